What follows belongs to an exercise in optimizing a design on an open flow for small area, a short achievable clock period and few clock cycles per item; a production flow would make more cautious choices.
At most, simulation tests tie the RTL to the original design; equivalence was not proved.
The runs stand in the order in which they began. Some may have run side by side, so a run need not build on the results above it, and the first need not be the original design.
Not every run is shown, and edits may drop behaviour that the tests do not exercise.
The RTL of runs 2 to 13, 15 and 17 was laid out without a check of its function.
Power is estimated from default activity; no workload was simulated.

File: design/flow/design.v
`timescale 1ns / 1ps
module s_axi_lite #(
    parameter S_AXI_DATA_WIDTH  = 32,
    parameter S_AXI_ADDR_WIDTH  = 32,
    parameter S_AXI_MEM_DEPTH   = 8 
)
(
    input                               s_axi_clk,
    input                               s_axi_resetn,
    input                               s_axi_awvalid,
    input      [S_AXI_ADDR_WIDTH-1:0]   s_axi_awaddr,
    output                              s_axi_awready,
    input                               s_axi_wvalid,
    input      [S_AXI_DATA_WIDTH-1:0]   s_axi_wdata,
    input      [S_AXI_DATA_WIDTH/8-1:0] s_axi_wstrb,
    output                              s_axi_wready,
    input                               s_axi_bready,
    output      [1:0]                   s_axi_bresp,
    output                              s_axi_bvalid,
    input                               s_axi_arvalid,
    input      [S_AXI_ADDR_WIDTH-1:0]   s_axi_araddr,
    output                              s_axi_arready,
    input                               s_axi_rready,
    output     [S_AXI_DATA_WIDTH-1:0]   s_axi_rdata,
    output      [1:0]                   s_axi_rresp,
    output                              s_axi_rvalid
);
localparam AW_HS = 0, AW_WT = 1;  
localparam W_WT  = 0, W_HS  = 1;  
localparam B_WT  = 0, B_HS  = 1;  
localparam AR_HS = 0, AR_WT = 1;  
localparam R_WT  = 0, R_HS  = 1;  
reg [S_AXI_ADDR_WIDTH-1:0] awaddr;  
reg                        awready;  
reg                        awstate;  
reg                        wready;  
reg                        wstate;  
reg      [1:0]             bresp;  
reg                        bvalid;  
reg                        bstate;  
reg [S_AXI_ADDR_WIDTH-1:0] araddr;  
reg                        arready;  
reg                        arstate;  
reg [S_AXI_DATA_WIDTH-1:0] rdata;  
reg      [1:0]             rresp;  
reg                        rvalid;  
reg                        rstate;  
reg [S_AXI_DATA_WIDTH-1:0] slv_mem [0:S_AXI_MEM_DEPTH-1];  
integer i;
wire    aw_handshake = s_axi_awvalid & s_axi_awready;  
wire    w_handshake  = s_axi_wvalid  & s_axi_wready;   
wire    b_handshake  = s_axi_bready  & s_axi_bvalid;   
wire    ar_handshake = s_axi_arvalid & s_axi_arready;  
wire    r_handshake  = s_axi_rready  & s_axi_rvalid;   
wire    addr_err     = (awaddr >= S_AXI_MEM_DEPTH);  
wire    slv_err      = addr_err; 
wire    invalid_read = (s_axi_araddr>>2)>=S_AXI_MEM_DEPTH;
assign  s_axi_awready = awready;
assign  s_axi_wready  = wready;
assign  s_axi_bvalid  = bvalid;
assign  s_axi_bresp   = bresp;
assign  s_axi_arready = arready;
assign  s_axi_rdata   = rdata;
assign  s_axi_rresp   = rresp;
assign  s_axi_rvalid  = rvalid;
always @(posedge s_axi_clk) begin  
    if(!s_axi_resetn) begin
        awready <= 0; awstate <= AW_HS;
    end 
    else begin
        case(awstate) 
            AW_HS: begin
                if(aw_handshake) begin
                    awready <= 0;
                    awaddr  <= s_axi_awaddr >> 2;  
                    awstate <= AW_WT;
                end
                else awready <= 1;
            end
            AW_WT: begin
                if(b_handshake) begin
                    awready <= 1;
                    awstate <= AW_HS;
                end
                else awready <= 0;
            end
            default: awstate <= AW_HS;
        endcase 
    end
end
always @(posedge s_axi_clk) begin    
    if(!s_axi_resetn) begin
        wstate <= W_WT; wready <= 0;
        for(i = 0; i<S_AXI_MEM_DEPTH; i = i + 1) begin
            slv_mem[i] <= 0;
        end
    end
    else begin
        case(wstate)
            W_WT: begin
                if(aw_handshake) begin
                    wready <= 1;
                    wstate <= W_HS;
                end
                else wready <= 0;
            end
            W_HS: begin
                if(w_handshake) begin
                    wready <= 0;
                    wstate <= W_WT;
                    if(!addr_err) begin  
                        for(i = 0; i <S_AXI_DATA_WIDTH/8; i = i + 1) begin
                            if(s_axi_wstrb[i]) slv_mem[awaddr][8*i+:8] <= s_axi_wdata[8*i+:8];
                        end
                    end
                end
            end
            default: wstate <=W_WT;
        endcase
    end
end
always @(posedge s_axi_clk) begin    
    if(!s_axi_resetn) begin
        bstate <= B_WT; bvalid <= 0;
    end
    else begin
        case(bstate)
            B_WT: begin
                if(w_handshake) begin
                    bresp  <= slv_err ? 2'b10:2'b00;
                    bvalid <= 1;
                    bstate <= B_HS; 
                end
                else bvalid <= 0;
            end
            B_HS: begin
                if(b_handshake) begin
                    bstate <= B_WT;
                    bvalid <= 0;
                end
                else bvalid <= 1;
            end
            default : bstate <= B_WT;
        endcase
    end
end
always @(posedge s_axi_clk) begin           
    if(!s_axi_resetn) begin
        arstate <= AR_HS; arready <= 0;
    end
    else begin
        case (arstate)
            AR_HS: begin
                if(ar_handshake) begin
                    arready <= 0;
                    arstate <= AR_WT;
                    araddr  <= s_axi_araddr >> 2;
                end
                else arready <= 1;
            end 
            AR_WT: begin
                if(r_handshake) begin
                    arready <= 1;
                    arstate <= AR_HS;
                end
                else arready <= 0;
            end
            default: arstate <= AR_HS;
        endcase
    end
end
always @(posedge s_axi_clk) begin
    if(!s_axi_resetn) begin
        rstate <= R_WT; rvalid <= 0;
    end
    else begin
        case (rstate)
            R_WT: begin
                if(ar_handshake) begin
                    rvalid <= 1;
                    if(invalid_read) begin 
                        rresp <= 2'b10;
                        rdata <= 0;
                    end
                    else begin
                        rresp <= 2'b00;
                        rdata <= slv_mem[s_axi_araddr>>2];
                    end                                  
                    rstate <= R_HS;
                end
                else rvalid <= 0;
            end
            R_HS: begin
                if(r_handshake) begin
                    rvalid <= 0;
                    rstate <= R_WT;
                end
                else rvalid <= 1;
            end
            default: rstate <= R_WT; 
        endcase
    end
end
endmodule
`timescale 1ns / 1ps
module top_module#(
    parameter S_AXI_DATA_WIDTH  = 32,
    parameter S_AXI_ADDR_WIDTH  = 32,
    parameter S_AXI_MEM_DEPTH   = 8  
)(
    input                               s_axi_clk,
    input                               s_axi_resetn,
    input                               s_axi_awvalid,
    input      [S_AXI_ADDR_WIDTH-1:0]   s_axi_awaddr,
    output                              s_axi_awready,
    input                               s_axi_wvalid,
    input      [S_AXI_DATA_WIDTH-1:0]   s_axi_wdata,
    input      [S_AXI_DATA_WIDTH/8-1:0] s_axi_wstrb,
    output                              s_axi_wready,
    input                               s_axi_bready,
    output      [1:0]                   s_axi_bresp,
    output                              s_axi_bvalid,
    input                               s_axi_arvalid,
    input      [S_AXI_ADDR_WIDTH-1:0]   s_axi_araddr,
    output                              s_axi_arready,
    input                               s_axi_rready,
    output     [S_AXI_DATA_WIDTH-1:0]   s_axi_rdata,
    output      [1:0]                   s_axi_rresp,
    output                              s_axi_rvalid
    );
    s_axi_lite #(
    .S_AXI_ADDR_WIDTH(S_AXI_ADDR_WIDTH),
    .S_AXI_DATA_WIDTH(S_AXI_DATA_WIDTH),
    .S_AXI_MEM_DEPTH(S_AXI_MEM_DEPTH)
     )Slave(
    .s_axi_clk(s_axi_clk),
    .s_axi_resetn(s_axi_resetn),
    .s_axi_awvalid(s_axi_awvalid),
    .s_axi_awaddr(s_axi_awaddr),
    .s_axi_awready(s_axi_awready),
    .s_axi_wvalid(s_axi_wvalid),
    .s_axi_wdata(s_axi_wdata),
    .s_axi_wstrb(s_axi_wstrb),
    .s_axi_wready(s_axi_wready),
    .s_axi_bready(s_axi_bready),
    .s_axi_bvalid(s_axi_bvalid),
    .s_axi_bresp(s_axi_bresp),
    .s_axi_arvalid(s_axi_arvalid),
    .s_axi_arready(s_axi_arready),
    .s_axi_araddr(s_axi_araddr),
    .s_axi_rready(s_axi_rready),
    .s_axi_rvalid(s_axi_rvalid),
    .s_axi_rdata(s_axi_rdata),
    .s_axi_rresp(s_axi_rresp)
    );
endmodule
File: design/flow/config.mk
export PLATFORM = sky130hd
export DESIGN_NAME = top_module
export DESIGN_NICKNAME = top_module
export VERILOG_FILES = /design/flow/design.v
export SDC_FILE = /design/flow/constraint.sdc
export NUM_CORES = 4
export LEC_CHECK = 0
export CAP_MARGIN = 20
export CORE_MARGIN = 2
export CORE_UTILIZATION = 40
export SLEW_MARGIN = 20
File: design/flow/run.sh
#!/bin/bash
# synth_recipe.tcl (not shown) runs the flow's synth.tcl, then flattens the netlist and writes it again
# the make line also repeats each setting of config.mk as NAME=value (left out here)
make -C /OpenROAD-flow-scripts/flow DESIGN_CONFIG=/design/flow/config.mk WORK_HOME=/design/flow/orfs CLKGATE_MAP_FILE= SYNTH_SCRIPT=/design/flow/synth_recipe.tcl finish
File: design/flow/constraint.sdc
create_clock -name core_clock -period 4.0 [get_ports {s_axi_clk}]
set_input_delay 0.8000 -clock core_clock [delete_from_list [all_inputs] [get_ports {s_axi_clk}]]
set_output_delay 0.8000 -clock core_clock [all_outputs]
set_load 0.01 [all_outputs]
==> impl_results.md, run 1 <==
- Number of clock sinks: 328
- WL/cell: 22.1 um
- Top post-synthesis cells by count: 320 x edfxtp_1, 245 x nor3_1, 64 x mux4_2, 59 x clkbuf_1, 38 x nand2_1
- Top FF cell, synth: edfxtp_1
- Share of cells above drive strength 1: 0.220
- Largest net degree at the start of global routing: 89
- Clock Path Buffers: 3
- Final Wtd Congestion: 0.771
- DIE AREA: 0.0390 mm2
- FF+latch area: 0.00977 mm2
- Sum of negative setup slack: 0 ns
- Post-Synth XOR/XNOR Area: 0
- RR Startpoint: Slave.awaddr[21]
- Critical path capture point: Slave.slv_mem[3][9]
- First-pass GRT wire length: 55700 um
- Synth top area cells: edfxtp_1 64%, mux4_2 9.6%, nor3_1 8.2%
- Max FO, Critical Path: 17
- FF-to-FF path depth: 5
- Final Cycle Share: 0.714
- Worst IR drop on VDD: 0.000366 V
- Mapped Area: 0.0150 mm2
- RSZ-0062 raised after global routing: no
- Final instance area: approximately 0.018 mm2
- Clk latency of the worst-skew pair: 0.52 ns
- Layout area overhead: 21.6%
- FFs w/ async S/R, synth: 0
- Pre-CTS worst setup slack: 0.857 ns
- H-tree depth: 2
- Initial antenna violation count: 0
- I/O pin count: around 150
- Post-DR vias/cell: 5.63
- Detailed Routing Iterations Pass 1: 8
- Placed inst area: 0.0170 mm2
- Most numerous cell in the Yosys netlist: edfxtp_1
- Final WL: 36100 um
- Min-delay worst type: reg2reg
- Top-area cell type share of the netlist area: 0.642
- Detail Placement HPWL: ~23000 um
- Dpl cells: about 1600
- Vias in the first global route: 9717
- Starting Density: 0.408
- CTS tree: yes
- Synth Register Bits: ~330
- Final hold vios: 0
- Via Count: 9175
- Final Skew: 0.00927 ns
- Syn Inst Count: 977
- Max cap viols: 0
- Period minus WS final: around 2.9 ns
- Status: complete, no violations
- Arrival time worst endpoint: between 3 and 4 ns
- Core area: 0.0367 mm2
- Cell taking the most area after synthesis: edfxtp_1
- Worst R2R End: Slave.slv_mem[3][9]
- Setup violations, final: 0
- Setup Buffers After CTS: 0
- Root buf cell: clkbuf_16
- Slew HR: 0.430
- Pins Over Slew Limit: 0
- Post-synthesis compound-gate area fraction: 0.0197
- Avg Inst Size Synth: around 15 um2
- Synth unique cells: 37
- Layout net count: approximately 1200
- WHS: 0.542 ns
- R2r setup slk: 1.14 ns
- Setup slack after layout: ~1.1 ns
- DIE HEIGHT: 197 um
- Mux contribution to synthesized area: 0.119
- Grt ovf: 0
- Post-synthesis adder-cell area fraction: 0
- CP Capture Type: flop
- FP Rows: 70
- Startpoint Class: flop
- PD cells: between 400 and 500 mW/mm2
- Slew @ Worst Pin: 0.849 ns
- Critical path origin: Slave.awaddr[21]
- N_diodes: 0
- Simple-Gate Fraction of Synth Area: 0.169
- Post-synth EDFFs: 320
- Clk pin slew, worst setup/hold paths: 0.05 ns
- Tot GR Track Use: 0.188
- Fill cells: just over 3000
- CTS buffer count: 38
- Setup Crit Path Kind: reg2reg
- Seq/Total Area, Yosys: 0.652
- Largest family of logic cells by synthesized area: simple AND/OR/NAND/NOR gates
- Critical Path RT: 4.23 ns
- Post-DRT Antenna Nets: 0
- Post-CTS Resized: 0
- Leak Pwr: 5.61 nW
- Die X: 197 um
- DR DRC count: 0
- CTS Hold Bufs: 0
- Max Fclk: 0.350 GHz
- Drt initial violations: 722
- Layout Cells excl Fill: 1630
- Synth warn: 1
- Port bufs: 141
- Area of the multi-input gates: between 0.004 and 0.005 mm2
## layout by cell type, fill, tap and decap left out, types with 12 or more instances in the layout
master	synthesis	final
o31ai_1	28	28
mux4_2	64	64
nor3_2	13	13
mux2i_1	34	34
buf_4	2	75
nor4_2	27	27
nand2_1	38	38
nor4_1	12	12
edfxtp_1	320	320
clkbuf_16	0	41
clkdlybuf4s50_1	0	138
clkbuf_1	59	12
nor3_1	245	245
nand3_1	33	33
## power breakdown
| group | total [mW] | internal, mW | switching [mW] |
|---|---|---|---|
| logic | 0.507 | 0.272 | 0.235 |
| registers | 3.95 | 3.91 | 0.0437 |
| clock network | 3.26 | 1.93 | 1.33 |
## sequential cells by signal (all words and copies together) (netlist names)
signal,count
Slave.rdata,32
Slave.wstate,1
Slave.rvalid,1
Slave.slv_mem,256
Slave.arstate,1
Slave.awaddr,30
Slave.arready,1
Slave.bstate,1
Slave.awstate,1
Slave.awready,1
Slave.rresp,1
Slave.wready,1
Slave.bresp,1
## metal layers
| metal | routed length, um | GRT usage | vias up |
|---|---|---|---|
| li1 | - | - | 4244 |
| met3 | 1700 | 0.0304 | 54 |
| met5 | 0 | 0 | - |
| met2 | 18800 | 0.336 | 251 |
| met4 | 723 | 0.0524 | 0 |
| met1 | 14900 | 0.237 | 4626 |
## how the worst min path moves through the flow
stage / start / endpoint / slack [ns] / cells past startpoint
final: Slave.wready / Slave.wready / 0.54 / 1
after global placement: Slave.wready / Slave.wready / 0.54 / 1
after global routing: Slave.arstate / Slave.arstate / 0.58 / 2
after floorplan: Slave.arstate / Slave.arstate / 0.53 / 2
after CTS: Slave.wready / Slave.wready / 0.55 / 1
after detailed placement: Slave.wready / Slave.wready / 0.53 / 1
## worst max-delay path, stage by stage (launching register included)
cell,delay [ns]
edfxtp_1,0.40
nor4_4,0.69
buf_4,0.29
nand3_4,0.32
o41ai_1,0.60
buf_4,0.25
## layout make-up
cell class                      count  share of cell area
Clock buffer                       53              0.0588
Clock inverter                     14             0.00522
Inverter                            4            0.000824
Multi-Input combinational cell    543               0.254
Sequential cell                   328               0.536
Tap cell                          468              0.0322
Timing Repair Buffer              220               0.113
## stage by stage
stage / power (mW) / utilization
3_5_place_dp: 4.54 / 0.465
6_report: 7.72 / 0.496
5_1_grt: 7.97 / 0.496
2_1_floorplan: 4.28 / -
3_3_place_gp: 4.53 / 0.465
4_1_cts: 7.80 / 0.496
## cell families after synthesis
family | Yosys count
AND/OR/NAND/NOR | 404
flip-flops | 328
buffers and inverters | 107
multiplexers | 98
AO/OA/AOI/OAI | 39
other | 1
Testbench counts, summed over its fixed seeds: cycles 39,304, ops 24,000.
==> run 2: changes to the inputs <==
==> design/flow/design.v (replaced) <==
`timescale 1ns / 1ps
module s_axi_lite #(
    parameter S_AXI_DATA_WIDTH  = 32,
    parameter S_AXI_ADDR_WIDTH  = 32,
    parameter S_AXI_MEM_DEPTH   = 8
)
(
    input                               s_axi_clk,
    input                               s_axi_resetn,
    input                               s_axi_awvalid,
    input      [S_AXI_ADDR_WIDTH-1:0]   s_axi_awaddr,
    output                              s_axi_awready,
    input                               s_axi_wvalid,
    input      [S_AXI_DATA_WIDTH-1:0]   s_axi_wdata,
    input      [S_AXI_DATA_WIDTH/8-1:0] s_axi_wstrb,
    output                              s_axi_wready,
    input                               s_axi_bready,
    output      [1:0]                   s_axi_bresp,
    output                              s_axi_bvalid,
    input                               s_axi_arvalid,
    input      [S_AXI_ADDR_WIDTH-1:0]   s_axi_araddr,
    output                              s_axi_arready,
    input                               s_axi_rready,
    output     [S_AXI_DATA_WIDTH-1:0]   s_axi_rdata,
    output      [1:0]                   s_axi_rresp,
    output                              s_axi_rvalid
);
reg                        bvalid;
reg                        berr;
reg                        rvalid;
reg                        rerr;
reg [S_AXI_DATA_WIDTH-1:0] rdata;
reg [S_AXI_DATA_WIDTH-1:0] slv_mem [0:S_AXI_MEM_DEPTH-1];
integer i, j;
wire b_free  = ~bvalid | s_axi_bready;
wire r_free  = ~rvalid | s_axi_rready;
wire wr      = s_axi_awvalid & s_axi_wvalid & b_free;
wire rd      = s_axi_arvalid & r_free;
wire aw_err  = (s_axi_awaddr >> 2) >= S_AXI_MEM_DEPTH;
wire ar_err  = (s_axi_araddr >> 2) >= S_AXI_MEM_DEPTH;
wire [$clog2(S_AXI_MEM_DEPTH)-1:0] aw_idx = s_axi_awaddr[2 +: $clog2(S_AXI_MEM_DEPTH)];
wire [$clog2(S_AXI_MEM_DEPTH)-1:0] ar_idx = s_axi_araddr[2 +: $clog2(S_AXI_MEM_DEPTH)];
assign s_axi_awready = s_axi_wvalid  & b_free;
assign s_axi_wready  = s_axi_awvalid & b_free;
assign s_axi_bvalid  = bvalid;
assign s_axi_bresp   = {berr, 1'b0};
assign s_axi_arready = r_free;
assign s_axi_rvalid  = rvalid;
assign s_axi_rdata   = rdata;
assign s_axi_rresp   = {rerr, 1'b0};
always @(posedge s_axi_clk) begin
    if (!s_axi_resetn) begin
        bvalid <= 1'b0;
    end else if (wr) begin
        bvalid <= 1'b1;
        berr   <= aw_err;
    end else if (s_axi_bready) begin
        bvalid <= 1'b0;
    end
end
always @(posedge s_axi_clk) begin
    if (!s_axi_resetn) begin
        rvalid <= 1'b0;
    end else if (rd) begin
        rvalid <= 1'b1;
        rerr   <= ar_err;
        rdata  <= ar_err ? {S_AXI_DATA_WIDTH{1'b0}} : slv_mem[ar_idx];
    end else if (s_axi_rready) begin
        rvalid <= 1'b0;
    end
end
always @(posedge s_axi_clk) begin
    for (i = 0; i < S_AXI_MEM_DEPTH; i = i + 1)
        for (j = 0; j < S_AXI_DATA_WIDTH/8; j = j + 1)
            if (!s_axi_resetn)
                slv_mem[i][8*j +: 8] <= 8'd0;
            else if (wr && !aw_err && aw_idx == i && s_axi_wstrb[j])
                slv_mem[i][8*j +: 8] <= s_axi_wdata[8*j +: 8];
end
endmodule
`timescale 1ns / 1ps
module top_module#(
    parameter S_AXI_DATA_WIDTH  = 32,
    parameter S_AXI_ADDR_WIDTH  = 32,
    parameter S_AXI_MEM_DEPTH   = 8  
)(
    input                               s_axi_clk,
    input                               s_axi_resetn,
    input                               s_axi_awvalid,
    input      [S_AXI_ADDR_WIDTH-1:0]   s_axi_awaddr,
    output                              s_axi_awready,
    input                               s_axi_wvalid,
    input      [S_AXI_DATA_WIDTH-1:0]   s_axi_wdata,
    input      [S_AXI_DATA_WIDTH/8-1:0] s_axi_wstrb,
    output                              s_axi_wready,
    input                               s_axi_bready,
    output      [1:0]                   s_axi_bresp,
    output                              s_axi_bvalid,
    input                               s_axi_arvalid,
    input      [S_AXI_ADDR_WIDTH-1:0]   s_axi_araddr,
    output                              s_axi_arready,
    input                               s_axi_rready,
    output     [S_AXI_DATA_WIDTH-1:0]   s_axi_rdata,
    output      [1:0]                   s_axi_rresp,
    output                              s_axi_rvalid
    );
    s_axi_lite #(
    .S_AXI_ADDR_WIDTH(S_AXI_ADDR_WIDTH),
    .S_AXI_DATA_WIDTH(S_AXI_DATA_WIDTH),
    .S_AXI_MEM_DEPTH(S_AXI_MEM_DEPTH)
     )Slave(
    .s_axi_clk(s_axi_clk),
    .s_axi_resetn(s_axi_resetn),
    .s_axi_awvalid(s_axi_awvalid),
    .s_axi_awaddr(s_axi_awaddr),
    .s_axi_awready(s_axi_awready),
    .s_axi_wvalid(s_axi_wvalid),
    .s_axi_wdata(s_axi_wdata),
    .s_axi_wstrb(s_axi_wstrb),
    .s_axi_wready(s_axi_wready),
    .s_axi_bready(s_axi_bready),
    .s_axi_bvalid(s_axi_bvalid),
    .s_axi_bresp(s_axi_bresp),
    .s_axi_arvalid(s_axi_arvalid),
    .s_axi_arready(s_axi_arready),
    .s_axi_araddr(s_axi_araddr),
    .s_axi_rready(s_axi_rready),
    .s_axi_rvalid(s_axi_rvalid),
    .s_axi_rdata(s_axi_rdata),
    .s_axi_rresp(s_axi_rresp)
    );
endmodule
==> run 2 against run 1 <==
Compared with the run above:
- non-clock buffer count decreased by 23
- first-iteration DRC count increased by 1.2%
- highest routed layer unchanged
- total power is 16% lower
- critical path type is now in2out
==> impl_results.md, run 2 <==
- Status: complete, no violations (unchanged)
- CTS Hold Bufs: 0 (unchanged)
- WL/cell: 18.3 um (was 22.1 um)
- Pins Over Slew Limit: 0 (unchanged)
- Largest register FFs: 256 (unchanged)
- Number of clock sinks: 292 (was 328)
- Met3 WL post-DR: 1350 um (was 1700 um)
- Synth Register Bits: 292 (was 328)
- WL met1: 16400 um (was 14900 um)
- FP Rows: 66 (was 70)
- CP Capture Type: output pin (was flop)
- Final hold vios: 0 (unchanged)
- Post-DR vias/cell: 5.16 (was 5.63)
- Post-CTS Resized: 0 (unchanged)
- Slew @ Worst Pin: 1.04 ns (was 0.849 ns)
- Initial antenna violation count: 0 (unchanged)
- CP peak stage delay: 0.55 ns (was 0.69 ns)
- Detailed Routing Iterations Pass 1: 5 (was 8)
- Post-layout util: 0.505 (was 0.496)
- DR WL met2: 17000 um (was 18800 um)
- RSZ-0062 raised after global routing: no (unchanged)
- Share of cells above drive strength 1: 0.109 (was 0.220)
- Commonest non-fill, non-tap cell in the layout: nand2_1 (was edfxtp_1)
- Top-area cell type share of the netlist area: 0.386 (was 0.642)
- Hold endpoint: Slave.slv_mem[5][4] (was Slave.wready)
- Max cap viols: 0 (unchanged)
- Clk latency of the worst-skew pair: 0.56 ns (was 0.52 ns)
- Most frequent cells in the layout: 306 x nand2_1, 303 x mux2i_1, 258 x dfxtp_1 (was 320 x edfxtp_1, 245 x nor3_1, 138 x clkdlybuf4s50_1)
- Crit-path cells: clkdlybuf4s50_1, nand2b_1, and2_1, clkdlybuf4s50_1 (was nor4_4, buf_4, nand3_4, o41ai_1, buf_4)
- WHS Path Cells: 2 (was 1)
- Max Fclk: 0.349 GHz (was 0.350 GHz)
- Port bufs: 141 (unchanged)
- Starting Density: 0.409 (was 0.408)
- Top Family by Delay on Critical Path: buffers and inverters (was simple AND/OR/NAND/NOR gates)
- Avg Inst Size Synth: 10.2 um2 (was 15.3 um2)
- H-tree depth: 1 (was 2)
- Dpl cells: 1870 (was 1563)
- Sum of negative setup slack: 0 ns (unchanged)
- Vias in the first global route: 9894 (was 9717)
- Hold_sp: Slave.slv_mem[5][4] (was Slave.wready)
- Core area: 0.0327 mm2 (was 0.0367 mm2)
- Min-delay worst type: reg2reg (unchanged)
- FFs w/ async S/R, synth: 0 (unchanged)
- Final instance area: 0.0165 mm2 (was 0.0182 mm2)
- Worst Path Buf+Inv: 2 (unchanged)
- Seq/Total Area, Yosys: 0.462 (was 0.652)
- Synth unique cells: 38 (was 37)
- Synth top area cells: dfxtp_1 39%, mux2i_1 23%, nand2_1 8.6% (was edfxtp_1 64%, mux4_2 9.6%, nor3_1 8.2%)
- CP max-delay cell: clkdlybuf4s50_1 (was nor4_4)
- Grt ovf: 0 (unchanged)
- CP dominant cell by count: clkdlybuf4s50_1 (was buf_4)
- Setup Buffers After CTS: 0 (unchanged)
- Synth warn: 2 (was 1)
- Clk pin slew, worst setup/hold paths: 0.06 ns (was 0.05 ns)
- Placed inst area: 0.0154 mm2 (was 0.0170 mm2)
- Layout net count: 1568 (was 1242)
- Startpoint Class: input pin (was flop)
- FF-to-FF path depth: 6 (was 5)
- Mapped Area: 0.0134 mm2 (was 0.0150 mm2)
- I/O pin count: 148 (unchanged)
- Tot GR Track Use: 0.199 (was 0.188)
- Period minus WS final: 2.87 ns (was 2.86 ns)
- RR Startpoint: Slave.bvalid (was Slave.awaddr[21])
- DR top layer: met4 (unchanged)
- Die X: 187 um (was 197 um)
- Regs by FF count: Slave.slv_mem (256), Slave.rdata (32) (was Slave.slv_mem (256), Slave.rdata (32), Slave.awaddr (30))
- Post-DRT Antenna Nets: 0 (unchanged)
- DIE HEIGHT: 187 um (was 197 um)
- Arrival time worst endpoint: 2.07 ns (was 3.08 ns)
- DIE AREA: 0.0349 mm2 (was 0.0390 mm2)
- N_diodes: 0 (unchanged)
- Drt initial violations: 731 (was 722)
- Detail Placement HPWL: 21900 um (was 23100 um)
- Via Count: 9955 (was 9175)
- Final Wtd Congestion: 0.761 (was 0.771)
- Post-synth EDFFs: 34 (was 320)
- Top post-synthesis cells by count: 307 x nand2_1, 303 x mux2i_1, 258 x dfxtp_1, 63 x clkbuf_1, 48 x nor2_1 (was 320 x edfxtp_1, 245 x nor3_1, 64 x mux4_2, 59 x clkbuf_1, 38 x nand2_1)
- Final WL: 35300 um (was 36100 um)
- Register with the most flip-flops: Slave.slv_mem (unchanged)
- Clock Path Buffers: 3 (unchanged)
- Top FF cell, synth: dfxtp_1 (was edfxtp_1)
- Max FO, Critical Path: 4 (was 17)
- Worst IR drop on VDD: 0.000338 V (was 0.000366 V)
- Layout area overhead: 23.3% (was 21.6%)
- Layout Cells excl Fill: 1928 (was 1630)
- Final Cycle Share: 0.717 (was 0.714)
- DR DRC count: 0 (unchanged)
- Setup Crit Path Kind: in2out (was reg2reg)
- Most numerous cell in the Yosys netlist: nand2_1 (was edfxtp_1)
- Worst R2R End: Slave.slv_mem[0][21] (was Slave.slv_mem[3][9])
- Leak Pwr: 5.82 nW (was 5.61 nW)
- PD cells: 392 mW/mm2 (was 424 mW/mm2)
- Slew HR: 0.305 (was 0.430)
- CTS tree: yes (unchanged)
- Fill cells: 3021 (was 3089)
- Largest net degree at the start of global routing: 132 (was 89)
- CTS buffer count: 31 (was 38)
- Cell taking the most area after synthesis: dfxtp_1 (was edfxtp_1)
- R2r setup slk: 1.83 ns (was 1.14 ns)
- Critical Path RT: 3.20 ns (was 4.23 ns)
- Setup violations, final: 0 (unchanged)
- First-pass GRT wire length: 56000 um (was 55700 um)
- Final Skew: 0.0154 ns (was 0.00927 ns)
- Root buf cell: clkbuf_16 (unchanged)
- Syn Inst Count: 1318 (was 977)
==> run 2: stage by stage <==
step / power, mW / hold slack, ns / setup slack (ns)
floorplan: 3.26 / 0.432 / 1.34
global route: 6.68 / 0.469 / 1.05
finish: 6.47 / 0.452 / 1.13
CTS: 6.52 / 0.457 / 1.12
detailed placement: 3.49 / 0.443 / 0.597
global placement: 3.49 / 0.440 / 0.639
==> run 2: logic make-up after synthesis <==
kind of cell | Yosys count | share of synthesized area
simple gates | 481 | 0.191
compound gates | 109 | 0.0616
buf+inv | 122 | 0.0408
mux | 313 | 0.244
flops | 292 | 0.462
other cells | 1 | 0.000280
==> run 2: worst max path at each step <==
stage	from	endpoint	slack, ns	cells after the start
2_1_floorplan	s_axi_awaddr[30]	Slave.slv_mem[1][16]	1.34	6
5_1_grt	s_axi_awaddr[7]	Slave.slv_mem[2][21]	1.05	7
3_5_place_dp	s_axi_awaddr[30]	Slave.slv_mem[0][21]	0.60	7
3_3_place_gp	s_axi_awaddr[30]	Slave.slv_mem[0][21]	0.64	7
4_1_cts	s_axi_bready	s_axi_wready	1.12	4
6_report	s_axi_bready	s_axi_wready	1.13	4
==> run 2: metal layers <==
| layer | GRT usage | vias to the layer above |
|---|---|---|
| met5 | 0 | - |
| met4 | 0.0360 | 0 |
| met3 | 0.0281 | 40 |
| met2 | 0.345 | 192 |
| met1 | 0.267 | 4806 |
| li1 | - | 4917 |
==> run 2: cell type report <==
| class | instances | area [um2] | share of cell area |
|---|---|---|---|
| Clock buffer | 39 | 866 | 0.0525 |
| Timing Repair Buffer | 197 | 1870 | 0.114 |
| Tap cell | 442 | 553 | 0.0335 |
| Sequential cell | 292 | 6190 | 0.375 |
| Multi-Input combinational cell | 905 | 6670 | 0.404 |
| Clock inverter | 19 | 221 | 0.0134 |
| Inverter | 34 | 128 | 0.00773 |
==> run 2: worst reg2reg max path: cells and delay by family, from the launching register on <==
family        cells  cell delay, ns
simple gates      3            0.99
flops             1            0.31
mux               1            0.21
buf+inv           2            0.60
==> run 2: where the power goes <==
part           internal [mW]  leakage [nW]  total, mW  switching [mW]
logic                  0.183          2.89      0.440           0.257
registers               2.98          2.38       2.98         0.00504
clock network           1.85         0.547       3.04            1.20
==> run 3: changes to the inputs <==
--- a/design/flow/design.v
+++ b/design/flow/design.v
@@ -70,11 +70,16 @@
     end
 end
+wire [S_AXI_DATA_WIDTH-1:0] wd = s_axi_wdata & {S_AXI_DATA_WIDTH{s_axi_resetn}};
+reg  [S_AXI_DATA_WIDTH/8-1:0] ben [0:S_AXI_MEM_DEPTH-1];
+always @(*) begin
+    for (i = 0; i < S_AXI_MEM_DEPTH; i = i + 1)
+        for (j = 0; j < S_AXI_DATA_WIDTH/8; j = j + 1)
+            ben[i][j] = ~s_axi_resetn | (wr & ~aw_err & (aw_idx == i) & s_axi_wstrb[j]);
+end
 always @(posedge s_axi_clk) begin
     for (i = 0; i < S_AXI_MEM_DEPTH; i = i + 1)
         for (j = 0; j < S_AXI_DATA_WIDTH/8; j = j + 1)
-            if (!s_axi_resetn)
-                slv_mem[i][8*j +: 8] <= 8'd0;
-            else if (wr && !aw_err && aw_idx == i && s_axi_wstrb[j])
-                slv_mem[i][8*j +: 8] <= s_axi_wdata[8*j +: 8];
+            if (ben[i][j])
+                slv_mem[i][8*j +: 8] <= wd[8*j +: 8];
 end
 endmodule
==> run 3 against run 2 <==
Compared with the run above:
- still clean on timing, DRC and antenna
- routed wire length shrank 27%
- critical path depth unchanged
- sequential power rose by 23%
==> impl_results.md, run 3 <==
- Status: complete, no violations (unchanged)
- Clock Path Buffers: 3 (unchanged)
- Vias in the first global route: 7226 (was 9894)
- WHS: 0.541 ns (was 0.452 ns)
- Top FF cell, synth: edfxtp_1 (was dfxtp_1)
- Clk pin slew, worst setup/hold paths: 0.06 ns (about the same)
- H-tree depth: 1 (unchanged)
- Worst IR drop on VDD: 0.000248 V (was 0.000338 V)
- Layout area overhead: 24.9% (was 23.3%)
- Slew HR: 0.427 (was 0.305)
- Mux contribution to synthesized area: 0.0270 (was 0.244)
- Post-DR vias/cell: 5.25 (was 5.16)
- Post-layout util: 0.504 (was 0.505)
- Seq/Total Area, Yosys: 0.737 (was 0.462)
- Area of the multi-input gates: 0.00270 mm2 (was 0.00667 mm2)
- Grt ovf: 0 (unchanged)
- Critical Path RT: 3.20 ns (about the same)
- Core area: 0.0294 mm2 (was 0.0327 mm2)
- Initial antenna violation count: 1 (was 0)
- Tot GR Track Use: 0.167 (was 0.199)
- Pins Over Slew Limit: 0 (unchanged)
- Mapped Area: 0.0119 mm2 (was 0.0134 mm2)
- Post-CTS Resized: 0 (unchanged)
- Detail Placement HPWL: 15900 um (was 21900 um)
- N_diodes: 0 (unchanged)
- Dpl cells: 1309 (was 1870)
- Setup Buffers After CTS: 0 (unchanged)
- Min-delay worst type: reg2reg (unchanged)
- Most frequent cells in the layout: 290 x edfxtp_1, 137 x clkdlybuf4s50_1, 64 x a221oi_1 (was 306 x nand2_1, 303 x mux2i_1, 258 x dfxtp_1)
- Largest family of logic cells by synthesized area: simple AND/OR/NAND/NOR gates (was multiplexers)
- Number of clock sinks: 292 (unchanged)
- Largest net degree at the start of global routing: 69 (was 132)
- Arrival time worst endpoint: 2.08 ns (was 2.07 ns)
- I/O pin count: 148 (unchanged)
- Largest register FFs: 256 (unchanged)
- Final Skew: 0.0162 ns (was 0.0154 ns)
- Post-DRT Antenna Nets: 0 (unchanged)
- Final Cycle Share: 0.720 (was 0.717)
- Layout Cells excl Fill: 1362 (was 1928)
- Drt initial violations: 494 (was 731)
- Leak Pwr: 5.14 nW (was 5.82 nW)
- Syn Inst Count: 796 (was 1318)
- CTS buffer count: 30 (was 31)
- Fill cells: 2496 (was 3021)
- Final WL: 25900 um (was 35300 um)
- Post-synth EDFFs: 290 (was 34)
- Final Wtd Congestion: 0.717 (was 0.761)
- DIE AREA: 0.0311 mm2 (was 0.0349 mm2)
- Synth Register Bits: 292 (unchanged)
- Avg Inst Size Synth: 14.9 um2 (was 10.2 um2)
- Setup Crit Path Kind: in2out (unchanged)
- Post-synthesis adder-cell area fraction: 0 (unchanged)
- RSZ-0062 raised after global routing: no (unchanged)
- Die X: 176 um (was 187 um)
- Via Count: 7156 (was 9955)
- Detailed Routing Iterations Pass 1: 5 (unchanged)
- Register with the most flip-flops: Slave.slv_mem (unchanged)
- Commonest non-fill, non-tap cell in the layout: edfxtp_1 (was nand2_1)
- FF+latch area: 0.00875 mm2 (was 0.00619 mm2)
- Startpoint Class: input pin (unchanged)
- DIE HEIGHT: 176 um (was 187 um)
- FFs w/ async S/R, synth: 0 (unchanged)
- Max Fclk: 0.347 GHz (was 0.349 GHz)
- Sum of negative setup slack: 0 ns (unchanged)
- Max FO, Critical Path: 4 (unchanged)
- Post-Synth XOR/XNOR Area: 0 (unchanged)
- CTS Hold Bufs: 0 (unchanged)
- Starting Density: 0.404 (was 0.409)
- Synth unique cells: 32 (was 38)
- CP Capture Type: output pin (unchanged)
- Pre-CTS worst setup slack: 0.695 ns (was 0.597 ns)
- Top post-synthesis cells by count: 290 x edfxtp_1, 64 x a221oi_1, 44 x o21ai_0, 37 x nand3_1, 36 x clkbuf_1 (was 307 x nand2_1, 303 x mux2i_1, 258 x dfxtp_1, 63 x clkbuf_1, 48 x nor2_1)
- Most numerous cell in the Yosys netlist: edfxtp_1 (was nand2_1)
- DR DRC count: 0 (unchanged)
- Setup violations, final: 0 (unchanged)
- Post-synthesis compound-gate area fraction: 0.0991 (was 0.0616)
- Placed inst area: 0.0138 mm2 (was 0.0154 mm2)
- Final Power: 7.10 mW (was 6.47 mW)
- Root buf cell: clkbuf_16 (unchanged)
- Final instance area: 0.0148 mm2 (was 0.0165 mm2)
- CTS tree: yes (unchanged)
- Port bufs: 141 (unchanged)
- R2r setup slk: 2.01 ns (was 1.83 ns)
- Final hold vios: 0 (unchanged)
- Slew @ Worst Pin: 0.856 ns (was 1.04 ns)
- Period minus WS final: 2.88 ns (was 2.87 ns)
- Regs by FF count: Slave.slv_mem (256), Slave.rdata (32) (unchanged)
- First-pass GRT wire length: 39900 um (was 56000 um)
- FP Rows: 63 (was 66)
- Max cap viols: 0 (unchanged)
- Layout net count: 1058 (was 1568)
- PD cells: 479 mW/mm2 (was 392 mW/mm2)
- Synth top area cells: edfxtp_1 73%, a221oi_1 4.7%, mux2i_1 2.7% (was dfxtp_1 39%, mux2i_1 23%, nand2_1 8.6%)
- Clk latency of the worst-skew pair: 0.55 ns (was 0.56 ns)
- Synth warn: 3 (was 2)
- Top-area cell type share of the netlist area: 0.734 (was 0.386)
- Cell taking the most area after synthesis: edfxtp_1 (was dfxtp_1)
- Share of cells above drive strength 1: 0.104 (was 0.109)
- Setup slack after layout: 1.12 ns (was 1.13 ns)
- WL/cell: 19.0 um (was 18.3 um)
- Simple-Gate Fraction of Synth Area: 0.100 (was 0.191)
[run 3: cell types whose count changed in the layout (fill, tap and decap cells not counted), sizes merged, moves of 33 or more]
cell | previous run | this run
nor4 | 44 | 11
mux2i | 303 | 32
edfxtp | 34 | 290
nand2 | 307 | 13
dfxtp | 258 | 2
o21ai | 0 | 64
[run 3: worst paths after layout]
check | cells after the start | to | start
max | 4 | s_axi_awready | s_axi_bready
min | 2 | Slave.rvalid | Slave.rvalid
max reg2reg | 5 | Slave.slv_mem[6][14] | Slave.bvalid
min reg2reg | 2 | Slave.rvalid | Slave.rvalid
[run 3: area by class of cell]
type / instances / share of cell area
inverter: 33 / 0.00836
timing repair buffer: 185 / 0.117
clock inverter: 17 / 0.0152
tap: 390 / 0.0329
clock buffer: 36 / 0.0536
multi-input combinational: 409 / 0.182
sequential: 292 / 0.590
[run 3: critical path, cell delays in order]
cell and delay (ns):
clkdlybuf4s50_1 0.45, nand2b_1 0.14, and2_1 0.15, clkdlybuf4s50_1 0.54
[run 3: per-layer routing]
metal  global-route usage  share of wire
met1                0.217           0.42
met2                0.287           0.48
met3               0.0284          0.070
met4               0.0496          0.022
met5                    0        0.00050
[run 3: cells by family (layout without fill, tap and decap cells)]
kind of cell / count (synthesis) / after routing
multiplexers: 32 / 32
AO/OA/AOI/OAI: 162 / 162
other: 1 / 2
flip-flops: 292 / 292
buffers and inverters: 96 / 271
AND/OR/NAND/NOR: 213 / 213
[run 3: where the power goes]
group	switching, mW	leakage (nW)	internal, mW
clock	1.13	0.488	1.73
combinational	0.308	1.87	0.260
sequential	0.0531	2.78	3.61
==> run 4: changes to the inputs <==
--- a/design/flow/config.mk
+++ b/design/flow/config.mk
@@ -9,3 +9,4 @@
 export CORE_MARGIN = 2
 export CORE_UTILIZATION = 40
+export CTS_BUF_LIST = sky130_fd_sc_hd__clkbuf_4
 export SLEW_MARGIN = 20
==> run 4 against run 3 <==
Compared with the run above:
- synthesized cell count unchanged
- count of clock-buffer cells in the layout up 67
- final area down 1.1%
- critical path type unchanged
- critical endpoint unchanged
==> impl_results.md, run 4 <==
- Most numerous cell in the Yosys netlist: edfxtp_1 (unchanged)
- RSZ-0062 raised after global routing: no (unchanged)
- CP Capture Type: output pin (unchanged)
- Mapped Area: 0.0119 mm2 (unchanged)
- WHS Path Cells: 2 (unchanged)
- Vias in the first global route: 7534 (was 7226)
- Cell taking the most area after synthesis: edfxtp_1 (unchanged)
- Critical Path RT: 3.20 ns (about the same)
- Critical path origin: s_axi_bready (unchanged)
- CTS Hold Bufs: 0 (unchanged)
- Largest register FFs: 256 (unchanged)
- Max Fclk: 0.347 GHz (about the same)
- Pins Over Slew Limit: 0 (unchanged)
- Max cap viols: 0 (unchanged)
- DR DRC count: 0 (unchanged)
- FP Rows: 63 (unchanged)
- Max FO, Critical Path: 4 (unchanged)
- Synth warn: 3 (unchanged)
- Top post-synthesis cells by count: 290 x edfxtp_1, 64 x a221oi_1, 44 x o21ai_0, 37 x nand3_1, 36 x clkbuf_1 (unchanged)
- DIE HEIGHT: 176 um (unchanged)
- Most frequent cells in the layout: 290 x edfxtp_1, 137 x clkdlybuf4s50_1, 103 x clkbuf_4 (was 290 x edfxtp_1, 137 x clkdlybuf4s50_1, 64 x a221oi_1)
- Hold_sp: Slave.rvalid (unchanged)
- Detailed Routing Iterations Pass 1: 5 (unchanged)
- Slew @ Worst Pin: 0.836 ns (was 0.856 ns)
- Min-delay worst type: reg2reg (unchanged)
- PD cells: 445 mW/mm2 (was 479 mW/mm2)
- Port bufs: 141 (unchanged)
- FF+latch area: 0.00875 mm2 (unchanged)
- Post-synth EDFFs: 290 (unchanged)
- I/O pin count: 148 (unchanged)
- Setup Crit Path Kind: in2out (unchanged)
- Avg Inst Size Synth: 14.9 um2 (unchanged)
- Die X: 176 um (unchanged)
- Synth unique cells: 32 (unchanged)
- Commonest non-fill, non-tap cell in the layout: edfxtp_1 (unchanged)
- Clk pin slew, worst setup/hold paths: 0.07 ns (was 0.06 ns)
- Layout area overhead: 23.6% (was 24.9%)
- Number of clock sinks: 292 (unchanged)
- Setup Buffers After CTS: 0 (unchanged)
- Leak Pwr: 5.17 nW (was 5.14 nW)
- Clock Path Buffers: 3 (unchanged)
- Post-DRT Antenna Nets: 0 (unchanged)
- Final Skew: 0.0418 ns (was 0.0162 ns)
- Largest net degree at the start of global routing: 69 (unchanged)
- Post-CTS Resized: 0 (unchanged)
- FFs w/ async S/R, synth: 0 (unchanged)
- Via Count: 7419 (was 7156)
- CTS buffer count: 73 (was 30)
- Seq/Total Area, Yosys: 0.737 (unchanged)
- Register with the most flip-flops: Slave.slv_mem (unchanged)
- Layout net count: 1101 (was 1058)
- Post-layout util: 0.499 (was 0.504)
- Grt ovf: 0 (unchanged)
- Period minus WS final: 2.88 ns (about the same)
- DIE AREA: 0.0311 mm2 (unchanged)
- Arrival time worst endpoint: 2.08 ns (about the same)
- Slew HR: 0.440 (was 0.427)
- Clk latency of the worst-skew pair: 0.65 ns (was 0.55 ns)
- Regs by FF count: Slave.slv_mem (256), Slave.rdata (32) (unchanged)
- Setup violations, final: 0 (unchanged)
- Initial antenna violation count: 2 (was 1)
- Share of cells above drive strength 1: 0.157 (was 0.104)
- Status: complete, no violations (unchanged)
- Synth Register Bits: 292 (unchanged)
- Post-DR vias/cell: 5.17 (was 5.25)
- WL/cell: 18.2 um (was 19.0 um)
- FF-to-FF path depth: 5 (unchanged)
- Synth top area cells: edfxtp_1 73%, a221oi_1 4.7%, mux2i_1 2.7% (unchanged)
- Final WL: 26100 um (was 25900 um)
- Final Cycle Share: 0.721 (was 0.720)
- Core area: 0.0294 mm2 (unchanged)
- Worst IR drop on VDD: 0.000154 V (was 0.000248 V)
- Starting Density: 0.404 (unchanged)
- RR Startpoint: Slave.bvalid (unchanged)
- Final Wtd Congestion: 0.717 (unchanged)
- Top FF cell, synth: edfxtp_1 (unchanged)
- CTS tree: yes (unchanged)
- Top-area cell type share of the netlist area: 0.734 (unchanged)
- Root buf cell: clkbuf_4 (was clkbuf_16)
- Drt initial violations: 387 (was 494)
- Detail Placement HPWL: 15900 um (unchanged)
- Startpoint Class: input pin (unchanged)
- First-pass GRT wire length: 40300 um (was 39900 um)
- Sum of negative setup slack: 0 ns (unchanged)
- Syn Inst Count: 796 (unchanged)
- H-tree depth: 3 (was 1)
- Tot GR Track Use: 0.171 (was 0.167)
- Final hold vios: 0 (unchanged)
- Fill cells: 2574 (was 2496)
- Area of the multi-input gates: 0.00270 mm2 (unchanged)
## run 4: critical path: stages
cell and delay, ns:
clkdlybuf4s50_1 0.45, nand2b_1 0.14, and2_1 0.15, clkdlybuf4s50_1 0.54
## run 4: per-layer routing
layer	routed length [um]	up-vias	global-route usage
met4	523	2	0.0682
met5	10	-	0
met2	12800	257	0.289
li1	-	3534	-
met1	11000	3591	0.212
met3	1740	35	0.0420
## run 4: layout make-up
type	instances	area share
diodes	1	0.000171
clock buffers	103	0.0527
clock inverters	22	0.00589
inverters	33	0.00845
multi-input cells	409	0.184
flip-flops and latches	292	0.597
well taps	390	0.0333
repair buffers	185	0.119
## run 4: power breakdown
part | switching (mW) | internal, mW | leakage, nW | total (mW)
clock | 1.11 | 1.19 | 0.521 | 2.29
sequential | 0.0533 | 3.61 | 2.78 | 3.67
combinational | 0.308 | 0.260 | 1.87 | 0.567
total | 1.47 | 5.06 | 5.17 | 6.53
## run 4: per-stage QoR
| step | worst slack [ns] | instance area [um2] | hold WS [ns] | power, mW | cells |
|---|---|---|---|---|---|
| after CTS | 1.11 | 14700 | 0.557 | 6.62 | 1434 |
| after detailed placement | 0.695 | 13800 | 0.536 | 4.31 | 1309 |
| after floorplan | 1.30 | 11900 | 0.546 | 4.02 | 797 |
| final | 1.12 | 14700 | 0.542 | 6.53 | 1435 |
| after global routing | 1.07 | 14700 | 0.594 | 6.84 | 1435 |
| after global placement | 0.727 | 13800 | 0.530 | 4.29 | 1309 |
## run 4: cells by family after synthesis
kind of cell    after synthesis  synth area share
simple gates                213             0.100
compound gates              162            0.0991
flops                       292             0.737
mux                          32            0.0270
buf+inv                      96            0.0359
other cells                   1          0.000316
## run 4: final timing paths
kind	to	slack, ns
max	s_axi_awready	1.12
min reg2reg	Slave.rvalid	0.54
min	Slave.rvalid	0.54
max reg2reg	Slave.slv_mem[6][15]	2.00
==> run 5: changes to the inputs <==
--- a/design/flow/config.mk
+++ b/design/flow/config.mk
@@ -9,4 +9,4 @@
 export CORE_MARGIN = 2
 export CORE_UTILIZATION = 40
-export CTS_BUF_LIST = sky130_fd_sc_hd__clkbuf_4
+export SETUP_SLACK_MARGIN = 1.8
 export SLEW_MARGIN = 20
==> run 5 against run 4 <==
Compared with the run above:
- still clean on timing, DRC and antenna
- die area is the same
- register-to-register slack improved by 0.27 ns
- critical path depth up 1
- total power rose by 12%
- fmax increased by 30%
- sequential cell count unchanged
- combinational power increased by 14%
- area after synthesis did not move
- hold slack worse by 0.016 ns
- critical path type is now in2reg
==> impl_results.md, run 5 <==
- CTS Hold Bufs: 0 (unchanged)
- Leak Pwr: 5.59 nW (was 5.17 nW)
- Comb power frac: 0.088 (was 0.087)
- Detailed Routing Iterations Pass 1: 4 (was 5)
- Slew @ Worst Pin: 0.958 ns (was 0.836 ns)
- DIE AREA: 0.0311 mm2 (unchanged)
- CTS buffer count: 30 (was 73)
- Top-area cell type share of the netlist area: 0.734 (unchanged)
- WHS Path Cells: 2 (unchanged)
- Fill cells: 2356 (was 2574)
- WL/cell: 19.9 um (was 18.2 um)
- NetSw: 1.55 mW (was 1.47 mW)
- Post-synth EDFFs: 290 (unchanged)
- Vias in the first global route: 7275 (was 7534)
- Setup Crit Path Kind: in2reg (was in2out)
- Grt ovf: 0 (unchanged)
- Clock Path Buffers: 3 (unchanged)
- CTS tree: yes (unchanged)
- PD cells: 463 mW/mm2 (was 445 mW/mm2)
- Slew HR: 0.362 (was 0.440)
- Setup violations, final: 0 (unchanged)
- Layout Cells excl Fill: 1376 (was 1435)
- CP max-delay cell: clkdlybuf4s50_1 (unchanged)
- Sw Ratio: 0.212 (was 0.225)
- Layout area overhead: 33.0% (was 23.6%)
- Most numerous cell in the Yosys netlist: edfxtp_1 (unchanged)
- Top FF cell, synth: edfxtp_1 (unchanged)
- Placed inst area: 0.0139 mm2 (was 0.0138 mm2)
- Root buf cell: clkbuf_16 (was clkbuf_4)
- Mapped Area: 0.0119 mm2 (unchanged)
- Avg Inst Size Synth: 14.9 um2 (unchanged)
- CP Capture Type: flop (was output pin)
- Arrival time worst endpoint: 2.48 ns (was 2.08 ns)
- DIE HEIGHT: 176 um (unchanged)
- Max FO, Critical Path: 8 (was 4)
- Cell-internal power: 5.75 mW (was 5.06 mW)
- Min-delay worst type: reg2reg (unchanged)
- Max cap viols: 0 (unchanged)
- Port bufs: 141 (unchanged)
- Synth unique cells: 32 (unchanged)
- Commonest non-fill, non-tap cell in the layout: edfxtp_1 (unchanged)
- DR DRC count: 0 (unchanged)
- Syn Inst Count: 796 (unchanged)
- Clk pin slew, worst setup/hold paths: 0.06 ns (was 0.07 ns)
- Synth warn: 3 (unchanged)
- I/O pin count: 148 (unchanged)
- Initial antenna violation count: 1 (was 2)
- Critical Path RT: 4.26 ns (was 3.20 ns)
- Worst IR drop on VDD: 0.000265 V (was 0.000154 V)
- Top Family by Delay on Critical Path: buffers and inverters (unchanged)
- N_diodes: 0 (was 1)
- Final Cycle Share: 0.555 (was 0.721)
- Regs by FF count: Slave.slv_mem (256), Slave.rdata (32) (unchanged)
- Synth Register Bits: 292 (unchanged)
- Final WL: 27400 um (was 26100 um)
- Post-DR vias/cell: 5.30 (was 5.17)
- Cell taking the most area after synthesis: edfxtp_1 (unchanged)
- FFs w/ async S/R, synth: 0 (unchanged)
- Final Power: 7.30 mW (was 6.53 mW)
- Clk latency of the worst-skew pair: 0.56 ns (was 0.65 ns)
- Number of cells on the critical path: 5 (was 4)
- Die X: 176 um (unchanged)
- Startpoint Class: input pin (unchanged)
- FF-to-FF path depth: 6 (was 5)
- Clock group share of total power: 0.409 (was 0.351)
- Drt initial violations: 488 (was 387)
- Core area: 0.0294 mm2 (unchanged)
- Pins Over Slew Limit: 0 (unchanged)
- Largest register FFs: 256 (unchanged)
- Final instance area: 0.0158 mm2 (was 0.0147 mm2)
- First-pass GRT wire length: 41600 um (was 40300 um)
- Tot GR Track Use: 0.177 (was 0.171)
- Final hold vios: 0 (unchanged)
- Status: complete, no violations (unchanged)
- Final Skew: 0.0178 ns (was 0.0418 ns)
- Register with the most flip-flops: Slave.slv_mem (unchanged)
- Synth top area cells: edfxtp_1 73%, a221oi_1 4.7%, mux2i_1 2.7% (unchanged)
- Crit-path cells: clkdlybuf4s50_1, nor2b_2, nand2_1, o21ai_4, buf_12 (was clkdlybuf4s50_1, nand2b_1, and2_1, clkdlybuf4s50_1)
- Layout net count: 1069 (was 1101)
- CP peak stage delay: 0.73 ns (was 0.54 ns)
- WHS: 0.526 ns (was 0.542 ns)
- Worst Path Buf+Inv: 2 (unchanged)
- Via Count: 7294 (was 7419)
- Final Wtd Congestion: 0.690 (was 0.717)
- Starting Density: 0.404 (unchanged)
- Period minus WS final: 2.22 ns (was 2.88 ns)
- Top post-synthesis cells by count: 290 x edfxtp_1, 64 x a221oi_1, 44 x o21ai_0, 37 x nand3_1, 36 x clkbuf_1 (unchanged)
- Max Fclk: 0.451 GHz (was 0.347 GHz)
- H-tree depth: 1 (was 3)
- Share of cells above drive strength 1: 0.170 (was 0.157)
- Flop pwr share: 0.503 (was 0.562)
- Detail Placement HPWL: 15500 um (was 15900 um)
- FP Rows: 63 (unchanged)
- Sum of negative setup slack: 0 ns (unchanged)
- Most frequent cells in the layout: 290 x edfxtp_1, 74 x clkdlybuf4s50_1, 64 x a221oi_1 (was 290 x edfxtp_1, 137 x clkdlybuf4s50_1, 103 x clkbuf_4)
- RSZ-0062 raised after global routing: yes (was no)
- Largest net degree at the start of global routing: 99 (was 69)
- Number of clock sinks: 292 (unchanged)
- Dpl cells: 1282 (was 1309)
- Seq/Total Area, Yosys: 0.737 (unchanged)
- Post-DRT Antenna Nets: 0 (unchanged)
run 5: cell counts after synthesis:
No cell type changed its count.
run 5: layout make-up:
| type | count | area, um2 | share of cell area |
|---|---|---|---|
| flip-flops and latches | 292 | 8750 | 0.554 |
| multi-input cells | 409 | 3130 | 0.198 |
| repair buffers | 196 | 2210 | 0.140 |
| clock buffers | 38 | 862 | 0.0546 |
| well taps | 390 | 488 | 0.0309 |
| clock inverters | 18 | 218 | 0.0138 |
| inverters | 33 | 124 | 0.00785 |
run 5: metal layers:
metal / vias up / routed length (um) / global-route usage
met1: 3632 / 11900 / 0.233
met3: 38 / 1480 / 0.0317
met2: 187 / 13400 / 0.299
li1: 3435 / - / -
met5: - / 12 / 0
met4: 2 / 540 / 0.0530
run 5: worst min-delay path, stage by stage, from the launching register on:
cell and delay [ns]:
dfxtp_1 0.33, nand2b_4 0.08, a21boi_0 0.07
run 5: worst paths after layout:
check                        from                   to  slack [ns]
hold / removal       Slave.bvalid         Slave.bvalid        0.53
hold reg to reg      Slave.bvalid         Slave.bvalid        0.53
setup reg to reg     Slave.bvalid  Slave.slv_mem[2][8]        2.27
setup / recovery  s_axi_awaddr[4]  Slave.slv_mem[6][8]        1.78
run 5: kinds of logic after synthesis:
group / share of synthesized area
buffers and inverters: 0.0359
other: 0.000316
flip-flops: 0.737
multiplexers: 0.0270
AO/OA/AOI/OAI: 0.0991
AND/OR/NAND/NOR: 0.100
run 5: timing repair:
action,in CTS,in global routing
cloned,1,0
gates resized for setup,102,15
setup endpoints to repair,295,238
hold endpoints to repair,0,0
setup buffers,36,1
pin swaps,43,10
run 5: power by group through the flow:
stage / combinational [mW] / clock [mW] / sequential [mW]
after floorplan: 0.315 / 0 / 3.73
after global placement: 0.571 / 0 / 3.73
after detailed placement: 0.578 / 0 / 3.74
after CTS: 0.646 / 3.03 / 3.67
after global routing: 0.701 / 3.13 / 3.69
final: 0.645 / 2.99 / 3.67
run 5: metrics by stage:
stage,setup WS (ns),utilization
after floorplan,1.53,-
after CTS,1.69,0.535
after global routing,1.78,0.537
after detailed placement,0.800,0.472
after global placement,0.791,0.472
final,1.78,0.537
==> run 6: changes to the inputs <==
==> design/flow/flow/run.sh (new file) <==
#!/bin/bash
set -euo pipefail
export BUFFER_PORTS_ARGS="-buffer_cell sky130_fd_sc_hd__buf_1"
bash standard.sh > standard.log 2>&1
==> design/flow/standard.sh (new file) <==
#!/bin/bash
# synth_recipe.tcl (not shown) runs the flow's synth.tcl, then flattens the netlist and writes it again
# the make line also repeats each setting of config.mk as NAME=value (left out here)
make -C /OpenROAD-flow-scripts/flow DESIGN_CONFIG=/design/flow/config.mk WORK_HOME=/design/flow/orfs CLKGATE_MAP_FILE= SYNTH_SCRIPT=/design/flow/synth_recipe.tcl "${@:-finish}"
--- a/design/flow/config.mk
+++ b/design/flow/config.mk
@@ -9,4 +9,3 @@
 export CORE_MARGIN = 2
 export CORE_UTILIZATION = 40
-export SETUP_SLACK_MARGIN = 1.8
 export SLEW_MARGIN = 20
removed: design/flow/run.sh
==> run 6 against run 5 <==
Compared with the run above:
- sequential share of layout area is 7.8 points higher
- area after synthesis stayed put
- still clean
- hold slack worse by 0.029 ns
- largest cell class unchanged
- highest routed layer unchanged
- sequential cell count stayed put
- die area stayed put
==> impl_results.md, run 6 <==
- CTS Hold Bufs: 0 (unchanged)
- Top post-synthesis cells by count: 290 x edfxtp_1, 64 x a221oi_1, 44 x o21ai_0, 37 x nand3_1, 36 x clkbuf_1 (unchanged)
- DR DRC count: 0 (unchanged)
- Setup violations, final: 0 (unchanged)
- Clock Path Buffers: 3 (unchanged)
- Clk latency of the worst-skew pair: 0.54 ns (was 0.56 ns)
- Seq/Total Area, Yosys: 0.737 (unchanged)
- FFs w/ async S/R, synth: 0 (unchanged)
- Most numerous cell in the Yosys netlist: edfxtp_1 (unchanged)
- Setup Crit Path Kind: in2reg (unchanged)
- Detailed Routing Iterations Pass 1: 4 (unchanged)
- Share of cells above drive strength 1: 0.0969 (was 0.170)
- Max Fclk: 0.408 GHz (was 0.451 GHz)
- Post-CTS Resized: 0 (was 102)
- Synth Register Bits: 292 (unchanged)
- Synth unique cells: 32 (unchanged)
- N_diodes: 0 (unchanged)
- Grt ovf: 0 (unchanged)
- Final Power: 6.72 mW (was 7.30 mW)
- Largest net degree at the start of global routing: 105 (was 99)
- Startpoint Class: input pin (unchanged)
- Clk pin slew, worst setup/hold paths: 0.06 ns (about the same)
- RR Startpoint: Slave.bvalid (unchanged)
- DIE HEIGHT: 176 um (unchanged)
- Syn Inst Count: 796 (unchanged)
- PD cells: 486 mW/mm2 (was 463 mW/mm2)
- Setup slack after layout: 1.55 ns (was 1.78 ns)
- WHS Path Cells: 3 (was 2)
- Avg Inst Size Synth: 14.9 um2 (unchanged)
- Final Cycle Share: 0.613 (was 0.555)
- Starting Density: 0.404 (unchanged)
- Setup Buffers After CTS: 0 (was 36)
- FP Rows: 63 (unchanged)
- WL/cell: 19.0 um (was 19.9 um)
- Worst R2R End: Slave.slv_mem[4][14] (was Slave.slv_mem[2][8])
- Crit-path cells: buf_1, nor4_1, and4_1, nand4_4, o21ai_1, buf_4 (was clkdlybuf4s50_1, nor2b_2, nand2_1, o21ai_4, buf_12)
- Pins Over Slew Limit: 0 (unchanged)
- Number of clock sinks: 292 (unchanged)
- I/O pin count: 148 (unchanged)
- Final instance area: 0.0138 mm2 (was 0.0158 mm2)
- Max FO, Critical Path: 16 (was 8)
- Top-area cell type share of the netlist area: 0.734 (unchanged)
- Via Count: 7035 (was 7294)
- Root buf cell: clkbuf_16 (unchanged)
- CTS buffer count: 30 (unchanged)
- Initial antenna violation count: 3 (was 1)
- Leak Pwr: 4.70 nW (was 5.59 nW)
- Detail Placement HPWL: 15600 um (was 15500 um)
- CP max-delay cell: o21ai_1 (was clkdlybuf4s50_1)
- Final Skew: 0.00535 ns (was 0.0178 ns)
- Drt initial violations: 376 (was 488)
- Fill cells: 2597 (was 2356)
- Port bufs: 141 (unchanged)
- First-pass GRT wire length: 39400 um (was 41600 um)
- Die X: 176 um (unchanged)
- Min-delay worst type: in2reg (was reg2reg)
- Worst IR drop on VDD: 0.000276 V (was 0.000265 V)
- Post-synth EDFFs: 290 (unchanged)
- Synth warn: 3 (unchanged)
- Top FF cell, synth: edfxtp_1 (unchanged)
- Max cap viols: 0 (unchanged)
- Period minus WS final: 2.45 ns (was 2.22 ns)
- Largest register FFs: 256 (unchanged)
- Arrival time worst endpoint: 2.71 ns (was 2.48 ns)
- Critical Path RT: 4.25 ns (was 4.26 ns)
- Tot GR Track Use: 0.166 (was 0.177)
- FF-to-FF path depth: 5 (was 6)
- Cell taking the most area after synthesis: edfxtp_1 (unchanged)
- Final Wtd Congestion: 0.744 (was 0.690)
- Most frequent cells in the layout: 290 x edfxtp_1, 137 x buf_1, 64 x a221oi_1 (was 290 x edfxtp_1, 74 x clkdlybuf4s50_1, 64 x a221oi_1)
- Synth top area cells: edfxtp_1 73%, a221oi_1 4.7%, mux2i_1 2.7% (unchanged)
- DIE AREA: 0.0311 mm2 (unchanged)
- Hold endpoint: Slave.rvalid (was Slave.bvalid)
- FF+latch area: 0.00875 mm2 (unchanged)
- Slew @ Worst Pin: 1.05 ns (was 0.958 ns)
- WHS: 0.497 ns (was 0.526 ns)
- Worst Path Buf+Inv: 2 (unchanged)
- Regs by FF count: Slave.slv_mem (256), Slave.rdata (32) (unchanged)
- CP peak stage delay: 0.55 ns (was 0.73 ns)
- Post-DR vias/cell: 5.17 (was 5.30)
- Sum of negative setup slack: 0 ns (unchanged)
- CP Capture Type: flop (unchanged)
- Final hold vios: 0 (unchanged)
- Post-DRT Antenna Nets: 0 (unchanged)
- Slew HR: 0.303 (was 0.362)
- Placed inst area: 0.0129 mm2 (was 0.0139 mm2)
- Layout net count: 1056 (was 1069)
- Top Family by Delay on Critical Path: simple AND/OR/NAND/NOR gates (was buffers and inverters)
- Register with the most flip-flops: Slave.slv_mem (unchanged)
- Status: complete, no violations (unchanged)
- CTS tree: yes (unchanged)
- R2r setup slk: 1.93 ns (was 2.27 ns)
- Final WL: 25900 um (was 27400 um)
- Commonest non-fill, non-tap cell in the layout: edfxtp_1 (unchanged)
- Hold_sp: s_axi_arvalid (was Slave.bvalid)
- Layout area overhead: 16.6% (was 33.0%)
- Core area: 0.0294 mm2 (unchanged)
- Area of the multi-input gates: 0.00270 mm2 (was 0.00313 mm2)
- Pre-CTS worst setup slack: 0.975 ns (was 0.800 ns)
- Mapped Area: 0.0119 mm2 (unchanged)
- RSZ-0062 raised after global routing: no (was yes)
- Vias in the first global route: 6928 (was 7275)
- H-tree depth: 1 (unchanged)
[run 6: changes by cell type in the layout (fill, tap and decap cells not counted), moves of 20 or more]
cell,change
buf_1,+137
buf_12,-32
buf_4,+21
clkdlybuf4s50_1,-74
dlygate4sd2_1,-52
o21ai_1,+20
o21ai_4,-32
[run 6: logic make-up after synthesis]
family          synth area share
compound gates            0.0991
buf+inv                   0.0359
other cells             0.000316
simple gates               0.100
flops                      0.737
mux                       0.0270
[run 6: through the flow]
stage / cells / util
CTS: 1360 / 0.471
floorplan: 797 / -
detailed placement: 1307 / 0.440
global route: 1360 / 0.471
finish: 1360 / 0.471
global placement: 1307 / 0.440
[run 6: where the power goes]
group / switching (mW) / total (mW) / leakage, nW / internal [mW]
Sequential: 0.0552 / 3.67 / 2.78 / 3.62
Combinational: 0.306 / 0.480 / 1.48 / 0.174
Clock: 1.11 / 2.57 / 0.435 / 1.47
[run 6: how the worst max path moves through the flow]
stage	from	endpoint	slack, ns	cells past startpoint
final	s_axi_awaddr[15]	Slave.slv_mem[4][14]	1.55	6
after global routing	s_axi_awaddr[15]	Slave.slv_mem[3][23]	1.45	5
after CTS	s_axi_awaddr[15]	Slave.slv_mem[4][14]	1.55	6
after detailed placement	s_axi_awaddr[15]	Slave.slv_mem[3][20]	0.97	5
after global placement	s_axi_awaddr[15]	Slave.slv_mem[4][15]	0.98	6
after floorplan	s_axi_awaddr[24]	Slave.slv_mem[6][16]	1.30	4
[run 6: area by class of cell]
type / count / share of cell area
flip-flops and latches: 292 / 0.632
multi-input cells: 409 / 0.195
repair buffers: 183 / 0.0627
clock buffers: 36 / 0.0574
well taps: 390 / 0.0353
inverters: 33 / 0.00895
clock inverters: 17 / 0.00805
[run 6: worst min-delay path, stage by stage]
cell,delay (ns)
buf_1,0.08
inv_1,0.05
a21boi_0,0.06
[run 6: routing by layer]
layer,track usage,up-vias,part of all wire
li1,-,3400,-
met3,0.0299,44,0.055
met2,0.285,210,0.49
met1,0.218,3375,0.43
met4,0.0437,6,0.021
met5,0,-,0.0015
==> run 7: changes to the inputs <==
==> design/flow/flow/run.sh (replaced) <==
#!/bin/bash
set -euo pipefail
export BUFFER_PORTS_ARGS="-buffer_cell sky130_fd_sc_hd__buf_1"
export CTS_ARGS="-sink_clustering_enable -repair_clock_nets -sink_clustering_size 20 -sink_clustering_max_diameter 60 -buf_list sky130_fd_sc_hd__clkbuf_8 -dont_use_dummy_load"
bash standard.sh > standard.log 2>&1
--- a/design/flow/config.mk
+++ b/design/flow/config.mk
@@ -9,3 +9,4 @@
 export CORE_MARGIN = 2
 export CORE_UTILIZATION = 40
+export SETUP_SLACK_MARGIN = 2.2
 export SLEW_MARGIN = 20
==> run 7 against run 6 <==
Compared with the run above:
- critical path depth rose by 1
- combinational power grew 47%
- first-iteration DRC count grew 56%
- utilization increased by 4.7 points
- sequential cell count did not move
- total power decreased by 13%
- critical endpoint is now Slave.slv_mem[5][25]
==> impl_results.md, run 7 <==
- Max Fclk: 0.487 GHz (was 0.408 GHz)
- FP Rows: 63 (unchanged)
- Clk latency of the worst-skew pair: 0.58 ns (was 0.54 ns)
- Max cap viols: 0 (unchanged)
- Detailed Routing Iterations Pass 1: 5 (was 4)
- Core area: 0.0294 mm2 (unchanged)
- Mapped Area: 0.0119 mm2 (unchanged)
- FFs w/ async S/R, synth: 0 (unchanged)
- Via Count: 7537 (was 7035)
- CTS buffer count: 24 (was 30)
- Post-synth EDFFs: 290 (unchanged)
- Root buf cell: clkbuf_8 (was clkbuf_16)
- Synth unique cells: 32 (unchanged)
- Setup Crit Path Kind: in2reg (unchanged)
- Top post-synthesis cells by count: 290 x edfxtp_1, 64 x a221oi_1, 44 x o21ai_0, 37 x nand3_1, 36 x clkbuf_1 (unchanged)
- WHS: 0.461 ns (was 0.497 ns)
- Final Wtd Congestion: 0.697 (was 0.744)
- Setup slack after layout: 1.94 ns (was 1.55 ns)
- Regs by FF count: Slave.slv_mem (256), Slave.rdata (32) (unchanged)
- Detail Placement HPWL: 15300 um (was 15600 um)
- Synth top area cells: edfxtp_1 73%, a221oi_1 4.7%, mux2i_1 2.7% (unchanged)
- PD cells: 383 mW/mm2 (was 486 mW/mm2)
- CTS tree: yes (unchanged)
- H-tree depth: 1 (unchanged)
- WL/cell: 22.7 um (was 19.0 um)
- Setup violations, final: 0 (unchanged)
- CP Capture Type: flop (unchanged)
- Layout net count: 1087 (was 1056)
- Grt ovf: 0 (unchanged)
- Sum of negative setup slack: 0 ns (unchanged)
- Max FO, Critical Path: 8 (was 16)
- Starting Density: 0.404 (unchanged)
- Seq/Total Area, Yosys: 0.737 (unchanged)
- Status: complete, no violations (unchanged)
- Avg Inst Size Synth: 14.9 um2 (unchanged)
- Commonest non-fill, non-tap cell in the layout: edfxtp_1 (unchanged)
- Final Skew: 0.0545 ns (was 0.00535 ns)
- Pins Over Slew Limit: 0 (unchanged)
- Cell taking the most area after synthesis: edfxtp_1 (unchanged)
- Share of cells above drive strength 1: 0.278 (was 0.0969)
- Largest net degree at the start of global routing: 129 (was 105)
- Layout area overhead: 28.3% (was 16.6%)
- Critical Path RT: 4.29 ns (was 4.25 ns)
- Synth Register Bits: 292 (unchanged)
- Tot GR Track Use: 0.185 (was 0.166)
- Post-DRT Antenna Nets: 0 (unchanged)
- Drt initial violations: 586 (was 376)
- Clk pin slew, worst setup/hold paths: 0.10 ns (was 0.06 ns)
- Period minus WS final: 2.06 ns (was 2.45 ns)
- DIE HEIGHT: 176 um (unchanged)
- Final hold vios: 0 (unchanged)
- Clock Path Buffers: 3 (unchanged)
- Slew @ Worst Pin: 0.577 ns (was 1.05 ns)
- Final WL: 31000 um (was 25900 um)
- Register with the most flip-flops: Slave.slv_mem (unchanged)
- Largest register FFs: 256 (unchanged)
- Final Cycle Share: 0.514 (was 0.613)
- Startpoint Class: input pin (unchanged)
- Number of clock sinks: 292 (unchanged)
- Top-area cell type share of the netlist area: 0.734 (unchanged)
- DIE AREA: 0.0311 mm2 (unchanged)
- Pre-CTS worst setup slack: 0.721 ns (was 0.975 ns)
- RSZ-0062 raised after global routing: yes (was no)
- Arrival time worst endpoint: 2.34 ns (was 2.71 ns)
- Min-delay worst type: in2reg (unchanged)
- CTS Hold Bufs: 0 (unchanged)
- Initial antenna violation count: 1 (was 3)
- Top FF cell, synth: edfxtp_1 (unchanged)
- First-pass GRT wire length: 43400 um (was 39400 um)
- Worst IR drop on VDD: 0.000220 V (was 0.000276 V)
- Die X: 176 um (unchanged)
- Vias in the first global route: 7271 (was 6928)
- Most numerous cell in the Yosys netlist: edfxtp_1 (unchanged)
- Final Power: 5.83 mW (was 6.72 mW)
- R2r setup slk: 2.10 ns (was 1.93 ns)
- Post-DR vias/cell: 5.51 (was 5.17)
- Syn Inst Count: 796 (unchanged)
- I/O pin count: 148 (unchanged)
- Slew HR: 0.610 (was 0.303)
- DR DRC count: 0 (unchanged)
- Leak Pwr: 5.21 nW (was 4.70 nW)
- Port bufs: 141 (unchanged)
- Most frequent cells in the layout: 290 x edfxtp_1, 103 x buf_1, 37 x nand3_1 (was 290 x edfxtp_1, 137 x buf_1, 64 x a221oi_1)
- Synth warn: 3 (unchanged)
run 7: cells by family (layout without fill, tap and decap cells):
group	count (synthesis)	count (layout)	share of synthesized area
other	1	3	0.000316
and+or+nand+nor	213	213	0.100
buffers and inverters	96	277	0.0359
AOI/OAI and AO/OA	162	162	0.0991
DFF	292	292	0.737
muxes	32	32	0.0270
run 7: per-stage QoR:
| stage | area [um2] | cells | utilization |
|---|---|---|---|
| final | 15200 | 1369 | 0.518 |
| after global routing | 15200 | 1368 | 0.518 |
| after CTS | 14900 | 1353 | 0.506 |
| after detailed placement | 13400 | 1274 | 0.456 |
| after global placement | 13400 | 1274 | 0.456 |
| after floorplan | 12700 | 797 | - |
run 7: area by class of cell:
cell class	count	area, um2
Fill cell	2384	14200
Inverter	33	124
Multi-Input combinational cell	409	3560
Antenna cell	1	2.50
Tap cell	390	488
Timing Repair Buffer	220	1970
Sequential cell	292	8750
Clock buffer	24	330
run 7: path summary, 6_finish.rpt:
kind	startpoint	to	cells past startpoint
worst min-delay path	s_axi_arvalid	Slave.rvalid	3
worst max-delay path	s_axi_awaddr[24]	Slave.slv_mem[5][25]	7
worst max register to register	Slave.bvalid	Slave.slv_mem[5][25]	8
worst min register to register	Slave.slv_mem[0][30]	Slave.rdata[30]	2
run 7: worst max-delay path, stage by stage:
cell and delay, ns:
buf_1 0.07, or4_4 0.56, nor2_8 0.17, nand4_4 0.16
clkbuf_16 0.24, o21ai_4 0.18, buf_12 0.15
run 7: report_power, final:
part	internal [mW]	switching, mW	total [mW]
clock	0.538	0.924	1.46
sequential	3.61	0.0577	3.67
combinational	0.301	0.404	0.705
run 7: timing repair:
| action | CTS | global route |
|---|---|---|
| setup endpoints to repair | 327 | 306 |
| setup buffers | 49 | 7 |
| gates resized for setup | 45 | 57 |
| gates cloned | 6 | 8 |
| pin swaps | 35 | 20 |
| hold endpoints to repair | 0 | 0 |
run 7: per-layer routing:
metal / part of all wire / GRT usage
met1: 0.43 / 0.253
met2: 0.49 / 0.309
met3: 0.060 / 0.0265
met4: 0.025 / 0.0548
met5: 0 / 0
==> run 8: changes to the inputs <==
--- a/design/flow/config.mk
+++ b/design/flow/config.mk
@@ -9,4 +9,4 @@
 export CORE_MARGIN = 2
 export CORE_UTILIZATION = 40
-export SETUP_SLACK_MARGIN = 2.2
+export SETUP_SLACK_MARGIN = 1.8
 export SLEW_MARGIN = 20
==> run 8 against run 7 <==
Compared with the run above:
- count of clock-buffer cells in the layout fell by 2
- clock skew shrank 0.0070 ns
- sequential cell count stayed put
- first-iteration DRC count shrank 20%
- routed wire length is 16% lower
- area after synthesis unchanged
- register-to-register slack improved by 0.08 ns
- sequential share of layout area is 6.6 points higher
==> impl_results.md, run 8 <==
- Avg Inst Size Synth: 14.9 um2 (unchanged)
- Critical Path RT: 3.20 ns (was 4.29 ns)
- Largest net degree at the start of global routing: 121 (was 129)
- Post-layout util: 0.464 (was 0.518)
- CTS buffer count: 22 (was 24)
- Number of clock sinks: 292 (unchanged)
- Setup slack after layout: 1.86 ns (was 1.94 ns)
- Synth top area cells: edfxtp_1 73%, a221oi_1 4.7%, mux2i_1 2.7% (unchanged)
- Commonest non-fill, non-tap cell in the layout: edfxtp_1 (unchanged)
- Top post-synthesis cells by count: 290 x edfxtp_1, 64 x a221oi_1, 44 x o21ai_0, 37 x nand3_1, 36 x clkbuf_1 (unchanged)
- Sum of negative setup slack: 0 ns (unchanged)
- Leak Pwr: 4.49 nW (was 5.21 nW)
- First-pass GRT wire length: 39500 um (was 43400 um)
- NetSw: 1.28 mW (was 1.39 mW)
- Flop pwr share: 0.658 (was 0.629)
- CTS tree: yes (unchanged)
- Final Power: 5.57 mW (was 5.83 mW)
- Setup violations, final: 0 (unchanged)
- Placed inst area: 0.0130 mm2 (was 0.0134 mm2)
- Min-delay worst type: in2reg (unchanged)
- Regs by FF count: Slave.slv_mem (256), Slave.rdata (32) (unchanged)
- Cell taking the most area after synthesis: edfxtp_1 (unchanged)
- Max FO, Critical Path: 4 (was 8)
- Synth warn: 3 (unchanged)
- Dpl cells: 1279 (was 1274)
- PD cells: 408 mW/mm2 (was 383 mW/mm2)
- Post-DRT Antenna Nets: 0 (unchanged)
- Detail Placement HPWL: 15200 um (was 15300 um)
- Slew HR: 0.403 (was 0.610)
- Port bufs: 141 (unchanged)
- Mapped Area: 0.0119 mm2 (unchanged)
- Pins Over Slew Limit: 0 (unchanged)
- Tot GR Track Use: 0.167 (was 0.185)
- WHS: 0.470 ns (was 0.461 ns)
- Max cap viols: 0 (unchanged)
- Startpoint Class: input pin (unchanged)
- Slew @ Worst Pin: 0.896 ns (was 0.577 ns)
- Top FF cell, synth: edfxtp_1 (unchanged)
- Root buf cell: clkbuf_8 (unchanged)
- Seq/Total Area, Yosys: 0.737 (unchanged)
- Starting Density: 0.404 (unchanged)
- Cell-internal power: 4.29 mW (was 4.45 mW)
- DIE HEIGHT: 176 um (unchanged)
- Drt initial violations: 469 (was 586)
- Top-area cell type share of the netlist area: 0.734 (unchanged)
- Most numerous cell in the Yosys netlist: edfxtp_1 (unchanged)
- Final hold vios: 0 (unchanged)
- Share of cells above drive strength 1: 0.103 (was 0.278)
- Vias in the first global route: 6807 (was 7271)
- I/O pin count: 148 (unchanged)
- Final instance area: 0.0136 mm2 (was 0.0152 mm2)
- Syn Inst Count: 796 (unchanged)
- H-tree depth: 1 (unchanged)
- RSZ-0062 raised after global routing: no (was yes)
- WL/cell: 19.9 um (was 22.7 um)
- Sw Ratio: 0.229 (was 0.238)
- Largest register FFs: 256 (unchanged)
- CP Capture Type: output pin (was flop)
- Die X: 176 um (unchanged)
- Clock Path Buffers: 3 (unchanged)
- Layout Cells excl Fill: 1318 (was 1369)
- Max Fclk: 0.468 GHz (was 0.487 GHz)
- Worst IR drop on VDD: 0.000264 V (was 0.000220 V)
- Final Wtd Congestion: 0.694 (was 0.697)
- FP Rows: 63 (unchanged)
- Detailed Routing Iterations Pass 1: 5 (unchanged)
- Via Count: 7039 (was 7537)
- Layout area overhead: 15.0% (was 28.3%)
- DR DRC count: 0 (unchanged)
- Final WL: 26200 um (was 31000 um)
- Final Cycle Share: 0.534 (was 0.514)
- Initial antenna violation count: 6 (was 1)
- Register with the most flip-flops: Slave.slv_mem (unchanged)
- Clk pin slew, worst setup/hold paths: 0.11 ns (was 0.10 ns)
- Comb power frac: 0.093 (was 0.121)
- Synth unique cells: 32 (unchanged)
- Synth Register Bits: 292 (unchanged)
- Status: complete, no violations (unchanged)
- Final Skew: 0.0476 ns (was 0.0545 ns)
- Core area: 0.0294 mm2 (unchanged)
- DIE AREA: 0.0311 mm2 (unchanged)
- Post-DR vias/cell: 5.34 (was 5.51)
- Pre-CTS worst setup slack: 0.826 ns (was 0.721 ns)
- Grt ovf: 0 (unchanged)
- Most frequent cells in the layout: 290 x edfxtp_1, 137 x buf_1, 64 x a221oi_1 (was 290 x edfxtp_1, 103 x buf_1, 37 x nand3_1)
- Fill cells: 2568 (was 2384)
- FFs w/ async S/R, synth: 0 (unchanged)
- Layout net count: 1035 (was 1087)
- Setup Crit Path Kind: in2out (was in2reg)
- Arrival time worst endpoint: 1.34 ns (was 2.34 ns)
- Clk latency of the worst-skew pair: 0.55 ns (was 0.58 ns)
- Post-synth EDFFs: 290 (unchanged)
- Clock group share of total power: 0.250 (about the same)
- Period minus WS final: 2.14 ns (was 2.06 ns)
==> run 8: cell families (layout without fill, tap and decap cells) <==
| kind of cell | count (synthesis) | count (layout) | synth area share |
|---|---|---|---|
| other | 1 | 4 | 0.000316 |
| multiplexers | 32 | 32 | 0.0270 |
| AO/OA/AOI/OAI | 162 | 162 | 0.0991 |
| buffers and inverters | 96 | 225 | 0.0359 |
| flip-flops | 292 | 292 | 0.737 |
| AND/OR/NAND/NOR | 213 | 213 | 0.100 |
==> run 8: final timing paths <==
| check | start | to | slack, ns | depth (start not counted) |
|---|---|---|---|---|
| worst min-delay path | s_axi_arvalid | Slave.rvalid | 0.47 | 3 |
| worst min register to register | Slave.rvalid | Slave.rvalid | 0.54 | 2 |
| worst max register to register | Slave.bvalid | Slave.slv_mem[0][25] | 2.18 | 5 |
| worst max-delay path | s_axi_bready | s_axi_wready | 1.86 | 4 |
==> run 8: final cells by class <==
type / count / area (um2) / share of cell area
inverter: 33 / 124 / 0.00908
sequential: 292 / 8750 / 0.641
antenna: 2 / 5.00 / 0.000367
timing repair buffer: 170 / 913 / 0.0669
multi-input combinational: 409 / 3070 / 0.225
tap: 390 / 488 / 0.0358
clock buffer: 22 / 303 / 0.0222
==> run 8: what timing repair did <==
item,CTS,global route
pin swaps,14,0
cloned,0,1
setup buffers,14,0
setup endpoints to repair,256,13
resized for setup,12,4
hold buffers,0,0
endpoints found under the hold margin,0,0
==> run 8: layer usage <==
metal	wire, um	up-vias	part of all wire	GRT usage
met5	34	-	0.0013	0
met4	518	6	0.020	0.0410
met3	1750	43	0.067	0.0304
met2	12800	205	0.49	0.275
met1	11200	3463	0.43	0.231
li1	-	3322	-	-
==> run 8: power by group through the flow <==
stage,registers (mW),clock network (mW),logic [mW]
3_3_place_gp,3.73,0,0.482
6_report,3.66,1.39,0.516
2_1_floorplan,3.73,0,0.315
4_1_cts,3.66,1.42,0.517
5_1_grt,3.68,1.53,0.576
3_5_place_dp,3.73,0,0.489
==> run 8: critical path: stages <==
cell	delay (ns)
buf_1	0.07
nand2b_1	0.17
and2_1	0.17
buf_1	0.13
==> run 9: changes to the inputs <==
==> design/flow/flow/run.sh (replaced) <==
#!/bin/bash
set -euo pipefail
export BUFFER_PORTS_ARGS="-buffer_cell sky130_fd_sc_hd__buf_1"

bash standard.sh > standard.log 2>&1
--- a/design/flow/config.mk
+++ b/design/flow/config.mk
@@ -6,7 +6,7 @@
 export NUM_CORES = 4
 export LEC_CHECK = 0
-export CAP_MARGIN = 20
+export CAP_MARGIN = 0
 export CORE_MARGIN = 2
 export CORE_UTILIZATION = 40
 export SETUP_SLACK_MARGIN = 1.8
-export SLEW_MARGIN = 20
+export SLEW_MARGIN = 0
==> run 9 against run 8 <==
Compared with the run above:
- utilization up 2.2 points
- area after synthesis unchanged
- via count up 1.7%
- first-iteration DRC count up 4.9%
- critical path depth unchanged
- count of clock-buffer cells in the layout up 12
- sequential cell count unchanged
- non-clock buffer count up 3
- fmax about the same
==> impl_results.md, run 9 <==
- First-pass GRT wire length: 40300 um (was 39500 um)
- FF+latch area: 0.00875 mm2 (unchanged)
- Clk pin slew, worst setup/hold paths: 0.06 ns (was 0.11 ns)
- RR Startpoint: Slave.bvalid (unchanged)
- Starting Density: 0.404 (unchanged)
- Worst R2R End: Slave.slv_mem[7][18] (was Slave.slv_mem[0][25])
- Period minus WS final: 2.14 ns (about the same)
- Placed inst area: 0.0130 mm2 (unchanged)
- Top FF cell, synth: edfxtp_1 (unchanged)
- WHS Path Cells: 3 (unchanged)
- Mapped Area: 0.0119 mm2 (unchanged)
- Register with the most flip-flops: Slave.slv_mem (unchanged)
- CTS Hold Bufs: 0 (unchanged)
- Setup violations, final: 0 (unchanged)
- Final hold vios: 0 (unchanged)
- WL/cell: 19.6 um (was 19.9 um)
- Tot GR Track Use: 0.170 (was 0.167)
- Port bufs: 141 (unchanged)
- Synth warn: 3 (unchanged)
- Synth unique cells: 32 (unchanged)
- Final Wtd Congestion: 0.694 (unchanged)
- Initial antenna violation count: 6 (unchanged)
- DR DRC count: 0 (unchanged)
- Detailed Routing Iterations Pass 1: 4 (was 5)
- Clk latency of the worst-skew pair: 0.55 ns (about the same)
- Final Cycle Share: 0.534 (about the same)
- Slew @ Worst Pin: 0.893 ns (was 0.896 ns)
- Synth Register Bits: 292 (unchanged)
- WHS: 0.493 ns (was 0.470 ns)
- Hold_sp: s_axi_arvalid (unchanged)
- Most numerous cell in the Yosys netlist: edfxtp_1 (unchanged)
- Slew HR: 0.405 (was 0.403)
- Leak Pwr: 4.80 nW (was 4.49 nW)
- Synth top area cells: edfxtp_1 73%, a221oi_1 4.7%, mux2i_1 2.7% (unchanged)
- Hold endpoint: Slave.rvalid (unchanged)
- Die X: 176 um (unchanged)
- Final Skew: 0.0104 ns (was 0.0476 ns)
- Top-area cell type share of the netlist area: 0.734 (unchanged)
- CTS tree: yes (unchanged)
- RSZ-0062 raised after global routing: no (unchanged)
- Detail Placement HPWL: 15200 um (unchanged)
- Fill cells: 2509 (was 2568)
- Max cap viols: 0 (unchanged)
- Worst IR drop on VDD: 0.000244 V (was 0.000264 V)
- Cell taking the most area after synthesis: edfxtp_1 (unchanged)
- H-tree depth: 1 (unchanged)
- Post-synth EDFFs: 290 (unchanged)
- PD cells: 477 mW/mm2 (was 408 mW/mm2)
- FF-to-FF path depth: 5 (unchanged)
- Commonest non-fill, non-tap cell in the layout: edfxtp_1 (unchanged)
- Final instance area: 0.0143 mm2 (was 0.0136 mm2)
- Area of the multi-input gates: 0.00307 mm2 (unchanged)
- CP Capture Type: output pin (unchanged)
- Sum of negative setup slack: 0 ns (unchanged)
- Setup Crit Path Kind: in2out (unchanged)
- DIE AREA: 0.0311 mm2 (unchanged)
- Vias in the first global route: 6991 (was 6807)
- Largest register FFs: 256 (unchanged)
- DIE HEIGHT: 176 um (unchanged)
- Drt initial violations: 492 (was 469)
- Min-delay worst type: in2reg (unchanged)
- Avg Inst Size Synth: 14.9 um2 (unchanged)
- Pins Over Slew Limit: 0 (unchanged)
- Regs by FF count: Slave.slv_mem (256), Slave.rdata (32) (unchanged)
- Arrival time worst endpoint: 1.34 ns (about the same)
- FP Rows: 63 (unchanged)
- FFs w/ async S/R, synth: 0 (unchanged)
- Final Power: 6.81 mW (was 5.57 mW)
- Share of cells above drive strength 1: 0.121 (was 0.103)
- Grt ovf: 0 (unchanged)
- Max FO, Critical Path: 4 (unchanged)
- Core area: 0.0294 mm2 (unchanged)
- Post-layout util: 0.486 (was 0.464)
- Clock Path Buffers: 3 (unchanged)
- Most frequent cells in the layout: 290 x edfxtp_1, 137 x buf_1, 64 x a221oi_1 (unchanged)
- Syn Inst Count: 796 (unchanged)
- Critical Path RT: 3.20 ns (about the same)
- Top post-synthesis cells by count: 290 x edfxtp_1, 64 x a221oi_1, 44 x o21ai_0, 37 x nand3_1, 36 x clkbuf_1 (unchanged)
- I/O pin count: 148 (unchanged)
- CTS buffer count: 29 (was 22)
- Post-DRT Antenna Nets: 0 (unchanged)
- R2r setup slk: 2.23 ns (was 2.18 ns)
- Number of clock sinks: 292 (unchanged)
- Post-DR vias/cell: 5.29 (was 5.34)
- Startpoint Class: input pin (unchanged)
- Layout net count: 1045 (was 1035)
- Final WL: 26500 um (was 26200 um)
- Layout area overhead: 20.5% (was 15.0%)
- Root buf cell: clkbuf_16 (was clkbuf_8)
- Status: complete, no violations (unchanged)
- Via Count: 7156 (was 7039)
- Max Fclk: 0.468 GHz (about the same)
- Largest net degree at the start of global routing: 121 (unchanged)
- Seq/Total Area, Yosys: 0.737 (unchanged)
==> run 9: changes by cell type in the layout (fill, tap and decap cells not counted), sizes merged <==
cell and change:
clkinvlp +1, buf +2, diode +1, clkbuf +13, clkinv +15, bufinv +3
==> run 9: kinds of logic (layout without fill, tap and decap cells) <==
kind of cell | count (synthesis) | in the layout | synth area share
and+or+nand+nor | 213 | 213 | 0.100
AOI/OAI and AO/OA | 162 | 162 | 0.0991
DFF | 292 | 292 | 0.737
other | 1 | 5 | 0.000316
muxes | 32 | 32 | 0.0270
buffers and inverters | 96 | 259 | 0.0359
==> run 9: report_power, final <==
part | total, mW | internal, mW | switching (mW)
registers | 3.67 | 3.61 | 0.0526
logic | 0.522 | 0.193 | 0.329
clock network | 2.62 | 1.51 | 1.11
==> run 9: per-layer routing <==
layer | global-route usage | up-vias | share of wire
li1 | - | 3380 | -
met2 | 0.283 | 170 | 0.48
met3 | 0.0310 | 40 | 0.052
met4 | 0.0382 | 6 | 0.017
met5 | 0 | - | 0.0015
met1 | 0.232 | 3560 | 0.45
==> run 9: worst max-delay path, cell delays in order <==
cell and delay (ns):
buf_1 0.07, nand2b_1 0.17, and2_1 0.17, buf_1 0.13
==> run 9: final cells by class <==
type                    count  share of cell area
diodes                      3            0.000525
clock buffers              34              0.0521
clock inverters            19              0.0114
inverters                  33             0.00867
multi-input cells         409               0.215
flip-flops and latches    292               0.612
well taps                 390              0.0341
repair buffers            173              0.0665
==> run 9: worst max path at each step <==
| stage | from | to | depth (start not counted) |
|---|---|---|---|
| after floorplan | s_axi_awaddr[24] | Slave.slv_mem[3][0] | 5 |
| after global placement | s_axi_awaddr[24] | Slave.slv_mem[7][28] | 5 |
| after detailed placement | s_axi_awaddr[24] | Slave.slv_mem[7][21] | 5 |
| after CTS | s_axi_araddr[2] | Slave.rdata[2] | 6 |
| after global routing | s_axi_bready | s_axi_wready | 4 |
| final | s_axi_bready | s_axi_wready | 4 |
==> run 9: per-stage QoR <==
stage	instances	setup slack (ns)
3_5_place_dp	1279	0.826
4_1_cts	1349	1.86
2_1_floorplan	797	1.53
6_report	1353	1.86
5_1_grt	1351	1.83
3_3_place_gp	1279	0.846
==> run 9: what timing repair did <==
action | 4_1_cts | 5_1_grt
endpoints found under the setup margin | 257 | 6
pin swaps | 16 | 0
setup buffers | 17 | 0
gates resized for setup | 13 | 2
gates cloned | 0 | 1
==> run 10: changes to the inputs <==
--- a/design/flow/design.v
+++ b/design/flow/design.v
@@ -26,47 +26,44 @@
     output                              s_axi_rvalid
 );
-reg                        bvalid;
-reg                        berr;
-reg                        rvalid;
-reg                        rerr;
-reg [S_AXI_DATA_WIDTH-1:0] rdata;
+localparam IW = $clog2(S_AXI_MEM_DEPTH);
+integer i, j;
 reg [S_AXI_DATA_WIDTH-1:0] slv_mem [0:S_AXI_MEM_DEPTH-1];
-integer i, j;
-wire b_free  = ~bvalid | s_axi_bready;
-wire r_free  = ~rvalid | s_axi_rready;
-wire wr      = s_axi_awvalid & s_axi_wvalid & b_free;
-wire rd      = s_axi_arvalid & r_free;
+reg  [IW:0] aw_e0, aw_e1;       
+reg  [1:0]  aw_cnt;
+reg         awready, wready;
+reg         b_e0, b_e1;         
+reg  [1:0]  b_cnt;
+reg         bvalid;
 wire aw_err  = (s_axi_awaddr >> 2) >= S_AXI_MEM_DEPTH;
-wire ar_err  = (s_axi_araddr >> 2) >= S_AXI_MEM_DEPTH;
-wire [$clog2(S_AXI_MEM_DEPTH)-1:0] aw_idx = s_axi_awaddr[2 +: $clog2(S_AXI_MEM_DEPTH)];
-wire [$clog2(S_AXI_MEM_DEPTH)-1:0] ar_idx = s_axi_araddr[2 +: $clog2(S_AXI_MEM_DEPTH)];
-assign s_axi_awready = s_axi_wvalid  & b_free;
-assign s_axi_wready  = s_axi_awvalid & b_free;
-assign s_axi_bvalid  = bvalid;
-assign s_axi_bresp   = {berr, 1'b0};
-assign s_axi_arready = r_free;
-assign s_axi_rvalid  = rvalid;
-assign s_axi_rdata   = rdata;
-assign s_axi_rresp   = {rerr, 1'b0};
+wire [IW:0] aw_in = {aw_err, s_axi_awaddr[2 +: IW]};
+wire aw_push = s_axi_awvalid & awready;
+wire w_fire  = s_axi_wvalid & wready;
+wire b_pop   = bvalid & s_axi_bready;
+wire [1:0] aw_cnt_n = aw_cnt + aw_push - w_fire;
+wire [1:0] b_cnt_n  = b_cnt + w_fire - b_pop;
 always @(posedge s_axi_clk) begin
     if (!s_axi_resetn) begin
-        bvalid <= 1'b0;
-    end else if (wr) begin
-        bvalid <= 1'b1;
-        berr   <= aw_err;
-    end else if (s_axi_bready) begin
-        bvalid <= 1'b0;
+        aw_cnt  <= 2'd0;
+        awready <= 1'b0;
+        wready  <= 1'b0;
+        b_cnt   <= 2'd0;
+        bvalid  <= 1'b0;
+    end else begin
+        aw_cnt  <= aw_cnt_n;
+        awready <= aw_cnt_n != 2'd2;
+        wready  <= aw_cnt_n != 2'd0 && b_cnt_n != 2'd2;
+        b_cnt   <= b_cnt_n;
+        bvalid  <= b_cnt_n != 2'd0;
     end
 end
 always @(posedge s_axi_clk) begin
-    if (!s_axi_resetn) begin
-        rvalid <= 1'b0;
-    end else if (rd) begin
-        rvalid <= 1'b1;
-        rerr   <= ar_err;
-        rdata  <= ar_err ? {S_AXI_DATA_WIDTH{1'b0}} : slv_mem[ar_idx];
-    end else if (s_axi_rready) begin
-        rvalid <= 1'b0;
-    end
+    if (w_fire) aw_e0 <= (aw_cnt == 2'd2) ? aw_e1 : aw_in;
+    else if (aw_push && aw_cnt == 2'd0) aw_e0 <= aw_in;
+    if (aw_push) aw_e1 <= aw_in;
+end
+always @(posedge s_axi_clk) begin
+    if (b_pop) b_e0 <= (b_cnt == 2'd2) ? b_e1 : aw_e0[IW];
+    else if (w_fire && b_cnt == 2'd0) b_e0 <= aw_e0[IW];
+    if (w_fire) b_e1 <= aw_e0[IW];
 end
 wire [S_AXI_DATA_WIDTH-1:0] wd = s_axi_wdata & {S_AXI_DATA_WIDTH{s_axi_resetn}};
@@ -75,5 +72,5 @@
     for (i = 0; i < S_AXI_MEM_DEPTH; i = i + 1)
         for (j = 0; j < S_AXI_DATA_WIDTH/8; j = j + 1)
-            ben[i][j] = ~s_axi_resetn | (wr & ~aw_err & (aw_idx == i) & s_axi_wstrb[j]);
+            ben[i][j] = ~s_axi_resetn | (w_fire & ~aw_e0[IW] & (aw_e0[IW-1:0] == i) & s_axi_wstrb[j]);
 end
 always @(posedge s_axi_clk) begin
@@ -83,4 +80,42 @@
                 slv_mem[i][8*j +: 8] <= wd[8*j +: 8];
 end
+reg                        rvalid, rfull, arready;
+reg                        rerr;
+reg [S_AXI_DATA_WIDTH-1:0] rdata;
+reg [IW:0]                 ar_q;       
+wire ar_err  = (s_axi_araddr >> 2) >= S_AXI_MEM_DEPTH;
+wire [IW:0] ar_in = {ar_err, s_axi_araddr[2 +: IW]};
+wire ar_push = s_axi_arvalid & arready;
+wire r_pop   = rvalid & s_axi_rready;
+wire r_load  = rfull ? r_pop : (ar_push & (~rvalid | r_pop));
+wire [IW:0] r_src = rfull ? ar_q : ar_in;
+wire r_valid_n = rfull | ar_push | (rvalid & ~r_pop);
+wire r_full_n  = rfull ? ~r_pop : (ar_push & rvalid & ~r_pop);
+always @(posedge s_axi_clk) begin
+    if (!s_axi_resetn) begin
+        rvalid  <= 1'b0;
+        rfull   <= 1'b0;
+        arready <= 1'b0;
+    end else begin
+        rvalid  <= r_valid_n;
+        rfull   <= r_full_n;
+        arready <= ~r_full_n;
+    end
+end
+always @(posedge s_axi_clk) begin
+    if (ar_push) ar_q <= ar_in;
+    if (r_load) begin
+        rerr  <= r_src[IW];
+        rdata <= r_src[IW] ? {S_AXI_DATA_WIDTH{1'b0}} : slv_mem[r_src[IW-1:0]];
+    end
+end
+assign s_axi_awready = awready;
+assign s_axi_wready  = wready;
+assign s_axi_bvalid  = bvalid;
+assign s_axi_bresp   = {b_e0, 1'b0};
+assign s_axi_arready = arready;
+assign s_axi_rvalid  = rvalid;
+assign s_axi_rdata   = rdata;
+assign s_axi_rresp   = {rerr, 1'b0};
 endmodule
 `timescale 1ns / 1ps
==> design/flow/flow/run.sh (replaced) <==
#!/bin/bash
set -euo pipefail
export BUFFER_PORTS_ARGS="-buffer_cell sky130_fd_sc_hd__buf_1"
export CTS_ARGS="-sink_clustering_enable -repair_clock_nets -sink_clustering_size 20 -sink_clustering_max_diameter 60 -buf_list sky130_fd_sc_hd__clkbuf_8 -dont_use_dummy_load"
bash standard.sh > standard.log 2>&1
--- a/design/flow/config.mk
+++ b/design/flow/config.mk
@@ -6,7 +6,7 @@
 export NUM_CORES = 4
 export LEC_CHECK = 0
-export CAP_MARGIN = 0
+export CAP_MARGIN = 20
 export CORE_MARGIN = 2
 export CORE_UTILIZATION = 40
 export SETUP_SLACK_MARGIN = 1.8
-export SLEW_MARGIN = 0
+export SLEW_MARGIN = 20
==> run 10 against run 9 <==
Compared with the run above:
- utilization decreased by 2.1 points
- area after synthesis increased by 6.7%
- clock power decreased by about 40%
- register-to-register slack got worse by 0.40 ns
- non-clock buffer count increased by 30
==> impl_results.md, run 10 <==
- Status: complete, no violations (unchanged)
- DIE AREA: 0.0331 mm2 (was 0.0311 mm2)
- Die X: 182 um (was 176 um)
- Final hold vios: 0 (unchanged)
- I/O pin count: 148 (unchanged)
- Most numerous cell in the Yosys netlist: edfxtp_1 (unchanged)
- Final WL: 29200 um (was 26500 um)
- Via Count: 7559 (was 7156)
- FP Rows: 65 (was 63)
- Synth warn: 3 (unchanged)
- Number of clock sinks: 313 (was 292)
- PD cells: 426 mW/mm2 (was 477 mW/mm2)
- Layout area overhead: 15.2% (was 20.5%)
- Startpoint Class: flop (was input pin)
- Slew @ Worst Pin: 0.944 ns (was 0.893 ns)
- CTS tree: yes (unchanged)
- Clk pin slew, worst setup/hold paths: 0.11 ns (was 0.06 ns)
- Final Wtd Congestion: 0.733 (was 0.694)
- Largest net degree at the start of global routing: 46 (was 121)
- Post-DRT Antenna Nets: 0 (unchanged)
- Post-DR vias/cell: 5.36 (was 5.29)
- WL/cell: 20.7 um (was 19.6 um)
- Commonest non-fill, non-tap cell in the layout: edfxtp_1 (unchanged)
- Largest register FFs: 256 (unchanged)
- Syn Inst Count: 824 (was 796)
- Max FO, Critical Path: 9 (was 4)
- Setup Crit Path Kind: reg2reg (was in2out)
- Pins Over Slew Limit: 0 (unchanged)
- Grt ovf: 0 (unchanged)
- Root buf cell: clkbuf_8 (was clkbuf_16)
- First-pass GRT wire length: 43400 um (was 40300 um)
- N_diodes: 0 (was 3)
- Min-delay worst type: in2reg (unchanged)
- Layout Cells excl Fill: 1411 (was 1353)
- Starting Density: 0.403 (was 0.404)
- DIE HEIGHT: 182 um (was 176 um)
- Clock Path Buffers: 3 (unchanged)
- Final instance area: 0.0146 mm2 (was 0.0143 mm2)
- Detailed Routing Iterations Pass 1: 5 (was 4)
- Detail Placement HPWL: 17400 um (was 15200 um)
- Tot GR Track Use: 0.174 (was 0.170)
- Fill cells: 2801 (was 2509)
- Period minus WS final: 2.17 ns (was 2.14 ns)
- Initial antenna violation count: 1 (was 6)
- Mapped Area: 0.0127 mm2 (was 0.0119 mm2)
- CP Capture Type: flop (was output pin)
- Final Skew: 0.0693 ns (was 0.0104 ns)
- Clk latency of the worst-skew pair: 0.59 ns (was 0.55 ns)
- Register with the most flip-flops: Slave.slv_mem (unchanged)
- Synth top area cells: edfxtp_1 72%, mux2i_1 2.5%, o21ai_0 2.3% (was edfxtp_1 73%, a221oi_1 4.7%, mux2i_1 2.7%)
- Pre-CTS worst setup slack: 0.927 ns (was 0.826 ns)
- Cell taking the most area after synthesis: edfxtp_1 (unchanged)
- Layout net count: 1122 (was 1045)
- Share of cells above drive strength 1: 0.163 (was 0.121)
- WHS: 0.455 ns (was 0.493 ns)
- CP peak stage delay: 0.52 ns (was 0.17 ns)
- Sum of negative setup slack: 0 ns (unchanged)
- Arrival time worst endpoint: 2.45 ns (was 1.34 ns)
- Top FF cell, synth: edfxtp_1 (unchanged)
- CTS buffer count: 27 (was 29)
- Max Fclk: 0.461 GHz (was 0.468 GHz)
- Port bufs: 141 (unchanged)
- Regs by FF count: Slave.slv_mem (256), Slave.rdata (32) (unchanged)
- CP max-delay cell: edfxtp_1 (was nand2b_1)
- H-tree depth: 1 (unchanged)
- Drt initial violations: 429 (was 492)
- Post-synth EDFFs: 303 (was 290)
- FF+latch area: 0.00930 mm2 (was 0.00875 mm2)
- FFs w/ async S/R, synth: 0 (unchanged)
- Vias in the first global route: 7301 (was 6991)
- Synth unique cells: 52 (was 32)
- DR DRC count: 0 (unchanged)
- Max cap viols: 0 (unchanged)
- Most frequent cells in the layout: 303 x edfxtp_1, 139 x buf_1, 65 x nor2_1 (was 290 x edfxtp_1, 137 x buf_1, 64 x a221oi_1)
- Avg Inst Size Synth: 15.4 um2 (was 14.9 um2)
- RSZ-0062 raised after global routing: yes (was no)
- Seq/Total Area, Yosys: 0.734 (was 0.737)
- Core area: 0.0314 mm2 (was 0.0294 mm2)
- Setup slack after layout: 1.83 ns (was 1.86 ns)
- Leak Pwr: 4.97 nW (was 4.80 nW)
- Slew HR: 0.358 (was 0.405)
- Area of the multi-input gates: 0.00321 mm2 (was 0.00307 mm2)
- Top post-synthesis cells by count: 303 x edfxtp_1, 66 x nor2_1, 59 x o21ai_0, 56 x nand2_1, 36 x and2_1 (was 290 x edfxtp_1, 64 x a221oi_1, 44 x o21ai_0, 37 x nand3_1, 36 x clkbuf_1)
- Synth Register Bits: 313 (was 292)
- Dpl cells: 1362 (was 1279)
- Final Cycle Share: 0.542 (was 0.534)
- Setup violations, final: 0 (unchanged)
- Top-area cell type share of the netlist area: 0.719 (was 0.734)
- Placed inst area: 0.0138 mm2 (was 0.0130 mm2)
- Worst IR drop on VDD: 0.000213 V (was 0.000244 V)
- Crit-path cells: mux2_4, nand2_1, nor2_1, a2111oi_2, nor3_1 (was buf_1, nand2b_1, and2_1, buf_1)
- Critical Path RT: 4.28 ns (was 3.20 ns)
==> run 10: cell types whose count changed after synthesis, moves of 20 or more <==
cell | previous run | this run
nor2_1 | 33 | 66
a21oi_1 | 0 | 35
inv_1 | 33 | 11
o2bb2ai_1 | 0 | 24
nor3_1 | 34 | 11
a22o_1 | 32 | 0
nand2_1 | 13 | 56
a221oi_1 | 64 | 7
nand3_1 | 37 | 6
clkbuf_1 | 36 | 16
nand2b_1 | 34 | 0
==> run 10: cell families after synthesis <==
| family | Yosys count | share of synthesized area |
|---|---|---|
| flip-flops | 313 | 0.734 |
| AO/OA/AOI/OAI | 192 | 0.117 |
| AND/OR/NAND/NOR | 208 | 0.0794 |
| multiplexers | 42 | 0.0367 |
| XOR/XNOR | 4 | 0.00277 |
| adder cells (fa/ha/maj) | 4 | 0.00395 |
| other | 1 | 0.000296 |
| buffers and inverters | 60 | 0.0253 |
==> run 10: what timing repair did <==
| item | in CTS | in global routing |
|---|---|---|
| setup endpoints to repair | 78 | 54 |
| cloned | 2 | 1 |
| buffers inserted | 11 | 8 |
| gates resized for setup | 19 | 7 |
| pin swaps | 3 | 2 |
| hold buffers | 0 | 0 |
| endpoints found under the hold margin | 0 | 0 |
==> run 10: worst paths after layout <==
kind / from / endpoint / slack (ns) / cells after the start
worst min-delay path: s_axi_awaddr[3] / Slave.aw_e1[1] / 0.45 / 1
worst min register to register: Slave.aw_e1[3] / Slave.aw_e0[3] / 0.56 / 1
worst max register to register: Slave.ar_q[0] / Slave.rdata[28] / 1.83 / 5
worst max-delay path: Slave.ar_q[0] / Slave.rdata[28] / 1.83 / 5
==> run 10: layout make-up <==
type	count	share of cell area
flip-flops and latches	313	0.637
multi-input cells	454	0.220
repair buffers	203	0.0797
well taps	402	0.0345
clock buffers	27	0.0255
inverters	12	0.00309
==> run 10: where the power goes <==
part | switching (mW) | internal, mW
Combinational | 0.459 | 0.270
Sequential | 0.0764 | 3.85
Clock | 0.962 | 0.601
==> run 10: routing by layer <==
layer	share of wire	vias to the layer above	track usage
met5	0.00044	-	0
met4	0.017	2	0.0368
met3	0.055	45	0.0247
met2	0.47	230	0.289
met1	0.46	3746	0.244
li1	-	3536	-
==> run 10: critical path: cells and delay by family, from the launching register on <==
kind	cells	cell delay, ns
multiplexers	1	0.41
flip-flops	1	0.52
AND/OR/NAND/NOR	3	0.52
AO/OA/AOI/OAI	1	0.46
==> run 10: metrics by stage <==
stage	util	power [mW]
after detailed placement	0.440	4.68
after global routing	0.465	6.46
final	0.465	6.22
after global placement	0.440	4.67
after CTS	0.459	6.25
after floorplan	-	4.43
==> run 11: changes to the inputs <==
==> design/flow/design.v: back to that of run 3 <==
--- a/design/flow/config.mk
+++ b/design/flow/config.mk
@@ -6,4 +6,5 @@
 export NUM_CORES = 4
 export LEC_CHECK = 0
+export ABC_AREA = 1
 export CAP_MARGIN = 20
 export CORE_MARGIN = 2
==> run 11 against run 10 <==
Compared with the run above:
- hold slack better by 0.11 ns
- sequential cell count fell by 21
- global-route usage hardly changed
- total power is 11% lower
- fmax up 0.18%
- worst setup slack better by 0.0038 ns
- critical path depth down 1
- non-clock buffer count shrank 41
- critical path type is now in2out
- critical endpoint is now s_axi_awready
- largest power group unchanged
- highest routed layer unchanged
==> impl_results.md, run 11 <==
- Status: complete, no violations (unchanged)
- CP Capture Type: output pin (was flop)
- Starting Density: 0.407 (was 0.403)
- Synth warn: 3 (unchanged)
- Seq/Total Area, Yosys: 0.698 (was 0.734)
- Final Skew: 0.0654 ns (was 0.0693 ns)
- CTS buffer count: 22 (was 27)
- RR Startpoint: Slave.bvalid (was Slave.ar_q[0])
- Placed inst area: 0.0134 mm2 (was 0.0138 mm2)
- Largest register FFs: 256 (unchanged)
- Pins Over Slew Limit: 0 (unchanged)
- Share of cells above drive strength 1: 0.0938 (was 0.163)
- Grt ovf: 0 (unchanged)
- Post-Synth XOR/XNOR Area: 0 (was 0.00277)
- Period minus WS final: 2.17 ns (about the same)
- Leak Pwr: 5.44 nW (was 4.97 nW)
- Simple-Gate Fraction of Synth Area: 0.197 (was 0.0794)
- WL/cell: 17.0 um (was 20.7 um)
- Min-delay worst type: in2reg (unchanged)
- Synth Register Bits: 292 (was 313)
- DR DRC count: 0 (unchanged)
- Top FF cell, synth: edfxtp_1 (unchanged)
- Number of clock sinks: 292 (was 313)
- Critical Path RT: 3.20 ns (was 4.28 ns)
- Worst R2R End: Slave.slv_mem[4][24] (was Slave.rdata[28])
- Port bufs: 141 (unchanged)
- FFs w/ async S/R, synth: 0 (unchanged)
- CTS tree: yes (unchanged)
- Post-DR vias/cell: 4.83 (was 5.36)
- RSZ-0062 raised after global routing: yes (unchanged)
- Root buf cell: clkbuf_8 (unchanged)
- Most numerous cell in the Yosys netlist: edfxtp_1 (unchanged)
- Register with the most flip-flops: Slave.slv_mem (unchanged)
- Fill cells: 2914 (was 2801)
- Drt initial violations: 603 (was 429)
- Avg Inst Size Synth: 11.0 um2 (was 15.4 um2)
- Crit-path cells: buf_1, inv_1, nor2_1, clkbuf_2 (was mux2_4, nand2_1, nor2_1, a2111oi_2, nor3_1)
- H-tree depth: 1 (unchanged)
- Regs by FF count: Slave.slv_mem (256), Slave.rdata (32) (unchanged)
- Critical path capture point: s_axi_awready (was Slave.rdata[28])
- Via Count: 8050 (was 7559)
- Vias in the first global route: 7788 (was 7301)
- PD cells: 399 mW/mm2 (was 426 mW/mm2)
- Clock Path Buffers: 3 (unchanged)
- Clk pin slew, worst setup/hold paths: 0.12 ns (was 0.11 ns)
- Syn Inst Count: 1140 (was 824)
- Most frequent cells in the layout: 290 x edfxtp_1, 265 x nand2_1, 171 x inv_1 (was 303 x edfxtp_1, 139 x buf_1, 65 x nor2_1)
- Commonest non-fill, non-tap cell in the layout: edfxtp_1 (unchanged)
- Cell taking the most area after synthesis: edfxtp_1 (unchanged)
- Critical path origin: s_axi_wvalid (was Slave.ar_q[0])
- Final hold vios: 0 (unchanged)
- Startpoint Class: input pin (was flop)
- Detailed Routing Iterations Pass 1: 5 (unchanged)
- Top post-synthesis cells by count: 290 x edfxtp_1, 266 x nand2_1, 172 x inv_1, 102 x nor2_1, 67 x nand3_1 (was 303 x edfxtp_1, 66 x nor2_1, 59 x o21ai_0, 56 x nand2_1, 36 x and2_1)
- Detail Placement HPWL: 17700 um (was 17400 um)
- Largest net degree at the start of global routing: 65 (was 46)
- Layout area overhead: 10.3% (was 15.2%)
- Final instance area: 0.0138 mm2 (was 0.0146 mm2)
- Synth top area cells: edfxtp_1 70%, nand2_1 8.0%, inv_1 5.2% (was edfxtp_1 72%, mux2i_1 2.5%, o21ai_0 2.3%)
- Mux contribution to synthesized area: 0 (was 0.0367)
- DIE HEIGHT: 181 um (was 182 um)
- Max cap viols: 0 (unchanged)
- R2r setup slk: 1.96 ns (was 1.83 ns)
- Arrival time worst endpoint: 1.37 ns (was 2.45 ns)
- First-pass GRT wire length: 43500 um (was 43400 um)
- Setup violations, final: 0 (unchanged)
- DIE AREA: 0.0328 mm2 (was 0.0331 mm2)
- FP Rows: 64 (was 65)
- Final Cycle Share: 0.541 (was 0.542)
- Synth unique cells: 28 (was 52)
- Setup Crit Path Kind: in2out (was reg2reg)
- Post-synthesis adder-cell area fraction: 0 (was 0.00395)
- Worst IR drop on VDD: 0.000250 V (was 0.000213 V)
- Post-synthesis compound-gate area fraction: 0.0288 (was 0.117)
- Clk latency of the worst-skew pair: 0.55 ns (was 0.59 ns)
- Initial antenna violation count: 5 (was 1)
- CP peak stage delay: 0.24 ns (was 0.52 ns)
- Post-synth EDFFs: 290 (was 303)
- CP max-delay cell: inv_1 (was edfxtp_1)
- Max Fclk: 0.462 GHz (was 0.461 GHz)
- Tot GR Track Use: 0.173 (was 0.174)
- Final WL: 28300 um (was 29200 um)
- Final Wtd Congestion: 0.740 (was 0.733)
- Die X: 181 um (was 182 um)
- Mapped Area: 0.0125 mm2 (was 0.0127 mm2)
- Sum of negative setup slack: 0 ns (unchanged)
- Slew @ Worst Pin: 0.958 ns (was 0.944 ns)
- Final Power: 5.52 mW (was 6.22 mW)
- Post-DRT Antenna Nets: 0 (unchanged)
- Max FO, Critical Path: 4 (was 9)
- I/O pin count: 148 (unchanged)
- Largest family of logic cells by synthesized area: simple AND/OR/NAND/NOR gates (was compound AO/OA/AOI/OAI gates)
- FF-to-FF path depth: 6 (was 5)
- Layout net count: 1377 (was 1122)
- Top-area cell type share of the netlist area: 0.695 (was 0.719)
- Core area: 0.0307 mm2 (was 0.0314 mm2)
- CTS Hold Bufs: 0 (unchanged)
- Slew HR: 0.360 (was 0.358)
[run 11: cell families after synthesis]
| group | count (synthesis) |
|---|---|
| and+or+nand+nor | 551 |
| buffers and inverters | 232 |
| AOI/OAI and AO/OA | 64 |
| other | 1 |
| DFF | 292 |
[run 11: what timing repair did]
action / in CTS / in global routing
cloned: 1 / 0
buffers inserted: 0 / 3
setup endpoints to repair: 188 / 132
pin swaps: 0 / 2
gates resized for setup: 3 / 6
[run 11: metrics by stage]
step,utilization,cells,hold WS (ns),setup WS [ns]
finish,0.450,1668,0.560,1.83
global route,0.449,1666,0.562,1.79
CTS,0.447,1661,0.535,1.75
detailed placement,0.437,1638,0.612,1.06
global placement,0.437,1638,0.614,1.15
floorplan,-,1141,0.624,1.76
[run 11: routing by layer]
metal,vias up,track usage,share of wire,routed length (um)
met2,263,0.296,0.47,13400
li1,4005,-,-,-
met3,42,0.0333,0.069,1950
met1,3738,0.225,0.43,12300
met5,-,0,0.00046,13
met4,2,0.0517,0.025,712
[run 11: layout make-up]
type | instances | area [um2] | area share
Multi-Input combinational cell | 618 | 2900 | 0.210
Clock buffer | 22 | 303 | 0.0219
Timing Repair Buffer | 162 | 716 | 0.0518
Inverter | 174 | 653 | 0.0472
Sequential cell | 292 | 8750 | 0.633
Antenna cell | 4 | 10.0 | 0.000724
Tap cell | 396 | 495 | 0.0358
[run 11: where the power goes]
part	internal [mW]	switching (mW)	leakage, nW
combinational	0.135	0.345	2.51
sequential	3.61	0.0507	2.77
clock	0.495	0.878	0.158
total	4.24	1.27	5.44
[run 11: critical path: cells and delay by family]
family | cells | cell delay, ns
and+or+nand+nor | 1 | 0.12
buffers and inverters | 3 | 0.45
[run 11: worst min-delay path by stage]
stage | from | endpoint | slack (ns) | depth (start not counted)
2_1_floorplan | Slave.bvalid | Slave.bvalid | 0.62 | 4
3_3_place_gp | Slave.rvalid | Slave.rvalid | 0.61 | 4
3_5_place_dp | Slave.rvalid | Slave.rvalid | 0.61 | 4
4_1_cts | s_axi_arvalid | Slave.rvalid | 0.53 | 3
5_1_grt | s_axi_arvalid | Slave.rvalid | 0.56 | 3
6_report | s_axi_arvalid | Slave.rvalid | 0.56 | 3
==> run 12: changes to the inputs <==
--- a/design/flow/config.mk
+++ b/design/flow/config.mk
@@ -6,8 +6,7 @@
 export NUM_CORES = 4
 export LEC_CHECK = 0
-export ABC_AREA = 1
 export CAP_MARGIN = 20
 export CORE_MARGIN = 2
 export CORE_UTILIZATION = 40
-export SETUP_SLACK_MARGIN = 1.8
+export SETUP_SLACK_MARGIN = 2.0
 export SLEW_MARGIN = 20
==> run 12 against run 11 <==
Compared with the run above:
- via count down 11%
- count of clock-buffer cells in the layout up 3
- total power up 3.7%
- critical path depth up 3
- clock power up 7%
- largest cell class unchanged
==> impl_results.md, run 12 <==
- Status: complete, no violations (unchanged)
- Grt ovf: 0 (unchanged)
- Clk latency of the worst-skew pair: 0.57 ns (was 0.55 ns)
- Avg Inst Size Synth: 14.9 um2 (was 11.0 um2)
- Arrival time worst endpoint: 2.34 ns (was 1.37 ns)
- Setup violations, final: 0 (unchanged)
- Largest register FFs: 256 (unchanged)
- Cell taking the most area after synthesis: edfxtp_1 (unchanged)
- Max cap viols: 0 (unchanged)
- Cell-internal power: 4.42 mW (was 4.24 mW)
- Critical Path RT: 4.25 ns (was 3.20 ns)
- Worst R2R End: Slave.slv_mem[1][9] (was Slave.slv_mem[4][24])
- Post-synthesis adder-cell area fraction: 0 (unchanged)
- Post-synth EDFFs: 290 (unchanged)
- Comb power frac: 0.104 (was 0.087)
- Clock Path Buffers: 3 (unchanged)
- CTS tree: yes (unchanged)
- WL/cell: 19.3 um (was 17.0 um)
- Layout area overhead: 21.5% (was 10.3%)
- Synth warn: 3 (unchanged)
- Fill cells: 2510 (was 2914)
- Starting Density: 0.404 (was 0.407)
- Tot GR Track Use: 0.167 (was 0.173)
- Max FO, Critical Path: 8 (was 4)
- Core area: 0.0294 mm2 (was 0.0307 mm2)
- CTS Hold Bufs: 0 (unchanged)
- Clock group share of total power: 0.255 (was 0.249)
- Final Cycle Share: 0.522 (was 0.541)
- Vias in the first global route: 7072 (was 7788)
- First-pass GRT wire length: 39800 um (was 43500 um)
- Layout net count: 1080 (was 1377)
- Clk pin slew, worst setup/hold paths: 0.10 ns (was 0.12 ns)
- Most numerous cell in the Yosys netlist: edfxtp_1 (unchanged)
- NetSw: 1.30 mW (was 1.27 mW)
- DIE AREA: 0.0311 mm2 (was 0.0328 mm2)
- FFs w/ async S/R, synth: 0 (unchanged)
- Critical path origin: s_axi_awaddr[24] (was s_axi_wvalid)
- Final hold vios: 0 (unchanged)
- Min-delay worst type: in2reg (unchanged)
- R2r setup slk: 2.16 ns (was 1.96 ns)
- Largest family of logic cells by synthesized area: simple AND/OR/NAND/NOR gates (unchanged)
- CP peak stage delay: 0.56 ns (was 0.24 ns)
- Via Count: 7131 (was 8050)
- Commonest non-fill, non-tap cell in the layout: edfxtp_1 (unchanged)
- WHS: 0.464 ns (was 0.560 ns)
- Post-Synth XOR/XNOR Area: 0 (unchanged)
- Number of clock sinks: 292 (unchanged)
- FP Rows: 63 (was 64)
- Critical path capture point: Slave.slv_mem[1][9] (was s_axi_awready)
- Die X: 176 um (was 181 um)
- Most frequent cells in the layout: 290 x edfxtp_1, 134 x buf_1, 44 x a221oi_1 (was 290 x edfxtp_1, 265 x nand2_1, 171 x inv_1)
- Period minus WS final: 2.09 ns (was 2.17 ns)
- Worst IR drop on VDD: 0.000198 V (was 0.000250 V)
- Top post-synthesis cells by count: 290 x edfxtp_1, 64 x a221oi_1, 44 x o21ai_0, 37 x nand3_1, 36 x clkbuf_1 (was 290 x edfxtp_1, 266 x nand2_1, 172 x inv_1, 102 x nor2_1, 67 x nand3_1)
- Register with the most flip-flops: Slave.slv_mem (unchanged)
- Largest net degree at the start of global routing: 67 (was 65)
- DR DRC count: 0 (unchanged)
- RSZ-0062 raised after global routing: yes (unchanged)
- CP max-delay cell: or4_4 (was inv_1)
- Post-synthesis compound-gate area fraction: 0.0991 (was 0.0288)
- Final WL: 26300 um (was 28300 um)
- FF-to-FF path depth: 7 (was 6)
- H-tree depth: 1 (unchanged)
- Final Skew: 0.0449 ns (was 0.0654 ns)
- CP Capture Type: flop (was output pin)
- Seq/Total Area, Yosys: 0.737 (was 0.698)
- Sum of negative setup slack: 0 ns (unchanged)
- PD cells: 397 mW/mm2 (was 399 mW/mm2)
- Mapped Area: 0.0119 mm2 (was 0.0125 mm2)
- Root buf cell: clkbuf_8 (unchanged)
- Top FF cell, synth: edfxtp_1 (unchanged)
- Post-DRT Antenna Nets: 0 (unchanged)
- Detail Placement HPWL: 14900 um (was 17700 um)
- Synth unique cells: 32 (was 28)
- Leak Pwr: 4.87 nW (was 5.44 nW)
- Top-area cell type share of the netlist area: 0.734 (was 0.695)
- Port bufs: 141 (unchanged)
- Initial antenna violation count: 1 (was 5)
- Flop pwr share: 0.640 (was 0.664)
- DIE HEIGHT: 176 um (was 181 um)
- Startpoint Class: input pin (unchanged)
- Post-DR vias/cell: 5.24 (was 4.83)
- CTS buffer count: 25 (was 22)
- Pins Over Slew Limit: 0 (unchanged)
- Max Fclk: 0.479 GHz (was 0.462 GHz)
- Final Power: 5.72 mW (was 5.52 mW)
- Simple-Gate Fraction of Synth Area: 0.100 (was 0.197)
- Mux contribution to synthesized area: 0.0270 (was 0)
- Drt initial violations: 394 (was 603)
- Regs by FF count: Slave.slv_mem (256), Slave.rdata (32) (unchanged)
- Slew @ Worst Pin: 0.570 ns (was 0.958 ns)
- Synth Register Bits: 292 (unchanged)
- Slew HR: 0.620 (was 0.360)
- Share of cells above drive strength 1: 0.176 (was 0.0938)
- Setup Crit Path Kind: in2reg (was in2out)
- RR Startpoint: Slave.bvalid (unchanged)
- I/O pin count: 148 (unchanged)
- Detailed Routing Iterations Pass 1: 4 (was 5)
- Final Wtd Congestion: 0.746 (was 0.740)
- Sw Ratio: 0.228 (was 0.231)
- Syn Inst Count: 796 (was 1140)
- Crit-path cells: buf_1, or4_4, nor2_8, nand4_4, buf_12, o21ai_4, buf_6 (was buf_1, inv_1, nor2_1, clkbuf_2)
- Synth top area cells: edfxtp_1 73%, a221oi_1 4.7%, mux2i_1 2.7% (was edfxtp_1 70%, nand2_1 8.0%, inv_1 5.2%)
## run 12: cell families (layout without fill, tap and decap cells)
kind of cell | count (synthesis) | count (layout)
AO/OA/AOI/OAI | 162 | 162
buffers and inverters | 96 | 270
flip-flops | 292 | 292
multiplexers | 32 | 32
other | 1 | 3
AND/OR/NAND/NOR | 213 | 213
## run 12: worst min-delay path by stage
stage | cells after the start | endpoint | slack [ns] | startpoint
final | 3 | Slave.rvalid | 0.46 | s_axi_arvalid
after floorplan | 2 | Slave.bvalid | 0.55 | Slave.bvalid
after global routing | 3 | Slave.rvalid | 0.46 | s_axi_arvalid
after global placement | 2 | Slave.rvalid | 0.51 | Slave.rvalid
after CTS | 3 | Slave.rvalid | 0.43 | s_axi_arvalid
after detailed placement | 2 | Slave.rvalid | 0.53 | Slave.rvalid
## run 12: worst max-delay path, delay by kind of cell
family	cells	cell delay [ns]
AO/OA/AOI/OAI	1	0.20
AND/OR/NAND/NOR	3	0.86
buffers and inverters	3	0.46
## run 12: metrics by stage
step / instances / area [um2] / util / worst slack, ns
3_5_place_dp: 1277 / 13100 / 0.446 / 0.791
3_3_place_gp: 1277 / 13100 / 0.446 / 0.845
4_1_cts: 1357 / 14200 / 0.484 / 1.89
2_1_floorplan: 797 / 12300 / - / 1.53
6_report: 1362 / 14400 / 0.490 / 1.91
5_1_grt: 1361 / 14400 / 0.490 / 1.89
## run 12: area by class of cell
| cell class | count | area (um2) | share of cell area |
|---|---|---|---|
| diodes | 1 | 2.50 | 0.000174 |
| clock buffers | 25 | 344 | 0.0239 |
| inverters | 33 | 124 | 0.00859 |
| multi-input cells | 409 | 3220 | 0.223 |
| flip-flops and latches | 292 | 8750 | 0.607 |
| well taps | 390 | 488 | 0.0338 |
| repair buffers | 212 | 1490 | 0.104 |
## run 12: power by group through the flow
stage | Clock [mW] | Sequential, mW | Combinational (mW)
floorplan | 0 | 3.73 | 0.340
global placement | 0 | 3.73 | 0.503
detailed placement | 0 | 3.73 | 0.511
CTS | 1.50 | 3.66 | 0.588
global route | 1.62 | 3.69 | 0.654
finish | 1.46 | 3.66 | 0.597
## run 12: what timing repair did
item / CTS / global route
setup endpoints to repair: 311 / 75
resized for setup: 20 / 22
pin swaps: 32 / 10
gates cloned: 0 / 2
setup buffers: 55 / 2
## run 12: per-layer routing
| metal | global-route usage | vias to the layer above | routed length [um] | part of all wire |
|---|---|---|---|---|
| li1 | - | 3425 | - | - |
| met1 | 0.217 | 3467 | 11300 | 0.43 |
| met2 | 0.294 | 205 | 13000 | 0.50 |
| met3 | 0.0263 | 34 | 1490 | 0.057 |
| met4 | 0.0413 | 0 | 527 | 0.020 |
| met5 | 0 | - | 0 | 0 |
==> run 13: changes to the inputs <==
--- a/design/flow/config.mk
+++ b/design/flow/config.mk
@@ -8,5 +8,5 @@
 export CAP_MARGIN = 20
 export CORE_MARGIN = 2
-export CORE_UTILIZATION = 40
-export SETUP_SLACK_MARGIN = 2.0
+export CORE_UTILIZATION = 60
+export SETUP_SLACK_MARGIN = 1.8
 export SLEW_MARGIN = 20
==> run 13 against run 12 <==
Compared with the run above:
- utilization rose by 19 points
- sequential share of layout area increased by 5.1 points
- hold slack improved by 0.064 ns
- die area is 33% lower
- register-to-register slack improved by 0.04 ns
- count of clock-buffer cells in the layout is 7 lower
- synthesized cell count stayed put
- combinational power down 17%
- clock power down 15%
- routed wire length shrank 5.0%
- final area fell by 7.7%
- critical path type unchanged
- critical endpoint is now Slave.slv_mem[2][27]
==> impl_results.md, run 13 <==
- Status: complete, no violations (unchanged)
- First-pass GRT wire length: 37700 um (was 39800 um)
- FP Rows: 51 (was 63)
- Tot GR Track Use: 0.242 (was 0.167)
- DR DRC count: 0 (unchanged)
- Post-layout util: 0.684 (was 0.490)
- I/O pin count: 148 (unchanged)
- Top-area cell type share of the netlist area: 0.734 (unchanged)
- Core area: 0.0195 mm2 (was 0.0294 mm2)
- Commonest non-fill, non-tap cell in the layout: edfxtp_1 (unchanged)
- Vias in the first global route: 7058 (was 7072)
- Largest net degree at the start of global routing: 79 (was 67)
- Die X: 145 um (was 176 um)
- Avg Inst Size Synth: 14.9 um2 (unchanged)
- Slew HR: 0.411 (was 0.620)
- Slew @ Worst Pin: 0.883 ns (was 0.570 ns)
- FFs w/ async S/R, synth: 0 (unchanged)
- Most numerous cell in the Yosys netlist: edfxtp_1 (unchanged)
- Critical Path RT: 4.19 ns (was 4.25 ns)
- Largest register FFs: 256 (unchanged)
- Top FF cell, synth: edfxtp_1 (unchanged)
- Worst Path Buf+Inv: 2 (was 3)
- Setup Crit Path Kind: in2reg (unchanged)
- Seq/Total Area, Yosys: 0.737 (unchanged)
- Top post-synthesis cells by count: 290 x edfxtp_1, 64 x a221oi_1, 44 x o21ai_0, 37 x nand3_1, 36 x clkbuf_1 (unchanged)
- Final hold vios: 0 (unchanged)
- Drt initial violations: 603 (was 394)
- Post-Synth XOR/XNOR Area: 0 (unchanged)
- Post-synth EDFFs: 290 (unchanged)
- CP Capture Type: flop (unchanged)
- Final Skew: 0.0377 ns (was 0.0449 ns)
- Max FO, Critical Path: 16 (was 8)
- Startpoint Class: input pin (unchanged)
- CTS tree: yes (unchanged)
- Largest family of logic cells by synthesized area: simple AND/OR/NAND/NOR gates (unchanged)
- Via Count: 7145 (was 7131)
- Min-delay worst type: in2reg (unchanged)
- RSZ-0062 raised after global routing: no (was yes)
- Synth unique cells: 32 (unchanged)
- Cell taking the most area after synthesis: edfxtp_1 (unchanged)
- Final Cycle Share: 0.538 (was 0.522)
- Port bufs: 141 (unchanged)
- Detailed Routing Iterations Pass 1: 4 (unchanged)
- Mux contribution to synthesized area: 0.0270 (unchanged)
- Regs by FF count: Slave.slv_mem (256), Slave.rdata (32) (unchanged)
- Mapped Area: 0.0119 mm2 (unchanged)
- Syn Inst Count: 796 (unchanged)
- Grt ovf: 0 (unchanged)
- Simple-Gate Fraction of Synth Area: 0.100 (unchanged)
- Register with the most flip-flops: Slave.slv_mem (unchanged)
- Clk latency of the worst-skew pair: 0.54 ns (was 0.57 ns)
- Initial antenna violation count: 1 (unchanged)
- Layout area overhead: 12.1% (was 21.5%)
- Max Fclk: 0.464 GHz (was 0.479 GHz)
- Pins Over Slew Limit: 0 (unchanged)
- CP peak stage delay: 0.56 ns (about the same)
- Share of cells above drive strength 1: 0.0939 (was 0.176)
- Post-synthesis compound-gate area fraction: 0.0991 (unchanged)
- DIE AREA: 0.0209 mm2 (was 0.0311 mm2)
- Sum of negative setup slack: 0 ns (unchanged)
- Final WL: 25000 um (was 26300 um)
- Synth Register Bits: 292 (unchanged)
- Layout net count: 1025 (was 1080)
- Root buf cell: clkbuf_8 (unchanged)
- Synth top area cells: edfxtp_1 73%, a221oi_1 4.7%, mux2i_1 2.7% (unchanged)
- Final Wtd Congestion: 0.733 (was 0.746)
- Post-DRT Antenna Nets: 0 (unchanged)
- Top Family by Delay on Critical Path: simple AND/OR/NAND/NOR gates (unchanged)
- Synth warn: 3 (unchanged)
- Clk pin slew, worst setup/hold paths: 0.11 ns (was 0.10 ns)
- WL/cell: 21.2 um (was 19.3 um)
- Period minus WS final: 2.15 ns (was 2.09 ns)
- Starting Density: 0.610 (was 0.404)
- Number of clock sinks: 292 (unchanged)
- Max cap viols: 0 (unchanged)
- Setup violations, final: 0 (unchanged)
- Post-synthesis adder-cell area fraction: 0 (unchanged)
- DIE HEIGHT: 145 um (was 176 um)
- N_diodes: 0 (was 1)
- Leak Pwr: 4.40 nW (was 4.87 nW)
- Worst IR drop on VDD: 0.000318 V (was 0.000198 V)
- Clock Path Buffers: 3 (unchanged)
- PD cells: 406 mW/mm2 (was 397 mW/mm2)
- CP max-delay cell: or4_4 (unchanged)
- CTS buffer count: 18 (was 25)
- H-tree depth: 1 (unchanged)
- Crit-path cells: buf_1, or4_4, nor2_8, nand4_4, buf_12, o21ai_4 (was buf_1, or4_4, nor2_8, nand4_4, buf_12, o21ai_4, buf_6)
- Arrival time worst endpoint: 2.35 ns (was 2.34 ns)
- Most frequent cells in the layout: 290 x edfxtp_1, 137 x buf_1, 64 x a221oi_1 (was 290 x edfxtp_1, 134 x buf_1, 44 x a221oi_1)
- Detail Placement HPWL: 14600 um (was 14900 um)
- Post-DR vias/cell: 6.05 (was 5.24)
run 13: cell counts after synthesis:
Identical to the previous run, type by type.
run 13: layout make-up:
| cell class | count | area (um2) |
|---|---|---|
| Clock buffer | 18 | 248 |
| Fill cell | 1359 | 6160 |
| Inverter | 33 | 124 |
| Multi-Input combinational cell | 409 | 3070 |
| Sequential cell | 292 | 8750 |
| Tap cell | 265 | 332 |
| Timing Repair Buffer | 164 | 782 |
run 13: stage by stage:
stage / hold slack (ns) / worst slack (ns) / total power [mW] / area [um2] / instances
after floorplan: 0.546 / 1.53 / 4.04 / 12200 / 797
after global placement: 0.502 / 0.846 / 4.19 / 12800 / 1152
final: 0.528 / 1.85 / 5.41 / 13300 / 1181
after detailed placement: 0.546 / 0.803 / 4.22 / 12800 / 1152
after global routing: 0.528 / 1.81 / 5.60 / 13300 / 1181
after CTS: 0.507 / 1.85 / 5.43 / 13300 / 1181
run 13: kinds of logic (layout without fill, tap and decap cells):
logic type | count (synthesis) | in the layout
DFF | 292 | 292
and+or+nand+nor | 213 | 213
AOI/OAI and AO/OA | 162 | 162
buffers and inverters | 96 | 215
muxes | 32 | 32
other | 1 | 2
run 13: routing by layer:
metal | GRT usage | share of wire | up-vias
li1 | - | - | 3303
met1 | 0.315 | 0.42 | 3584
met4 | 0.0547 | 0.013 | 2
met2 | 0.437 | 0.51 | 227
met5 | 0 | 0.00044 | -
met3 | 0.0331 | 0.058 | 29
run 13: tightest hold or removal path: cells and delay by family:
family	cells	cell delay (ns)
compound gates	1	0.07
buf+inv	2	0.14
run 13: repair_timing:
action | 4_1_cts | 5_1_grt
buffers inserted | 11 | 0
hold buffers | 0 | 0
gates resized for setup | 18 | 1
setup endpoints to repair | 318 | 3
pin swaps | 16 | 0
run 13: final timing paths:
kind,slack (ns),start,endpoint,cells after the start
hold / removal,0.53,s_axi_arvalid,Slave.rvalid,3
setup / recovery,1.85,s_axi_awaddr[24],Slave.slv_mem[2][27],6
hold reg to reg,0.57,Slave.bvalid,Slave.bvalid,2
setup reg to reg,2.20,Slave.bvalid,Slave.slv_mem[2][27],5
run 13: power breakdown:
group / internal [mW] / total (mW) / switching, mW / leakage (nW)
registers: 3.61 / 3.67 / 0.0577 / 2.78
clock network: 0.410 / 1.24 / 0.832 / 0.129
logic: 0.177 / 0.497 / 0.320 / 1.48
==> run 14: changes to the inputs <==
--- a/design/flow/design.v
+++ b/design/flow/design.v
@@ -26,4 +26,8 @@
     output                              s_axi_rvalid
 );
+localparam IW = (S_AXI_MEM_DEPTH <= 2)  ? 1 : (S_AXI_MEM_DEPTH <= 4)   ? 2 :
+                (S_AXI_MEM_DEPTH <= 8)  ? 3 : (S_AXI_MEM_DEPTH <= 16)  ? 4 :
+                (S_AXI_MEM_DEPTH <= 32) ? 5 : (S_AXI_MEM_DEPTH <= 64)  ? 6 :
+                (S_AXI_MEM_DEPTH <= 128)? 7 : 8;
 reg                        bvalid;
 reg                        berr;
@@ -39,6 +43,6 @@
 wire aw_err  = (s_axi_awaddr >> 2) >= S_AXI_MEM_DEPTH;
 wire ar_err  = (s_axi_araddr >> 2) >= S_AXI_MEM_DEPTH;
-wire [$clog2(S_AXI_MEM_DEPTH)-1:0] aw_idx = s_axi_awaddr[2 +: $clog2(S_AXI_MEM_DEPTH)];
-wire [$clog2(S_AXI_MEM_DEPTH)-1:0] ar_idx = s_axi_araddr[2 +: $clog2(S_AXI_MEM_DEPTH)];
+wire [IW-1:0] aw_idx = s_axi_awaddr[2 +: IW];
+wire [IW-1:0] ar_idx = s_axi_araddr[2 +: IW];
 assign s_axi_awready = s_axi_wvalid  & b_free;
 assign s_axi_wready  = s_axi_awvalid & b_free;
==> design/flow/flow/run.sh (replaced) <==
#!/bin/bash
# Standard ORFS flow with two changes: the port buffers are buf_1 cells, and
# the clock tree uses clkbuf_8 cells on sink clusters without dummy loads.
set -euo pipefail
export BUFFER_PORTS_ARGS="-buffer_cell sky130_fd_sc_hd__buf_1"
export CTS_ARGS="-sink_clustering_enable -repair_clock_nets -sink_clustering_size 16 -sink_clustering_max_diameter 50 -buf_list sky130_fd_sc_hd__clkbuf_8 -dont_use_dummy_load"
bash standard.sh > standard.log 2>&1
--- a/design/flow/config.mk
+++ b/design/flow/config.mk
@@ -8,5 +8,5 @@
 export CAP_MARGIN = 20
 export CORE_MARGIN = 2
-export CORE_UTILIZATION = 60
+export CORE_UTILIZATION = 40
 export SETUP_SLACK_MARGIN = 1.8
 export SLEW_MARGIN = 20
==> run 14 against run 13 <==
Compared with the run above:
- routed wire length grew 5.2%
- worst setup slack lost 0.014 ns
- clock skew grew 0.028 ns
- via count shrank 0.50%
==> impl_results.md, run 14 <==
- Status: complete, no violations (unchanged)
- Post-synth EDFFs: 290 (unchanged)
- FFs w/ async S/R, synth: 0 (unchanged)
- I/O pin count: 148 (unchanged)
- Top FF cell, synth: edfxtp_1 (unchanged)
- Top-area cell type share of the netlist area: 0.734 (unchanged)
- DIE AREA: 0.0311 mm2 (was 0.0209 mm2)
- Die X: 176 um (was 145 um)
- Largest net degree at the start of global routing: 121 (was 79)
- Pins Over Slew Limit: 0 (unchanged)
- DR DRC count: 0 (unchanged)
- Detail Placement HPWL: 15200 um (was 14600 um)
- Avg Inst Size Synth: 14.9 um2 (unchanged)
- Max cap viols: 0 (unchanged)
- CTS tree: yes (unchanged)
- Layout area overhead: 16.1% (was 12.1%)
- Critical Path RT: 4.35 ns (was 4.19 ns)
- Final WL: 26300 um (was 25000 um)
- Min-delay worst type: in2reg (unchanged)
- Post-DR vias/cell: 5.33 (was 6.05)
- PD cells: 417 mW/mm2 (was 406 mW/mm2)
- WHS: 0.431 ns (was 0.528 ns)
- Cell taking the most area after synthesis: edfxtp_1 (unchanged)
- Port bufs: 141 (unchanged)
- CP Capture Type: flop (unchanged)
- Regs by FF count: Slave.slv_mem (256), Slave.rdata (32) (unchanged)
- Via Count: 7109 (was 7145)
- Post-DRT Antenna Nets: 0 (unchanged)
- Slew @ Worst Pin: 0.889 ns (was 0.883 ns)
- Register with the most flip-flops: Slave.slv_mem (unchanged)
- Post-layout util: 0.469 (was 0.684)
- Grt ovf: 0 (unchanged)
- DIE HEIGHT: 176 um (was 145 um)
- Core area: 0.0294 mm2 (was 0.0195 mm2)
- Root buf cell: clkbuf_8 (unchanged)
- Worst IR drop on VDD: 0.000219 V (was 0.000318 V)
- RR Startpoint: Slave.bvalid (unchanged)
- Tot GR Track Use: 0.169 (was 0.242)
- Max Fclk: 0.461 GHz (was 0.464 GHz)
- Clk pin slew, worst setup/hold paths: 0.09 ns (was 0.11 ns)
- Share of cells above drive strength 1: 0.116 (was 0.0939)
- Largest register FFs: 256 (unchanged)
- Sum of negative setup slack: 0 ns (unchanged)
- R2r setup slk: 2.16 ns (was 2.20 ns)
- Synth Register Bits: 292 (unchanged)
- First-pass GRT wire length: 40100 um (was 37700 um)
- Layout net count: 1048 (was 1025)
- Max FO, Critical Path: 13 (was 16)
- Startpoint Class: input pin (unchanged)
- FP Rows: 63 (was 51)
- Initial antenna violation count: 5 (was 1)
- Vias in the first global route: 6958 (was 7058)
- Arrival time worst endpoint: 2.52 ns (was 2.35 ns)
- Final Wtd Congestion: 0.694 (was 0.733)
- Synth top area cells: edfxtp_1 73%, a221oi_1 4.7%, mux2i_1 2.7% (unchanged)
- Seq/Total Area, Yosys: 0.737 (unchanged)
- CTS buffer count: 29 (was 18)
- Most numerous cell in the Yosys netlist: edfxtp_1 (unchanged)
- Synth warn: 3 (unchanged)
- Synth unique cells: 32 (unchanged)
- Most frequent cells in the layout: 290 x edfxtp_1, 136 x buf_1, 64 x a221oi_1 (was 290 x edfxtp_1, 137 x buf_1, 64 x a221oi_1)
- Hold_sp: s_axi_arvalid (unchanged)
- Commonest non-fill, non-tap cell in the layout: edfxtp_1 (unchanged)
- Hold endpoint: Slave.rvalid (unchanged)
- Final Cycle Share: 0.542 (was 0.538)
- Final hold vios: 0 (unchanged)
- Slew HR: 0.407 (was 0.411)
- WL/cell: 19.7 um (was 21.2 um)
- Setup violations, final: 0 (unchanged)
- Mapped Area: 0.0119 mm2 (unchanged)
- Detailed Routing Iterations Pass 1: 4 (unchanged)
- Setup Crit Path Kind: in2reg (unchanged)
- Clk latency of the worst-skew pair: 0.59 ns (was 0.54 ns)
- Worst R2R End: Slave.slv_mem[4][23] (was Slave.slv_mem[2][27])
- Drt initial violations: 502 (was 603)
- RSZ-0062 raised after global routing: no (unchanged)
- Starting Density: 0.404 (was 0.610)
- WHS Path Cells: 3 (unchanged)
- FF-to-FF path depth: 5 (unchanged)
- Syn Inst Count: 796 (unchanged)
- Number of clock sinks: 292 (unchanged)
- Clock Path Buffers: 3 (unchanged)
- Top post-synthesis cells by count: 290 x edfxtp_1, 64 x a221oi_1, 44 x o21ai_0, 37 x nand3_1, 36 x clkbuf_1 (unchanged)
- Period minus WS final: 2.17 ns (was 2.15 ns)
- Final Skew: 0.0662 ns (was 0.0377 ns)
- H-tree depth: 1 (unchanged)
- Leak Pwr: 4.56 nW (was 4.40 nW)
## run 14: cell counts after synthesis
No cell type changed its count.
## run 14: metal layers
metal  up-vias  part of all wire  global-route usage
li1       3349                 -                   -
met1      3525              0.44               0.231
met2       187              0.48               0.279
met3        44             0.055              0.0301
met4         4             0.024              0.0458
met5         -           0.00087                   0
## run 14: area by class of cell
class                           instances  area, um2
Fill cell                            2577      15600
Sequential cell                       292       8750
Multi-Input combinational cell        409       3060
Timing Repair Buffer                  176        947
Tap cell                              390        488
Clock buffer                           29        399
Inverter                               33        124
Antenna cell                            4       10.0
## run 14: worst max-delay path by stage
stage | from | end | slack [ns] | cells past startpoint
after floorplan | s_axi_awaddr[24] | Slave.slv_mem[3][0] | 1.53 | 5
after global placement | s_axi_awaddr[24] | Slave.slv_mem[7][28] | 0.85 | 5
after detailed placement | s_axi_awaddr[24] | Slave.slv_mem[7][21] | 0.83 | 5
after CTS | Slave.bvalid | s_axi_wready | 1.84 | 3
after global routing | Slave.bvalid | s_axi_wready | 1.80 | 3
final | s_axi_araddr[2] | Slave.rdata[2] | 1.83 | 6
## run 14: what timing repair did
| item | CTS | global route |
|---|---|---|
| gates resized for setup | 12 | 4 |
| pin swaps | 13 | 0 |
| buffers inserted | 19 | 1 |
| setup endpoints to repair | 256 | 12 |
| cloned | 0 | 1 |
| hold buffers | 0 | 0 |
## run 14: cell families after synthesis
| logic type | count (synthesis) | share of synthesized area |
|---|---|---|
| other | 1 | 0.000316 |
| AND/OR/NAND/NOR | 213 | 0.100 |
| flip-flops | 292 | 0.737 |
| AO/OA/AOI/OAI | 162 | 0.0991 |
| multiplexers | 32 | 0.0270 |
| buffers and inverters | 96 | 0.0359 |
## run 14: power breakdown
group / internal [mW] / switching (mW)
Combinational: 0.191 / 0.328
Clock: 0.642 / 0.919
Sequential: 3.61 / 0.0527
Total: 4.44 / 1.30
## run 14: metrics by stage
step,worst slack (ns),power [mW],cells,instance area (um2)
final,1.83,5.74,1333,13800
after global routing,1.80,5.98,1330,13800
after CTS,1.84,5.80,1327,13700
after detailed placement,0.826,4.22,1279,13000
after global placement,0.846,4.21,1279,13000
after floorplan,1.53,4.04,797,12200
## run 14: worst max-delay path, stage by stage
cell      delay [ns]
clkbuf_4        0.26
nor2b_2         0.58
buf_4           0.29
a22o_1          0.15
a221oi_1        0.08
nor3_1          0.34
Testbench counts for the RTL of run 14, summed over its fixed seeds: cycles 16,950, ops 24,000.
==> run 15: changes to the inputs <==
--- a/design/flow/design.v
+++ b/design/flow/design.v
@@ -30,13 +30,14 @@
                 (S_AXI_MEM_DEPTH <= 32) ? 5 : (S_AXI_MEM_DEPTH <= 64)  ? 6 :
                 (S_AXI_MEM_DEPTH <= 128)? 7 : 8;
-reg                        bvalid;
+localparam NB = S_AXI_DATA_WIDTH/8;
+reg                        bvalid, bidle;    
 reg                        berr;
-reg                        rvalid;
+reg                        rvalid, ridle;    
 reg                        rerr;
 reg [S_AXI_DATA_WIDTH-1:0] rdata;
 reg [S_AXI_DATA_WIDTH-1:0] slv_mem [0:S_AXI_MEM_DEPTH-1];
 integer i, j;
-wire b_free  = ~bvalid | s_axi_bready;
-wire r_free  = ~rvalid | s_axi_rready;
+wire b_free  = bidle | s_axi_bready;
+wire r_free  = ridle | s_axi_rready;
 wire wr      = s_axi_awvalid & s_axi_wvalid & b_free;
 wire rd      = s_axi_arvalid & r_free;
@@ -56,32 +57,47 @@
     if (!s_axi_resetn) begin
         bvalid <= 1'b0;
+        bidle  <= 1'b1;
     end else if (wr) begin
         bvalid <= 1'b1;
+        bidle  <= 1'b0;
         berr   <= aw_err;
     end else if (s_axi_bready) begin
         bvalid <= 1'b0;
+        bidle  <= 1'b1;
     end
+end
+reg [S_AXI_MEM_DEPTH-1:0]  rsel;
+reg [S_AXI_DATA_WIDTH-1:0] rmux;
+always @(*) begin
+    for (i = 0; i < S_AXI_MEM_DEPTH; i = i + 1)
+        rsel[i] = ~ar_err & (ar_idx == i);
+    rmux = {S_AXI_DATA_WIDTH{1'b0}};
+    for (i = 0; i < S_AXI_MEM_DEPTH; i = i + 1)
+        rmux = rmux | (slv_mem[i] & {S_AXI_DATA_WIDTH{rsel[i]}});
 end
 always @(posedge s_axi_clk) begin
     if (!s_axi_resetn) begin
         rvalid <= 1'b0;
+        ridle  <= 1'b1;
     end else if (rd) begin
         rvalid <= 1'b1;
+        ridle  <= 1'b0;
         rerr   <= ar_err;
-        rdata  <= ar_err ? {S_AXI_DATA_WIDTH{1'b0}} : slv_mem[ar_idx];
+        rdata  <= rmux;
     end else if (s_axi_rready) begin
         rvalid <= 1'b0;
+        ridle  <= 1'b1;
     end
 end
 wire [S_AXI_DATA_WIDTH-1:0] wd = s_axi_wdata & {S_AXI_DATA_WIDTH{s_axi_resetn}};
-reg  [S_AXI_DATA_WIDTH/8-1:0] ben [0:S_AXI_MEM_DEPTH-1];
+reg  [NB-1:0] ben [0:S_AXI_MEM_DEPTH-1];
 always @(*) begin
     for (i = 0; i < S_AXI_MEM_DEPTH; i = i + 1)
-        for (j = 0; j < S_AXI_DATA_WIDTH/8; j = j + 1)
+        for (j = 0; j < NB; j = j + 1)
             ben[i][j] = ~s_axi_resetn | (wr & ~aw_err & (aw_idx == i) & s_axi_wstrb[j]);
 end
 always @(posedge s_axi_clk) begin
     for (i = 0; i < S_AXI_MEM_DEPTH; i = i + 1)
-        for (j = 0; j < S_AXI_DATA_WIDTH/8; j = j + 1)
+        for (j = 0; j < NB; j = j + 1)
             if (ben[i][j])
                 slv_mem[i][8*j +: 8] <= wd[8*j +: 8];
==> run 15 against run 14 <==
Compared with the run above:
- still clean on timing, DRC and antenna
- hold slack improved by 0.015 ns
- count of clock-buffer cells in the layout unchanged
- sequential cell count increased by 2
- largest cell class unchanged
- largest power group unchanged
==> impl_results.md, run 15 <==
- Status: complete, no violations (unchanged)
- Largest register FFs: 256 (unchanged)
- PD cells: 392 mW/mm2 (was 417 mW/mm2)
- Sum of negative setup slack: 0 ns (unchanged)
- Most frequent cells in the layout: 290 x edfxtp_1, 137 x buf_1, 78 x nand2_1 (was 290 x edfxtp_1, 136 x buf_1, 64 x a221oi_1)
- Worst IR drop on VDD: 0.000220 V (was 0.000219 V)
- Min-delay worst type: in2reg (unchanged)
- Grt ovf: 0 (unchanged)
- Post-DR vias/cell: 5.22 (was 5.33)
- Final Skew: 0.0288 ns (was 0.0662 ns)
- N_diodes: 0 (was 4)
- Port bufs: 141 (unchanged)
- Top post-synthesis cells by count: 290 x edfxtp_1, 78 x nand2_1, 64 x mux2i_1, 64 x nand2b_1, 34 x and2_1 (was 290 x edfxtp_1, 64 x a221oi_1, 44 x o21ai_0, 37 x nand3_1, 36 x clkbuf_1)
- Most numerous cell in the Yosys netlist: edfxtp_1 (unchanged)
- Max FO, Critical Path: 33 (was 13)
- Register with the most flip-flops: Slave.slv_mem (unchanged)
- Via Count: 6996 (was 7109)
- Leak Pwr: 4.75 nW (was 4.56 nW)
- Synth top area cells: edfxtp_1 69%, mux4_2 5.7%, mux2i_1 5.1% (was edfxtp_1 73%, a221oi_1 4.7%, mux2i_1 2.7%)
- DR DRC count: 0 (unchanged)
- Layout Cells excl Fill: 1339 (was 1333)
- Period minus WS final: 2.16 ns (was 2.17 ns)
- Detailed Routing Iterations Pass 1: 4 (unchanged)
- Clk latency of the worst-skew pair: 0.57 ns (was 0.59 ns)
- Layout area overhead: 17.8% (was 16.1%)
- Pins Over Slew Limit: 0 (unchanged)
- Setup Crit Path Kind: in2reg (unchanged)
- Startpoint Class: input pin (unchanged)
- Regs by FF count: Slave.slv_mem (256), Slave.rdata (32) (unchanged)
- Avg Inst Size Synth: 16.5 um2 (was 14.9 um2)
- Setup violations, final: 0 (unchanged)
- RSZ-0062 raised after global routing: no (unchanged)
- Max Fclk: 0.464 GHz (was 0.461 GHz)
- Dpl cells: 1269 (was 1279)
- DIE AREA: 0.0331 mm2 (was 0.0311 mm2)
- Max cap viols: 0 (unchanged)
- Synth Register Bits: 294 (was 292)
- Die X: 182 um (was 176 um)
- Top FF cell, synth: edfxtp_1 (unchanged)
- Detail Placement HPWL: 16000 um (was 15200 um)
- Post-DRT Antenna Nets: 0 (unchanged)
- I/O pin count: 148 (unchanged)
- Critical Path RT: 4.20 ns (was 4.35 ns)
- Largest net degree at the start of global routing: 130 (was 121)
- H-tree depth: 1 (unchanged)
- Clk pin slew, worst setup/hold paths: 0.09 ns (about the same)
- Initial antenna violation count: 0 (was 5)
- Post-layout util: 0.475 (was 0.469)
- Slew @ Worst Pin: 0.992 ns (was 0.889 ns)
- FP Rows: 65 (was 63)
- CTS buffer count: 29 (unchanged)
- Syn Inst Count: 765 (was 796)
- Starting Density: 0.403 (was 0.404)
- First-pass GRT wire length: 40500 um (was 40100 um)
- Post-synth EDFFs: 290 (unchanged)
- CP Capture Type: flop (unchanged)
- Fill cells: 2701 (was 2577)
- DIE HEIGHT: 182 um (was 176 um)
- Final Cycle Share: 0.539 (was 0.542)
- CTS tree: yes (unchanged)
- Layout net count: 1046 (was 1048)
- Seq/Total Area, Yosys: 0.694 (was 0.737)
- WHS: 0.446 ns (was 0.431 ns)
- Vias in the first global route: 7003 (was 6958)
- Mapped Area: 0.0127 mm2 (was 0.0119 mm2)
- Tot GR Track Use: 0.160 (was 0.169)
- Cell taking the most area after synthesis: edfxtp_1 (unchanged)
- Drt initial violations: 429 (was 502)
- Synth unique cells: 36 (was 32)
- Synth warn: 3 (unchanged)
- Final WL: 26300 um (about the same)
- Share of cells above drive strength 1: 0.212 (was 0.116)
- Clock Path Buffers: 3 (unchanged)
- Final hold vios: 0 (unchanged)
- Commonest non-fill, non-tap cell in the layout: edfxtp_1 (unchanged)
- Root buf cell: clkbuf_8 (unchanged)
- WL/cell: 19.6 um (was 19.7 um)
- Final Wtd Congestion: 0.716 (was 0.694)
- Top-area cell type share of the netlist area: 0.688 (was 0.734)
- FFs w/ async S/R, synth: 0 (unchanged)
- Arrival time worst endpoint: 2.35 ns (was 2.52 ns)
- Number of clock sinks: 294 (was 292)
- Core area: 0.0314 mm2 (was 0.0294 mm2)
- Slew HR: 0.339 (was 0.407)
==> run 15: cell families (layout without fill, tap and decap cells) <==
kind of cell	count (synthesis)	after routing	synth area share
compound gates	101	101	0.0787
simple gates	213	213	0.0910
other cells	1	2	0.000296
mux	96	96	0.108
flops	294	294	0.694
buf+inv	60	231	0.0281
==> run 15: critical path, stage by stage <==
cell and delay (ns):
buf_1 0.10, nor4_4 0.28, nand4_1 0.12, buf_4 0.36
o31ai_4 0.64
==> run 15: where the power goes <==
part,total [mW],leakage (nW),switching (mW),internal (mW)
logic,0.594,1.76,0.335,0.259
registers,3.69,2.79,0.0532,3.63
clock network,1.55,0.209,0.912,0.643
==> run 15: timing repair <==
action	4_1_cts	5_1_grt
resized for setup	1	2
setup endpoints to repair	154	111
hold buffers	0	0
pin swaps	12	15
endpoints found under the hold margin	0	0
buffers inserted	22	19
==> run 15: per-stage QoR <==
stage / cell area, um2 / power (mW) / worst slack, ns
2_1_floorplan: 13200 / 4.14 / 1.57
3_3_place_gp: 14000 / 4.30 / 0.931
3_5_place_dp: 14000 / 4.31 / 0.886
4_1_cts: 14700 / 5.87 / 1.80
5_1_grt: 14900 / 6.07 / 1.80
6_report: 14900 / 5.84 / 1.84
==> run 15: per-layer routing <==
metal  wire [um]  vias up  track usage
met3        1230       33       0.0251
li1            -     3289            -
met4         404        0       0.0381
met1       11400     3521        0.213
met5           0        -            0
met2       13300      153        0.276
==> run 15: path summary, 6_finish.rpt <==
kind	from	to	slack, ns	cells after the start
setup reg to reg	Slave.bidle	Slave.slv_mem[0][19]	2.03	4
hold reg to reg	Slave.rvalid	Slave.rvalid	0.46	2
hold / removal	s_axi_arvalid	Slave.ridle	0.45	2
setup / recovery	s_axi_awaddr[6]	Slave.slv_mem[0][19]	1.84	5
==> run 15: cell type report <==
class	count	area [um2]	area share
clock buffer	29	399	0.0268
inverter	1	3.75	0.000252
sequential	294	8790	0.590
tap	402	503	0.0338
multi-input combinational	412	3990	0.268
timing repair buffer	201	1220	0.0816
==> run 16: changes to the inputs <==
==> design/flow/design.v: back to that of run 14 <==
--- a/design/flow/config.mk
+++ b/design/flow/config.mk
@@ -6,4 +6,5 @@
 export NUM_CORES = 4
 export LEC_CHECK = 0
+export ABC_CLOCK_PERIOD_IN_PS = 10000
 export CAP_MARGIN = 20
 export CORE_MARGIN = 2
==> run 16 against run 15 <==
Compared with the run above:
- register-to-register slack improved by 0.13 ns
- area after synthesis fell by 6.2%
- utilization fell by 0.61 points
- still clean
- clock power barely moved
- combinational power fell by 12%
- highest routed layer is now met5
- final area fell by 7.5%
==> impl_results.md, run 16 <==
- Arrival time worst endpoint: 2.52 ns (was 2.35 ns)
- Critical Path RT: 4.35 ns (was 4.20 ns)
- Clk pin slew, worst setup/hold paths: 0.09 ns (about the same)
- Initial antenna violation count: 5 (was 0)
- Clk latency of the worst-skew pair: 0.59 ns (was 0.57 ns)
- Synth Register Bits: 292 (was 294)
- NetSw: 1.30 mW (about the same)
- First-pass GRT wire length: 40100 um (was 40500 um)
- DIE HEIGHT: 176 um (was 182 um)
- Leak Pwr: 4.56 nW (was 4.75 nW)
- FF-to-FF path depth: 5 (was 4)
- Synth top area cells: edfxtp_1 73%, a221oi_1 4.7%, mux2i_1 2.7% (was edfxtp_1 69%, mux4_2 5.7%, mux2i_1 5.1%)
- Top FF cell, synth: edfxtp_1 (unchanged)
- FFs w/ async S/R, synth: 0 (unchanged)
- DIE AREA: 0.0311 mm2 (was 0.0331 mm2)
- Post-Synth XOR/XNOR Area: 0 (unchanged)
- Max Fclk: 0.461 GHz (was 0.464 GHz)
- Pins Over Slew Limit: 0 (unchanged)
- Largest family of logic cells by synthesized area: simple AND/OR/NAND/NOR gates (was multiplexers)
- Avg Inst Size Synth: 14.9 um2 (was 16.5 um2)
- PD cells: 417 mW/mm2 (was 392 mW/mm2)
- Syn Inst Count: 796 (was 765)
- Root buf cell: clkbuf_8 (unchanged)
- Top post-synthesis cells by count: 290 x edfxtp_1, 64 x a221oi_1, 44 x o21ai_0, 37 x nand3_1, 36 x clkbuf_1 (was 290 x edfxtp_1, 78 x nand2_1, 64 x mux2i_1, 64 x nand2b_1, 34 x and2_1)
- Synth unique cells: 32 (was 36)
- Setup slack after layout: 1.83 ns (was 1.84 ns)
- Max cap viols: 0 (unchanged)
- Pre-CTS worst setup slack: 0.826 ns (was 0.886 ns)
- Worst R2R End: Slave.slv_mem[4][23] (was Slave.slv_mem[0][19])
- I/O pin count: 148 (unchanged)
- Starting Density: 0.404 (was 0.403)
- Final WL: 26300 um (about the same)
- Post-DRT Antenna Nets: 0 (unchanged)
- Post-synthesis compound-gate area fraction: 0.0991 (was 0.0787)
- Startpoint Class: input pin (unchanged)
- Die X: 176 um (was 182 um)
- Comb power frac: 0.090 (was 0.102)
- Detailed Routing Iterations Pass 1: 4 (unchanged)
- WHS Path Cells: 3 (was 2)
- CTS buffer count: 29 (unchanged)
- Mapped Area: 0.0119 mm2 (was 0.0127 mm2)
- DR DRC count: 0 (unchanged)
- Regs by FF count: Slave.slv_mem (256), Slave.rdata (32) (unchanged)
- Sum of negative setup slack: 0 ns (unchanged)
- Slew HR: 0.407 (was 0.339)
- Flop pwr share: 0.638 (was 0.632)
- Drt initial violations: 502 (was 429)
- Cell-internal power: 4.44 mW (was 4.54 mW)
- Status: complete, no violations (unchanged)
- WHS: 0.431 ns (was 0.446 ns)
- Clock group share of total power: 0.272 (was 0.266)
- Final Skew: 0.0662 ns (was 0.0288 ns)
- Grt ovf: 0 (unchanged)
- Final Wtd Congestion: 0.694 (was 0.716)
- Tot GR Track Use: 0.169 (was 0.160)
- Slew @ Worst Pin: 0.889 ns (was 0.992 ns)
- Most frequent cells in the layout: 290 x edfxtp_1, 136 x buf_1, 64 x a221oi_1 (was 290 x edfxtp_1, 137 x buf_1, 78 x nand2_1)
- Port bufs: 141 (unchanged)
- Vias in the first global route: 6958 (was 7003)
- Cell taking the most area after synthesis: edfxtp_1 (unchanged)
- Fill cells: 2577 (was 2701)
- R2r setup slk: 2.16 ns (was 2.03 ns)
- Post-layout util: 0.469 (was 0.475)
- Register with the most flip-flops: Slave.slv_mem (unchanged)
- Final Cycle Share: 0.542 (was 0.539)
- Via Count: 7109 (was 6996)
- Sw Ratio: 0.226 (was 0.223)
- CTS tree: yes (unchanged)
- Hold endpoint: Slave.rvalid (was Slave.ridle)
- Post-synth EDFFs: 290 (unchanged)
- CTS Hold Bufs: 0 (unchanged)
- H-tree depth: 1 (unchanged)
- Min-delay worst type: in2reg (unchanged)
- Max FO, Critical Path: 13 (was 33)
- Clock Path Buffers: 3 (unchanged)
- Mux contribution to synthesized area: 0.0270 (was 0.108)
- Share of cells above drive strength 1: 0.116 (was 0.212)
- Hold_sp: s_axi_arvalid (unchanged)
- Final hold vios: 0 (unchanged)
- WL/cell: 19.7 um (was 19.6 um)
- Synth warn: 3 (unchanged)
- Most numerous cell in the Yosys netlist: edfxtp_1 (unchanged)
- RSZ-0062 raised after global routing: no (unchanged)
- Setup violations, final: 0 (unchanged)
- CP Capture Type: flop (unchanged)
- Largest net degree at the start of global routing: 121 (was 130)
- Worst IR drop on VDD: 0.000219 V (was 0.000220 V)
- Layout net count: 1048 (was 1046)
- Top-area cell type share of the netlist area: 0.734 (was 0.688)
- Post-synthesis adder-cell area fraction: 0 (unchanged)
- Detail Placement HPWL: 15200 um (was 16000 um)
- FP Rows: 63 (was 65)
- Period minus WS final: 2.17 ns (was 2.16 ns)
- Seq/Total Area, Yosys: 0.737 (was 0.694)
- Post-DR vias/cell: 5.33 (was 5.22)
- Layout area overhead: 16.1% (was 17.8%)
- Commonest non-fill, non-tap cell in the layout: edfxtp_1 (unchanged)
- Core area: 0.0294 mm2 (was 0.0314 mm2)
- Number of clock sinks: 292 (was 294)
- Simple-Gate Fraction of Synth Area: 0.100 (was 0.0910)
- Largest register FFs: 256 (unchanged)
- RR Startpoint: Slave.bvalid (was Slave.bidle)
- Setup Crit Path Kind: in2reg (unchanged)
-- run 16: cell types whose count changed after synthesis, moves of 32 or more --
| cell | before | now |
|---|---|---|
| nand2_1 | 78 | 13 |
| o21ai_0 | 2 | 44 |
| mux2i_1 | 64 | 32 |
| o22a_1 | 32 | 0 |
| mux4_2 | 32 | 0 |
| inv_1 | 1 | 33 |
| nand3_1 | 5 | 37 |
| a22o_1 | 0 | 32 |
| nor3_1 | 2 | 34 |
| a221oi_1 | 0 | 64 |
-- run 16: final cells by class --
class                   count  area [um2]  share of cell area
flip-flops and latches    292        8750               0.635
multi-input cells         409        3060               0.222
repair buffers            176         947              0.0687
well taps                 390         488              0.0354
clock buffers              29         399              0.0290
inverters                  33         124             0.00899
diodes                      4        10.0            0.000726
-- run 16: through the flow --
step                      power, mW  instances  instance area, um2
after floorplan                4.04        797               12200
after global placement         4.21       1279               13000
after detailed placement       4.22       1279               13000
after CTS                      5.80       1327               13700
after global routing           5.98       1330               13800
final                          5.74       1333               13800
-- run 16: worst max path at each step --
stage,endpoint,from,slack [ns],cells past startpoint
after floorplan,Slave.slv_mem[3][0],s_axi_awaddr[24],1.53,5
after global placement,Slave.slv_mem[7][28],s_axi_awaddr[24],0.85,5
after detailed placement,Slave.slv_mem[7][21],s_axi_awaddr[24],0.83,5
after CTS,s_axi_wready,Slave.bvalid,1.84,3
after global routing,s_axi_wready,Slave.bvalid,1.80,3
final,Slave.rdata[2],s_axi_araddr[2],1.83,6
-- run 16: layer usage --
metal,vias to the layer above,GRT usage,part of all wire
li1,3349,-,-
met1,3525,0.231,0.44
met2,187,0.279,0.48
met3,44,0.0301,0.055
met4,4,0.0458,0.024
met5,-,0,0.00087
-- run 16: power groups by stage --
stage | clock network [mW] | registers, mW | logic (mW)
floorplan | 0 | 3.73 | 0.315
global placement | 0 | 3.73 | 0.482
detailed placement | 0 | 3.73 | 0.489
CTS | 1.61 | 3.67 | 0.518
global route | 1.72 | 3.69 | 0.580
finish | 1.56 | 3.66 | 0.520
-- run 16: cells by family (layout without fill, tap and decap cells) --
group,after synthesis,in the layout
simple gates,213,213
flops,292,292
compound gates,162,162
mux,32,32
other cells,1,6
buf+inv,96,238
-- run 16: repair_timing --
action	CTS	global route
endpoints found under the setup margin	256	12
setup buffers	19	1
endpoints found under the hold margin	0	0
gates cloned	0	1
gates resized for setup	12	4
pin swaps	13	0
-- run 16: critical path: stages --
cell and delay (ns):
clkbuf_4 0.26, nor2b_2 0.58, buf_4 0.29, a22o_1 0.15
a221oi_1 0.08, nor3_1 0.34
Testbench counts for the RTL of run 16, summed over its fixed seeds: cycles 16,950, ops 24,000.
==> run 17: changes to the inputs <==
==> design/flow/design.v: back to that of run 15 <==
==> run 17 against run 16 <==
Compared with the run above:
- still clean
- non-clock buffer count grew 25
- clock power about the same
- total power is 1.6% higher
- critical path type unchanged
==> impl_results.md, run 17 <==
- Top post-synthesis cells by count: 290 x edfxtp_1, 78 x nand2_1, 64 x mux2i_1, 64 x nand2b_1, 34 x and2_1 (was 290 x edfxtp_1, 64 x a221oi_1, 44 x o21ai_0, 37 x nand3_1, 36 x clkbuf_1)
- Max FO, Critical Path: 33 (was 13)
- Synth Register Bits: 294 (was 292)
- Post-synth EDFFs: 290 (unchanged)
- RR Startpoint: Slave.bidle (was Slave.bvalid)
- Clock group share of total power: 0.266 (was 0.272)
- Most numerous cell in the Yosys netlist: edfxtp_1 (unchanged)
- H-tree depth: 1 (unchanged)
- Worst R2R End: Slave.slv_mem[0][19] (was Slave.slv_mem[4][23])
- Die X: 182 um (was 176 um)
- Min-delay worst type: in2reg (unchanged)
- N_diodes: 0 (was 4)
- Register with the most flip-flops: Slave.slv_mem (unchanged)
- Slew HR: 0.339 (was 0.407)
- Post-DRT Antenna Nets: 0 (unchanged)
- CP max-delay cell: o31ai_4 (was nor2b_2)
- Starting Density: 0.403 (was 0.404)
- First-pass GRT wire length: 40500 um (was 40100 um)
- Root buf cell: clkbuf_8 (unchanged)
- Period minus WS final: 2.16 ns (was 2.17 ns)
- Worst Path Buf+Inv: 2 (unchanged)
- Final Wtd Congestion: 0.716 (was 0.694)
- Seq/Total Area, Yosys: 0.694 (was 0.737)
- WL/cell: 19.6 um (was 19.7 um)
- Clk pin slew, worst setup/hold paths: 0.09 ns (about the same)
- WHS Path Cells: 2 (was 3)
- Critical Path RT: 4.20 ns (was 4.35 ns)
- Synth warn: 3 (unchanged)
- Initial antenna violation count: 0 (was 5)
- Grt ovf: 0 (unchanged)
- Worst IR drop on VDD: 0.000220 V (was 0.000219 V)
- Largest register FFs: 256 (unchanged)
- Drt initial violations: 429 (was 502)
- Placed inst area: 0.0140 mm2 (was 0.0130 mm2)
- Core area: 0.0314 mm2 (was 0.0294 mm2)
- DR DRC count: 0 (unchanged)
- Regs by FF count: Slave.slv_mem (256), Slave.rdata (32) (unchanged)
- Post-DR vias/cell: 5.22 (was 5.33)
- Final WL: 26300 um (about the same)
- R2r setup slk: 2.03 ns (was 2.16 ns)
- Final Skew: 0.0288 ns (was 0.0662 ns)
- Layout area overhead: 17.8% (was 16.1%)
- Mapped Area: 0.0127 mm2 (was 0.0119 mm2)
- Port bufs: 141 (unchanged)
- Number of clock sinks: 294 (was 292)
- Detailed Routing Iterations Pass 1: 4 (unchanged)
- Crit-path cells: buf_1, nor4_4, nand4_1, buf_4, o31ai_4 (was clkbuf_4, nor2b_2, buf_4, a22o_1, a221oi_1, nor3_1)
- Share of cells above drive strength 1: 0.212 (was 0.116)
- DIE AREA: 0.0331 mm2 (was 0.0311 mm2)
- Startpoint Class: input pin (unchanged)
- Max cap viols: 0 (unchanged)
- CTS Hold Bufs: 0 (unchanged)
- Vias in the first global route: 7003 (was 6958)
- Synth top area cells: edfxtp_1 69%, mux4_2 5.7%, mux2i_1 5.1% (was edfxtp_1 73%, a221oi_1 4.7%, mux2i_1 2.7%)
- Cell taking the most area after synthesis: edfxtp_1 (unchanged)
- Setup Crit Path Kind: in2reg (unchanged)
- Status: complete, no violations (unchanged)
- Leak Pwr: 4.75 nW (was 4.56 nW)
- CP Capture Type: flop (unchanged)
- Top FF cell, synth: edfxtp_1 (unchanged)
- Largest net degree at the start of global routing: 130 (was 121)
- Via Count: 6996 (was 7109)
- Cell-internal power: 4.54 mW (was 4.44 mW)
- Synth unique cells: 36 (was 32)
- Hold endpoint: Slave.ridle (was Slave.rvalid)
- CTS buffer count: 29 (unchanged)
- Sw Ratio: 0.223 (was 0.226)
- PD cells: 392 mW/mm2 (was 417 mW/mm2)
- NetSw: 1.30 mW (about the same)
- Flop pwr share: 0.632 (was 0.638)
- CTS tree: yes (unchanged)
- Setup violations, final: 0 (unchanged)
- Clk latency of the worst-skew pair: 0.57 ns (was 0.59 ns)
- Final Cycle Share: 0.539 (was 0.542)
- Tot GR Track Use: 0.160 (was 0.169)
- DIE HEIGHT: 182 um (was 176 um)
- Sum of negative setup slack: 0 ns (unchanged)
- Commonest non-fill, non-tap cell in the layout: edfxtp_1 (unchanged)
- FFs w/ async S/R, synth: 0 (unchanged)
- Top Family by Delay on Critical Path: compound AO/OA/AOI/OAI gates (was simple AND/OR/NAND/NOR gates)
- Max Fclk: 0.464 GHz (was 0.461 GHz)
- Detail Placement HPWL: 16000 um (was 15200 um)
- Pins Over Slew Limit: 0 (unchanged)
- Top-area cell type share of the netlist area: 0.688 (was 0.734)
- FF-to-FF path depth: 4 (was 5)
- Comb power frac: 0.102 (was 0.090)
- CP peak stage delay: 0.64 ns (was 0.58 ns)
- Syn Inst Count: 765 (was 796)
- RSZ-0062 raised after global routing: no (unchanged)
- Hold_sp: s_axi_arvalid (unchanged)
- Avg Inst Size Synth: 16.5 um2 (was 14.9 um2)
- Most frequent cells in the layout: 290 x edfxtp_1, 137 x buf_1, 78 x nand2_1 (was 290 x edfxtp_1, 136 x buf_1, 64 x a221oi_1)
- Final instance area: 0.0149 mm2 (was 0.0138 mm2)
- Layout net count: 1046 (was 1048)
- Clock Path Buffers: 3 (unchanged)
- I/O pin count: 148 (unchanged)
- Final hold vios: 0 (unchanged)
- Slew @ Worst Pin: 0.992 ns (was 0.889 ns)
- FP Rows: 65 (was 63)
- Arrival time worst endpoint: 2.35 ns (was 2.52 ns)
run 17: logic make-up after synthesis:
| family | Yosys count | share of synthesized area |
|---|---|---|
| flops | 294 | 0.694 |
| simple gates | 213 | 0.0910 |
| compound gates | 101 | 0.0787 |
| mux | 96 | 0.108 |
| buf+inv | 60 | 0.0281 |
| other cells | 1 | 0.000296 |
run 17: power by group through the flow:
stage               sequential, mW  clock (mW)  combinational [mW]
floorplan                     3.76           0               0.380
finish                        3.69        1.55               0.594
detailed placement            3.76           0               0.554
global route                  3.71        1.71               0.650
CTS                           3.69        1.61               0.578
global placement              3.75           0               0.546
run 17: metrics by stage:
stage | hold slack, ns | total power [mW] | instances | worst slack (ns) | util
floorplan | 0.471 | 4.14 | 766 | 1.57 | -
global placement | 0.441 | 4.30 | 1269 | 0.931 | 0.446
detailed placement | 0.449 | 4.31 | 1269 | 0.886 | 0.446
CTS | 0.403 | 5.87 | 1320 | 1.80 | 0.467
global route | 0.405 | 6.07 | 1339 | 1.80 | 0.475
finish | 0.446 | 5.84 | 1339 | 1.84 | 0.475
run 17: worst max path at each step:
| stage | startpoint | to | depth (start not counted) |
|---|---|---|---|
| detailed placement | s_axi_awaddr[24] | Slave.slv_mem[7][7] | 4 |
| floorplan | s_axi_awaddr[23] | Slave.slv_mem[2][10] | 4 |
| finish | s_axi_awaddr[6] | Slave.slv_mem[0][19] | 5 |
| global placement | s_axi_awaddr[24] | Slave.slv_mem[4][28] | 4 |
| CTS | s_axi_awaddr[6] | Slave.slv_mem[2][6] | 5 |
| global route | s_axi_awaddr[6] | Slave.slv_mem[0][19] | 5 |
run 17: final cells by class:
| type | count | area (um2) |
|---|---|---|
| Clock buffer | 29 | 399 |
| Fill cell | 2701 | 16500 |
| Inverter | 1 | 3.75 |
| Multi-Input combinational cell | 412 | 3990 |
| Sequential cell | 294 | 8790 |
| Tap cell | 402 | 503 |
| Timing Repair Buffer | 201 | 1220 |
run 17: per-layer routing:
layer  vias up  share of wire  track usage  routed length, um
li1       3289              -            -                  -
met1      3521           0.43        0.213              11400
met2       153           0.50        0.276              13300
met3        33          0.047       0.0251               1230
met4         0          0.015       0.0381                404
met5         -              0            0                  0
run 17: what timing repair did:
item                                    CTS  global route
pin swaps                                12            15
gates resized for setup                   1             2
endpoints found under the setup margin  154           111
setup buffers                            22            19
==> run 18: changes to the inputs <==
==> design/flow/design.v: back to that of run 14 <==
--- a/design/flow/config.mk
+++ b/design/flow/config.mk
@@ -6,5 +6,5 @@
 export NUM_CORES = 4
 export LEC_CHECK = 0
-export ABC_CLOCK_PERIOD_IN_PS = 10000
+export ABC_CLOCK_PERIOD_IN_PS = 1500
 export CAP_MARGIN = 20
 export CORE_MARGIN = 2
==> run 18 against run 17 <==
Compared with the run above:
- routed wire length grew 0.13%
- combinational power shrank 12%
- clock skew grew 0.037 ns
- via count grew 1.6%
- cell count shrank 0.45%
- utilization shrank 0.61 points
- hold slack lost 0.015 ns
- sequential power is essentially flat
==> impl_results.md, run 18 <==
- Status: complete, no violations (unchanged)
- Critical Path RT: 4.35 ns (was 4.20 ns)
- Seq/Total Area, Yosys: 0.737 (was 0.694)
- Mux contribution to synthesized area: 0.0270 (was 0.108)
- WHS: 0.431 ns (was 0.446 ns)
- First-pass GRT wire length: 40100 um (was 40500 um)
- Detailed Routing Iterations Pass 1: 4 (unchanged)
- Max FO, Critical Path: 13 (was 33)
- Met3 WL post-DR: 1460 um (was 1230 um)
- Min-delay worst type: in2reg (unchanged)
- DR WL met2: 12700 um (was 13300 um)
- Hold_sp: s_axi_arvalid (unchanged)
- Simple-Gate Fraction of Synth Area: 0.100 (was 0.0910)
- Crit-path cells: clkbuf_4, nor2b_2, buf_4, a22o_1, a221oi_1, nor3_1 (was buf_1, nor4_4, nand4_1, buf_4, o31ai_4)
- R2r setup slk: 2.16 ns (was 2.03 ns)
- Fill cells: 2577 (was 2701)
- Placed inst area: 0.0130 mm2 (was 0.0140 mm2)
- Post-synthesis adder-cell area fraction: 0 (unchanged)
- Synth top area cells: edfxtp_1 73%, a221oi_1 4.7%, mux2i_1 2.7% (was edfxtp_1 69%, mux4_2 5.7%, mux2i_1 5.1%)
- I/O pin count: 148 (unchanged)
- Pins Over Slew Limit: 0 (unchanged)
- Worst Path Buf+Inv: 2 (unchanged)
- WL met1: 11500 um (was 11400 um)
- Largest family of logic cells by synthesized area: simple AND/OR/NAND/NOR gates (was multiplexers)
- Most numerous cell in the Yosys netlist: edfxtp_1 (unchanged)
- Most frequent cells in the layout: 290 x edfxtp_1, 136 x buf_1, 64 x a221oi_1 (was 290 x edfxtp_1, 137 x buf_1, 78 x nand2_1)
- Layout area overhead: 16.1% (was 17.8%)
- Share of cells above drive strength 1: 0.116 (was 0.212)
- Number of clock sinks: 292 (was 294)
- WHS Path Cells: 3 (was 2)
- Layout net count: 1048 (was 1046)
- Post-synthesis compound-gate area fraction: 0.0991 (was 0.0787)
- Vias in the first global route: 6958 (was 7003)
- Clk pin slew, worst setup/hold paths: 0.09 ns (about the same)
- Synth Register Bits: 292 (was 294)
- Startpoint Class: input pin (unchanged)
- Synth warn: 3 (unchanged)
- Setup Crit Path Kind: in2reg (unchanged)
- Final hold vios: 0 (unchanged)
- Post-Synth XOR/XNOR Area: 0 (unchanged)
- Largest net degree at the start of global routing: 121 (was 130)
- Setup violations, final: 0 (unchanged)
- Port bufs: 141 (unchanged)
- Grt ovf: 0 (unchanged)
- Starting Density: 0.404 (was 0.403)
- FF-to-FF path depth: 5 (was 4)
- Final Power: 5.74 mW (was 5.84 mW)
- Final Skew: 0.0662 ns (was 0.0288 ns)
- Post-synth EDFFs: 290 (unchanged)
- CTS buffer count: 29 (unchanged)
- FP Rows: 63 (was 65)
- Mapped Area: 0.0119 mm2 (was 0.0127 mm2)
- Cell taking the most area after synthesis: edfxtp_1 (unchanged)
- Leak Pwr: 4.56 nW (was 4.75 nW)
- Pre-CTS worst setup slack: 0.826 ns (was 0.886 ns)
- Post-DRT Antenna Nets: 0 (unchanged)
- Max Fclk: 0.461 GHz (was 0.464 GHz)
- CP peak stage delay: 0.58 ns (was 0.64 ns)
- Avg Inst Size Synth: 14.9 um2 (was 16.5 um2)
- DIE HEIGHT: 176 um (was 182 um)
- Root buf cell: clkbuf_8 (unchanged)
- Arrival time worst endpoint: 2.52 ns (was 2.35 ns)
- Hold endpoint: Slave.rvalid (was Slave.ridle)
- Post-DR vias/cell: 5.33 (was 5.22)
- Worst IR drop on VDD: 0.000219 V (was 0.000220 V)
- CP Capture Type: flop (unchanged)
- CTS Hold Bufs: 0 (unchanged)
- FFs w/ async S/R, synth: 0 (unchanged)
- Final Cycle Share: 0.542 (was 0.539)
- Largest register FFs: 256 (unchanged)
- Worst R2R End: Slave.slv_mem[4][23] (was Slave.slv_mem[0][19])
- H-tree depth: 1 (unchanged)
- DIE AREA: 0.0311 mm2 (was 0.0331 mm2)
- Detail Placement HPWL: 15200 um (was 16000 um)
- Regs by FF count: Slave.slv_mem (256), Slave.rdata (32) (unchanged)
- Clock Path Buffers: 3 (unchanged)
- Register with the most flip-flops: Slave.slv_mem (unchanged)
- Core area: 0.0294 mm2 (was 0.0314 mm2)
- Tot GR Track Use: 0.169 (was 0.160)
- Die X: 176 um (was 182 um)
- Final instance area: 0.0138 mm2 (was 0.0149 mm2)
- DR top layer: met5 (was met4)
- Final WL: 26300 um (about the same)
- CP max-delay cell: nor2b_2 (was o31ai_4)
- Top-area cell type share of the netlist area: 0.734 (was 0.688)
- Setup slack after layout: 1.83 ns (was 1.84 ns)
- Period minus WS final: 2.17 ns (was 2.16 ns)
- Sum of negative setup slack: 0 ns (unchanged)
- RR Startpoint: Slave.bvalid (was Slave.bidle)
- Via Count: 7109 (was 6996)
- Top FF cell, synth: edfxtp_1 (unchanged)
- Drt initial violations: 502 (was 429)
- DR DRC count: 0 (unchanged)
- Synth unique cells: 32 (was 36)
- Slew @ Worst Pin: 0.889 ns (was 0.992 ns)
- PD cells: 417 mW/mm2 (was 392 mW/mm2)
- Clk latency of the worst-skew pair: 0.59 ns (was 0.57 ns)
- CTS tree: yes (unchanged)
- Top Family by Delay on Critical Path: simple AND/OR/NAND/NOR gates (was compound AO/OA/AOI/OAI gates)
- WL/cell: 19.7 um (was 19.6 um)
- Syn Inst Count: 796 (was 765)
- Final Wtd Congestion: 0.694 (was 0.716)
- Top post-synthesis cells by count: 290 x edfxtp_1, 64 x a221oi_1, 44 x o21ai_0, 37 x nand3_1, 36 x clkbuf_1 (was 290 x edfxtp_1, 78 x nand2_1, 64 x mux2i_1, 64 x nand2b_1, 34 x and2_1)
- RSZ-0062 raised after global routing: no (unchanged)
- Slew HR: 0.407 (was 0.339)
- Max cap viols: 0 (unchanged)
- Commonest non-fill, non-tap cell in the layout: edfxtp_1 (unchanged)
- Initial antenna violation count: 5 (was 0)
## run 18: how the worst max path moves through the flow
| stage | startpoint | end | slack, ns | cells after the start |
|---|---|---|---|---|
| finish | s_axi_araddr[2] | Slave.rdata[2] | 1.83 | 6 |
| floorplan | s_axi_awaddr[24] | Slave.slv_mem[3][0] | 1.53 | 5 |
| global route | Slave.bvalid | s_axi_wready | 1.80 | 3 |
| detailed placement | s_axi_awaddr[24] | Slave.slv_mem[7][21] | 0.83 | 5 |
| global placement | s_axi_awaddr[24] | Slave.slv_mem[7][28] | 0.85 | 5 |
| CTS | Slave.bvalid | s_axi_wready | 1.84 | 3 |
## run 18: cell type report
| cell class | instances | area, um2 | area share |
|---|---|---|---|
| flip-flops and latches | 292 | 8750 | 0.635 |
| multi-input cells | 409 | 3060 | 0.222 |
| repair buffers | 176 | 947 | 0.0687 |
| well taps | 390 | 488 | 0.0354 |
| clock buffers | 29 | 399 | 0.0290 |
| inverters | 33 | 124 | 0.00899 |
| diodes | 4 | 10.0 | 0.000726 |
## run 18: report_power, final
part	internal [mW]	switching, mW	total (mW)
clock	0.642	0.919	1.56
sequential	3.61	0.0527	3.66
combinational	0.191	0.328	0.520
## run 18: per-layer routing
metal	up-vias	track usage
li1	3349	-
met1	3525	0.231
met2	187	0.279
met3	44	0.0301
met4	4	0.0458
met5	-	0
## run 18: worst min-delay path: cells and delay by family
kind / cells / cell delay, ns
buffers and inverters: 2 / 0.12
AO/OA/AOI/OAI: 1 / 0.06
## run 18: through the flow
stage	cells	utilization
floorplan	797	-
global placement	1279	0.442
detailed placement	1279	0.442
CTS	1327	0.467
global route	1330	0.468
finish	1333	0.469
## run 18: kinds of logic (layout without fill, tap and decap cells)
| kind of cell | after synthesis | count (layout) |
|---|---|---|
| DFF | 292 | 292 |
| and+or+nand+nor | 213 | 213 |
| AOI/OAI and AO/OA | 162 | 162 |
| buffers and inverters | 96 | 238 |
| muxes | 32 | 32 |
| other | 1 | 6 |
## run 18: what timing repair did
action,CTS,global route
resized for setup,12,4
setup buffers,19,1
gates cloned,0,1
pin swaps,13,0
endpoints found under the setup margin,256,12
Testbench counts for the RTL of run 18, summed over its fixed seeds: cycles 16,950, ops 24,000.
==> run 19: changes to the inputs <==
==> design/flow/flow/run.sh (replaced) <==
#!/bin/bash
# Standard ORFS flow with three changes: synthesis maps logic with an
# area-oriented ABC script (flow/abc.script; everything else in synthesis is
# the standard synth_recipe.tcl), the port buffers are buf_1 cells, and the
# clock tree uses clkbuf_8 cells on sink clusters without dummy loads.
set -euo pipefail
HERE=$(pwd)
rm -rf "$HERE/abc_scripts"
cp -r "$FLOW_HOME/scripts" "$HERE/abc_scripts"
cp "$HERE/flow/abc.script" "$HERE/abc_scripts/abc_speed.script"
SCRIPTS_DIR="$HERE/abc_scripts" bash standard.sh synth > synth.log 2>&1
export BUFFER_PORTS_ARGS="-buffer_cell sky130_fd_sc_hd__buf_1"
export CTS_ARGS="-sink_clustering_enable -repair_clock_nets -sink_clustering_size 16 -sink_clustering_max_diameter 50 -buf_list sky130_fd_sc_hd__clkbuf_8 -dont_use_dummy_load"
bash standard.sh > layout.log 2>&1
==> design/flow/flow/abc.script (new file) <==
strash
&get -n
&fraig -x
&put
scorr
dc2
dretime
strash
&get -n
&dch -f
&nf -R 1000 -p
&put
strash
dch -f
amap
topo
stime -c
--- a/design/flow/config.mk
+++ b/design/flow/config.mk
@@ -6,5 +6,4 @@
 export NUM_CORES = 4
 export LEC_CHECK = 0
-export ABC_CLOCK_PERIOD_IN_PS = 1500
 export CAP_MARGIN = 20
 export CORE_MARGIN = 2
==> run 19 against run 18 <==
Compared with the run above:
- synthesized cell count decreased by 30%
- die area decreased by 11%
- clock skew decreased by 0.0099 ns
- critical path type unchanged
- worst setup slack got worse by 0.43 ns
- still clean on timing, DRC and antenna
- combinational power decreased by 15%
- sequential share of layout area increased by 3.5 points
- largest cell class unchanged
- hold slack improved by 0.14 ns
- cell count decreased by 17%
==> impl_results.md, run 19 <==
- Status: complete, no violations (unchanged)
- Most numerous cell in the Yosys netlist: edfxtp_1 (unchanged)
- Sum of negative setup slack: 0 ns (unchanged)
- Synth top area cells: edfxtp_1 82%, a222oi_1 5.4%, nor2b_1 2.1% (was edfxtp_1 73%, a221oi_1 4.7%, mux2i_1 2.7%)
- Largest register FFs: 256 (unchanged)
- Register with the most flip-flops: Slave.slv_mem (unchanged)
- Largest net degree at the start of global routing: 35 (was 121)
- Most frequent cells in the layout: 290 x edfxtp_1, 136 x buf_1, 57 x a222oi_1 (was 290 x edfxtp_1, 136 x buf_1, 64 x a221oi_1)
- Clock Path Buffers: 3 (unchanged)
- Arrival time worst endpoint: 2.82 ns (was 2.52 ns)
- CTS Hold Bufs: 0 (unchanged)
- Post-synth EDFFs: 290 (unchanged)
- Cell-internal power: 4.34 mW (was 4.44 mW)
- CTS tree: yes (unchanged)
- Tot GR Track Use: 0.187 (was 0.169)
- Post-DRT Antenna Nets: 0 (unchanged)
- Critical Path RT: 4.23 ns (was 4.35 ns)
- Top FF cell, synth: edfxtp_1 (unchanged)
- Worst IR drop on VDD: 0.000239 V (was 0.000219 V)
- WHS Path Cells: 4 (was 3)
- Layout net count: 883 (was 1048)
- Max Fclk: 0.386 GHz (was 0.461 GHz)
- Clock group share of total power: 0.256 (was 0.272)
- RSZ-0062 raised after global routing: yes (was no)
- Mapped Area: 0.0106 mm2 (was 0.0119 mm2)
- Detailed Routing Iterations Pass 1: 6 (was 4)
- Drt initial violations: 644 (was 502)
- Clk pin slew, worst setup/hold paths: 0.09 ns (about the same)
- Post-DR vias/cell: 5.79 (was 5.33)
- Regs by FF count: Slave.slv_mem (256), Slave.rdata (32) (unchanged)
- Hold endpoint: Slave.rvalid (unchanged)
- DR DRC count: 0 (unchanged)
- Grt ovf: 0 (unchanged)
- Worst R2R End: Slave.slv_mem[1][16] (was Slave.slv_mem[4][23])
- Cell taking the most area after synthesis: edfxtp_1 (unchanged)
- Die X: 167 um (was 176 um)
- H-tree depth: 1 (unchanged)
- Seq/Total Area, Yosys: 0.828 (was 0.737)
- Leak Pwr: 4.02 nW (was 4.56 nW)
- Commonest non-fill, non-tap cell in the layout: edfxtp_1 (unchanged)
- CP Capture Type: flop (unchanged)
- Clk latency of the worst-skew pair: 0.56 ns (was 0.59 ns)
- Port bufs: 141 (unchanged)
- Period minus WS final: 2.59 ns (was 2.17 ns)
- Final Power: 5.53 mW (was 5.74 mW)
- R2r setup slk: 1.64 ns (was 2.16 ns)
- RR Startpoint: Slave.bvalid (unchanged)
- FF-to-FF path depth: 7 (was 5)
- Sw Ratio: 0.216 (was 0.226)
- PD cells: 423 mW/mm2 (was 417 mW/mm2)
- Synth unique cells: 21 (was 32)
- DIE AREA: 0.0277 mm2 (was 0.0311 mm2)
- Hold_sp: s_axi_rready (was s_axi_arvalid)
- FP Rows: 59 (was 63)
- Flop pwr share: 0.664 (was 0.638)
- Comb power frac: 0.080 (was 0.090)
- NetSw: 1.19 mW (was 1.30 mW)
- Top-area cell type share of the netlist area: 0.824 (was 0.734)
- Root buf cell: clkbuf_8 (unchanged)
- Final Cycle Share: 0.648 (was 0.542)
- DR top layer: met5 (unchanged)
- Via Count: 6424 (was 7109)
- Final Wtd Congestion: 0.817 (was 0.694)
- Startpoint Class: input pin (unchanged)
- Core area: 0.0260 mm2 (was 0.0294 mm2)
- Setup Crit Path Kind: in2reg (unchanged)
- Number of clock sinks: 292 (unchanged)
- Slew @ Worst Pin: 0.781 ns (was 0.889 ns)
- Final WL: 26400 um (was 26300 um)
- DIE HEIGHT: 167 um (was 176 um)
- Avg Inst Size Synth: 19.0 um2 (was 14.9 um2)
- Min-delay worst type: in2reg (unchanged)
- I/O pin count: 148 (unchanged)
- Detail Placement HPWL: 15300 um (was 15200 um)
- Setup violations, final: 0 (unchanged)
- WL/cell: 23.8 um (was 19.7 um)
- Fill cells: 2134 (was 2577)
- Share of cells above drive strength 1: 0.193 (was 0.116)
- Met3 WL post-DR: 2430 um (was 1460 um)
- DR WL met2: 13000 um (was 12700 um)
- Post-layout util: 0.503 (was 0.469)
- Layout area overhead: 23.5% (was 16.1%)
- Synth Register Bits: 292 (unchanged)
- Syn Inst Count: 556 (was 796)
- First-pass GRT wire length: 39100 um (was 40100 um)
- Synth warn: 3 (unchanged)
- Top post-synthesis cells by count: 290 x edfxtp_1, 57 x a222oi_1, 36 x nor2b_1, 32 x o21ai_0, 30 x a31oi_1 (was 290 x edfxtp_1, 64 x a221oi_1, 44 x o21ai_0, 37 x nand3_1, 36 x clkbuf_1)
- Final hold vios: 0 (unchanged)
- Final Skew: 0.0563 ns (was 0.0662 ns)
- Max cap viols: 0 (unchanged)
- Vias in the first global route: 6683 (was 6958)
- Initial antenna violation count: 2 (was 5)
- WL met1: 10600 um (was 11500 um)
- Slew HR: 0.479 (was 0.407)
- FFs w/ async S/R, synth: 0 (unchanged)
- WHS: 0.570 ns (was 0.431 ns)
- Max FO, Critical Path: 8 (was 13)
- CTS buffer count: 25 (was 29)
- Starting Density: 0.407 (was 0.404)
- Pins Over Slew Limit: 0 (unchanged)
run 19: cell types whose count changed in the layout (fill, tap and decap cells not counted), sizes merged, moves of 29 or more:
cell / before / now
a221oi: 64 / 5
a222oi: 0 / 57
nand3: 37 / 0
and2: 35 / 0
nand2b: 34 / 0
inv: 33 / 0
mux2i: 32 / 0
nor2b: 4 / 36
o21ai: 64 / 32
a31oi: 0 / 30
nor2: 34 / 4
a22oi: 0 / 29
run 19: metal layers:
metal / vias to the layer above / GRT usage
met5: - / 0
met2: 336 / 0.322
met3: 35 / 0.0428
met4: 2 / 0.0446
met1: 3191 / 0.241
li1: 2860 / -
run 19: cell families (layout without fill, tap and decap cells):
group | after synthesis | in the layout | share of synthesized area
compound gates | 161 | 161 | 0.118
buf+inv | 15 | 232 | 0.00675
flops | 292 | 292 | 0.828
other cells | 1 | 3 | 0.000355
simple gates | 87 | 87 | 0.0470
run 19: power by group through the flow:
stage	clock network [mW]	registers [mW]	logic (mW)
6_report	1.41	3.67	0.444
5_1_grt	1.56	3.69	0.478
4_1_cts	1.45	3.67	0.440
3_5_place_dp	0	3.74	0.374
3_3_place_gp	0	3.72	0.362
2_1_floorplan	0	3.73	0.190
run 19: critical path, cell delays in order:
cell and delay (ns):
buf_1 0.08, nor4_2 0.30, nand4_1 0.13, or3_4 0.34, buf_4 0.15, nor2_4 0.09
nand2_4 0.08, or3_4 0.45, o21ai_2 0.19, buf_6 0.20
run 19: worst max-delay path by stage:
stage,end,startpoint,cells after the start,slack [ns]
5_1_grt,Slave.slv_mem[6][19],s_axi_awaddr[5],10,1.34
2_1_floorplan,Slave.slv_mem[0][0],s_axi_awaddr[29],5,1.11
3_3_place_gp,Slave.slv_mem[5][8],s_axi_awaddr[6],8,0.70
3_5_place_dp,Slave.slv_mem[5][8],s_axi_awaddr[6],8,0.68
6_report,Slave.slv_mem[6][19],s_axi_awaddr[5],10,1.41
4_1_cts,Slave.slv_mem[1][16],s_axi_awaddr[6],8,1.45
run 19: area by class of cell:
class,count,area [um2],area share
sequential,292,8750,0.670
inverter,11,50.0,0.00383
clock buffer,25,344,0.0264
antenna,1,2.50,0.000192
tap,335,419,0.0321
multi-input combinational,250,2230,0.171
timing repair buffer,196,1260,0.0965
run 19: through the flow:
stage               cell area (um2)  cells  worst slack [ns]
global placement              12000   1053             0.697
finish                        13100   1110              1.41
CTS                           13000   1109              1.45
detailed placement            12000   1053             0.678
floorplan                     10900    557              1.11
global route                  13100   1109              1.34
run 19: repair_timing:
action / CTS / global route
pin swaps: 24 / 17
buffers inserted: 31 / 0
endpoints found under the setup margin: 299 / 258
cloned: 0 / 0
resized for setup: 42 / 15
==> run 20: changes to the inputs <==
==> design/flow/flow/abc.script (replaced) <==
strash
dch -f
amap -F 4 -A 4
topo
stime -c
==> run 20 against run 19 <==
Compared with the run above:
- still clean on timing, DRC and antenna
- count of clock-buffer cells in the layout grew 1
- first-iteration DRC count up 17%
- final area grew 3.0%
- clock power is 4% higher
- critical path depth fell by 2
- utilization is 1.1 points higher
- sequential power about the same
- non-clock buffer count up 10
- critical path type unchanged
==> impl_results.md, run 20 <==
- Status: complete, no violations (unchanged)
- Top Family by Delay on Critical Path: simple AND/OR/NAND/NOR gates (unchanged)
- Die X: 168 um (was 167 um)
- Detail Placement HPWL: 15900 um (was 15300 um)
- Synth unique cells: 25 (was 21)
- Largest net degree at the start of global routing: 34 (was 35)
- CP peak stage delay: 0.53 ns (was 0.45 ns)
- Initial antenna violation count: 3 (was 2)
- Final hold vios: 0 (unchanged)
- Clk latency of the worst-skew pair: 0.56 ns (about the same)
- CP Capture Type: flop (unchanged)
- H-tree depth: 1 (unchanged)
- First-pass GRT wire length: 40700 um (was 39100 um)
- Via Count: 6598 (was 6424)
- Worst Path Buf+Inv: 2 (was 3)
- Port bufs: 141 (unchanged)
- CTS tree: yes (unchanged)
- Root buf cell: clkbuf_8 (unchanged)
- Mapped Area: 0.0107 mm2 (was 0.0106 mm2)
- Clock Path Buffers: 3 (unchanged)
- Min-delay worst type: in2reg (unchanged)
- Worst IR drop on VDD: 0.000203 V (was 0.000239 V)
- Layout net count: 918 (was 883)
- Commonest non-fill, non-tap cell in the layout: edfxtp_1 (unchanged)
- Synth Register Bits: 292 (unchanged)
- Final WL: 27000 um (was 26400 um)
- Critical Path RT: 4.25 ns (was 4.23 ns)
- DIE AREA: 0.0281 mm2 (was 0.0277 mm2)
- FF+latch area: 0.00875 mm2 (about the same)
- Regs by FF count: Slave.slv_mem (256), Slave.rdata (32) (unchanged)
- I/O pin count: 148 (unchanged)
- Period minus WS final: 2.52 ns (was 2.59 ns)
- Slew HR: 0.363 (was 0.479)
- FFs w/ async S/R, synth: 0 (unchanged)
- Seq/Total Area, Yosys: 0.817 (was 0.828)
- Fill cells: 2077 (was 2134)
- PD cells: 415 mW/mm2 (was 423 mW/mm2)
- Synth warn: 3 (unchanged)
- Clk pin slew, worst setup/hold paths: 0.08 ns (was 0.09 ns)
- Area of the multi-input gates: 0.00239 mm2 (was 0.00223 mm2)
- Starting Density: 0.409 (was 0.407)
- Setup Crit Path Kind: in2reg (unchanged)
- Post-synth EDFFs: 290 (unchanged)
- Post-DRT Antenna Nets: 0 (unchanged)
- Layout area overhead: 25.5% (was 23.5%)
- Startpoint Class: input pin (unchanged)
- FP Rows: 59 (unchanged)
- Top post-synthesis cells by count: 290 x edfxtp_1, 64 x o21ai_0, 62 x a22oi_1, 36 x nor2b_1, 32 x a222oi_1 (was 290 x edfxtp_1, 57 x a222oi_1, 36 x nor2b_1, 32 x o21ai_0, 30 x a31oi_1)
- Top FF cell, synth: edfxtp_1 (unchanged)
- Register with the most flip-flops: Slave.slv_mem (unchanged)
- CTS Hold Bufs: 0 (unchanged)
- Slew @ Worst Pin: 0.955 ns (was 0.781 ns)
- Core area: 0.0262 mm2 (was 0.0260 mm2)
- Tot GR Track Use: 0.193 (was 0.187)
- Detailed Routing Iterations Pass 1: 5 (was 6)
- Most numerous cell in the Yosys netlist: edfxtp_1 (unchanged)
- Pins Over Slew Limit: 0 (unchanged)
- Max Fclk: 0.397 GHz (was 0.386 GHz)
- Synth top area cells: edfxtp_1 81%, a22oi_1 4.3%, a222oi_1 3.0% (was edfxtp_1 82%, a222oi_1 5.4%, nor2b_1 2.1%)
- Cell taking the most area after synthesis: edfxtp_1 (unchanged)
- Crit-path cells: buf_6, nor4_4, nand4_1, nand4b_1, or2_4, or4_4, o21ai_4, buf_12 (was buf_1, nor4_2, nand4_1, or3_4, buf_4, nor2_4, nand2_4, or3_4, o21ai_2, buf_6)
- Arrival time worst endpoint: 2.77 ns (was 2.82 ns)
- Max FO, Critical Path: 8 (unchanged)
- Vias in the first global route: 6888 (was 6683)
- WHS: 0.547 ns (was 0.570 ns)
- Syn Inst Count: 579 (was 556)
- CTS buffer count: 26 (was 25)
- WL/cell: 23.5 um (was 23.8 um)
- Avg Inst Size Synth: 18.5 um2 (was 19.0 um2)
- DIE HEIGHT: 168 um (was 167 um)
- Share of cells above drive strength 1: 0.195 (was 0.193)
- Number of clock sinks: 292 (unchanged)
- DR DRC count: 0 (unchanged)
- Max cap viols: 0 (unchanged)
- Leak Pwr: 4.11 nW (was 4.02 nW)
- Drt initial violations: 753 (was 644)
- Final Skew: 0.0308 ns (was 0.0563 ns)
- Most frequent cells in the layout: 290 x edfxtp_1, 134 x buf_1, 62 x a22oi_1 (was 290 x edfxtp_1, 136 x buf_1, 57 x a222oi_1)
- Largest register FFs: 256 (unchanged)
- Setup violations, final: 0 (unchanged)
- RSZ-0062 raised after global routing: yes (unchanged)
- Sum of negative setup slack: 0 ns (unchanged)
- Final Wtd Congestion: 0.792 (was 0.817)
- Grt ovf: 0 (unchanged)
- Top-area cell type share of the netlist area: 0.813 (was 0.824)
- CP max-delay cell: or4_4 (was or3_4)
- Post-DR vias/cell: 5.75 (was 5.79)
- Final Cycle Share: 0.630 (was 0.648)
## run 20: cell count changes after synthesis, sizes merged, moves of 3 or more
cell / change
a22oi: +33
o21ai: +32
a31oi: -29
a41oi: +29
a222oi: -25
or3: -12
nand2: -10
or4: +8
a221oi: -4
a22o: -4
and3: +4
nor3: -3
## run 20: worst paths after layout
check                                 startpoint             endpoint  slack, ns  cells past startpoint
worst min-delay path               s_axi_arvalid         Slave.rvalid       0.55                      3
worst min register to register      Slave.rvalid         Slave.rvalid       0.61                      3
worst max-delay path            s_axi_awaddr[13]  Slave.slv_mem[1][3]       1.48                      8
worst max register to register      Slave.bvalid  Slave.slv_mem[1][3]       1.81                      7
## run 20: worst min-delay path, delay by kind of cell
| kind | cells | cell delay, ns |
|---|---|---|
| and+or+nand+nor | 2 | 0.16 |
| buffers and inverters | 1 | 0.10 |
## run 20: timing repair
item | in CTS | in global routing
endpoints found under the setup margin | 287 | 278
setup buffers | 48 | 1
gates resized for setup | 19 | 14
cloned | 1 | 0
pin swaps | 34 | 16
## run 20: per-layer routing
layer	vias to the layer above	routed length (um)	global-route usage
met5	-	13	0
met4	2	475	0.0465
met3	34	2430	0.0437
met2	327	12900	0.321
met1	3267	11200	0.260
li1	2968	-	-
## run 20: cells by family (layout without fill, tap and decap cells)
logic type | Yosys count | after routing | share of synthesized area
buffers and inverters | 16 | 244 | 0.00701
other | 1 | 5 | 0.000350
AOI/OAI and AO/OA | 193 | 193 | 0.132
DFF | 292 | 292 | 0.817
and+or+nand+nor | 77 | 78 | 0.0443
## run 20: layout make-up
class,count,share of cell area
multi-input combinational,273,0.178
clock buffer,26,0.0266
antenna,3,0.000558
sequential,292,0.651
inverter,12,0.00391
timing repair buffer,206,0.109
tap,335,0.0312
## run 20: power breakdown
group / switching [mW] / leakage [nW] / total, mW / internal (mW)
clock: 0.883 / 0.187 / 1.46 / 0.579
combinational: 0.278 / 1.14 / 0.454 / 0.177
sequential: 0.0582 / 2.78 / 3.67 / 3.61
## run 20: through the flow
stage,total power [mW],instance area [um2],worst slack [ns],instances,util
6_report,5.59,13400,1.48,1147,0.513
4_1_cts,5.61,13400,1.48,1143,0.511
3_5_place_dp,4.11,12200,0.795,1068,0.467
2_1_floorplan,3.92,11200,1.30,580,-
5_1_grt,5.80,13400,1.37,1144,0.513
3_3_place_gp,4.08,12200,0.876,1068,0.467
==> run 21: changes to the inputs <==
==> design/flow/flow/abc.script (replaced) <==
strash
dch
amap
topo
stime -c
==> run 21 against run 20 <==
Compared with the run above:
- area after synthesis rose by 1.5%
- sequential share of layout area fell by 0.71 points
- via count rose by 1.1%
- non-clock buffer count fell by 6
- sequential cell count did not move
- cell count rose by 5.8%
- critical path depth did not move
- first-iteration DRC count fell by 41%
- hold slack got worse by 0.064 ns
- critical path type unchanged
==> impl_results.md, run 21 <==
- Seq/Total Area, Yosys: 0.805 (was 0.817)
- Top Family by Delay on Critical Path: simple AND/OR/NAND/NOR gates (unchanged)
- Port bufs: 141 (unchanged)
- Max FO, Critical Path: 8 (unchanged)
- Clk pin slew, worst setup/hold paths: 0.09 ns (was 0.08 ns)
- Layout net count: 981 (was 918)
- Placed inst area: 0.0124 mm2 (was 0.0122 mm2)
- Register with the most flip-flops: Slave.slv_mem (unchanged)
- CP peak stage delay: 0.53 ns (about the same)
- Mapped Area: 0.0109 mm2 (was 0.0107 mm2)
- Number of clock sinks: 292 (unchanged)
- Final WL: 26300 um (was 27000 um)
- DR DRC count: 0 (unchanged)
- RR Startpoint: Slave.bvalid (unchanged)
- Max Fclk: 0.396 GHz (was 0.397 GHz)
- Final Skew: 0.0323 ns (was 0.0308 ns)
- N_diodes: 0 (was 3)
- Post-DR vias/cell: 5.50 (was 5.75)
- CP Capture Type: flop (unchanged)
- Share of cells above drive strength 1: 0.178 (was 0.195)
- Layout area overhead: 25.1% (was 25.5%)
- PD cells: 420 mW/mm2 (was 415 mW/mm2)
- I/O pin count: 148 (unchanged)
- Worst IR drop on VDD: 0.000242 V (was 0.000203 V)
- Synth top area cells: edfxtp_1 80%, a222oi_1 2.9%, o21ai_0 2.9% (was edfxtp_1 81%, a22oi_1 4.3%, a222oi_1 3.0%)
- CTS buffer count: 29 (was 26)
- Synth Register Bits: 292 (unchanged)
- Slew HR: 0.551 (was 0.363)
- Max cap viols: 0 (unchanged)
- Die X: 169 um (was 168 um)
- Hold_sp: s_axi_arvalid (unchanged)
- Post-DRT Antenna Nets: 0 (unchanged)
- Synth unique cells: 22 (was 25)
- CP max-delay cell: or4_4 (unchanged)
- Synth warn: 3 (unchanged)
- Slew @ Worst Pin: 0.673 ns (was 0.955 ns)
- Worst Path Buf+Inv: 2 (unchanged)
- DIE HEIGHT: 169 um (was 168 um)
- FFs w/ async S/R, synth: 0 (unchanged)
- Avg Inst Size Synth: 16.9 um2 (was 18.5 um2)
- Tot GR Track Use: 0.185 (was 0.193)
- Syn Inst Count: 644 (was 579)
- Dpl cells: 1137 (was 1068)
- CTS tree: yes (unchanged)
- Worst R2R End: Slave.slv_mem[1][31] (was Slave.slv_mem[1][3])
- FF-to-FF path depth: 7 (unchanged)
- Setup Crit Path Kind: in2reg (unchanged)
- WL/cell: 21.7 um (was 23.5 um)
- Pins Over Slew Limit: 0 (unchanged)
- Regs by FF count: Slave.slv_mem (256), Slave.rdata (32) (unchanged)
- Vias in the first global route: 6765 (was 6888)
- WHS Path Cells: 3 (unchanged)
- Most numerous cell in the Yosys netlist: edfxtp_1 (unchanged)
- Sum of negative setup slack: 0 ns (unchanged)
- Setup violations, final: 0 (unchanged)
- R2r setup slk: 1.78 ns (was 1.81 ns)
- Hold endpoint: Slave.rvalid (unchanged)
- Starting Density: 0.406 (was 0.409)
- Min-delay worst type: in2reg (unchanged)
- Status: complete, no violations (unchanged)
- Drt initial violations: 442 (was 753)
- Final Wtd Congestion: 0.706 (was 0.792)
- H-tree depth: 1 (unchanged)
- Grt ovf: 0 (unchanged)
- Initial antenna violation count: 0 (was 3)
- Largest register FFs: 256 (unchanged)
- Final instance area: 0.0136 mm2 (was 0.0134 mm2)
- Final Cycle Share: 0.631 (was 0.630)
- Detail Placement HPWL: 14900 um (was 15900 um)
- Post-synth EDFFs: 290 (unchanged)
- Top post-synthesis cells by count: 290 x edfxtp_1, 77 x clkinv_1, 64 x o21ai_0, 36 x nor2b_1 (was 290 x edfxtp_1, 64 x o21ai_0, 62 x a22oi_1, 36 x nor2b_1, 32 x a222oi_1)
- Layout Cells excl Fill: 1213 (was 1147)
- Top FF cell, synth: edfxtp_1 (unchanged)
- Detailed Routing Iterations Pass 1: 5 (unchanged)
- Final hold vios: 0 (unchanged)
- Via Count: 6670 (was 6598)
- Most frequent cells in the layout: 290 x edfxtp_1, 136 x buf_1, 74 x clkinv_1 (was 290 x edfxtp_1, 134 x buf_1, 62 x a22oi_1)
- Commonest non-fill, non-tap cell in the layout: edfxtp_1 (unchanged)
- Period minus WS final: 2.53 ns (was 2.52 ns)
- Startpoint Class: input pin (unchanged)
- Core area: 0.0268 mm2 (was 0.0262 mm2)
- Crit-path cells: buf_1, nor4_4, nand4_1, nand4b_1, or2_4, or4_4, o21ai_4, buf_12 (was buf_6, nor4_4, nand4_1, nand4b_1, or2_4, or4_4, o21ai_4, buf_12)
- Arrival time worst endpoint: 2.79 ns (was 2.77 ns)
- Root buf cell: clkbuf_8 (unchanged)
- Clock Path Buffers: 3 (unchanged)
- Largest net degree at the start of global routing: 35 (was 34)
- Top-area cell type share of the netlist area: 0.801 (was 0.813)
- Leak Pwr: 4.19 nW (was 4.11 nW)
- FP Rows: 60 (was 59)
- RSZ-0062 raised after global routing: yes (unchanged)
- Cell taking the most area after synthesis: edfxtp_1 (unchanged)
- First-pass GRT wire length: 39300 um (was 40700 um)
- Number of cells on the critical path: 8 (unchanged)
- DIE AREA: 0.0285 mm2 (was 0.0281 mm2)
- Critical Path RT: 4.26 ns (was 4.25 ns)
- Clk latency of the worst-skew pair: 0.58 ns (was 0.56 ns)
-- run 21: worst max path at each step --
stage | start | to | slack [ns]
after detailed placement | s_axi_awaddr[30] | Slave.slv_mem[4][12] | 0.82
after global routing | s_axi_awaddr[30] | Slave.slv_mem[1][31] | 1.35
final | s_axi_awaddr[12] | Slave.slv_mem[1][31] | 1.47
after floorplan | s_axi_awaddr[13] | Slave.slv_mem[4][0] | 1.30
after global placement | s_axi_awaddr[30] | Slave.slv_mem[4][9] | 0.85
after CTS | s_axi_awaddr[30] | Slave.slv_mem[3][3] | 1.53
-- run 21: worst min-delay path: stages --
cell and delay (ns):
buf_1 0.10, nor2_1 0.05, nor2_1 0.06
-- run 21: cell type report --
class,instances,area [um2]
fill,2214,13200
sequential,292,8750
multi-input combinational,274,2360
timing repair buffer,200,1370
tap,341,427
clock buffer,29,399
inverter,77,297
-- run 21: power by group --
part	internal, mW	switching, mW	total [mW]
Clock	0.643	0.907	1.55
Sequential	3.61	0.0566	3.67
Combinational	0.187	0.300	0.487
-- run 21: routing by layer --
metal	vias up	GRT usage	wire (um)	share of wire
met1	3300	0.239	11100	0.42
li1	3099	-	-	-
met3	37	0.0250	1480	0.056
met5	-	0	0	0
met4	0	0.0506	474	0.018
met2	234	0.328	13300	0.50
-- run 21: what timing repair did --
item,in CTS,in global routing
gates resized for setup,26,8
hold endpoints to repair,0,0
hold buffers,0,0
cloned,2,0
endpoints found under the setup margin,320,278
pin swaps,34,15
buffers inserted,45,0
-- run 21: kinds of logic after synthesis --
logic type,after synthesis,synth area share
AOI/OAI and AO/OA,193,0.122
buffers and inverters,81,0.0294
other,1,0.000345
and+or+nand+nor,77,0.0431
DFF,292,0.805
-- run 21: metrics by stage --
| stage | setup slack [ns] | utilization | hold WS (ns) | total power, mW |
|---|---|---|---|---|
| 6_report | 1.47 | 0.507 | 0.484 | 5.70 |
| 4_1_cts | 1.53 | 0.506 | 0.460 | 5.74 |
| 2_1_floorplan | 1.30 | - | 0.580 | 3.95 |
| 3_5_place_dp | 0.822 | 0.463 | 0.594 | 4.14 |
| 5_1_grt | 1.35 | 0.507 | 0.525 | 5.91 |
| 3_3_place_gp | 0.850 | 0.463 | 0.593 | 4.12 |
==> run 22: changes to the inputs <==
--- a/design/flow/design.v
+++ b/design/flow/design.v
@@ -30,13 +30,14 @@
                 (S_AXI_MEM_DEPTH <= 32) ? 5 : (S_AXI_MEM_DEPTH <= 64)  ? 6 :
                 (S_AXI_MEM_DEPTH <= 128)? 7 : 8;
-reg                        bvalid;
+localparam NB = S_AXI_DATA_WIDTH/8;
+reg                        bvalid, bidle;    
 reg                        berr;
-reg                        rvalid;
+reg                        rvalid, ridle;    
 reg                        rerr;
 reg [S_AXI_DATA_WIDTH-1:0] rdata;
 reg [S_AXI_DATA_WIDTH-1:0] slv_mem [0:S_AXI_MEM_DEPTH-1];
-integer i, j;
-wire b_free  = ~bvalid | s_axi_bready;
-wire r_free  = ~rvalid | s_axi_rready;
+integer i;
+wire b_free  = bidle | s_axi_bready;
+wire r_free  = ridle | s_axi_rready;
 wire wr      = s_axi_awvalid & s_axi_wvalid & b_free;
 wire rd      = s_axi_arvalid & r_free;
@@ -56,9 +57,12 @@
     if (!s_axi_resetn) begin
         bvalid <= 1'b0;
+        bidle  <= 1'b1;
     end else if (wr) begin
         bvalid <= 1'b1;
+        bidle  <= 1'b0;
         berr   <= aw_err;
     end else if (s_axi_bready) begin
         bvalid <= 1'b0;
+        bidle  <= 1'b1;
     end
 end
@@ -66,25 +70,94 @@
     if (!s_axi_resetn) begin
         rvalid <= 1'b0;
+        ridle  <= 1'b1;
     end else if (rd) begin
         rvalid <= 1'b1;
+        ridle  <= 1'b0;
         rerr   <= ar_err;
-        rdata  <= ar_err ? {S_AXI_DATA_WIDTH{1'b0}} : slv_mem[ar_idx];
     end else if (s_axi_rready) begin
         rvalid <= 1'b0;
+        ridle  <= 1'b1;
     end
 end
+reg  [S_AXI_MEM_DEPTH-1:0]                  rsel;
+wire [S_AXI_MEM_DEPTH*S_AXI_DATA_WIDTH-1:0] mem_flat;
+wire [S_AXI_DATA_WIDTH-1:0]                 rdata_next;
+genvar g;
+generate
+    for (g = 0; g < S_AXI_MEM_DEPTH; g = g + 1) begin : g_flat
+        assign mem_flat[g*S_AXI_DATA_WIDTH +: S_AXI_DATA_WIDTH] = slv_mem[g];
+    end
+endgenerate
+always @(*)
+    for (i = 0; i < S_AXI_MEM_DEPTH; i = i + 1)
+        rsel[i] = rd & ~ar_err & (ar_idx == i);
+s_axi_lite_rmux #(
+    .S_AXI_DATA_WIDTH(S_AXI_DATA_WIDTH),
+    .S_AXI_MEM_DEPTH(S_AXI_MEM_DEPTH)
+) rmux_i (
+    .mem(mem_flat),
+    .sel(rsel),
+    .q(rdata),
+    .hold(~rd),
+    .data(rdata_next)
+);
+always @(posedge s_axi_clk)
+    rdata <= rdata_next;
 wire [S_AXI_DATA_WIDTH-1:0] wd = s_axi_wdata & {S_AXI_DATA_WIDTH{s_axi_resetn}};
-reg  [S_AXI_DATA_WIDTH/8-1:0] ben [0:S_AXI_MEM_DEPTH-1];
-always @(*) begin
+reg  [S_AXI_MEM_DEPTH-1:0]  reg_en;
+wire [NB-1:0] byte_en = s_axi_wstrb | {NB{~s_axi_resetn}};
+always @(*)
     for (i = 0; i < S_AXI_MEM_DEPTH; i = i + 1)
-        for (j = 0; j < S_AXI_DATA_WIDTH/8; j = j + 1)
-            ben[i][j] = ~s_axi_resetn | (wr & ~aw_err & (aw_idx == i) & s_axi_wstrb[j]);
-end
-always @(posedge s_axi_clk) begin
-    for (i = 0; i < S_AXI_MEM_DEPTH; i = i + 1)
-        for (j = 0; j < S_AXI_DATA_WIDTH/8; j = j + 1)
-            if (ben[i][j])
-                slv_mem[i][8*j +: 8] <= wd[8*j +: 8];
-end
+        reg_en[i] = ~s_axi_resetn | (wr & ~aw_err & (aw_idx == i));
+genvar gi, gj;
+generate
+    for (gi = 0; gi < S_AXI_MEM_DEPTH; gi = gi + 1) begin : g_reg
+        for (gj = 0; gj < NB; gj = gj + 1) begin : g_byte
+            wire ben;
+            s_axi_lite_and2 en_i (.a(reg_en[gi]), .b(byte_en[gj]), .y(ben));
+            always @(posedge s_axi_clk)
+                if (ben) slv_mem[gi][8*gj +: 8] <= wd[8*gj +: 8];
+        end
+    end
+endgenerate
+endmodule
+module s_axi_lite_rmux #(
+    parameter S_AXI_DATA_WIDTH  = 32,
+    parameter S_AXI_MEM_DEPTH   = 8
+)
+(
+    input  [S_AXI_MEM_DEPTH*S_AXI_DATA_WIDTH-1:0] mem,
+    input  [S_AXI_MEM_DEPTH-1:0]                  sel,
+    input  [S_AXI_DATA_WIDTH-1:0]                 q,
+    input                                         hold,
+    output [S_AXI_DATA_WIDTH-1:0]                 data
+);
+localparam W = S_AXI_DATA_WIDTH;
+genvar k;
+generate
+    for (k = 0; k < W; k = k + 1) begin : g_bit
+        wire n0, n1, n2;
+        s_axi_lite_g_aoi222 g_0 (.a1(sel[0]), .a2(mem[0*W+k]), .b1(sel[1]), .b2(mem[1*W+k]),
+                                 .c1(sel[2]), .c2(mem[2*W+k]), .y(n0));
+        s_axi_lite_g_aoi222 g_1 (.a1(sel[3]), .a2(mem[3*W+k]), .b1(sel[4]), .b2(mem[4*W+k]),
+                                 .c1(sel[5]), .c2(mem[5*W+k]), .y(n1));
+        s_axi_lite_g_aoi222 g_2 (.a1(sel[6]), .a2(mem[6*W+k]), .b1(sel[7]), .b2(mem[7*W+k]),
+                                 .c1(hold),   .c2(q[k]),        .y(n2));
+        s_axi_lite_g_nand3  g_o (.a(n0), .b(n1), .c(n2), .y(data[k]));
+    end
+endgenerate
+endmodule
+module s_axi_lite_g_aoi222 (input a1, input a2, input b1, input b2, input c1, input c2, output y);
+assign y = ~((a1 & a2) | (b1 & b2) | (c1 & c2));
+endmodule
+module s_axi_lite_g_nand3 (input a, input b, input c, output y);
+assign y = ~(a & b & c);
+endmodule
+module s_axi_lite_and2 (
+    input  a,
+    input  b,
+    output y
+);
+assign y = a & b;
 endmodule
 `timescale 1ns / 1ps
==> design/flow/run.sh (new file) <==
#!/bin/bash
# synth_recipe.tcl (not shown) runs the flow's synth.tcl, then flattens the netlist and writes it again
# the make line also repeats each setting of config.mk as NAME=value (left out here)
make -C /OpenROAD-flow-scripts/flow DESIGN_CONFIG=/design/flow/config.mk WORK_HOME=/design/flow/orfs CLKGATE_MAP_FILE= SYNTH_SCRIPT=/design/flow/synth_recipe.tcl finish
removed: design/flow/flow/run.sh
removed: design/flow/flow/abc.script
removed: design/flow/standard.sh
==> run 22 against run 21 <==
Compared with the run above:
- utilization rose by 4.0 points
- register-to-register slack gained 0.36 ns
- sequential power shrank 1%
- global-route usage rose by 0.39 points
- synthesized cell count is 19% higher
- combinational power is about 30% higher
==> impl_results.md, run 22 <==
- Mapped Area: 0.0118 mm2 (was 0.0109 mm2)
- Worst IR drop on VDD: 0.000323 V (was 0.000242 V)
- Met1 Use GR: 0.259 (was 0.239)
- Post-synth EDFFs: 258 (was 290)
- I/O pin count: 148 (unchanged)
- Synth warn: 2 (was 3)
- Pins Over Slew Limit: 0 (unchanged)
- Top-area cell type share of the netlist area: 0.656 (was 0.801)
- Max cap viols: 0 (unchanged)
- First-pass GRT wire length: 43800 um (was 39300 um)
- M3 GR Usage: 0.0394 (was 0.0250)
- Seq/Total Area, Yosys: 0.717 (was 0.805)
- Final WL: 29400 um (was 26300 um)
- Slew HR: 0.454 (was 0.551)
- Top post-synthesis cells by count: 258 x edfxtp_1, 44 x nand2_1, 38 x mux2_2, 37 x a22o_1 (was 290 x edfxtp_1, 77 x clkinv_1, 64 x o21ai_0, 36 x nor2b_1)
- DIE HEIGHT: 176 um (was 169 um)
- Startpoint Class: input pin (unchanged)
- Grt ovf: 0 (unchanged)
- Most frequent cells in the layout: 258 x edfxtp_1, 67 x clkdlybuf4s50_1, 40 x dlygate4sd2_1 (was 290 x edfxtp_1, 136 x buf_1, 74 x clkinv_1)
- Port bufs: 141 (unchanged)
- N_diodes: 0 (unchanged)
- CP Capture Type: flop (unchanged)
- Layout area overhead: 33.6% (was 25.1%)
- Critical Path RT: 4.26 ns (about the same)
- Arrival time worst endpoint: 2.51 ns (was 2.79 ns)
- Synth top area cells: edfxtp_1 66%, dfxtp_1 6.1%, mux2_2 3.6% (was edfxtp_1 80%, a222oi_1 2.9%, o21ai_0 2.9%)
- Dpl cells: 1239 (was 1137)
- Status: complete, no violations (unchanged)
- Syn Inst Count: 765 (was 644)
- Via Count: 7248 (was 6670)
- Clk latency of the worst-skew pair: 0.55 ns (was 0.58 ns)
- Regs by FF count: Slave.slv_mem (256), Slave.rdata (32) (unchanged)
- Area of the multi-input gates: 0.00350 mm2 (was 0.00236 mm2)
- RSZ-0062 raised after global routing: yes (unchanged)
- Vias in the first global route: 7295 (was 6765)
- DIE AREA: 0.0309 mm2 (was 0.0285 mm2)
- Drt initial violations: 514 (was 442)
- Avg Inst Size Synth: 15.4 um2 (was 16.9 um2)
- PD cells: 445 mW/mm2 (was 420 mW/mm2)
- FFs w/ async S/R, synth: 0 (unchanged)
- Largest net degree at the start of global routing: 42 (was 35)
- Max FO, Critical Path: 6 (was 8)
- Final hold vios: 0 (unchanged)
- Detail Placement HPWL: 17900 um (was 14900 um)
- Setup violations, final: 0 (unchanged)
- Initial antenna violation count: 0 (unchanged)
- Clock Path Buffers: 3 (unchanged)
- Largest register FFs: 256 (unchanged)
- H-tree depth: 1 (unchanged)
- Root buf cell: clkbuf_16 (was clkbuf_8)
- Min-delay worst type: reg2reg (was in2reg)
- CTS Hold Bufs: 0 (unchanged)
- CTS buffer count: 30 (was 29)
- Detailed Routing Iterations Pass 1: 4 (was 5)
- Post-DRT Antenna Nets: 0 (unchanged)
- Leak Pwr: 5.59 nW (was 4.19 nW)
- Core area: 0.0289 mm2 (was 0.0268 mm2)
- FP Rows: 62 (was 60)
- Synth Register Bits: 294 (was 292)
- Layout Cells excl Fill: 1345 (was 1213)
- Sum of negative setup slack: 0 ns (unchanged)
- Most numerous cell in the Yosys netlist: edfxtp_1 (unchanged)
- Tot GR Track Use: 0.189 (was 0.185)
- Layout net count: 1044 (was 981)
- Clk pin slew, worst setup/hold paths: 0.06 ns (was 0.09 ns)
- Synth unique cells: 41 (was 22)
- Slew @ Worst Pin: 0.817 ns (was 0.673 ns)
- Setup Crit Path Kind: in2reg (unchanged)
- DR DRC count: 0 (unchanged)
- Starting Density: 0.409 (was 0.406)
- Final Skew: 0.00749 ns (was 0.0323 ns)
- Final Cycle Share: 0.562 (was 0.631)
- Commonest non-fill, non-tap cell in the layout: edfxtp_1 (unchanged)
- Top FF cell, synth: edfxtp_1 (unchanged)
- Max Fclk: 0.445 GHz (was 0.396 GHz)
- Final Wtd Congestion: 0.746 (was 0.706)
- Fill cells: 2346 (was 2214)
- Post-DR vias/cell: 5.39 (was 5.50)
- Gr busiest metal: met2 (unchanged)
- Number of clock sinks: 294 (was 292)
- CTS tree: yes (unchanged)
- Share of cells above drive strength 1: 0.291 (was 0.178)
- Routing usage on met2: 0.312 (was 0.328)
- WL/cell: 21.9 um (was 21.7 um)
- Cell taking the most area after synthesis: edfxtp_1 (unchanged)
- Register with the most flip-flops: Slave.slv_mem (unchanged)
- Period minus WS final: 2.25 ns (was 2.53 ns)
- Die X: 176 um (was 169 um)
- FF+latch area: 0.00847 mm2 (was 0.00875 mm2)
run 22: changes by cell type after synthesis, sizes merged, moves of 34 or more:
cell / change
clkinv: -77
buf: +57
nand2: +43
mux2: +38
a22o: +37
and2: +35
dfxtp: +34
run 22: final timing paths:
path	startpoint	endpoint	slack, ns	depth (start not counted)
setup reg to reg	Slave.ridle	Slave.rdata[21]	2.14	8
setup / recovery	s_axi_awaddr[7]	Slave.slv_mem[3][11]	1.75	9
hold / removal	Slave.slv_mem[7][2]	Slave.rdata[2]	0.45	1
hold reg to reg	Slave.slv_mem[7][2]	Slave.rdata[2]	0.45	1
run 22: through the flow:
stage,utilization,worst slack (ns),area [um2],power [mW],hold slack (ns)
floorplan,-,1.51,11900,3.96,0.428
global placement,0.471,0.556,13600,4.20,0.433
detailed placement,0.471,0.557,13600,4.21,0.441
CTS,0.540,1.74,15600,7.03,0.455
global route,0.547,1.73,15800,7.25,0.482
finish,0.547,1.75,15800,7.02,0.452
run 22: per-layer routing:
layer  part of all wire  up-vias  wire [um]
li1                   -     3316          -
met4              0.017        0        502
met5                  0        -          0
met1               0.43     3613      12600
met3              0.077       41       2280
met2               0.48      278      14000
run 22: cell type report:
class / instances / share of cell area
tap: 384 / 0.0305
clock inverter: 21 / 0.0114
multi-input combinational: 386 / 0.222
inverter: 4 / 0.00111
clock buffer: 35 / 0.0508
timing repair buffer: 221 / 0.148
sequential: 294 / 0.537
run 22: cells by family after synthesis:
family / after synthesis / synth area share
buffers and inverters: 86 / 0.0428
other: 1 / 0.000317
DFF: 294 / 0.717
muxes: 61 / 0.0600
and+or+nand+nor: 158 / 0.0706
AOI/OAI and AO/OA: 165 / 0.109
run 22: repair_timing:
action | 4_1_cts | 5_1_grt
setup buffers | 45 | 4
resized for setup | 200 | 66
endpoints found under the hold margin | 0 | 0
endpoints found under the setup margin | 327 | 280
pin swaps | 40 | 21
run 22: report_power, final:
part / internal (mW) / leakage [nW] / switching [mW] / total (mW)
Combinational: 0.297 / 2.33 / 0.334 / 0.631
Clock: 1.62 / 0.480 / 1.15 / 2.76
Sequential: 3.57 / 2.78 / 0.0505 / 3.62
run 22: worst max-delay path, stage by stage:
cell and delay [ns]:
buf_2 0.12, nor4_4 0.26, nand4_1 0.17, buf_6 0.17
nor4_4 0.24, buf_6 0.25, nand2_8 0.10, o21ai_4 0.23
buf_12 0.16
Testbench counts for the RTL of run 22, summed over its fixed seeds: cycles 16,950, ops 24,000.

-- static timing again, ports no longer ideal --
How much do the figures lean on ideal ports? The routed layouts below were timed once more, with nothing changed but the port constraints. Step 1, drivers: a clkbuf_16 drives s_axi_clk and a buf_2 each remaining input, both assumed. Step 2 times the ports against the registers' clock, not the clock port: input delays grow and output delays shrink by t, the midpoint of the rising clock arrivals with the driver on. Three values: ideal ports, drivers, drivers and shift; two values: the first two.
run	shift t [ns]	setup WS [ns]	slew at the worst register clock pin (ns)
run 1	0.565	1.143 / 1.143 / 0.849	0.06 / 0.06
run 2	0.604	1.131 / 1.093 / 0.617	0.06 / 0.06
run 3	0.587	1.119 / 1.096 / 0.737	0.07 / 0.07
run 4	0.679	1.117 / 1.095 / 0.725	0.07 / 0.07
run 5	0.598	1.782 / 1.807 / 1.209	0.06 / 0.06
run 6	0.587	1.548 / 1.573 / 0.987	0.06 / 0.06
run 7	0.603	1.945 / 1.913 / 1.365	0.12 / 0.12
run 8	0.573	1.864 / 1.845 / 1.311	0.12 / 0.12
run 9	0.586	1.864 / 1.844 / 1.315	0.07 / 0.07
run 10	0.602	1.830 / 1.830 / 1.318	0.12 / 0.12
run 11	0.567	1.834 / 1.814 / 1.332	0.12 / 0.12
run 12	0.595	1.911 / 1.911 / 1.340	0.12 / 0.12
run 13	0.568	1.846 / 1.839 / 1.301	0.12 / 0.12
run 14	0.609	1.833 / 1.826 / 1.229	0.10 / 0.10
run 15	0.596	1.844 / 1.865 / 1.269	0.09 / 0.09
run 16	0.609	1.833 / 1.826 / 1.229	0.10 / 0.10
run 17	0.596	1.844 / 1.865 / 1.269	0.09 / 0.09
run 18	0.609	1.833 / 1.826 / 1.229	0.10 / 0.10
run 19	0.582	1.406 / 1.429 / 0.848	0.09 / 0.09
run 20	0.585	1.480 / 1.489 / 0.904	0.10 / 0.10
run 21	0.599	1.475 / 1.496 / 0.897	0.10 / 0.10
run 22	0.594	1.752 / 1.774 / 1.180	0.06 / 0.06
After both steps every run listed still meets setup and hold.
